This is an optimization exercise on Yosys and OpenROAD, whose aim is a short achievable clock period and few clock cycles, not a production implementation.
At most, simulation tests tie the RTL to the original design; equivalence was not proved.
Runs are listed by start time; runs that overlapped did not see each other's results, and the first one shown may already differ from the original design.
Not every run is shown, and edits may drop behaviour that the tests do not exercise.
Function not checked in runs 2 to 7 and 9 to 15: the RTL went through the layout flow alone.
No activity file was given, so power comes from the tool's default toggle rates.

### flow/run.sh
#!/bin/bash
# synth_recipe.tcl (not shown) runs the flow's synth.tcl, then flattens the netlist and writes it again
# the make line also repeats each setting of config.mk as NAME=value (left out here)
make -C /OpenROAD-flow-scripts/flow DESIGN_CONFIG=/design/flow/config.mk WORK_HOME=/design/flow/orfs CLKGATE_MAP_FILE= SYNTH_SCRIPT=/design/flow/synth_recipe.tcl finish
### flow/config.mk
export PLATFORM = sky130hd
export DESIGN_NAME = Pipeline_top
export DESIGN_NICKNAME = Pipeline_top
export VERILOG_FILES = /design/flow/design.v
export SDC_FILE = /design/flow/constraint.sdc
export NUM_CORES = 4
export LEC_CHECK = 0
export CAP_MARGIN = 20
export CORE_MARGIN = 2
export CORE_UTILIZATION = 40
export SLEW_MARGIN = 20
### flow/constraint.sdc
create_clock -name core_clock -period 10.0 [get_ports {clk}]
set_input_delay 2.0000 -clock core_clock [delete_from_list [all_inputs] [get_ports {clk}]]
set_output_delay 2.0000 -clock core_clock [all_outputs]
set_load 0.01 [all_outputs]
### flow/design.v
module PC_Module(clk,rst,en,PC,PC_Next);
    input clk,rst,en;
    input [31:0]PC_Next;
    output [31:0]PC;
    reg [31:0]PC;
    always @(posedge clk)
    begin
        if(rst == 1'b0)
            PC <= {32{1'b0}};
        else if(en)
            PC <= PC_Next;
    end
endmodule
module PC_Adder (a,b,c);
    input [31:0]a,b;
    output [31:0]c;
    assign c = a + b;
endmodule
module Mux (a,b,s,c);
    input [31:0]a,b;
    input s;
    output [31:0]c;
    assign c = (~s) ? a : b ;
endmodule
module Mux_3_by_1 (a,b,c,s,d);
    input [31:0] a,b,c;
    input [1:0] s;
    output [31:0] d;
    assign d = (s == 2'b00) ? a : (s == 2'b01) ? b : (s == 2'b10) ? c : 32'h00000000;
endmodule
module Main_Decoder(
    input  [6:0] Op,
    output RegWrite,
    output [1:0] ImmSrc,
    output ALUSrc,
    output MemWrite,
    output ResultSrc,
    output Branch,
    output [1:0] ALUOp
);
    assign RegWrite =
           (Op == 7'b0000011) |    
           (Op == 7'b0110011) |    
           (Op == 7'b0010011);     
    assign ImmSrc =
           (Op == 7'b0100011) ? 2'b01 :    
           (Op == 7'b1100011) ? 2'b10 :    
                                2'b00;    
    assign ALUSrc =
           (Op == 7'b0000011) |
           (Op == 7'b0100011) |
           (Op == 7'b0010011);
    assign MemWrite = (Op == 7'b0100011);
    assign ResultSrc = (Op == 7'b0000011);
    assign Branch = (Op == 7'b1100011);
    assign ALUOp =
           (Op == 7'b0110011) ? 2'b10 :    
           (Op == 7'b0010011) ? 2'b10 :    
           (Op == 7'b1100011) ? 2'b01 :    
                                2'b00;    
endmodule
module ALU_Decoder(ALUOp,funct3,funct7,op,ALUControl);
    input [1:0]ALUOp;
    input [2:0]funct3;
    input [6:0]funct7,op;
    output [2:0]ALUControl;
    assign ALUControl = (ALUOp == 2'b00) ? 3'b000 :
                        (ALUOp == 2'b01) ? 3'b001 :
                        ((ALUOp == 2'b10) & (funct3 == 3'b000) & ({op[5],funct7[5]} == 2'b11)) ? 3'b001 : 
                        ((ALUOp == 2'b10) & (funct3 == 3'b000) & ({op[5],funct7[5]} != 2'b11)) ? 3'b000 : 
                        ((ALUOp == 2'b10) & (funct3 == 3'b010)) ? 3'b101 : 
                        ((ALUOp == 2'b10) & (funct3 == 3'b110)) ? 3'b011 : 
                        ((ALUOp == 2'b10) & (funct3 == 3'b111)) ? 3'b010 : 
                                                                  3'b000 ;
endmodule
module ALU(A,B,Result,ALUControl,OverFlow,Carry,Zero,Negative);
    input [31:0]A,B;
    input [2:0]ALUControl;
    output Carry,OverFlow,Zero,Negative;
    output [31:0]Result;
    wire Cout;
    wire [31:0]Sum;
    assign {Cout,Sum} = (ALUControl[0] == 1'b0) ? A + B :
                                          (A + ((~B)+1)) ;
    assign Result = (ALUControl == 3'b000) ? Sum :
                    (ALUControl == 3'b001) ? Sum :
                    (ALUControl == 3'b010) ? A & B :
                    (ALUControl == 3'b011) ? A | B :
                    (ALUControl == 3'b101) ? {{31{1'b0}},((A[31] ^ B[31]) ? A[31] : Sum[31])} : {32{1'b0}};
    assign OverFlow = ((Sum[31] ^ A[31]) & 
                      (~(ALUControl[0] ^ B[31] ^ A[31])) &
                      (~ALUControl[1]));
    assign Carry = ((~ALUControl[1]) & Cout);
    assign Zero = &(~Result);
    assign Negative = Result[31];
endmodule
module Sign_Extend (In,ImmSrc,Imm_Ext);
    input [31:0] In;
    input [1:0] ImmSrc;
    output [31:0] Imm_Ext;
    assign Imm_Ext =  (ImmSrc == 2'b00) ? {{20{In[31]}},In[31:20]} : 
                     (ImmSrc == 2'b01) ? {{20{In[31]}},In[31:25],In[11:7]} :
                     (ImmSrc == 2'b10) ? {{20{In[31]}},In[7],In[30:25],In[11:8],1'b0} : 32'h00000000;
endmodule
module Register_File(clk,rst,WE3,WD3,A1,A2,A3,RD1,RD2);
    input clk,rst,WE3;
    input [4:0]A1,A2,A3;
    input [31:0]WD3;
    output [31:0]RD1,RD2;
    reg [31:0] Register [31:1];
    always @ (posedge clk)
    begin
        if(WE3 & (A3 != 5'h00))
            Register[A3] <= WD3;
    end
    wire [31:0] R1 = (A1 == 5'h00) ? 32'd0 :
                     (WE3 & (A3 == A1)) ? WD3 : Register[A1];
    wire [31:0] R2 = (A2 == 5'h00) ? 32'd0 :
                     (WE3 & (A3 == A2)) ? WD3 : Register[A2];
    assign RD1 = (rst==1'b0) ? 32'd0 : R1;
    assign RD2 = (rst==1'b0) ? 32'd0 : R2;
endmodule
module hazard_unit(rst, RegWriteM, RegWriteW, RD_M, RD_W, Rs1_E, Rs2_E, ForwardAE, ForwardBE,
                   ResultSrcE, RD_E, Rs1_D, Rs2_D, PCSrcE, StallF, StallD, FlushD, FlushE);
    input rst, RegWriteM, RegWriteW;
    input [4:0] RD_M, RD_W, Rs1_E, Rs2_E;
    output [1:0] ForwardAE, ForwardBE;
    input ResultSrcE, PCSrcE;
    input [4:0] RD_E, Rs1_D, Rs2_D;
    output StallF, StallD, FlushD, FlushE;
    assign ForwardAE = (rst == 1'b0) ? 2'b00 : 
                       ((RegWriteM == 1'b1) & (RD_M != 5'h00) & (RD_M == Rs1_E)) ? 2'b10 :
                       ((RegWriteW == 1'b1) & (RD_W != 5'h00) & (RD_W == Rs1_E)) ? 2'b01 : 2'b00;
    assign ForwardBE = (rst == 1'b0) ? 2'b00 : 
                       ((RegWriteM == 1'b1) & (RD_M != 5'h00) & (RD_M == Rs2_E)) ? 2'b10 :
                       ((RegWriteW == 1'b1) & (RD_W != 5'h00) & (RD_W == Rs2_E)) ? 2'b01 : 2'b00;
    wire lwStall = ResultSrcE & ((RD_E == Rs1_D) | (RD_E == Rs2_D));
    assign StallF = lwStall;
    assign StallD = lwStall;
    assign FlushD = PCSrcE;
    assign FlushE = lwStall | PCSrcE;
endmodule
module fetch_cycle(
    input        clk,
    input        rst,
    input        PCSrcE,
    input [31:0] PCTargetE,
    input        StallF,
    input        StallD,
    input        FlushD,
    output [31:0] imem_addr,
    input  [31:0] imem_rdata,
    output [31:0] InstrD,
    output [31:0] PCD,
    output [31:0] PCPlus4D
);
    wire [31:0] PCF;
    wire [31:0] PCNext;
    wire [31:0] PCPlus4F;
    wire [31:0] InstrF;
    assign PCNext = PCSrcE ? PCTargetE : PCPlus4F;
    PC_Module u_pc (
        .clk     (clk),
        .rst     (rst),
        .en      (~StallF),
        .PC      (PCF),
        .PC_Next (PCNext)
    );
    PC_Adder u_pc_adder (
        .a (PCF),
        .b (32'h0000_0004),
        .c (PCPlus4F)
    );
    assign imem_addr = PCF;
    assign InstrF    = (rst == 1'b0) ? {32{1'b0}} : imem_rdata;
    reg [31:0] InstrF_reg;
    reg [31:0] PCF_reg;
    reg [31:0] PCPlus4F_reg;
    always @(posedge clk or negedge rst) begin
        if (!rst) begin
            InstrF_reg    <= 32'h0000_0000;
            PCF_reg       <= 32'h0000_0000;
            PCPlus4F_reg  <= 32'h0000_0000;
        end else if (FlushD) begin
            InstrF_reg    <= 32'h0000_0000;
            PCF_reg       <= 32'h0000_0000;
            PCPlus4F_reg  <= 32'h0000_0000;
        end else if (!StallD) begin
            InstrF_reg    <= InstrF;
            PCF_reg       <= PCF;
            PCPlus4F_reg  <= PCPlus4F;
        end
    end
    assign InstrD   = rst ? InstrF_reg    : 32'h0000_0000;
    assign PCD      = rst ? PCF_reg       : 32'h0000_0000;
    assign PCPlus4D = rst ? PCPlus4F_reg  : 32'h0000_0000;
endmodule
module decode_cycle(
    input clk,
    input rst,
    input FlushE,
    input [31:0] InstrD,
    input [31:0] PCD,
    input [31:0] PCPlus4D,
    input RegWriteW,
    input [4:0] RDW,
    input [31:0] ResultW,
    output RegWriteE,
    output ALUSrcE,
    output MemWriteE,
    output ResultSrcE,
    output BranchE,
    output [2:0] ALUControlE,
    output [31:0] RD1_E,
    output [31:0] RD2_E,
    output [31:0] Imm_Ext_E,
    output [4:0]  RD_E,
    output [31:0] PCE,
    output [31:0] PCPlus4E,
    output [4:0] RS1_E,
    output [4:0] RS2_E,
    output [2:0] funct3E,
    output [4:0] RS1_D,
    output [4:0] RS2_D
);
    wire [6:0] opcode = InstrD[6:0];
    wire [4:0] rd     = InstrD[11:7];
    wire [2:0] funct3 = InstrD[14:12];
    wire [4:0] rs1    = InstrD[19:15];
    wire [4:0] rs2    = InstrD[24:20];
    wire [6:0] funct7 = InstrD[31:25];
    assign RS1_D = rs1;
    assign RS2_D = rs2;
    wire RegWriteD;
    wire [1:0] ImmSrc;
    wire ALUSrcD;
    wire MemWriteD;
    wire ResultSrcD;
    wire BranchD;
    wire [1:0] ALUOp;
    Main_Decoder main_dec (
        .Op(opcode),
        .RegWrite(RegWriteD),
        .ImmSrc(ImmSrc),
        .ALUSrc(ALUSrcD),
        .MemWrite(MemWriteD),
        .ResultSrc(ResultSrcD),
        .Branch(BranchD),
        .ALUOp(ALUOp)
    );
    wire [2:0] ALUControlD;
    ALU_Decoder alu_dec (
        .funct3(funct3),
        .funct7(funct7),
        .op(opcode),
        .ALUOp(ALUOp),
        .ALUControl(ALUControlD)
    );
    wire [31:0] RD1_D;
    wire [31:0] RD2_D;
    Register_File rf (
        .clk(clk),
        .rst(rst),
        .WE3(RegWriteW),
        .A1(rs1),
        .A2(rs2),
        .A3(RDW),
        .WD3(ResultW),
        .RD1(RD1_D),
        .RD2(RD2_D)
    );
    wire [31:0] Imm_Ext_D;
    Sign_Extend imm_ext (
        .In(InstrD),
        .ImmSrc(ImmSrc),
        .Imm_Ext(Imm_Ext_D)
    );
    reg RegWriteD_r, ALUSrcD_r, MemWriteD_r, ResultSrcD_r, BranchD_r;
    reg [2:0] ALUControlD_r;
    reg [31:0] RD1_D_r, RD2_D_r, Imm_Ext_D_r;
    reg [4:0] rd_r;
    reg [31:0] PCD_r, PCPlus4D_r;
    reg [4:0] rs1_r, rs2_r;
    reg [2:0] funct3_r;
    always @(posedge clk or negedge rst) begin
        if (!rst) begin
            RegWriteD_r   <= 0;
            ALUSrcD_r     <= 0;
            MemWriteD_r   <= 0;
            ResultSrcD_r  <= 0;
            BranchD_r     <= 0;
            ALUControlD_r <= 0;
            RD1_D_r       <= 0;
            RD2_D_r       <= 0;
            Imm_Ext_D_r   <= 0;
            rd_r          <= 0;
            PCD_r         <= 0;
            PCPlus4D_r    <= 0;
            rs1_r         <= 0;
            rs2_r         <= 0;
            funct3_r      <= 0;
        end else if (FlushE) begin
            RegWriteD_r   <= 0;
            ALUSrcD_r     <= 0;
            MemWriteD_r   <= 0;
            ResultSrcD_r  <= 0;
            BranchD_r     <= 0;
            ALUControlD_r <= 0;
            RD1_D_r       <= 0;
            RD2_D_r       <= 0;
            Imm_Ext_D_r   <= 0;
            rd_r          <= 0;
            PCD_r         <= 0;
            PCPlus4D_r    <= 0;
            rs1_r         <= 0;
            rs2_r         <= 0;
            funct3_r      <= 0;
        end else begin
            RegWriteD_r   <= RegWriteD;
            ALUSrcD_r     <= ALUSrcD;
            MemWriteD_r   <= MemWriteD;
            ResultSrcD_r  <= ResultSrcD;
            BranchD_r     <= BranchD;
            ALUControlD_r <= ALUControlD;
            RD1_D_r       <= RD1_D;
            RD2_D_r       <= RD2_D;
            Imm_Ext_D_r   <= Imm_Ext_D;
            rd_r          <= rd;
            PCD_r         <= PCD;
            PCPlus4D_r    <= PCPlus4D;
            rs1_r         <= rs1;
            rs2_r         <= rs2;
            funct3_r      <= funct3;
        end
    end
    assign RegWriteE   = RegWriteD_r;
    assign ALUSrcE     = ALUSrcD_r;
    assign MemWriteE   = MemWriteD_r;
    assign ResultSrcE  = ResultSrcD_r;
    assign BranchE     = BranchD_r;
    assign ALUControlE= ALUControlD_r;
    assign RD1_E       = RD1_D_r;
    assign RD2_E       = RD2_D_r;
    assign Imm_Ext_E   = Imm_Ext_D_r;
    assign RD_E        = rd_r;
    assign PCE         = PCD_r;
    assign PCPlus4E    = PCPlus4D_r;
    assign RS1_E       = rs1_r;
    assign RS2_E       = rs2_r;
    assign funct3E     = funct3_r;
endmodule
module execute_cycle(
    clk, rst, 
    RegWriteE, ALUSrcE, MemWriteE, ResultSrcE, BranchE,
    ALUControlE, RD1_E, RD2_E, Imm_Ext_E, RD_E,
    PCE, PCPlus4E, 
    funct3E,          
    PCSrcE, PCTargetE,
    RegWriteM, MemWriteM, ResultSrcM,
    RD_M, PCPlus4M, WriteDataM, ALU_ResultM,
    ResultW, ForwardA_E, ForwardB_E
);
    input clk, rst;
    input RegWriteE, ALUSrcE, MemWriteE, ResultSrcE, BranchE;
    input [2:0] ALUControlE;
    input [31:0] RD1_E, RD2_E, Imm_Ext_E;
    input [4:0] RD_E;
    input [31:0] PCE, PCPlus4E;
    input [2:0] funct3E;        
    input [31:0] ResultW;
    input [1:0] ForwardA_E, ForwardB_E;
    output PCSrcE;
    output [31:0] PCTargetE;
    output RegWriteM, MemWriteM, ResultSrcM;
    output [4:0] RD_M;
    output [31:0] PCPlus4M, WriteDataM, ALU_ResultM;
    wire [31:0] Src_A, Src_B_interim, Src_B;
    wire [31:0] ResultE;
    wire ZeroE;
    Mux_3_by_1 srca_mux (
        .a(RD1_E),
        .b(ResultW),
        .c(ALU_ResultM),
        .s(ForwardA_E),
        .d(Src_A)
    );
    Mux_3_by_1 srcb_mux (
        .a(RD2_E),
        .b(ResultW),
        .c(ALU_ResultM),
        .s(ForwardB_E),
        .d(Src_B_interim)
    );
    Mux alu_src_mux (
        .a(Src_B_interim),
        .b(Imm_Ext_E),
        .s(ALUSrcE),
        .c(Src_B)
    );
    ALU alu (
        .A(Src_A),
        .B(Src_B),
        .Result(ResultE),
        .ALUControl(ALUControlE),
        .OverFlow(),
        .Carry(),
        .Zero(ZeroE),
        .Negative()
    );
    PC_Adder br_add (
        .a(PCE),
        .b(Imm_Ext_E),
        .c(PCTargetE)
    );
    reg branch_taken;
    always @(*) begin
        case (funct3E)
            3'b000: branch_taken = (ZeroE);       
            3'b001: branch_taken = (!ZeroE);      
            default: branch_taken = 1'b0;         
        endcase
    end
    assign PCSrcE = BranchE && branch_taken;
    reg RegWriteE_r, MemWriteE_r, ResultSrcE_r;
    reg [4:0] RD_E_r;
    reg [31:0] PCPlus4E_r, RD2_E_r, ResultE_r;
    always @(posedge clk or negedge rst) begin
        if(!rst) begin
            RegWriteE_r <= 0;
            MemWriteE_r <= 0;
            ResultSrcE_r <= 0;
            RD_E_r <= 0;
            PCPlus4E_r <= 0;
            RD2_E_r <= 0;
            ResultE_r <= 0;
        end else begin
            RegWriteE_r <= RegWriteE;
            MemWriteE_r <= MemWriteE;
            ResultSrcE_r <= ResultSrcE;
            RD_E_r <= RD_E;
            PCPlus4E_r <= PCPlus4E;
            RD2_E_r <= Src_B_interim;
            ResultE_r <= ResultE;
        end
    end
    assign RegWriteM = RegWriteE_r;
    assign MemWriteM = MemWriteE_r;
    assign ResultSrcM = ResultSrcE_r;
    assign RD_M = RD_E_r;
    assign PCPlus4M = PCPlus4E_r;
    assign WriteDataM = RD2_E_r;
    assign ALU_ResultM = ResultE_r;
endmodule
module memory_cycle(clk, rst, RegWriteM, MemWriteM, ResultSrcM, RD_M, PCPlus4M, WriteDataM, 
    ALU_ResultM, RegWriteW, ResultSrcW, RD_W, PCPlus4W, ALU_ResultW, ReadDataW,
    dmem_addr, dmem_wdata, dmem_we, dmem_rdata);
    input clk, rst, RegWriteM, MemWriteM, ResultSrcM;
    input [4:0] RD_M; 
    input [31:0] PCPlus4M, WriteDataM, ALU_ResultM;
    output RegWriteW, ResultSrcW; 
    output [4:0] RD_W;
    output [31:0] PCPlus4W, ALU_ResultW, ReadDataW;
    output [31:0] dmem_addr, dmem_wdata;
    output dmem_we;
    input [31:0] dmem_rdata;
    wire [31:0] ReadDataM;
    reg RegWriteM_r, ResultSrcM_r;
    reg [4:0] RD_M_r;
    reg [31:0] PCPlus4M_r, ALU_ResultM_r, ReadDataM_r;
    assign dmem_addr  = ALU_ResultM;
    assign dmem_wdata = WriteDataM;
    assign dmem_we    = MemWriteM;
    assign ReadDataM  = (~rst) ? 32'd0 : dmem_rdata;
    always @(posedge clk or negedge rst) begin
        if (rst == 1'b0) begin
            RegWriteM_r <= 1'b0; 
            ResultSrcM_r <= 1'b0;
            RD_M_r <= 5'h00;
            PCPlus4M_r <= 32'h00000000; 
            ALU_ResultM_r <= 32'h00000000; 
            ReadDataM_r <= 32'h00000000;
        end
        else begin
            RegWriteM_r <= RegWriteM; 
            ResultSrcM_r <= ResultSrcM;
            RD_M_r <= RD_M;
            PCPlus4M_r <= PCPlus4M; 
            ALU_ResultM_r <= ALU_ResultM; 
            ReadDataM_r <= ReadDataM;
        end
    end 
    assign RegWriteW = RegWriteM_r;
    assign ResultSrcW = ResultSrcM_r;
    assign RD_W = RD_M_r;
    assign PCPlus4W = PCPlus4M_r;
    assign ALU_ResultW = ALU_ResultM_r;
    assign ReadDataW = ReadDataM_r;
endmodule
module writeback_cycle(clk, rst, ResultSrcW, PCPlus4W, ALU_ResultW, ReadDataW, ResultW);
input clk, rst, ResultSrcW;
input [31:0] PCPlus4W, ALU_ResultW, ReadDataW;
output [31:0] ResultW;
Mux result_mux (    
                .a(ALU_ResultW),
                .b(ReadDataW),
                .s(ResultSrcW),
                .c(ResultW)
                );
endmodule
module Pipeline_top(
    input         clk,
    input         rst,
    output [31:0] imem_addr,
    input  [31:0] imem_rdata,
    output [31:0] dmem_addr,
    output [31:0] dmem_wdata,
    output        dmem_we,
    input  [31:0] dmem_rdata
);
    wire PCSrcE;
    wire RegWriteE;
    wire ALUSrcE;
    wire MemWriteE;
    wire ResultSrcE;
    wire BranchE;
    wire RegWriteM;
    wire MemWriteM;
    wire ResultSrcM;
    wire RegWriteW;
    wire ResultSrcW;
    wire [2:0] ALUControlE;
    wire [4:0] RD_E;
    wire [4:0] RD_M;
    wire [4:0] RDW;
    wire [4:0] RS1_E;
    wire [4:0] RS2_E;
    wire [31:0] PCTargetE;
    wire [31:0] InstrD;
    wire [31:0] PCD;
    wire [31:0] PCPlus4D;
    wire [31:0] RD1_E;
    wire [31:0] RD2_E;
    wire [31:0] Imm_Ext_E;
    wire [31:0] PCE;
    wire [31:0] PCPlus4E;
    wire [31:0] PCPlus4M;
    wire [31:0] WriteDataM;
    wire [31:0] ALU_ResultM;
    wire [31:0] PCPlus4W;
    wire [31:0] ALU_ResultW;
    wire [31:0] ReadDataW;
    wire [31:0] ResultW;
    wire [1:0] ForwardAE;
    wire [1:0] ForwardBE;
    wire [2:0] funct3E;
    wire [4:0] RS1_D;
    wire [4:0] RS2_D;
    wire StallF, StallD, FlushD, FlushE;
    fetch_cycle u_fetch (
        .clk       (clk),
        .rst       (rst),
        .PCSrcE    (PCSrcE),
        .PCTargetE (PCTargetE),
        .StallF    (StallF),
        .StallD    (StallD),
        .FlushD    (FlushD),
        .imem_addr (imem_addr),
        .imem_rdata(imem_rdata),
        .InstrD    (InstrD),
        .PCD       (PCD),
        .PCPlus4D  (PCPlus4D)
    );
    decode_cycle u_decode (
    .clk        (clk),
    .rst        (rst),
    .FlushE     (FlushE),
    .InstrD     (InstrD),
    .PCD        (PCD),
    .PCPlus4D   (PCPlus4D),
    .RegWriteW  (RegWriteW),
    .RDW        (RDW),
    .ResultW    (ResultW),
    .RegWriteE  (RegWriteE),
    .ALUSrcE    (ALUSrcE),
    .MemWriteE  (MemWriteE),
    .ResultSrcE (ResultSrcE),
    .BranchE    (BranchE),
    .ALUControlE(ALUControlE),
    .RD1_E      (RD1_E),
    .RD2_E      (RD2_E),
    .Imm_Ext_E  (Imm_Ext_E),
    .RD_E       (RD_E),
    .PCE        (PCE),
    .PCPlus4E   (PCPlus4E),
    .RS1_E      (RS1_E),
    .RS2_E      (RS2_E),
    .funct3E    (funct3E),
    .RS1_D      (RS1_D),
    .RS2_D      (RS2_D)
    );
    execute_cycle u_execute (
        .clk         (clk),
        .rst         (rst),
        .RegWriteE   (RegWriteE),
        .ALUSrcE     (ALUSrcE),
        .MemWriteE   (MemWriteE),
        .ResultSrcE  (ResultSrcE),
        .BranchE     (BranchE),
        .ALUControlE (ALUControlE),
        .RD1_E       (RD1_E),
        .RD2_E       (RD2_E),
        .Imm_Ext_E   (Imm_Ext_E),
        .RD_E        (RD_E),
        .PCE         (PCE),
        .PCPlus4E    (PCPlus4E),
        .ResultW     (ResultW),
        .ForwardA_E  (ForwardAE),
        .ForwardB_E  (ForwardBE),
        .PCSrcE      (PCSrcE),
        .RegWriteM   (RegWriteM),
        .MemWriteM   (MemWriteM),
        .ResultSrcM  (ResultSrcM),
        .RD_M        (RD_M),
        .PCPlus4M    (PCPlus4M),
        .WriteDataM  (WriteDataM),
        .ALU_ResultM (ALU_ResultM),
        .PCTargetE   (PCTargetE),
        .funct3E     (funct3E)
    );
    memory_cycle u_memory (
        .clk         (clk),
        .rst         (rst),
        .RegWriteM   (RegWriteM),
        .MemWriteM   (MemWriteM),
        .ResultSrcM  (ResultSrcM),
        .RD_M        (RD_M),
        .PCPlus4M    (PCPlus4M),
        .WriteDataM  (WriteDataM),
        .ALU_ResultM (ALU_ResultM),
        .RegWriteW   (RegWriteW),
        .ResultSrcW  (ResultSrcW),
        .RD_W        (RDW),
        .PCPlus4W    (PCPlus4W),
        .ALU_ResultW (ALU_ResultW),
        .ReadDataW   (ReadDataW),
        .dmem_addr   (dmem_addr),
        .dmem_wdata  (dmem_wdata),
        .dmem_we     (dmem_we),
        .dmem_rdata  (dmem_rdata)
    );
    writeback_cycle u_writeback (
        .clk        (clk),
        .rst        (rst),
        .ResultSrcW (ResultSrcW),
        .PCPlus4W   (PCPlus4W),
        .ALU_ResultW(ALU_ResultW),
        .ReadDataW  (ReadDataW),
        .ResultW    (ResultW)
    );
    hazard_unit u_hazard (
        .rst       (rst),
        .RegWriteM (RegWriteM),
        .RegWriteW (RegWriteW),
        .RD_M      (RD_M),
        .RD_W      (RDW),
        .Rs1_E     (RS1_E),
        .Rs2_E     (RS2_E),
        .ForwardAE (ForwardAE),
        .ForwardBE (ForwardBE),
        .ResultSrcE(ResultSrcE),
        .RD_E      (RD_E),
        .Rs1_D     (RS1_D),
        .Rs2_D     (RS2_D),
        .PCSrcE    (PCSrcE),
        .StallF    (StallF),
        .StallD    (StallD),
        .FlushD    (FlushD),
        .FlushE    (FlushE)
    );
endmodule
==> results of run 1 <==
worst max-delay path by stage:
| stage | slack (ns) | to | depth (start not counted) | start |
|---|---|---|---|---|
| floorplan | 2.45 | u_decode.rs1_r[4] | 26 | rst |
| global placement | 0.45 | u_fetch.u_pc.PC[26] | 24 | rst |
| detailed placement | 0.46 | u_fetch.u_pc.PC[26] | 24 | rst |
| CTS | 1.31 | u_fetch.u_pc.PC[26] | 24 | rst |
| global route | 0.80 | u_fetch.u_pc.PC[26] | 24 | rst |
| finish | 1.26 | u_fetch.u_pc.PC[26] | 24 | rst |
metal layers:
metal	vias to the layer above	GRT usage, %	wire (um)
met5	-	0	13
met4	2	10.55	10170
met3	522	4.890	22490
met2	2753	43.23	114900
met1	26740	36.78	98630
li1	22700	-	-
kinds of logic (layout without fill, tap and decap cells):
family | after synthesis | count (layout) | synth area share [%]
mux | 497 | 497 | 11.20
buf+inv | 656 | 785 | 3.602
fa+ha+maj | 130 | 130 | 2.365
compound gates | 1465 | 1465 | 14.27
other cells | 0 | 11 | 0
xor+xnor | 85 | 85 | 1.068
flops | 1366 | 1366 | 55.92
simple gates | 1790 | 1790 | 11.57
critical path, cell delays in order:
cell       delay [ns]
buf_8            0.21
nand2_1          0.11
or4_4            0.56
nor4_4           0.31
a21oi_2          0.22
buf_4            0.26
a221oi_1         0.54
inv_1            0.14
ha_1             0.53
inv_1            0.18
a21oi_1          0.23
o31ai_1          0.10
buf_4            0.16
a2111oi_0        0.68
o22ai_1          0.19
or4_1            0.65
mux2i_1          0.20
a2111o_1         0.38
nor4_1           0.31
nand3b_1         0.24
a21oi_4          0.57
buf_4            0.29
o211ai_1         0.12
o2111a_1         0.20
power by group:
part           switching [mW]  internal (mW)
Clock                    2.40           3.03
Combinational            1.21          0.524
Sequential              0.126           6.39
Total                    3.74           9.95
cell usage in the layout, fill, tap and decap left out, types with 32 or more instances in the layout:
cell type and count:
a211oi_1 248, a21oi_1 370, a221oi_1 113, a311oi_1 115, a31oi_1 91, and2_1 70, and3_1 75, buf_4 143
clkbuf_16 150, clkdlybuf4s50_1 161, dfrtp_1 334, dfxtp_1 32, edfxtp_1 992, ha_1 127, inv_1 191, mux2_2 53
mux2i_1 219, mux4_2 221, nand2_1 790, nand3_1 134, nor2_1 365, nor2_4 34, nor2b_1 110, nor3_1 51
o211ai_1 82, o21ai_0 170, o22ai_1 48, o31ai_1 36, xnor2_1 64
metrics by stage:
step,power (mW),hold WS (ns),area [um^2]
2_1_floorplan,7.532,0.3312,69720
6_report,13.69,0.3482,79010
4_1_cts,13.73,0.3507,78980
3_5_place_dp,8.337,0.3372,74190
5_1_grt,14.11,0.3538,78980
3_3_place_gp,8.323,0.3338,74190
cell type report:
type / instances / area, um^2 / area share (%)
diodes: 11 / 27.53 / 0.03484
multi-input cells: 3967 / 28600 / 36.19
inverters: 197 / 742.0 / 0.9391
clock inverters: 85 / 818.3 / 1.036
repair buffers: 317 / 2940 / 3.721
clock buffers: 186 / 3969 / 5.023
flip-flops and latches: 1366 / 39010 / 49.37
well taps: 2325 / 2909 / 3.682
==> impl_metrics.ini, run 1 <==
[global_route]
grt_max_degree = 154
gr-total-overflow = 0
antenna_found_initial = 9
grt_pass1_vias = 50920
grt_pass1_wl_um = 356000
gr-usage-all-layers_pct = 27.10

[synthesis]
yosysWarnings = 6
ys_types = 95
synth-main-ff-cell = edfxtp_1
syn-cell-area_um2 = 69720
synth-seq-cells = 1366
synth_top_area_share_pct = 42.73
synth_top_cell_by_area = edfxtp_1
synth_top_cells_by_count = 992 x edfxtp_1, 800 x nand2_1, 403 x nor2_1
synthTopCellsByArea = edfxtp_1 43%, dfrtp_1 12%, mux4_2 7.1%
syn_nets = 6185
seq_area_frac_synth_pct = 55.92
async_flop_share_pct = 25.04
synth_edf_count = 992
avgSynthCellArea_um2 = 11.64
synth_cells = 5989
yosysMostFrequentCell = edfxtp_1

[min_path]
min_path_cells = 0
whs_endpoint = u_memory.ResultSrcM_r
min_from = u_execute.ResultSrcE_r
holdCritPathClass = reg2reg

[final_layout]
fillers = 15780
layout.nets = 6194
top_register = u_decode.rf.Register
finalNonFillerCells = 8454
largest_register_ffs = 992
fin_util_pct = 45.55
final_layout_size_suffix_gt1_share_pct = 12.24
syn2layout_area_growth_pct = 13.32

[sta]
fmax_ghz = 0.1144
report.final.slew_viol_count = 0
rsz0062_at_grt = no
final_hold_viol_count = 0
fin_setup_tns_ns = 0
worstMarginPinSlew_ns = 1.152
finalSetupViolCount = 0
slew-limit-headroom_pct = 23.14
min_period_over_period_pct = 87.43
clock_skew_ns = 0.05903
timing.final.crit_period_ns = 8.743
fin_ws_ns = 1.257

[routing]
wirelength_um = 246200
final_antenna_net_count = 0
vias_per_cell = 6.236
wl_per_cell_um = 29.12
drt_pass1_iterations = 6
drt_iter0_drc = 6586
vias = 52720
drcViolationCount = 0

[clock_network]
root_buffer = clkbuf_16
cts_resized = 0
cts_tree = yes
ctsHoldBuffers = 0
cts_buffers = 149
htree_num_levels = 4
post_cts_buffers = 0
cts_buffer_depth = 3
clk_pin_slew_ns = 0.06
cts.sinks = 1366
clk_latency_ns = 0.84

[die]
die_y_um = 421.5
rows = 153
ios = 163
core_um2 = 173400
die_x_um = 421.5
start_util_pct = 40.20
die-area_um2 = 177700

[run_status]
status = no timing/DRC/antenna violations

[setup_path]
arrival_ns = 9.45
reg2reg_from = u_execute.RD_E_r[0]
crit_required_ns = 10.71
critPathLaunchType = input pin
critical_path_class = in2reg
worstRegToRegCells = 24
cp_max_fo = 26
rrSetupSlack_ns = 1.71
critPathCaptureType = flop
worstReg2RegEnd = u_fetch.u_pc.PC[26]

[placed_design]
post-dp-hpwl_um = 154400
io_buffers = 162
routabilityCongestion = 0.9329
dpl_worst_slack_ns = 0.4613
dpl.cell_count = 8172

[run]
maxCapViolCount = 0

[power_and_ir_drop]
ir_drop_v = 0.0001973
p_per_area_nw_per_um2 = 173.2
p_leak_nw = 28.16
Testbench counts, summed over its fixed seeds: cycles 117,931.
==> run 2: changes to the inputs <==
==> flow/design.v (replaced) <==
module Pipeline_top(
    input         clk,
    input         rst,
    output [31:0] imem_addr,
    input  [31:0] imem_rdata,
    output [31:0] dmem_addr,
    output [31:0] dmem_wdata,
    output        dmem_we,
    input  [31:0] dmem_rdata
);
    reg  [31:0] pcF;
    reg         vD;
    reg  [31:0] instrD, pcD;
    reg         hitD, predTD;
    reg  [1:0]  ctrD;
    reg  [9:0]  btgtD;
    reg         regwE, memwE, loadE, brE, bneE, predTE, hitE, mismE;
    reg  [1:0]  ctrE;
    reg  [4:0]  rdE;
    reg         subE, andE, orE, sltE;
    reg         faME, faWE, fbME, fbWE, fsME, fsWE;
    reg  [31:0] opAE, opBE, sdE, pc4E, tgtE;
    reg  [4:0]  bidxE, btagE;
    reg         regwM, memwM, loadM;
    reg  [4:0]  rdM;
    reg  [31:0] aluM, wdM;
    reg         bupdM;
    reg  [4:0]  bidxM, btagM;
    reg  [9:0]  btgtM;
    reg  [1:0]  bctrM;
    reg         regwW;
    reg  [4:0]  rdW;
    reg  [31:0] resW;
    reg  [31:0] rf [1:31];
    reg  [31:0] btb_v;
    reg  [4:0]  btb_tag [0:31];
    reg  [9:0]  btb_tgt [0:31];
    reg  [1:0]  btb_ctr [0:31];
    assign imem_addr = pcF;
    wire [4:0]  fidx    = pcF[6:2];
    wire        f_hit   = btb_v[fidx] & (btb_tag[fidx] == pcF[11:7]);
    wire [1:0]  f_ctr   = btb_ctr[fidx];
    wire [9:0]  f_btgt  = btb_tgt[fidx];
    wire        f_predT = f_hit & f_ctr[1];
    wire [31:0] pc4F    = pcF + 32'd4;
    wire [6:0] op     = instrD[6:0];
    wire [4:0] rdD    = instrD[11:7];
    wire [2:0] f3     = instrD[14:12];
    wire [4:0] rs1    = instrD[19:15];
    wire [4:0] rs2    = instrD[24:20];
    wire isR = (op == 7'b0110011);
    wire isI = (op == 7'b0010011);
    wire isL = (op == 7'b0000011);
    wire isS = (op == 7'b0100011);
    wire isB = (op == 7'b1100011);
    wire use1 = isR | isI | isL | isS | isB;
    wire use2 = isR | isS | isB;
    wire regwD = vD & (isR | isI | isL) & (rdD != 5'd0);
    wire [31:0] immI = {{20{instrD[31]}}, instrD[31:20]};
    wire [31:0] immS = {{20{instrD[31]}}, instrD[31:25], instrD[11:7]};
    wire [31:0] immB = {{20{instrD[31]}}, instrD[7], instrD[30:25], instrD[11:8], 1'b0};
    wire aluop = isR | isI;
    wire subD  = aluop & (f3 == 3'b010 | (isR & f3 == 3'b000 & instrD[30]));
    wire sltD  = aluop & (f3 == 3'b010);
    wire orD   = aluop & (f3 == 3'b110);
    wire andD  = aluop & (f3 == 3'b111);
    wire [31:0] rf1 = (rs1 == 5'd0) ? 32'd0 : (regwW & (rdW == rs1)) ? resW : rf[rs1];
    wire [31:0] rf2 = (rs2 == 5'd0) ? 32'd0 : (regwW & (rdW == rs2)) ? resW : rf[rs2];
    wire fa_m = regwE & (rdE == rs1);
    wire fa_w = ~fa_m & regwM & (rdM == rs1);
    wire fs_m = regwE & (rdE == rs2);
    wire fs_w = ~fs_m & regwM & (rdM == rs2);
    wire bReg = isR | isB;
    wire stall = vD & loadE & regwE & ((use1 & (rdE == rs1)) | (use2 & (rdE == rs2)));
    wire [31:0] pc4D  = pcD + 32'd4;
    wire [31:0] tgtD  = pcD + immB;
    wire        staticT = (f3 == 3'b001) | instrD[31];
    wire        brD     = vD & isB;
    wire        predTD2 = vD & (hitD ? predTD : (isB & staticT));
    wire        mismD   = predTD & ((tgtD[11:2] != btgtD) | (tgtD[31:12] != pcD[31:12]));
    wire [31:0] A  = faME ? aluM : faWE ? resW : opAE;
    wire [31:0] B  = fbME ? aluM : fbWE ? resW : opBE;
    wire [31:0] SD = fsME ? aluM : fsWE ? resW : sdE;
    wire [31:0] sum = A + (B ^ {32{subE}}) + {31'd0, subE};
    wire        lt  = (A[31] ^ B[31]) ? A[31] : sum[31];
    wire [31:0] aluE = andE ? (A & B) :
                       orE  ? (A | B) :
                       sltE ? {31'd0, lt} : sum;
    wire eq     = (A == B);
    wire takenE = brE & (eq ^ bneE);
    wire ex_redirect = takenE ? (~predTE | mismE) : predTE;
    wire [31:0] rpc  = takenE ? tgtE : pc4E;
    wire id_redirect = brD & ~hitD & staticT & ~stall & ~ex_redirect;
    wire [31:0] pc_next = ex_redirect ? rpc :
                          stall       ? pcF :
                          id_redirect ? tgtD :
                          f_predT     ? {pcF[31:12], f_btgt, 2'b00} : pc4F;
    always @(posedge clk or negedge rst) begin
        if (!rst) pcF <= 32'd0;
        else      pcF <= pc_next;
    end
    always @(posedge clk or negedge rst) begin
        if (!rst) begin
            vD <= 1'b0;
        end else if (ex_redirect | id_redirect) begin
            vD <= 1'b0;
        end else if (!stall) begin
            vD <= 1'b1;
        end
    end
    always @(posedge clk) begin
        if (!stall) begin
            instrD <= imem_rdata;
            pcD    <= pcF;
            hitD   <= f_hit;
            predTD <= f_predT;
            ctrD   <= f_ctr;
            btgtD  <= f_btgt;
        end
    end
    wire bubbleE = ex_redirect | stall | ~vD;
    always @(posedge clk or negedge rst) begin
        if (!rst) begin
            regwE <= 1'b0; memwE <= 1'b0; loadE <= 1'b0; brE <= 1'b0; predTE <= 1'b0;
        end else if (bubbleE) begin
            regwE <= 1'b0; memwE <= 1'b0; loadE <= 1'b0; brE <= 1'b0; predTE <= 1'b0;
        end else begin
            regwE  <= regwD;
            memwE  <= isS;
            loadE  <= isL;
            brE    <= isB;
            predTE <= predTD2;
        end
    end
    always @(posedge clk) begin
        rdE   <= rdD;
        bneE  <= (f3 == 3'b001);
        hitE  <= hitD;
        mismE <= mismD;
        ctrE  <= ctrD;
        subE  <= subD;
        sltE  <= sltD;
        orE   <= orD;
        andE  <= andD;
        faME  <= fa_m;
        faWE  <= fa_w;
        fbME  <= bReg & fs_m;
        fbWE  <= bReg & fs_w;
        fsME  <= fs_m;
        fsWE  <= fs_w;
        opAE  <= rf1;
        opBE  <= bReg ? rf2 : (isS ? immS : immI);
        sdE   <= rf2;
        pc4E  <= pc4D;
        tgtE  <= tgtD;
        bidxE <= pcD[6:2];
        btagE <= pcD[11:7];
    end
    always @(posedge clk or negedge rst) begin
        if (!rst) begin
            regwM <= 1'b0; memwM <= 1'b0; loadM <= 1'b0; bupdM <= 1'b0;
        end else begin
            regwM <= regwE; memwM <= memwE; loadM <= loadE; bupdM <= brE;
        end
    end
    always @(posedge clk) begin
        rdM   <= rdE;
        aluM  <= aluE;
        wdM   <= SD;
        bidxM <= bidxE;
        btagM <= btagE;
        btgtM <= tgtE[11:2];
        bctrM <= ~hitE ? {2{takenE}} :
                 takenE ? ((ctrE == 2'b11) ? 2'b11 : ctrE + 2'b01) :
                          ((ctrE == 2'b00) ? 2'b00 : ctrE - 2'b01);
    end
    assign dmem_addr  = aluM;
    assign dmem_wdata = wdM;
    assign dmem_we    = memwM;
    always @(posedge clk or negedge rst) begin
        if (!rst) regwW <= 1'b0;
        else      regwW <= regwM;
    end
    always @(posedge clk) begin
        rdW  <= rdM;
        resW <= loadM ? dmem_rdata : aluM;
    end
    always @(posedge clk) begin
        if (regwW) rf[rdW] <= resW;
    end
    always @(posedge clk or negedge rst) begin
        if (!rst) btb_v <= 32'd0;
        else if (bupdM) btb_v[bidxM] <= 1'b1;
    end
    always @(posedge clk) begin
        if (bupdM) begin
            btb_tag[bidxM] <= btagM;
            btb_tgt[bidxM] <= btgtM;
            btb_ctr[bidxM] <= bctrM;
        end
    end
endmodule
==> impl_metrics.ini, run 2 <==
[run_status]
status = no timing/DRC/antenna violations

[power_and_ir_drop]
p_int_mw = 16.46
p_leak_nw = 34.65
p_seq_share_pct = 49.0
power_frac_comb_pct = 17.5
p_clk_share_pct = 33.5
p_sw_mw = 6.897
swShare_pct = 29.52
p_per_area_nw_per_um2 = 227.4
power.total_mw = 23.36
ir_drop_v = 0.0001817

[synthesis]
avgSynthCellArea_um2 = 16.15
synthTopCellsByArea = edfxtp_1 54%, mux4_2 15%, dfxtp_1 7.1%
async_flop_share_pct = 3.729
yosysMostFrequentCell = edfxtp_1
synth-seq-cells = 2011
ys_types = 97
yosysWarnings = 1
syn-cell-area_um2 = 90450
synth_edf_count = 1614
syn_nets = 5800
synth_top_cells_by_count = 1614 x edfxtp_1, 613 x mux4_2, 322 x dfxtp_1
synth_cells = 5602
synth-main-ff-cell = edfxtp_1
seq_area_frac_synth_pct = 62.79
synth_top_area_share_pct = 53.58
synth_top_cell_by_area = edfxtp_1

[setup_path]
crit_path_max_incr_delay_ns = 0.77
cp_cell_sequence = buf_4 -> mux2i_1 -> o21a_1 -> ha_1 -> nor4_1 -> nand4_1 -> or3_1 -> a21boi_2 -> buf_4 -> nor2_1 -> or2_1 -> nor2_4 -> nand2_2 -> nor4_1 -> a211oi_1 -> o21ai_0
cp_num_buf_inv = 2
critical_path_depth = 16
crit_path_top_delay_cell = dfxtp_2
critPathTopFamily = simple AND/OR/NAND/NOR gates
cp_max_fo = 35
critical_path_class = reg2reg
arrival_ns = 7.35
critPathLaunchType = flop
worstRegToRegCells = 16
critPathCaptureType = flop
crit_required_ns = 10.77

[routing]
vias_per_cell = 6.105
drcViolationCount = 0
drt_pass1_iterations = 6
drt_iter0_drc = 6606
vias = 54400
wl_per_cell_um = 31.68
final_antenna_net_count = 0
wirelength_um = 282300

[final_layout]
final_layout_size_suffix_gt1_share_pct = 22.89
final_cell_mix = 1614 x edfxtp_1, 613 x mux4_2, 279 x dfxtp_1, 276 x mux2i_1, 243 x nor2_1
fin_util_pct = 45.67
final_common_cell = edfxtp_1
final_area_um2 = 102700
top_register = rf
reg.largest.list = rf (992), btb_tgt (320), btb_tag (160)
fillers = 19280
layout.nets = 5934
syn2layout_area_growth_pct = 13.57
largest_register_ffs = 992
finalNonFillerCells = 8910

[clock_network]
htree_num_levels = 4
cts_buffer_depth = 3
cts_buffers = 206
cts_resized = 0
cts_tree = yes
post_cts_buffers = 0
clk_pin_slew_ns = 0.06
ctsHoldBuffers = 0
clk_latency_ns = 0.88
cts.sinks = 2011
root_buffer = clkbuf_16

[global_route]
antenna_found_initial = 11
grt_pass1_wl_um = 402100
gr-total-overflow = 0
gr-usage-all-layers_pct = 24.24
grt_max_degree = 114
grt_pass1_vias = 54380

[placed_design]
dpl_worst_slack_ns = 3.137
post-dp-hpwl_um = 170100
place_area_um2 = 95800
io_buffers = 162
dpl.cell_count = 8520
routabilityCongestion = 0.9186

[min_path]
min_path_cells = 0
holdCritPathClass = reg2reg

[die]
core_um2 = 224900
die-area_um2 = 229900
ios = 163
die_x_um = 479.5
start_util_pct = 40.22
rows = 174
die_y_um = 479.5

[sta]
fin_ws_ns = 3.419
min_period_over_period_pct = 65.81
clock_skew_ns = 0.06127
worstMarginPinSlew_ns = 1.186
timing.final.crit_period_ns = 6.581
finalSetupViolCount = 0
hold_slack_ns = 0.3111
rsz0062_at_grt = no
slew-limit-headroom_pct = 20.75
fmax_ghz = 0.1520
final_hold_viol_count = 0
report.final.slew_viol_count = 0
fin_setup_tns_ns = 0

[run]
maxCapViolCount = 0
run 2: cell count changes in the layout (fill, tap and decap cells not counted), moves of 76 or more:
cell,before,now
dfxtp_1,32,279
nor2b_1,110,22
mux2_2,53,129
a211oi_1,248,87
mux4_2,221,613
nand2_1,790,213
a311oi_1,115,5
edfxtp_1,992,1614
dfrtp_1,334,70
a21oi_1,370,242
nor2_1,365,243
run 2: power by group through the flow:
| stage | Combinational (mW) | Clock [mW] | Sequential [mW] |
|---|---|---|---|
| 3_5_place_dp | 4.05 | 0 | 11.6 |
| 4_1_cts | 4.07 | 7.92 | 11.4 |
| 3_3_place_gp | 4.04 | 0 | 11.5 |
| 5_1_grt | 4.34 | 8.26 | 11.5 |
| 6_report | 4.09 | 7.83 | 11.4 |
| 2_1_floorplan | 2.64 | 0 | 11.1 |
run 2: final cells by class:
type	count	area, um^2	share of cell area, %
Antenna cell	2	5.005	0.004872
Clock buffer	289	5837	5.682
Clock inverter	99	1030	1.002
Inverter	118	442.9	0.4312
Multi-Input combinational cell	3097	32030	31.18
Sequential cell	2011	56870	55.36
Tap cell	2992	3744	3.644
Timing Repair Buffer	302	2769	2.696
run 2: final timing paths:
check | start | end | slack, ns
min in group asynchronous | rst | memwM | 1.18
max in group asynchronous | rst | pcF[3] | 8.21
worst min-delay path | btagE[4] | btagM[4] | 0.31
worst min register to register | btagE[4] | btagM[4] | 0.31
worst max register to register | faWE | pcF[28] | 3.42
worst max-delay path | faWE | pcF[28] | 3.42
run 2: kinds of logic after synthesis:
kind of cell	Yosys count	share of synthesized area, %
flip-flops	2011	62.79
multiplexers	1037	20.48
AO/OA/AOI/OAI	887	6.464
AND/OR/NAND/NOR	862	4.407
buffers and inverters	494	2.291
XOR/XNOR	179	1.733
adder cells (fa/ha/maj)	132	1.843
run 2: per-layer routing:
layer  wire length [um]  track usage (%)  part of all wire, %
met2             134400            39.06                   48
met4              12900            10.41                  4.6
met3              21140            3.986                  7.5
met5                  0                0                    0
met1             113800            32.58                   40
==> run 3: changes to the inputs <==
==> flow/flow/run.sh (new file) <==
#!/bin/bash
# Standard ORFS layout with a larger setup-slack target for the timing repair
# steps (the constraints and clock period are the standard flow's own).
set -euo pipefail
bash standard.sh SETUP_SLACK_MARGIN=7 finish > standard_flow.log 2>&1
==> flow/standard.sh (new file) <==
#!/bin/bash
# synth_recipe.tcl (not shown) runs the flow's synth.tcl, then flattens the netlist and writes it again
# the make line also repeats each setting of config.mk as NAME=value (left out here)
make -C /OpenROAD-flow-scripts/flow DESIGN_CONFIG=/design/flow/config.mk WORK_HOME=/design/flow/orfs CLKGATE_MAP_FILE= SYNTH_SCRIPT=/design/flow/synth_recipe.tcl "${@:-finish}"
removed: flow/run.sh
==> impl_metrics.ini, run 3 <==
[min_path]
min_path_cells = 0
min_from = btagE[3]
whs_endpoint = btagM[3]
holdCritPathClass = reg2reg

[clock_network]
htree_num_levels = 4
cts_buffer_depth = 3
cts.sinks = 2011
ctsHoldBuffers = 0
root_buffer = clkbuf_16
cts_tree = yes
clk_latency_ns = 0.89
clk_pin_slew_ns = 0.07
cts_buffers = 205

[routing]
drt_iter0_drc = 7623
wirelength_um = 310700
vias = 57670
wl_per_cell_um = 33.57
drt_pass1_iterations = 7
drcViolationCount = 0
final_antenna_net_count = 0
vias_per_cell = 6.231

[power_and_ir_drop]
p_sw_mw = 7.504
p_int_mw = 17.21
p_seq_share_pct = 46.7
ir_drop_v = 0.0001844
p_per_area_nw_per_um2 = 225.5
p_clk_share_pct = 31.3
swShare_pct = 30.36
p_leak_nw = 37.69
power.total_mw = 24.72
power_frac_comb_pct = 22.0

[sta]
clock_skew_ns = 0.08721
fin_setup_tns_ns = 0
final_hold_viol_count = 0
timing.final.crit_period_ns = 4.066
fin_ws_ns = 5.934
min_period_over_period_pct = 40.66
finalSetupViolCount = 0
slew-limit-headroom_pct = 24.18
report.final.slew_viol_count = 0
hold_slack_ns = 0.3251
worstMarginPinSlew_ns = 1.133
rsz0062_at_grt = yes
fmax_ghz = 0.2460

[global_route]
grt_pass1_vias = 57050
gr-usage-all-layers_pct = 26.40
grt_max_degree = 76
gr-total-overflow = 0
grt_pass1_wl_um = 432300
antenna_found_initial = 7

[die]
die-area_um2 = 229900
ios = 163
rows = 174
die_x_um = 479.5
die_y_um = 479.5
core_um2 = 224900
start_util_pct = 40.22

[synthesis]
synth-main-ff-cell = edfxtp_1
synth_top_cell_by_area = edfxtp_1
async_flop_share_pct = 3.729
synth-seq-cells = 2011
avgSynthCellArea_um2 = 16.15
ys_types = 97
syn-cell-area_um2 = 90450
synth_cells = 5602
synthTopCellsByArea = edfxtp_1 54%, mux4_2 15%, dfxtp_1 7.1%
syn_nets = 5800
yosysMostFrequentCell = edfxtp_1
synth_top_cells_by_count = 1614 x edfxtp_1, 613 x mux4_2, 322 x dfxtp_1
synth_top_area_share_pct = 53.58
yosysWarnings = 1
seq_area_frac_synth_pct = 62.79
synth_edf_count = 1614

[setup_path]
critPathLaunch = faWE
arrival_ns = 4.87
crit_required_ns = 10.80
worstReg2RegEnd = pcF[30]
critical_path_class = reg2reg
worstRegToRegCells = 19
reg2reg_from = faWE
critPathLaunchType = flop
critPathCaptureType = flop
rrSetupSlack_ns = 5.93
cp_max_fo = 8

[final_layout]
fillers = 18610
multi_input_area_um2 = 34280
final_cell_mix = 1614 x edfxtp_1, 619 x mux4_2, 317 x buf_4, 264 x mux2i_1, 235 x nor2_1
final_layout_size_suffix_gt1_share_pct = 34.89
finalNonFillerCells = 9255
top_register = rf
register_area_um2 = 57170
reg.largest.list = rf (992), btb_tgt (320), btb_tag (160)
layout.nets = 6277
syn2layout_area_growth_pct = 21.20
largest_register_ffs = 992
final_common_cell = edfxtp_1

[run]
maxCapViolCount = 0

[placed_design]
dpl_worst_slack_ns = 3.303
routabilityCongestion = 0.9373
dpl.cell_count = 8514
post-dp-hpwl_um = 172300
io_buffers = 162

[run_status]
status = no timing/DRC/antenna violations
-- run 3: cell types whose count changed in the layout (fill, tap and decap cells not counted), moves of 62 or more --
cell             delta
a21oi_1            -70
a21oi_2            +62
buf_4             +184
buf_6             +125
clkdlybuf4s50_1    -97
dfxtp_1            -68
dfxtp_4            +73
-- run 3: cell type report --
type	instances	share of cell area, %
clock inverters	86	0.9484
well taps	2992	3.415
clock buffers	299	5.230
repair buffers	633	6.572
multi-input cells	3110	31.27
inverters	118	0.4086
flip-flops and latches	2011	52.15
diodes	6	0.01370
-- run 3: worst max-delay path by stage --
stage	end	slack [ns]
floorplan	pcF[12]	6.41
global placement	pcF[6]	3.36
detailed placement	pcF[14]	3.30
CTS	pcF[9]	6.05
global route	aluM[0]	5.80
finish	pcF[30]	5.93
-- run 3: timing repair --
item	CTS	global route
pin swaps	128	124
gates cloned	46	4
resized for setup	1044	210
endpoints found under the setup margin	609	578
buffers inserted	226	73
-- run 3: through the flow --
step	instance area (um^2)	utilization [%]
finish	109600	48.75
global route	109600	48.75
CTS	107900	47.99
detailed placement	95990	42.68
global placement	95980	42.68
floorplan	90950	-
-- run 3: power groups by stage --
| stage | registers (mW) | logic [mW] | clock network [mW] |
|---|---|---|---|
| finish | 11.5 | 5.44 | 7.74 |
| floorplan | 11.1 | 2.69 | 0 |
| global placement | 11.7 | 3.96 | 0 |
| CTS | 11.5 | 5.06 | 7.82 |
| global route | 11.6 | 5.69 | 8.16 |
| detailed placement | 11.7 | 3.96 | 0 |
-- run 3: cell families (layout without fill, tap and decap cells) --
group,count (synthesis),after routing,synth area share [%]
adder cells (fa/ha/maj),132,132,1.843
AO/OA/AOI/OAI,887,889,6.464
flip-flops,2011,2011,62.79
AND/OR/NAND/NOR,862,873,4.407
buffers and inverters,494,1136,2.291
other,0,6,0
XOR/XNOR,179,179,1.733
multiplexers,1037,1037,20.48
-- run 3: routing by layer --
metal  GRT usage [%]  vias up  share of wire [%]
li1                -    23480                  -
met1           35.10    30150                 39
met2           41.54     3308                 46
met3           5.220      732                9.3
met4           13.00        2                5.7
met5               0        -             0.0042
-- run 3: worst max-delay path: stages (launching register included) --
cell,delay [ns]
dfxtp_4,0.38
buf_12,0.16
buf_4,0.13
mux2i_1,0.11
o21a_1,0.20
ha_1,0.32
nor4_4,0.38
nand4_1,0.18
buf_6,0.18
or3_4,0.42
a21boi_4,0.27
nor2_4,0.09
or2_4,0.29
nor2_4,0.13
buf_12,0.18
nand2_8,0.13
nand2_8,0.16
buf_12,0.14
o21ai_2,0.05
o21ai_1,0.08
==> run 4: changes to the inputs <==
==> flow/run.sh (new file) <==
#!/bin/bash
# synth_recipe.tcl (not shown) runs the flow's synth.tcl, then flattens the netlist and writes it again
# the make line also repeats each setting of config.mk as NAME=value (left out here)
make -C /OpenROAD-flow-scripts/flow DESIGN_CONFIG=/design/flow/config.mk WORK_HOME=/design/flow/orfs CLKGATE_MAP_FILE= SYNTH_SCRIPT=/design/flow/synth_recipe.tcl finish
--- a/flow/config.mk
+++ b/flow/config.mk
@@ -8,4 +8,6 @@
 export CAP_MARGIN = 20
 export CORE_MARGIN = 2
 export CORE_UTILIZATION = 40
+export GPL_TIMING_DRIVEN = 1
+export SETUP_SLACK_MARGIN = 5
 export SLEW_MARGIN = 20
removed: flow/flow/run.sh
removed: flow/standard.sh
==> impl_metrics.ini, run 4 <==
[final_layout]
final_layout_size_suffix_gt1_share_pct = 23.38
final_common_cell = edfxtp_1
largest_register_ffs = 992
syn2layout_area_growth_pct = 13.97
reg.largest.list = rf (992), btb_tgt (320), btb_tag (160)
final_cell_mix = 1614 x edfxtp_1, 613 x mux4_2, 279 x dfxtp_1, 275 x mux2i_1, 242 x nor2_1
fillers = 19260
top_register = rf
layout.nets = 5958

[setup_path]
crit_required_ns = 10.78
critPathLaunchType = flop
critical_path_class = reg2reg
critPathCaptureType = flop
cp_max_fo = 35
arrival_ns = 5.52

[clock_network]
cts_buffers = 206
cts_buffer_depth = 3
cts_tree = yes
htree_num_levels = 4
clk_latency_ns = 0.88
root_buffer = clkbuf_16
clk_pin_slew_ns = 0.06
cts.sinks = 2011

[die]
die_x_um = 479.5
rows = 174
core_um2 = 224900
start_util_pct = 40.22
ios = 163
die_y_um = 479.5
die-area_um2 = 229900

[min_path]
holdCritPathClass = reg2reg

[sta]
final_hold_viol_count = 0
slew-limit-headroom_pct = 20.39
finalSetupViolCount = 0
report.final.slew_viol_count = 0
rsz0062_at_grt = no
fin_setup_tns_ns = 0
clock_skew_ns = 0.05714
timing.final.crit_period_ns = 4.748
min_period_over_period_pct = 47.48
fmax_ghz = 0.2106
worstMarginPinSlew_ns = 1.191

[synthesis]
synth_top_area_share_pct = 53.58
synth-main-ff-cell = edfxtp_1
synth_top_cells_by_count = 1614 x edfxtp_1, 613 x mux4_2, 322 x dfxtp_1
syn_nets = 5800
syn-cell-area_um2 = 90450
yosysMostFrequentCell = edfxtp_1
synth_edf_count = 1614
seq_area_frac_synth_pct = 62.79
avgSynthCellArea_um2 = 16.15
synthTopCellsByArea = edfxtp_1 54%, mux4_2 15%, dfxtp_1 7.1%
synth_cells = 5602
ys_types = 97
synth-seq-cells = 2011
synth_top_cell_by_area = edfxtp_1
yosysWarnings = 1
async_flop_share_pct = 3.729

[power_and_ir_drop]
p_leak_nw = 34.81
ir_drop_v = 0.0001821
power.total_mw = 23.36
p_per_area_nw_per_um2 = 226.6

[routing]
drcViolationCount = 0
wirelength_um = 282900
vias = 54690
final_antenna_net_count = 0
drt_pass1_iterations = 6
drt_iter0_drc = 7031
wl_per_cell_um = 31.66
vias_per_cell = 6.120

[run]
maxCapViolCount = 0

[placed_design]
routabilityCongestion = 0.9186
post-dp-hpwl_um = 170100
io_buffers = 162

[global_route]
gr-usage-all-layers_pct = 24.26
grt_pass1_vias = 54370
grt_pass1_wl_um = 402400
antenna_found_initial = 11
grt_max_degree = 114
gr-total-overflow = 0

[run_status]
status = no timing/DRC/antenna violations
run 4: cell count changes in the layout (fill, tap and decap cells not counted), sizes merged, moves of 2 or more:
cell,before,now
bufbuf,16,0
inv,124,127
clkinv,62,72
buf,550,164
clkbuf,302,289
clkdlybuf4s50,64,161
diode,6,4
nand2,223,216
run 4: kinds of logic (layout without fill, tap and decap cells):
logic type | after synthesis | count (layout) | synth area share (%)
AOI/OAI and AO/OA | 887 | 887 | 6.464
xor gates and xnor gates | 179 | 179 | 1.733
adders and majority gates | 132 | 132 | 1.843
buffers and inverters | 494 | 831 | 2.291
DFF | 2011 | 2011 | 62.79
muxes | 1037 | 1037 | 20.48
other | 0 | 4 | 0
and+or+nand+nor | 862 | 863 | 4.407
run 4: path summary, 6_finish.rpt:
kind                            cells after the start      from  slack, ns        to
worst max register to register                     17      fbWE       5.25   pcF[28]
worst max-delay path                               17      fbWE       5.25   pcF[28]
max in group asynchronous                           1       rst       8.19    pcF[3]
worst min register to register                      0  btagE[4]       0.31  btagM[4]
min in group asynchronous                           1       rst       1.17     memwM
worst min-delay path                                0  btagE[4]       0.31  btagM[4]
run 4: area by class of cell:
type | instances | area [um^2] | share of cell area (%)
inverters | 118 | 442.9 | 0.4297
repair buffers | 325 | 3007 | 2.917
well taps | 2992 | 3744 | 3.631
flip-flops and latches | 2011 | 56890 | 55.18
diodes | 4 | 10.01 | 0.009710
clock inverters | 99 | 1030 | 0.9989
clock buffers | 289 | 5837 | 5.662
multi-input cells | 3098 | 32130 | 31.17
run 4: timing repair:
item / 4_1_cts / 5_1_grt
pin swaps: 4 / 1
setup buffers: 4 / 19
hold buffers: 0 / 0
cloned: 0 / 1
setup endpoints to repair: 45 / 38
resized for setup: 44 / 17
run 4: power by group:
part | switching, mW | total, mW | internal (mW)
registers | 1.17 | 11.4 | 10.3
logic | 2.35 | 4.10 | 1.75
clock network | 3.38 | 7.83 | 4.45
run 4: layer usage:
| metal | GRT usage (%) | up-vias | part of all wire (%) |
|---|---|---|---|
| met5 | 0 | - | 0 |
| met4 | 10.23 | 0 | 4.5 |
| met3 | 3.910 | 559 | 7.7 |
| met2 | 39.17 | 2615 | 48 |
| met1 | 32.65 | 28760 | 40 |
| li1 | - | 22760 | - |
run 4: through the flow:
stage          worst slack, ns  cell area [um^2]  utilization [%]  hold slack [ns]  instances
2_1_floorplan            5.664             90450                -           0.3096       5602
3_3_place_gp             3.173             95750            42.57           0.3124       8518
3_5_place_dp             3.137             95800            42.60           0.3171       8520
4_1_cts                  4.946            102800            45.72           0.3070       8912
5_1_grt                  5.006            103100            45.84           0.3140       8934
6_report                 5.252            103100            45.84           0.3087       8936
run 4: worst max-delay path, cell delays in order (launching register included):
cell and delay [ns]:
dfxtp_4 0.42, buf_12 0.22, mux2_2 0.37, mux2i_2 0.28, ha_1 0.30, nor4_2 0.33
nand4_1 0.12, buf_4 0.18, or3_1 0.37, a21boi_2 0.17, buf_6 0.26, nor2_4 0.14
or2_4 0.35, nor2_4 0.22, nand2_8 0.19, nor4_1 0.36, a211oi_1 0.08, o21ai_0 0.20
==> run 5: changes to the inputs <==
==> flow/design.v (replaced) <==
module Pipeline_top(
    input         clk,
    input         rst,
    output [31:0] imem_addr,
    input  [31:0] imem_rdata,
    output [31:0] dmem_addr,
    output [31:0] dmem_wdata,
    output        dmem_we,
    input  [31:0] dmem_rdata
);
    localparam BB = 5;               
    localparam BN = 1 << BB;         
    localparam TB = 10 - BB;         
    reg  [31:0] pcF;                 
    reg  [31:0] pcO;                 
    reg         vD;
    reg  [31:0] instrD, pcD;
    reg         hitD, predTD;
    reg  [1:0]  ctrD;
    reg  [9:0]  btgtD;
    reg         regwE, memwE, loadE, brE, predTE;
    reg         bneE, hitE, mismE;
    reg  [1:0]  ctrE;
    reg  [4:0]  rdE;
    reg         addE, subE, andE, orE, sltE;
    reg         faME, fbME, fbMPE, fbMNE, fsME;
    reg  [31:0] opAE, opBE, opBXE, sdE, pc4E, tgtE;
    reg  [BB-1:0] bidxE;
    reg  [TB-1:0] btagE;
    reg         regwM, memwM, loadM;
    reg  [4:0]  rdM;
    reg  [31:0] aluM, aluMn, wdM;
    reg         bupdM;
    reg  [BB-1:0] bidxM;
    reg  [TB-1:0] btagM;
    reg  [9:0]  btgtM;
    reg  [1:0]  bctrM;
    reg         regwW;
    reg  [4:0]  rdW;
    reg  [31:0] resW;
    reg  [31:0] rf [1:31];
    reg  [BN-1:0] btb_v;
    reg  [TB-1:0] btb_tag [0:BN-1];
    reg  [9:0]    btb_tgt [0:BN-1];
    reg  [1:0]    btb_ctr [0:BN-1];
    assign imem_addr = pcO;
    wire [BB-1:0] fidx  = pcF[BB+1:2];
    wire        f_hit   = btb_v[fidx] & (btb_tag[fidx] == pcF[11:BB+2]);
    wire [1:0]  f_ctr   = btb_ctr[fidx];
    wire [9:0]  f_btgt  = btb_tgt[fidx];
    wire        f_predT = f_hit & f_ctr[1];
    wire [31:0] pc4F    = pcF + 32'd4;
    wire [6:0] op     = instrD[6:0];
    wire [4:0] rdD    = instrD[11:7];
    wire [2:0] f3     = instrD[14:12];
    wire [4:0] rs1    = instrD[19:15];
    wire [4:0] rs2    = instrD[24:20];
    wire isR = (op == 7'b0110011);
    wire isI = (op == 7'b0010011);
    wire isL = (op == 7'b0000011);
    wire isS = (op == 7'b0100011);
    wire isB = (op == 7'b1100011);
    wire use1 = isR | isI | isL | isS | isB;
    wire use2 = isR | isS | isB;
    wire regwD = vD & (isR | isI | isL) & (rdD != 5'd0);
    wire [31:0] immI = {{20{instrD[31]}}, instrD[31:20]};
    wire [31:0] immS = {{20{instrD[31]}}, instrD[31:25], instrD[11:7]};
    wire [31:0] immB = {{20{instrD[31]}}, instrD[7], instrD[30:25], instrD[11:8], 1'b0};
    wire aluop = isR | isI;
    wire sltD  = aluop & (f3 == 3'b010);
    wire orD   = aluop & (f3 == 3'b110);
    wire andD  = aluop & (f3 == 3'b111);
    wire addD  = ~(sltD | orD | andD);
    wire subD  = isR & (f3 == 3'b000) & instrD[30];
    wire [31:0] resM = loadM ? dmem_rdata : aluM;
    wire [31:0] rf1 = (rs1 == 5'd0) ? 32'd0 : (regwW & (rdW == rs1)) ? resW : rf[rs1];
    wire [31:0] rf2 = (rs2 == 5'd0) ? 32'd0 : (regwW & (rdW == rs2)) ? resW : rf[rs2];
    wire fa_m = regwE & (rdE == rs1);
    wire fa_w = regwM & (rdM == rs1);
    wire fs_m = regwE & (rdE == rs2);
    wire fs_w = regwM & (rdM == rs2);
    wire bReg = isR | isB;
    wire [31:0] srcA = fa_w ? resM : rf1;
    wire [31:0] srcS = fs_w ? resM : rf2;
    wire [31:0] srcB = bReg ? srcS : (isS ? immS : immI);
    wire stall = vD & loadE & regwE & ((use1 & (rdE == rs1)) | (use2 & (rdE == rs2)));
    wire [31:0] pc4D  = pcD + 32'd4;
    wire [31:0] tgtD  = pcD + immB;
    wire        staticT = (f3 == 3'b001) | instrD[31];
    wire        brD     = vD & isB;
    wire        predTD2 = vD & (hitD ? predTD : (isB & staticT));
    wire        mismD   = predTD & ((tgtD[11:2] != btgtD) | (tgtD[31:12] != pcD[31:12]));
    wire        id_redirect = brD & ~hitD & staticT & ~stall;
    wire [31:0] A  = faME ? aluM : opAE;
    wire [31:0] B  = fbME ? aluM : opBE;
    wire [31:0] BX = ({32{fbMPE}} & aluM) | ({32{fbMNE}} & aluMn) | opBXE;
    wire [31:0] SD = fsME ? aluM : sdE;
    wire [32:0] sum33 = {A, 1'b1} + {BX, subE};
    wire [31:0] sum   = sum33[32:1];
    wire        lt    = $signed(A) < $signed(B);
    wire [31:0] aluE  = ({32{addE}} & sum) |
                        ({32{andE}} & (A & B)) |
                        ({32{orE}}  & (A | B)) |
                        {31'd0, sltE & lt};
    wire eq = (A == B);
    wire tk_eq = brE & ~bneE;                
    wire tk_ne = brE & bneE;                 
    wire rd_tk = ~predTE | mismE;            
    wire rd_nt = predTE;                     
    wire redir_eq = tk_eq ? rd_tk : rd_nt;
    wire redir_ne = tk_ne ? rd_tk : rd_nt;
    wire [31:0] rpc_eq = tk_eq ? tgtE : pc4E;
    wire [31:0] rpc_ne = tk_ne ? tgtE : pc4E;
    wire ex_redirect = eq ? redir_eq : redir_ne;
    wire takenE      = eq ? tk_eq : tk_ne;
    wire [31:0] pc_fd = stall       ? pcF :
                        id_redirect ? tgtD :
                        f_predT     ? {pcF[31:12], f_btgt, 2'b00} : pc4F;
    wire [31:0] pc_eq = redir_eq ? rpc_eq : pc_fd;
    wire [31:0] pc_ne = redir_ne ? rpc_ne : pc_fd;
    wire [31:0] pc_next = eq ? pc_eq : pc_ne;
    always @(posedge clk or negedge rst) begin
        if (!rst) pcF <= 32'd0;
        else      pcF <= pc_next;
    end
    always @(posedge clk) begin
        pcO <= rst ? pc_next : 32'd0;
    end
    always @(posedge clk or negedge rst) begin
        if (!rst) begin
            vD <= 1'b0;
        end else if (ex_redirect | id_redirect) begin
            vD <= 1'b0;
        end else if (!stall) begin
            vD <= 1'b1;
        end
    end
    always @(posedge clk) begin
        if (!stall) begin
            instrD <= imem_rdata;
            pcD    <= pcF;
            hitD   <= f_hit;
            predTD <= f_predT;
            ctrD   <= f_ctr;
            btgtD  <= f_btgt;
        end
    end
    wire bubbleE = ex_redirect | stall | ~vD;
    always @(posedge clk or negedge rst) begin
        if (!rst) begin
            regwE <= 1'b0; memwE <= 1'b0; loadE <= 1'b0; brE <= 1'b0; predTE <= 1'b0;
        end else if (bubbleE) begin
            regwE <= 1'b0; memwE <= 1'b0; loadE <= 1'b0; brE <= 1'b0; predTE <= 1'b0;
        end else begin
            regwE  <= regwD;
            memwE  <= isS;
            loadE  <= isL;
            brE    <= isB;
            predTE <= predTD2;
        end
    end
    always @(posedge clk) begin
        rdE   <= rdD;
        bneE  <= (f3 == 3'b001);
        hitE  <= hitD;
        mismE <= mismD;
        ctrE  <= ctrD;
        addE  <= addD;
        subE  <= subD;
        sltE  <= sltD;
        orE   <= orD;
        andE  <= andD;
        faME  <= fa_m;
        fbME  <= bReg & fs_m;
        fbMPE <= bReg & fs_m & ~subD;
        fbMNE <= bReg & fs_m & subD;
        fsME  <= fs_m;
        opAE  <= srcA;
        opBE  <= srcB;
        opBXE <= (bReg & fs_m) ? 32'd0 : (subD ? ~srcB : srcB);
        sdE   <= srcS;
        pc4E  <= pc4D;
        tgtE  <= tgtD;
        bidxE <= pcD[BB+1:2];
        btagE <= pcD[11:BB+2];
    end
    always @(posedge clk or negedge rst) begin
        if (!rst) begin
            regwM <= 1'b0; loadM <= 1'b0; bupdM <= 1'b0;
        end else begin
            regwM <= regwE; loadM <= loadE; bupdM <= brE;
        end
    end
    always @(posedge clk) begin
        memwM <= rst & memwE;
        rdM   <= rdE;
        aluM  <= aluE;
        aluMn <= ~aluE;
        wdM   <= SD;
        bidxM <= bidxE;
        btagM <= btagE;
        btgtM <= tgtE[11:2];
        bctrM <= ~hitE ? {2{takenE}} :
                 takenE ? ((ctrE == 2'b11) ? 2'b11 : ctrE + 2'b01) :
                          ((ctrE == 2'b00) ? 2'b00 : ctrE - 2'b01);
    end
    assign dmem_addr  = ~aluMn;
    assign dmem_wdata = wdM;
    assign dmem_we    = memwM;
    always @(posedge clk or negedge rst) begin
        if (!rst) regwW <= 1'b0;
        else      regwW <= regwM;
    end
    always @(posedge clk) begin
        rdW  <= rdM;
        resW <= resM;
    end
    always @(posedge clk) begin
        if (regwW) rf[rdW] <= resW;
    end
    always @(posedge clk or negedge rst) begin
        if (!rst) btb_v <= {BN{1'b0}};
        else if (bupdM) btb_v[bidxM] <= 1'b1;
    end
    always @(posedge clk) begin
        if (bupdM) begin
            btb_tag[bidxM] <= btagM;
            btb_tgt[bidxM] <= btgtM;
            btb_ctr[bidxM] <= bctrM;
        end
    end
endmodule
==> flow/flow/run.sh (new file) <==
#!/bin/bash
# Standard ORFS layout with a larger setup-slack target for the timing repair
# steps (the constraints and clock period are the standard flow's own).
set -euo pipefail
bash standard.sh SETUP_SLACK_MARGIN=7 finish > standard_flow.log 2>&1
==> flow/standard.sh (new file) <==
#!/bin/bash
# synth_recipe.tcl (not shown) runs the flow's synth.tcl, then flattens the netlist and writes it again
# the make line also repeats each setting of config.mk as NAME=value (left out here)
make -C /OpenROAD-flow-scripts/flow DESIGN_CONFIG=/design/flow/config.mk WORK_HOME=/design/flow/orfs CLKGATE_MAP_FILE= SYNTH_SCRIPT=/design/flow/synth_recipe.tcl "${@:-finish}"
--- a/flow/config.mk
+++ b/flow/config.mk
@@ -8,6 +8,4 @@
 export CAP_MARGIN = 20
 export CORE_MARGIN = 2
 export CORE_UTILIZATION = 40
-export GPL_TIMING_DRIVEN = 1
-export SETUP_SLACK_MARGIN = 5
 export SLEW_MARGIN = 20
removed: flow/run.sh
==> impl_metrics.ini, run 5 <==
[power_and_ir_drop]
p_per_area_nw_per_um2 = 221.5
p_leak_nw = 41.16
ir_drop_v = 0.0001743

[setup_path]
cp_cell_sequence = buf_6 -> buf_12 -> buf_16 -> mux2i_4 -> ha_4 -> nor4_4 -> nand4_1 -> buf_6 -> o31a_1 -> o21a_4 -> o21a_4 -> buf_12 -> nor3_4 -> nand2_2 -> or2_4 -> buf_6 -> o311ai_4 -> and2_1
cp_max_fo = 5
cp_num_buf_inv = 6
worstReg2RegEnd = pcO[23]
cp_common_cell = buf_6
crit_required_ns = 10.82
critical_path_depth = 18
rrSetupSlack_ns = 6.07
critPathLaunchType = flop
critPathLaunch = fbME
arrival_ns = 4.75
critPathTopFamily = simple AND/OR/NAND/NOR gates
worstRegToRegCells = 18
crit_end = pcO[23]
crit_path_max_incr_delay_ns = 0.41
reg2reg_from = fbME
critical_path_class = reg2reg
crit_path_top_delay_cell = dfxtp_4
critPathCaptureType = flop

[synthesis]
yosysMostFrequentCell = edfxtp_1
synth_cells = 5672
syn-cell-area_um2 = 93370
synth-seq-cells = 2112
synthTopCellsByArea = edfxtp_1 52%, mux4_2 17%, dfxtp_1 9.1%
synth-main-ff-cell = edfxtp_1
synth_edf_count = 1614
async_flop_share_pct = 3.504
syn_nets = 5903
synth_top_cells_by_count = 1614 x edfxtp_1, 693 x mux4_2, 424 x dfxtp_1
avgSynthCellArea_um2 = 16.46
seq_area_frac_synth_pct = 62.98
synth_top_cell_by_area = edfxtp_1
synth_top_area_share_pct = 51.91
ys_types = 86
yosysWarnings = 1

[sta]
timing.final.crit_period_ns = 3.933
worstMarginPinSlew_ns = 1.163
fin_setup_tns_ns = 0
min_period_over_period_pct = 39.33
finalSetupViolCount = 0
fin_ws_ns = 6.067
report.final.slew_viol_count = 0
rsz0062_at_grt = yes
final_hold_viol_count = 0
clock_skew_ns = 0.09178
slew-limit-headroom_pct = 22.35
fmax_ghz = 0.2543

[die]
start_util_pct = 40.19
die_y_um = 487.1
ios = 163
die-area_um2 = 237300
core_um2 = 232300
die_x_um = 487.1
rows = 177

[final_layout]
reg.largest.list = rf (992), btb_tgt (320), btb_tag (160)
top_register = rf
final_layout_size_suffix_gt1_share_pct = 39.35
final_cell_mix = 1614 x edfxtp_1, 693 x mux4_2, 355 x buf_4, 289 x dfxtp_1, 243 x nor2_1
layout.nets = 6549
fillers = 18820
syn2layout_area_growth_pct = 24.93
largest_register_ffs = 992
final_common_cell = edfxtp_1

[global_route]
grt_max_degree = 67
gr-usage-all-layers_pct = 25.09
antenna_found_initial = 5
gr-total-overflow = 0
grt_pass1_vias = 57920
grt_pass1_wl_um = 426000

[clock_network]
root_buffer = clkbuf_16
cts_buffers = 218
clk_latency_ns = 0.88
htree_num_levels = 4
ctsHoldBuffers = 0
cts_buffer_depth = 3
cts.sinks = 2112
cts_tree = yes
clk_pin_slew_ns = 0.06

[placed_design]
dpl_worst_slack_ns = 4.617
io_buffers = 162
post-dp-hpwl_um = 172800
routabilityCongestion = 0.8634

[routing]
wl_per_cell_um = 32.01
wirelength_um = 306200
drcViolationCount = 0
vias_per_cell = 6.096
vias = 58300
drt_pass1_iterations = 9
drt_iter0_drc = 6676
final_antenna_net_count = 0

[min_path]
holdCritPathClass = reg2reg
min_path_cells = 0

[run_status]
status = no timing/DRC/antenna violations

[run]
maxCapViolCount = 0
run 5: cell types whose count changed in the layout (fill, tap and decap cells not counted), moves of 58 or more:
cell and change:
buf_6 +175, inv_1 +73, nand2_1 -92, a221oi_1 -64, buf_12 +58, mux4_2 +80
mux2i_1 -87, buf_16 +58, a21oi_1 -119, dfxtp_2 +74, buf_4 +207, mux2_2 -67
clkdlybuf4s50_1 -97, o21ai_0 -147
run 5: how the worst min path moves through the flow:
stage	end	slack (ns)	startpoint
global placement	bidxM[1]	0.31	bidxE[1]
CTS	btagM[4]	0.33	btagE[4]
finish	btagM[4]	0.33	btagE[4]
global route	btagM[4]	0.34	btagE[4]
detailed placement	btagM[1]	0.31	btagE[1]
floorplan	bidxM[0]	0.31	bidxE[0]
run 5: what timing repair did:
| action | CTS | global route |
|---|---|---|
| resized for setup | 1306 | 246 |
| buffers inserted | 301 | 121 |
| setup endpoints to repair | 896 | 415 |
| pin swaps | 201 | 174 |
| gates cloned | 51 | 10 |
run 5: through the flow:
step / std cells / power (mW) / util (%) / hold WS [ns] / cell area (um^2)
6_report: 9564 / 25.84 / 50.21 / 0.3267 / 116600
5_1_grt: 9558 / 26.66 / 50.20 / 0.3358 / 116600
4_1_cts: 9426 / 25.67 / 49.21 / 0.3297 / 114300
3_5_place_dp: 8658 / 16.34 / 42.77 / 0.3121 / 99350
3_3_place_gp: 8658 / 16.26 / 42.77 / 0.3109 / 99350
2_1_floorplan: 5672 / 14.41 / - / 0.3096 / 94200
run 5: logic make-up after synthesis:
kind of cell | Yosys count | synth area share, %
xor gates and xnor gates | 182 | 1.784
and+or+nand+nor | 766 | 3.896
DFF | 2112 | 62.98
adders and majority gates | 165 | 2.227
muxes | 1015 | 20.28
buffers and inverters | 602 | 2.529
AOI/OAI and AO/OA | 830 | 6.301
run 5: report_power, final:
group	leakage, nW	internal [mW]	switching [mW]
logic	18.1	2.49	2.87
clock network	3.67	4.86	3.59
registers	19.4	10.8	1.26
total	41.2	18.1	7.72
run 5: final cells by class:
type | count | area (um^2) | area share (%)
antenna | 7 | 17.52 | 0.01502
clock buffer | 266 | 5882 | 5.043
clock inverter | 150 | 1652 | 1.416
inverter | 245 | 952.2 | 0.8163
multi-input combinational | 2963 | 36020 | 30.88
sequential | 2112 | 59070 | 50.64
tap | 3043 | 3807 | 3.264
timing repair buffer | 777 | 9239 | 7.920
timing repair inverter | 1 | 8.758 | 0.007509
run 5: worst register-to-register path: cells and delay by family, from the launching register on:
| family | cells | cell delay, ns |
|---|---|---|
| adders and majority gates | 1 | 0.25 |
| DFF | 1 | 0.41 |
| AOI/OAI and AO/OA | 4 | 0.92 |
| buffers and inverters | 6 | 0.78 |
| and+or+nand+nor | 6 | 1.27 |
| muxes | 1 | 0.28 |
run 5: layer usage:
metal / track usage [%] / up-vias / part of all wire [%]
met4: 11.58 / 0 / 5.3
met5: 0 / - / 0
met1: 32.12 / 30610 / 38
met3: 3.693 / 717 / 7.4
li1: - / 24050 / -
met2: 42.16 / 2919 / 49
==> run 6: changes to the inputs <==
--- a/flow/design.v
+++ b/flow/design.v
@@ -8,7 +8,7 @@
     output        dmem_we,
     input  [31:0] dmem_rdata
 );
-    localparam BB = 5;               
+    localparam BB = 4;               
     localparam BN = 1 << BB;         
     localparam TB = 10 - BB;         
     reg  [31:0] pcF;                 
@@ -16,39 +16,45 @@
     reg         vD;
     reg  [31:0] instrD, pcD;
     reg         hitD, predTD;
-    reg  [1:0]  ctrD;
     reg  [9:0]  btgtD;
     reg         regwE, memwE, loadE, brE, predTE;
-    reg         bneE, hitE, mismE;
-    reg  [1:0]  ctrE;
+    reg         bneE, hitE;
     reg  [4:0]  rdE;
     reg         addE, subE, andE, orE, sltE;
     reg         faME, fbME, fbMPE, fbMNE, fsME;
     reg  [31:0] opAE, opBE, opBXE, sdE, pc4E, tgtE;
+    reg  [9:0]  btgtE;
+    reg  [19:0] pchE;
+    reg         backE;
     reg  [BB-1:0] bidxE;
     reg  [TB-1:0] btagE;
     reg         regwM, memwM, loadM;
     reg  [4:0]  rdM;
     reg  [31:0] aluM, aluMn, wdM;
-    reg         bupdM;
+    reg         redirM;              
+    reg  [31:0] rpcM;
+    reg         bupdM, takenM, backM;
     reg  [BB-1:0] bidxM;
     reg  [TB-1:0] btagM;
     reg  [9:0]  btgtM;
-    reg  [1:0]  bctrM;
     reg         regwW;
     reg  [4:0]  rdW;
     reg  [31:0] resW;
     reg  [31:0] rf [1:31];
     reg  [BN-1:0] btb_v;
-    reg  [TB-1:0] btb_tag [0:BN-1];
-    reg  [9:0]    btb_tgt [0:BN-1];
-    reg  [1:0]    btb_ctr [0:BN-1];
+    reg  [BN-1:0] btb_pred;          
+    reg  [TB-1:0] btb_tag  [0:BN-1];
+    reg  [9:0]    btb_tgt  [0:BN-1];
+    reg  [1:0]    btb_ctr  [0:BN-1];
+    reg  [4:0]    btb_cnt  [0:BN-1];  
+    reg  [4:0]    btb_trip [0:BN-1];  
+    reg  [BN-1:0] btb_tv;             
+    reg  [BN-1:0] btb_back;           
     assign imem_addr = pcO;
     wire [BB-1:0] fidx  = pcF[BB+1:2];
     wire        f_hit   = btb_v[fidx] & (btb_tag[fidx] == pcF[11:BB+2]);
-    wire [1:0]  f_ctr   = btb_ctr[fidx];
     wire [9:0]  f_btgt  = btb_tgt[fidx];
-    wire        f_predT = f_hit & f_ctr[1];
+    wire        f_predT = f_hit & btb_pred[fidx];
     wire [31:0] pc4F    = pcF + 32'd4;
     wire [6:0] op     = instrD[6:0];
     wire [4:0] rdD    = instrD[11:7];
@@ -89,8 +95,8 @@
     wire        staticT = (f3 == 3'b001) | instrD[31];
     wire        brD     = vD & isB;
     wire        predTD2 = vD & (hitD ? predTD : (isB & staticT));
-    wire        mismD   = predTD & ((tgtD[11:2] != btgtD) | (tgtD[31:12] != pcD[31:12]));
     wire        id_redirect = brD & ~hitD & staticT & ~stall;
+    wire killE = redirM;             
     wire [31:0] A  = faME ? aluM : opAE;
     wire [31:0] B  = fbME ? aluM : opBE;
     wire [31:0] BX = ({32{fbMPE}} & aluM) | ({32{fbMNE}} & aluMn) | opBXE;
@@ -102,23 +108,14 @@
                         ({32{andE}} & (A & B)) |
                         ({32{orE}}  & (A | B)) |
                         {31'd0, sltE & lt};
-    wire eq = (A == B);
-    wire tk_eq = brE & ~bneE;                
-    wire tk_ne = brE & bneE;                 
-    wire rd_tk = ~predTE | mismE;            
-    wire rd_nt = predTE;                     
-    wire redir_eq = tk_eq ? rd_tk : rd_nt;
-    wire redir_ne = tk_ne ? rd_tk : rd_nt;
-    wire [31:0] rpc_eq = tk_eq ? tgtE : pc4E;
-    wire [31:0] rpc_ne = tk_ne ? tgtE : pc4E;
-    wire ex_redirect = eq ? redir_eq : redir_ne;
-    wire takenE      = eq ? tk_eq : tk_ne;
-    wire [31:0] pc_fd = stall       ? pcF :
-                        id_redirect ? tgtD :
-                        f_predT     ? {pcF[31:12], f_btgt, 2'b00} : pc4F;
-    wire [31:0] pc_eq = redir_eq ? rpc_eq : pc_fd;
-    wire [31:0] pc_ne = redir_ne ? rpc_ne : pc_fd;
-    wire [31:0] pc_next = eq ? pc_eq : pc_ne;
+    wire eq     = (A == B);
+    wire takenE = brE & (eq ^ bneE);
+    wire mismE  = hitE & ((tgtE[11:2] != btgtE) | (tgtE[31:12] != pchE));
+    wire mispE  = takenE ? (~predTE | mismE) : predTE;
+    wire [31:0] pc_next = redirM      ? rpcM :
+                          stall       ? pcF :
+                          id_redirect ? tgtD :
+                          f_predT     ? {pcF[31:12], f_btgt, 2'b00} : pc4F;
     always @(posedge clk or negedge rst) begin
         if (!rst) pcF <= 32'd0;
         else      pcF <= pc_next;
@@ -129,7 +126,7 @@
     always @(posedge clk or negedge rst) begin
         if (!rst) begin
             vD <= 1'b0;
-        end else if (ex_redirect | id_redirect) begin
+        end else if (redirM | id_redirect) begin
             vD <= 1'b0;
         end else if (!stall) begin
             vD <= 1'b1;
@@ -141,11 +138,10 @@
             pcD    <= pcF;
             hitD   <= f_hit;
             predTD <= f_predT;
-            ctrD   <= f_ctr;
             btgtD  <= f_btgt;
         end
     end
-    wire bubbleE = ex_redirect | stall | ~vD;
+    wire bubbleE = redirM | stall | ~vD;
     always @(posedge clk or negedge rst) begin
         if (!rst) begin
             regwE <= 1'b0; memwE <= 1'b0; loadE <= 1'b0; brE <= 1'b0; predTE <= 1'b0;
@@ -163,8 +159,6 @@
         rdE   <= rdD;
         bneE  <= (f3 == 3'b001);
         hitE  <= hitD;
-        mismE <= mismD;
-        ctrE  <= ctrD;
         addE  <= addD;
         subE  <= subD;
         sltE  <= sltD;
@@ -181,28 +175,34 @@
         sdE   <= srcS;
         pc4E  <= pc4D;
         tgtE  <= tgtD;
+        btgtE <= btgtD;
+        pchE  <= pcD[31:12];
+        backE <= instrD[31];
         bidxE <= pcD[BB+1:2];
         btagE <= pcD[11:BB+2];
     end
     always @(posedge clk or negedge rst) begin
         if (!rst) begin
-            regwM <= 1'b0; loadM <= 1'b0; bupdM <= 1'b0;
+            regwM <= 1'b0; loadM <= 1'b0; bupdM <= 1'b0; redirM <= 1'b0;
         end else begin
-            regwM <= regwE; loadM <= loadE; bupdM <= brE;
-        end
-    end
-    always @(posedge clk) begin
-        memwM <= rst & memwE;
-        rdM   <= rdE;
-        aluM  <= aluE;
-        aluMn <= ~aluE;
-        wdM   <= SD;
-        bidxM <= bidxE;
-        btagM <= btagE;
-        btgtM <= tgtE[11:2];
-        bctrM <= ~hitE ? {2{takenE}} :
-                 takenE ? ((ctrE == 2'b11) ? 2'b11 : ctrE + 2'b01) :
-                          ((ctrE == 2'b00) ? 2'b00 : ctrE - 2'b01);
+            regwM  <= regwE & ~killE;
+            loadM  <= loadE & ~killE;
+            bupdM  <= brE & ~killE;
+            redirM <= mispE & ~killE;
+        end
+    end
+    always @(posedge clk) begin
+        memwM  <= rst & memwE & ~killE;
+        rdM    <= rdE;
+        aluM   <= aluE;
+        aluMn  <= ~aluE;
+        wdM    <= SD;
+        rpcM   <= takenE ? tgtE : pc4E;
+        takenM <= takenE;
+        backM  <= backE;
+        bidxM  <= bidxE;
+        btagM  <= btagE;
+        btgtM  <= tgtE[11:2];
     end
     assign dmem_addr  = ~aluMn;
     assign dmem_wdata = wdM;
@@ -218,15 +218,34 @@
     always @(posedge clk) begin
         if (regwW) rf[rdW] <= resW;
     end
+    wire       u_hit  = btb_v[bidxM] & (btb_tag[bidxM] == btagM);
+    wire [1:0] u_ctr0 = btb_ctr[bidxM];
+    wire [4:0] u_cnt0 = btb_cnt[bidxM];
+    wire [4:0] u_trp0 = btb_trip[bidxM];
+    wire       u_tv0  = btb_tv[bidxM];
+    wire [1:0] u_ctr  = ~u_hit ? {2{takenM}} :
+                        takenM ? ((u_ctr0 == 2'b11) ? 2'b11 : u_ctr0 + 2'b01) :
+                                 ((u_ctr0 == 2'b00) ? 2'b00 : u_ctr0 - 2'b01);
+    wire [4:0] u_cnt  = ~takenM ? 5'd0 :
+                        ~u_hit ? 5'd1 :
+                        (u_cnt0 == 5'd31) ? 5'd31 : u_cnt0 + 5'd1;
+    wire [4:0] u_trp  = (u_hit & ~takenM) ? u_cnt0 : u_trp0;
+    wire       u_tv   = u_hit & (takenM ? u_tv0 : (u_cnt0 != 5'd31));
+    wire       u_pred = (backM & u_tv) ? (u_cnt != u_trp) : u_ctr[1];
     always @(posedge clk or negedge rst) begin
         if (!rst) btb_v <= {BN{1'b0}};
         else if (bupdM) btb_v[bidxM] <= 1'b1;
     end
     always @(posedge clk) begin
         if (bupdM) begin
-            btb_tag[bidxM] <= btagM;
-            btb_tgt[bidxM] <= btgtM;
-            btb_ctr[bidxM] <= bctrM;
+            btb_tag[bidxM]  <= btagM;
+            btb_tgt[bidxM]  <= btgtM;
+            btb_ctr[bidxM]  <= u_ctr;
+            btb_cnt[bidxM]  <= u_cnt;
+            btb_trip[bidxM] <= u_trp;
+            btb_tv[bidxM]   <= u_tv;
+            btb_back[bidxM] <= backM;
+            btb_pred[bidxM] <= u_pred;
         end
     end
 endmodule
==> impl_metrics.ini, run 6 <==
[run_status]
status = no timing/DRC/antenna violations

[final_layout]
fillers = 19080
final_cell_mix = 1548 x edfxtp_1, 694 x mux4_2, 366 x dfxtp_1, 263 x buf_4, 257 x mux2i_1
reg.largest.list = rf (992), btb_tgt (160), btb_tag (96)
layout.nets = 6502
largest_register_ffs = 992
final_layout_size_suffix_gt1_share_pct = 37.53
syn2layout_area_growth_pct = 23.46
multi_input_area_um2 = 36900
fin_util_pct = 49.56
finalNonFillerCells = 9509
final_common_cell = edfxtp_1
register_area_um2 = 57890
final_area_um2 = 115000
top_register = rf

[clock_network]
root_buffer = clkbuf_16
htree_num_levels = 4
cts_buffer_depth = 3
clk_pin_slew_ns = 0.07
cts_tree = yes
clk_latency_ns = 0.86
cts_buffers = 211
cts.sinks = 2091

[power_and_ir_drop]
p_per_area_nw_per_um2 = 222.3
swShare_pct = 29.88
p_int_mw = 17.93
p_sw_mw = 7.639
p_seq_share_pct = 46.5
ir_drop_v = 0.0001736
power_frac_comb_pct = 21.5
power.total_mw = 25.57
p_clk_share_pct = 31.9
p_leak_nw = 40.00

[global_route]
antenna_found_initial = 15
gr-total-overflow = 0
grt_max_degree = 72
gr-usage-all-layers_pct = 25.00
grt_pass1_wl_um = 425400
grt_pass1_vias = 57760

[min_path]
min_path_cells = 0
whs_endpoint = bidxM[3]
min_from = bidxE[3]
holdCritPathClass = reg2reg

[routing]
final_antenna_net_count = 0
wl_per_cell_um = 32.10
vias = 58040
vias_per_cell = 6.104
drcViolationCount = 0
wirelength_um = 305200
drt_pass1_iterations = 5
drt_iter0_drc = 7070

[sta]
fmax_ghz = 0.2730
clock_skew_ns = 0.05535
slew-limit-headroom_pct = 22.18
worstMarginPinSlew_ns = 1.166
report.final.slew_viol_count = 0
finalSetupViolCount = 0
timing.final.crit_period_ns = 3.663
fin_ws_ns = 6.337
min_period_over_period_pct = 36.63
rsz0062_at_grt = yes
final_hold_viol_count = 0
hold_slack_ns = 0.3161
fin_setup_tns_ns = 0

[synthesis]
ys_types = 95
async_flop_share_pct = 2.822
yosysWarnings = 1
synth_fa_ha_area_share_pct = 2.259
synth_top_family_by_area = multiplexers
synth_xor_area_share_pct = 1.673
synthMuxAreaShare_pct = 21.58
syn_nets = 5983
seq_area_frac_synth_pct = 61.88
synthTopCellsByArea = edfxtp_1 50%, mux4_2 16%, dfxtp_1 10%
synth_cells = 5750
synth_top_area_share_pct = 49.89
syn-cell-area_um2 = 93170
synth-main-ff-cell = edfxtp_1
synth-seq-cells = 2091
synth_top_cells_by_count = 1548 x edfxtp_1, 682 x mux4_2, 484 x dfxtp_1
yosysMostFrequentCell = edfxtp_1
synth-simple-area-share_pct = 4.313
synth_top_cell_by_area = edfxtp_1
synth_edf_count = 1548
synth-compound-area-share_pct = 5.740
avgSynthCellArea_um2 = 16.20

[placed_design]
place_area_um2 = 98930
routabilityCongestion = 0.8967
post-dp-hpwl_um = 164900
dpl.cell_count = 8713
io_buffers = 162
dpl_worst_slack_ns = 4.900

[run]
maxCapViolCount = 0

[setup_path]
critical_path_class = reg2reg
worstRegToRegCells = 14
worstReg2RegEnd = btb_pred[9]
crit_path_max_incr_delay_ns = 0.49
crit_required_ns = 10.59
cp_cell_sequence = buf_12 -> buf_16 -> mux4_2 -> mux2i_1 -> xnor2_1 -> or3_4 -> o31ai_4 -> and3_4 -> buf_12 -> nand2_8 -> o221ai_2 -> and4bb_4 -> buf_12 -> o41ai_2
cp_common_cell = buf_12
crit_path_top_delay_cell = mux4_2
reg2reg_from = bidxM[0]
cp_max_fo = 8
rrSetupSlack_ns = 6.34
arrival_ns = 4.25
critPathLaunchType = flop
critPathCaptureType = flop

[die]
die_y_um = 486.6
start_util_pct = 40.14
die_x_um = 486.6
ios = 163
core_um2 = 232100
die-area_um2 = 236800
rows = 177
==> run 6: cell count changes after synthesis, moves of 20 or more <==
cell,previous run,this run
xor2_1,57,77
nand2_1,133,204
a21o_1,57,27
mux4_1,0,23
clkbuf_1,240,216
dfxtp_1,424,484
inv_1,241,211
edfxtp_1,1614,1548
a211oi_1,157,111
a21oi_1,196,243
mux2i_1,249,316
==> run 6: kinds of logic after synthesis <==
group           after synthesis
buf+inv                     572
flops                      2091
simple gates                847
mux                        1108
xor+xnor                    178
fa+ha+maj                   167
compound gates              787
==> run 6: power groups by stage <==
stage               registers [mW]  clock network (mW)  logic (mW)
floorplan                     11.4                   0        2.95
finish                        11.9                8.16        5.50
global placement              12.0                   0        4.04
global route                  12.0                8.60        5.80
detailed placement            12.1                   0        4.07
CTS                           11.9                8.25        5.05
==> run 6: worst max-delay path, delay by kind of cell (launching register included) <==
kind | cells | cell delay, ns
DFF | 1 | 0.40
buffers and inverters | 4 | 0.56
xor gates and xnor gates | 1 | 0.11
muxes | 2 | 0.66
and+or+nand+nor | 4 | 1.15
AOI/OAI and AO/OA | 3 | 0.48
==> run 6: timing repair <==
action	in CTS	in global routing
pin swaps	175	160
cloned	48	21
hold buffers	0	0
buffers inserted	193	123
gates resized for setup	1179	325
endpoints found under the setup margin	1154	652
==> run 6: cell type report <==
class	instances	area share, %
clock inverters	113	1.078
inverters	214	0.7190
flip-flops and latches	2091	50.33
clock buffers	290	5.137
diodes	7	0.01523
multi-input cells	3090	32.08
well taps	3043	3.310
repair buffers	661	7.334
==> run 6: worst max path at each step <==
stage                  start          end  slack [ns]  cells after the start
floorplan           bidxM[0]  btb_pred[9]        6.31                     19
global placement    bidxM[0]  btb_pred[9]        4.92                     11
detailed placement  bidxM[0]  btb_pred[0]        4.90                     11
CTS                 bidxM[0]  btb_pred[9]        6.45                     12
global route        bidxM[0]  btb_pred[9]        6.27                     14
finish              bidxM[0]  btb_pred[9]        6.34                     14
==> run 6: per-layer routing <==
metal	vias to the layer above	wire length, um	global-route usage [%]
met5	-	13	0
met4	2	17180	12.16
met3	664	25340	4.081
met2	3003	143600	39.81
met1	30390	119100	33.42
li1	23980	-	-
==> run 7: changes to the inputs <==
--- a/flow/config.mk
+++ b/flow/config.mk
@@ -7,5 +7,6 @@
 export LEC_CHECK = 0
 export CAP_MARGIN = 20
 export CORE_MARGIN = 2
-export CORE_UTILIZATION = 40
+export CORE_UTILIZATION = 60
+export GPL_TIMING_DRIVEN = 1
 export SLEW_MARGIN = 20
==> impl_metrics.ini, run 7 <==
[synthesis]
ys_types = 95
syn-cell-area_um2 = 93170
syn_nets = 5983
yosysMostFrequentCell = edfxtp_1
async_flop_share_pct = 2.822
synth_top_cells_by_count = 1548 x edfxtp_1, 682 x mux4_2, 484 x dfxtp_1
synth_top_area_share_pct = 49.89
synth-main-ff-cell = edfxtp_1
yosysWarnings = 1
seq_area_frac_synth_pct = 61.88
synth-seq-cells = 2091
avgSynthCellArea_um2 = 16.20
synth_cells = 5750
synth_edf_count = 1548
synth_top_cell_by_area = edfxtp_1
synthTopCellsByArea = edfxtp_1 50%, mux4_2 16%, dfxtp_1 10%

[clock_network]
cts_tree = yes
htree_num_levels = 4
cts.sinks = 2091
cts_buffers = 208
clk_latency_ns = 0.83
clk_pin_slew_ns = 0.06
ctsHoldBuffers = 0
root_buffer = clkbuf_16
cts_buffer_depth = 3

[routing]
drt_iter0_drc = 7946
final_antenna_net_count = 0
vias = 58770
wl_per_cell_um = 34.02
vias_per_cell = 6.898
wirelength_um = 289800
drt_pass1_iterations = 8
drcViolationCount = 0

[power_and_ir_drop]
p_clk_share_pct = 31.7
p_leak_nw = 40.03
p_sw_mw = 7.537
power_frac_comb_pct = 21.9
p_seq_share_pct = 46.4
p_int_mw = 17.98
ir_drop_v = 0.0001995
power.total_mw = 25.51
p_per_area_nw_per_um2 = 224.3
swShare_pct = 29.54

[setup_path]
crit_required_ns = 10.55
critPathTopFamily = simple AND/OR/NAND/NOR gates
cp_num_buf_inv = 4
critPathLaunchType = flop
cp_cell_sequence = buf_12 -> buf_16 -> mux4_2 -> a22oi_2 -> nand2_2 -> ha_4 -> and4b_1 -> and2b_2 -> or3b_1 -> o31ai_1 -> nor3_1 -> nand4_1 -> and4bb_4 -> buf_12 -> buf_16 -> o41ai_4
arrival_ns = 4.38
critical_path_class = reg2reg
crit_path_top_delay_cell = mux4_2
cp_max_fo = 8
critPathCaptureType = flop
crit_path_max_incr_delay_ns = 0.51

[final_layout]
top_register = rf
final_area_um2 = 113700
largest_register_ffs = 992
register_area_um2 = 57870
final_layout_size_suffix_gt1_share_pct = 37.55
final_common_cell = edfxtp_1
reg.largest.list = rf (992), btb_tgt (160), btb_tag (96)
final_cell_mix = 1548 x edfxtp_1, 693 x mux4_2, 371 x dfxtp_1, 260 x buf_4, 257 x mux2i_1
fillers = 9389
layout.nets = 6528
syn2layout_area_growth_pct = 22.07
multi_input_area_um2 = 36770

[run]
maxCapViolCount = 0

[die]
rows = 144
die_y_um = 398.1
ios = 163
core_um2 = 154200
die-area_um2 = 158500
start_util_pct = 60.41
die_x_um = 398.1

[global_route]
met1_usage_pct = 51.57
grt_max_degree = 67
gr-total-overflow = 0
grt_pass1_vias = 57530
antenna_found_initial = 5
busiest_layer = met2
met2_usage_pct = 54.45
gr-usage-all-layers_pct = 35.98
use_met3_pct = 8.689
grt_pass1_wl_um = 406000

[placed_design]
io_buffers = 162
post-dp-hpwl_um = 154500
place_area_um2 = 97670
routabilityCongestion = 0.9117

[sta]
report.final.slew_viol_count = 0
slew-limit-headroom_pct = 21.87
final_hold_viol_count = 0
rsz0062_at_grt = yes
min_period_over_period_pct = 38.23
fmax_ghz = 0.2615
finalSetupViolCount = 0
worstMarginPinSlew_ns = 1.171
fin_setup_tns_ns = 0
clock_skew_ns = 0.03481
timing.final.crit_period_ns = 3.823

[min_path]
holdCritPathClass = reg2reg

[run_status]
status = no timing/DRC/antenna violations
==> run 7: through the flow <==
stage,util [%],setup WS [ns],cells,hold slack (ns)
after global routing,73.74,6.144,8519,0.3390
after detailed placement,63.33,5.146,7715,0.3143
after global placement,63.32,5.173,7714,0.3144
final,73.74,6.177,8520,0.3288
after floorplan,-,6.306,5750,0.3095
after CTS,71.95,6.334,8397,0.3301
==> run 7: routing by layer <==
layer,vias up,part of all wire (%)
li1,24010,-
met1,30410,38
met5,-,0.0090
met2,3727,46
met4,4,3.7
met3,613,12
==> run 7: cells by family (layout without fill, tap and decap cells) <==
family / Yosys count / in the layout / share of synthesized area, %
DFF: 2091 / 2091 / 61.88
muxes: 1108 / 1110 / 21.58
and+or+nand+nor: 847 / 849 / 4.313
AOI/OAI and AO/OA: 787 / 788 / 5.740
buffers and inverters: 572 / 1291 / 2.558
xor gates and xnor gates: 178 / 178 / 1.673
adders and majority gates: 167 / 167 / 2.259
other: 0 / 2 / 0
==> run 7: power groups by stage <==
stage | Clock [mW] | Combinational (mW) | Sequential [mW]
6_report | 8.10 | 5.59 | 11.8
5_1_grt | 8.48 | 5.86 | 11.9
4_1_cts | 8.15 | 5.05 | 11.8
3_5_place_dp | 0 | 4.11 | 11.9
3_3_place_gp | 0 | 4.07 | 11.9
2_1_floorplan | 0 | 2.95 | 11.4
==> run 7: worst paths after layout <==
check,slack (ns),start,endpoint,cells past startpoint
min in group asynchronous,1.06,rst,pcF[27],1
setup / recovery,6.18,bidxM[0],btb_pred[6],16
hold / removal,0.33,backE,backM,0
setup reg to reg,6.18,bidxM[0],btb_pred[6],16
max in group asynchronous,7.75,rst,pcF[2],2
hold reg to reg,0.33,backE,backM,0
==> run 7: cell type report <==
cell class                      instances  share of cell area [%]
Sequential cell                      2091                   50.88
Multi-Input combinational cell       3092                   32.33
Timing Repair Buffer                  688                   7.626
Clock buffer                          283                   5.037
Tap cell                             2044                   2.249
Clock inverter                        106                   1.144
Inverter                              214                  0.7305
Antenna cell                            2                0.004400
==> run 7: what timing repair did <==
action,in CTS,in global routing
pin swaps,201,167
gates resized for setup,1182,340
endpoints found under the setup margin,1075,688
setup buffers,237,102
gates cloned,56,18
==> run 8: changes to the inputs <==
--- a/flow/design.v
+++ b/flow/design.v
@@ -103,7 +103,7 @@
     wire [31:0] SD = fsME ? aluM : sdE;
     wire [32:0] sum33 = {A, 1'b1} + {BX, subE};
     wire [31:0] sum   = sum33[32:1];
-    wire        lt    = $signed(A) < $signed(B);
+    wire        lt    = (A[31] ^ B[31]) ? A[31] : (A[30:0] < B[30:0]);
     wire [31:0] aluE  = ({32{addE}} & sum) |
                         ({32{andE}} & (A & B)) |
                         ({32{orE}}  & (A | B)) |
--- a/flow/config.mk
+++ b/flow/config.mk
@@ -7,6 +7,5 @@
 export LEC_CHECK = 0
 export CAP_MARGIN = 20
 export CORE_MARGIN = 2
-export CORE_UTILIZATION = 60
-export GPL_TIMING_DRIVEN = 1
+export CORE_UTILIZATION = 40
 export SLEW_MARGIN = 20
==> impl_metrics.ini, run 8 <==
[final_layout]
largest_register_ffs = 992
final_layout_size_suffix_gt1_share_pct = 38.79
top_register = rf
multi_input_area_um2 = 37440
register_area_um2 = 57900
reg.largest.list = rf (992), btb_tgt (160), btb_tag (96)
syn2layout_area_growth_pct = 25.19
final_cell_mix = 1548 x edfxtp_1, 692 x mux4_2, 370 x dfxtp_1, 288 x buf_4, 235 x nor2_1
final_common_cell = edfxtp_1
layout.nets = 6631
fillers = 18830

[min_path]
holdCritPathClass = reg2reg
min_from = backE

[sta]
worstMarginPinSlew_ns = 1.269
fin_setup_tns_ns = 0
min_period_over_period_pct = 40.22
finalSetupViolCount = 0
timing.final.crit_period_ns = 4.022
report.final.slew_viol_count = 0
hold_slack_ns = 0.3294
final_hold_viol_count = 0
slew-limit-headroom_pct = 15.26
fmax_ghz = 0.2486
clock_skew_ns = 0.06365
rsz0062_at_grt = yes

[clock_network]
clk_pin_slew_ns = 0.06
root_buffer = clkbuf_16
ctsHoldBuffers = 0
cts_tree = yes
clk_latency_ns = 0.88
cts.sinks = 2091
cts_buffer_depth = 3
htree_num_levels = 4
cts_buffers = 213

[setup_path]
critical_path_class = reg2reg
critPathCaptureType = flop
reg2reg_from = bidxM[0]
arrival_ns = 4.58
crit_required_ns = 10.56
critPathLaunchType = flop
critPathLaunch = bidxM[0]
cp_max_fo = 8

[synthesis]
synth_top_cell_by_area = edfxtp_1
synth_edf_count = 1548
synthTopCellsByArea = edfxtp_1 50%, mux4_2 17%, dfxtp_1 10%
synth_cells = 5793
yosysMostFrequentCell = edfxtp_1
syn_nets = 6025
synth_top_cells_by_count = 1548 x edfxtp_1, 686 x mux4_2, 484 x dfxtp_1
synth-main-ff-cell = edfxtp_1
syn-cell-area_um2 = 93210
yosysWarnings = 1
seq_area_frac_synth_pct = 61.85
synth_top_area_share_pct = 49.87
ys_types = 102
async_flop_share_pct = 2.822
synth-seq-cells = 2091
avgSynthCellArea_um2 = 16.09

[routing]
wirelength_um = 308600
drt_pass1_iterations = 8
drcViolationCount = 0
final_antenna_net_count = 0
vias = 59060
vias_per_cell = 6.129
wl_per_cell_um = 32.03
drt_iter0_drc = 7212

[placed_design]
post-dp-hpwl_um = 170200
io_buffers = 162
routabilityCongestion = 0.9048

[die]
rows = 177
die_y_um = 486.7
core_um2 = 232100
start_util_pct = 40.16
die_x_um = 486.7
ios = 163
die-area_um2 = 236900

[run_status]
status = no timing/DRC/antenna violations

[power_and_ir_drop]
ir_drop_v = 0.0001779
p_per_area_nw_per_um2 = 220.7
p_leak_nw = 40.72

[global_route]
grt_max_degree = 65
gr-usage-all-layers_pct = 25.16
grt_pass1_vias = 57560
grt_pass1_wl_um = 427500
gr-total-overflow = 0
antenna_found_initial = 10

[run]
maxCapViolCount = 0
==> run 8: cell types whose count changed after synthesis, moves of 10 or more <==
cell,before,now
a21oi_1,243,195
a32o_1,1,12
nor2b_1,46,30
nand2_1,204,299
mux2i_1,316,266
xnor2_1,101,125
nand3_1,58,46
o32a_1,1,12
o21bai_1,28,38
mux2_2,86,57
inv_1,211,222
==> run 8: per-layer routing <==
layer / global-route usage (%) / vias up / share of wire, %
li1: - / 24280 / -
met1: 33.50 / 30850 / 39
met2: 40.51 / 3238 / 47
met3: 4.411 / 691 / 8.9
met4: 11.15 / 4 / 5.3
met5: 0 / - / 0.0087
==> run 8: cell type report <==
class	instances	area share [%]
antenna	7	0.01501
clock buffer	285	5.043
clock inverter	117	1.042
inverter	227	0.7795
multi-input combinational	3122	32.08
sequential	2091	49.62
tap	3043	3.263
timing repair buffer	744	8.159
==> run 8: cell families after synthesis <==
family	share of synthesized area [%]
flip-flops	61.85
AND/OR/NAND/NOR	4.510
buffers and inverters	2.556
adder cells (fa/ha/maj)	2.244
XOR/XNOR	1.955
AO/OA/AOI/OAI	6.155
multiplexers	20.73
==> run 8: power by group <==
part,internal (mW),switching (mW),leakage [nW]
clock,4.62,3.52,3.46
sequential,10.7,1.24,18.8
combinational,2.65,3.06,18.5
total,17.9,7.82,40.7
==> run 8: worst paths after layout <==
kind / slack, ns / cells past startpoint / end
max reg2reg: 5.98 / 15 / btb_pred[13]
min: 0.33 / 0 / backM
min in group asynchronous: 0.98 / 1 / pcF[29]
min reg2reg: 0.33 / 0 / backM
max: 5.98 / 15 / btb_pred[13]
max in group asynchronous: 7.71 / 2 / loadM
==> run 8: timing repair <==
action | in CTS | in global routing
pin swaps | 197 | 222
gates cloned | 57 | 15
gates resized for setup | 1316 | 377
setup endpoints to repair | 1298 | 868
buffers inserted | 248 | 148
==> run 8: critical path, cell delays in order (launching register included) <==
cell	delay, ns
dfxtp_4	0.47
buf_12	0.15
mux4_2	0.49
a22o_1	0.26
a221oi_4	0.27
inv_2	0.10
ha_4	0.20
a21boi_4	0.17
nand2_4	0.15
mux2i_1	0.14
or3_4	0.42
a221o_1	0.32
a211oi_4	0.19
buf_6	0.16
clkbuf_16	0.16
o41ai_2	0.06
==> run 8: stage by stage <==
stage | area, um^2 | utilization [%] | instances | worst slack [ns] | power, mW
after floorplan | 93630 | - | 5793 | 6.287 | 14.34
after global placement | 98780 | 42.56 | 8759 | 4.508 | 16.10
after detailed placement | 98780 | 42.56 | 8759 | 4.400 | 16.18
after CTS | 113300 | 48.80 | 9466 | 6.033 | 25.29
after global routing | 116700 | 50.27 | 9634 | 5.927 | 26.57
final | 116700 | 50.28 | 9636 | 5.978 | 25.75
Testbench counts for the RTL of run 8, summed over its fixed seeds: cycles 96,020.
==> run 9: changes to the inputs <==
==> flow/design.v (replaced) <==
module Pipeline_top(
    input         clk,
    input         rst,
    output [31:0] imem_addr,
    input  [31:0] imem_rdata,
    output [31:0] dmem_addr,
    output [31:0] dmem_wdata,
    output        dmem_we,
    input  [31:0] dmem_rdata
);
    localparam BB = 4;               
    localparam BN = 1 << BB;         
    localparam TB = 10 - BB;         
    reg  [31:0] pcF;                 
    reg  [BB-1:0] pcI;               
    reg  [31:0] pcOn;                
    reg         vD;
    reg  [31:0] instrD, pcD;
    reg         hitD, predTD;
    reg  [11:0] bimmD;
    reg         regwE, memwE, loadE, brE, predTE;
    reg         bneE;
    reg  [4:0]  rdE;
    reg         addE, subE, andE, orE, sltE;
    reg         faME, fbME, fsME;
    reg         s00E, s10E, s01aE, s01sE, s11aE;
    reg  [31:0] opAE, opBE, opBXE, sdE, altE, tgtE;
    reg  [11:0] bimmE;
    reg         aokE;
    reg  [BB-1:0] bidxE;
    reg  [TB-1:0] btagE;
    reg         regwM, memwM, loadM;
    reg  [4:0]  rdM;
    reg  [31:0] aluM, aluMn, wdM;
    reg         redirM;              
    reg  [31:0] rpcM;
    reg         bupdM, takenM;
    reg  [BB-1:0] bidxM;
    reg  [TB-1:0] btagM;
    reg  [9:0]  btgtM;
    reg  [11:0] bimmM;
    reg         uhitM, utv0M;
    reg  [1:0]  uctr0M;
    reg  [4:0]  ucnt0M, utrp0M;
    reg         regwW;
    reg  [4:0]  rdW;
    reg  [31:0] resW;
    reg  [31:0] rf [1:31];
    reg  [BN-1:0] btb_v;
    reg  [BN-1:0] btb_pred;          
    reg  [TB-1:0] btb_tag  [0:BN-1];
    reg  [9:0]    btb_tgt  [0:BN-1];
    reg  [11:0]   btb_imm  [0:BN-1];  
    reg  [1:0]    btb_ctr  [0:BN-1];
    reg  [4:0]    btb_cnt  [0:BN-1];  
    reg  [4:0]    btb_trip [0:BN-1];  
    reg  [BN-1:0] btb_tv;             
    assign imem_addr = ~pcOn;
    wire [BB-1:0] fidx  = pcI;
    wire        f_hit   = btb_v[fidx] & (btb_tag[fidx] == pcF[11:BB+2]);
    wire [9:0]  f_btgt  = btb_tgt[fidx];
    wire        f_predT = f_hit & btb_pred[fidx];
    wire [31:0] pc4F    = pcF + 32'd4;
    wire [6:0] op     = instrD[6:0];
    wire [4:0] rdD    = instrD[11:7];
    wire [2:0] f3     = instrD[14:12];
    wire [4:0] rs1    = instrD[19:15];
    wire [4:0] rs2    = instrD[24:20];
    wire isR = (op == 7'b0110011);
    wire isI = (op == 7'b0010011);
    wire isL = (op == 7'b0000011);
    wire isS = (op == 7'b0100011);
    wire isB = (op == 7'b1100011);
    wire use1 = isR | isI | isL | isS | isB;
    wire use2 = isR | isS | isB;
    wire regwD = vD & (isR | isI | isL) & (rdD != 5'd0);
    wire [31:0] immI = {{20{instrD[31]}}, instrD[31:20]};
    wire [31:0] immS = {{20{instrD[31]}}, instrD[31:25], instrD[11:7]};
    wire [31:0] immB = {{20{instrD[31]}}, instrD[7], instrD[30:25], instrD[11:8], 1'b0};
    wire aluop = isR | isI;
    wire sltD  = aluop & (f3 == 3'b010);
    wire orD   = aluop & (f3 == 3'b110);
    wire andD  = aluop & (f3 == 3'b111);
    wire addD  = ~(sltD | orD | andD);
    wire subD  = (isR & (f3 == 3'b000) & instrD[30]) | sltD;
    wire [31:0] resM = loadM ? dmem_rdata : aluM;
    wire [31:0] rf1 = (rs1 == 5'd0) ? 32'd0 : (regwW & (rdW == rs1)) ? resW : rf[rs1];
    wire [31:0] rf2 = (rs2 == 5'd0) ? 32'd0 : (regwW & (rdW == rs2)) ? resW : rf[rs2];
    wire fa_m = regwE & (rdE == rs1);
    wire fa_w = regwM & (rdM == rs1);
    wire fs_m = regwE & (rdE == rs2);
    wire fs_w = regwM & (rdM == rs2);
    wire bReg = isR | isB;
    wire fb_m = bReg & fs_m;
    wire [31:0] srcA = fa_w ? resM : rf1;
    wire [31:0] srcS = fs_w ? resM : rf2;
    wire [31:0] srcB = bReg ? srcS : (isS ? immS : immI);
    wire stall = vD & loadE & regwE & ((use1 & (rdE == rs1)) | (use2 & (rdE == rs2)));
    wire [31:0] pc4D    = pcD + 32'd4;
    wire [31:0] tgtD    = pcD + immB;
    wire        staticT = isB & ((f3 == 3'b001) | instrD[31]);
    wire        mismD   = hitD & predTD & ~(isB & (immB[12:1] == bimmD));
    wire        predTD2 = (hitD & ~mismD) ? predTD : staticT;
    wire        id_redirect = vD & ~stall & (mismD | (~hitD & staticT));
    wire [31:0] id_pc   = staticT ? tgtD : pc4D;
    wire killE = redirM;             
    wire [31:0] A  = faME ? aluM : opAE;
    wire [31:0] B  = fbME ? aluM : opBE;
    wire [31:0] SD = fsME ? aluM : sdE;
    wire [32:0] s00  = {opAE, 1'b1} + {opBXE, subE};
    wire [32:0] s10  = {aluM, 1'b1} + {opBXE, subE};
    wire [31:0] s01a = opAE + aluM;
    wire [32:0] s01s = {opAE, 1'b1} + {aluMn, 1'b1};
    wire [31:0] sum  = ({32{s00E}}  & s00[32:1]) |
                       ({32{s10E}}  & s10[32:1]) |
                       ({32{s01aE}} & s01a) |
                       ({32{s01sE}} & s01s[32:1]) |
                       ({32{s11aE}} & {aluM[30:0], 1'b0});
    wire        lt   = (A[31] ^ B[31]) ? A[31] : sum[31];
    wire [31:0] aluE = ({32{addE}} & sum) |
                       ({32{andE}} & (A & B)) |
                       ({32{orE}}  & (A | B)) |
                       {31'd0, sltE & lt};
    wire eq     = (A == B);
    wire takenE = eq ^ bneE;
    wire [31:0] pc_next = redirM      ? rpcM :
                          stall       ? pcF :
                          id_redirect ? id_pc :
                          f_predT     ? {pcF[31:12], f_btgt, 2'b00} : pc4F;
    always @(posedge clk) begin
        pcF  <= rst ? pc_next : 32'd0;
        pcOn <= rst ? ~pc_next : 32'hFFFF_FFFF;
    end
    always @(posedge clk or negedge rst) begin
        if (!rst) pcI <= {BB{1'b0}};
        else      pcI <= pc_next[BB+1:2];
    end
    always @(posedge clk or negedge rst) begin
        if (!rst) begin
            vD <= 1'b0;
        end else if (redirM | id_redirect) begin
            vD <= 1'b0;
        end else if (!stall) begin
            vD <= 1'b1;
        end
    end
    always @(posedge clk) begin
        if (!stall) begin
            instrD <= imem_rdata;
            pcD    <= pcF;
            hitD   <= f_hit;
            predTD <= f_predT;
            bimmD  <= btb_imm[fidx];
        end
    end
    wire bubbleE = redirM | stall | ~vD;
    always @(posedge clk or negedge rst) begin
        if (!rst) begin
            regwE <= 1'b0; memwE <= 1'b0; loadE <= 1'b0; brE <= 1'b0;
        end else if (bubbleE) begin
            regwE <= 1'b0; memwE <= 1'b0; loadE <= 1'b0; brE <= 1'b0;
        end else begin
            regwE  <= regwD;
            memwE  <= isS;
            loadE  <= isL;
            brE    <= isB;
        end
    end
    always @(posedge clk) begin
        rdE    <= rdD;
        bneE   <= (f3 == 3'b001);
        predTE <= predTD2;
        addE   <= addD;
        subE   <= subD;
        sltE   <= sltD;
        orE    <= orD;
        andE   <= andD;
        faME   <= fa_m;
        fbME   <= fb_m;
        fsME   <= fs_m;
        s00E   <= ~fa_m & ~fb_m;
        s10E   <=  fa_m & ~fb_m;
        s01aE  <= ~fa_m &  fb_m & ~subD;
        s01sE  <= ~fa_m &  fb_m &  subD;
        s11aE  <=  fa_m &  fb_m & ~subD;
        opAE   <= srcA;
        opBE   <= srcB;
        opBXE  <= subD ? ~srcB : srcB;
        sdE    <= srcS;
        altE   <= predTD2 ? pc4D : tgtD;
        tgtE   <= tgtD;
        bimmE  <= immB[12:1];
        aokE   <= (tgtD[31:12] == pcD[31:12]);
        bidxE  <= pcD[BB+1:2];
        btagE  <= pcD[11:BB+2];
    end
    always @(posedge clk or negedge rst) begin
        if (!rst) begin
            regwM <= 1'b0; loadM <= 1'b0; bupdM <= 1'b0; redirM <= 1'b0;
        end else begin
            regwM  <= regwE & ~killE;
            loadM  <= loadE & ~killE;
            bupdM  <= brE & aokE & ~killE;
            redirM <= brE & (takenE ^ predTE) & ~killE;
        end
    end
    always @(posedge clk) begin
        memwM  <= rst & memwE & ~killE;
        rdM    <= rdE;
        aluM   <= aluE;
        aluMn  <= ~aluE;
        wdM    <= SD;
        rpcM   <= altE;
        takenM <= takenE;
        bidxM  <= bidxE;
        btagM  <= btagE;
        btgtM  <= tgtE[11:2];
        bimmM  <= bimmE;
    end
    assign dmem_addr  = ~aluMn;
    assign dmem_wdata = wdM;
    assign dmem_we    = memwM;
    always @(posedge clk or negedge rst) begin
        if (!rst) regwW <= 1'b0;
        else      regwW <= regwM;
    end
    always @(posedge clk) begin
        rdW  <= rdM;
        resW <= resM;
    end
    always @(posedge clk) begin
        if (regwW) rf[rdW] <= resW;
    end
    wire [1:0] u_ctr = ~uhitM ? {2{takenM}} :
                       takenM ? ((uctr0M == 2'b11) ? 2'b11 : uctr0M + 2'b01) :
                                ((uctr0M == 2'b00) ? 2'b00 : uctr0M - 2'b01);
    wire [4:0] u_cnt = ~takenM ? 5'd0 :
                       ~uhitM ? 5'd1 :
                       (ucnt0M == 5'd31) ? 5'd31 : ucnt0M + 5'd1;
    wire [4:0] u_trp = (uhitM & ~takenM) ? ucnt0M : utrp0M;
    wire       u_tv  = uhitM & (takenM ? utv0M : (ucnt0M != 5'd31));
    wire       u_pred = (bimmM[11] & u_tv) ? (u_cnt != u_trp) : u_ctr[1];
    wire same = bupdM & (bidxM == bidxE);
    always @(posedge clk) begin
        uhitM  <= same ? (btagM == btagE) : (btb_v[bidxE] & (btb_tag[bidxE] == btagE));
        uctr0M <= same ? u_ctr : btb_ctr[bidxE];
        ucnt0M <= same ? u_cnt : btb_cnt[bidxE];
        utrp0M <= same ? u_trp : btb_trip[bidxE];
        utv0M  <= same ? u_tv  : btb_tv[bidxE];
    end
    always @(posedge clk or negedge rst) begin
        if (!rst) btb_v <= {BN{1'b0}};
        else if (bupdM) btb_v[bidxM] <= 1'b1;
    end
    always @(posedge clk) begin
        if (bupdM) begin
            btb_tag[bidxM]  <= btagM;
            btb_tgt[bidxM]  <= btgtM;
            btb_imm[bidxM]  <= bimmM;
            btb_ctr[bidxM]  <= u_ctr;
            btb_cnt[bidxM]  <= u_cnt;
            btb_trip[bidxM] <= u_trp;
            btb_tv[bidxM]   <= u_tv;
            btb_pred[bidxM] <= u_pred;
        end
    end
endmodule
==> impl_metrics.ini, run 9 <==
[sta]
fin_setup_tns_ns = 0
worstMarginPinSlew_ns = 1.201
min_period_over_period_pct = 36.58
report.final.slew_viol_count = 0
finalSetupViolCount = 0
rsz0062_at_grt = yes
clock_skew_ns = 0.05687
timing.final.crit_period_ns = 3.658
fmax_ghz = 0.2734
final_hold_viol_count = 0
hold_slack_ns = 0.3137
slew-limit-headroom_pct = 19.86

[routing]
wl_per_cell_um = 31.25
drt_pass1_iterations = 9
vias_per_cell = 6.176
drt_iter0_drc = 8572
drcViolationCount = 0
final_antenna_net_count = 0
vias = 68130
wirelength_um = 344700

[clock_network]
cts.sinks = 2255
ctsHoldBuffers = 0
clk_latency_ns = 0.92
htree_num_levels = 4
root_buffer = clkbuf_16
clk_pin_slew_ns = 0.07
cts_buffer_depth = 3
cts_tree = yes
cts_buffers = 223

[power_and_ir_drop]
p_sw_mw = 7.218
ir_drop_v = 0.0001901
p_clk_share_pct = 34.0
p_int_mw = 17.73
power_frac_comb_pct = 19.1
p_per_area_nw_per_um2 = 195.8
swShare_pct = 28.94
p_seq_share_pct = 46.9
p_leak_nw = 43.48

[final_layout]
register_area_um2 = 63080
largest_register_ffs = 992
syn2layout_area_growth_pct = 21.29
top_register = rf
reg.largest.list = rf (992), btb_imm (192), btb_tgt (160)
layout.nets = 7616
final_layout_size_suffix_gt1_share_pct = 34.63
fillers = 21980
final_common_cell = edfxtp_1
multi_input_area_um2 = 43480
final_cell_mix = 1742 x edfxtp_1, 799 x mux4_2, 333 x buf_4, 326 x dfxtp_1, 319 x nand2_1

[setup_path]
critPathCaptureType = flop
cp_max_fo = 7
critPathLaunchType = flop
critical_path_class = reg2reg
crit_required_ns = 10.77
worstReg2RegEnd = pcF[16]
arrival_ns = 4.43
reg2reg_from = pcI[0]
rrSetupSlack_ns = 6.34
worstRegToRegCells = 13

[synthesis]
seq_area_frac_synth_pct = 59.72
syn_nets = 7110
yosysMostFrequentCell = edfxtp_1
yosysWarnings = 1
synthTopCellsByArea = edfxtp_1 50%, mux4_2 17%, dfxtp_1 9.2%
syn-cell-area_um2 = 105000
ys_types = 91
synth_top_cell_by_area = edfxtp_1
synth_top_cells_by_count = 1742 x edfxtp_1, 799 x mux4_2, 483 x dfxtp_1
async_flop_share_pct = 1.330
synth_top_area_share_pct = 49.80
synth-main-ff-cell = edfxtp_1
synth-seq-cells = 2255
avgSynthCellArea_um2 = 15.42
synth_cells = 6813
synth_edf_count = 1742

[run_status]
status = no timing/DRC/antenna violations

[placed_design]
post-dp-hpwl_um = 196000
routabilityCongestion = 0.8922
io_buffers = 162

[min_path]
min_path_cells = 0
holdCritPathClass = reg2reg
min_from = altE[21]
whs_endpoint = rpcM[21]

[global_route]
grt_pass1_vias = 67080
gr-total-overflow = 0
antenna_found_initial = 14
grt_pass1_wl_um = 484100
gr-usage-all-layers_pct = 25.23
grt_max_degree = 67

[die]
die-area_um2 = 266700
die_x_um = 516.5
start_util_pct = 40.12
die_y_um = 516.5
ios = 163
rows = 188
core_um2 = 261800

[run]
maxCapViolCount = 0
==> run 9: cell types whose count changed in the layout (fill, tap and decap cells not counted), moves of 49 or more <==
cell      delta
mux2i_1     +49
edfxtp_1   +194
xnor2_1     +61
buf_12      -52
nand2_1     +97
o21ai_0     +59
mux4_2     +107
a21oi_1    +112
==> run 9: power groups by stage <==
stage	clock, mW	sequential (mW)	combinational, mW
after floorplan	0	11.4	2.61
after global placement	0	11.8	3.62
after detailed placement	0	11.9	3.66
after CTS	8.58	11.7	4.37
after global routing	8.93	11.8	5.08
final	8.48	11.7	4.75
==> run 9: cell families after synthesis <==
kind of cell | Yosys count | share of synthesized area, %
buffers and inverters | 676 | 2.513
XOR/XNOR | 282 | 2.407
flip-flops | 2255 | 59.72
AND/OR/NAND/NOR | 1113 | 5.069
AO/OA/AOI/OAI | 1115 | 7.044
multiplexers | 1141 | 20.46
adder cells (fa/ha/maj) | 231 | 2.787
==> run 9: cell type report <==
cell class                 count  area share (%)
antenna                        2        0.003928
clock buffer                 294           4.796
clock inverter               125           1.017
inverter                     276          0.8573
multi-input combinational   3885           34.13
sequential                  2255           49.51
tap                         3515           3.452
timing repair buffer         678           6.237
==> run 9: routing by layer <==
layer  up-vias  GRT usage, %  routed length, um
met5         -             0                 93
met4        14         11.44              18020
met3       766         4.341              29570
met2      3519         39.98             161000
met1     35650         34.03             136000
li1      28180             -                  -
==> run 9: worst max-delay path by stage <==
stage	slack, ns	startpoint	cells past startpoint	end
CTS	6.35	pcI[0]	13	pcF[16]
global route	6.18	pcI[0]	12	pcOn[25]
finish	6.34	pcI[0]	13	pcF[16]
floorplan	6.35	bupdM	3	btb_cnt[13][0]
global placement	5.10	pcI[0]	11	pcOn[17]
detailed placement	5.12	pcI[0]	11	pcOn[17]
==> run 9: metrics by stage <==
stage	area [um^2]	setup WS (ns)	std cells	util, %	total power [mW]
detailed placement	111400	5.120	10220	42.54	15.52
global route	127400	6.183	11030	48.66	25.77
global placement	111300	5.103	10220	42.52	15.44
finish	127400	6.342	11030	48.66	24.94
floorplan	105600	6.347	6813	-	14.02
CTS	124700	6.348	10910	47.64	24.63
==> run 9: critical path, stage by stage, from the launching register on <==
cell and delay (ns):
dfrtp_4 0.50, buf_16 0.15, mux4_2 0.49, mux4_2 0.53, xor2_1 0.17, nor4_2 0.26
nand4bb_1 0.19, or2_4 0.35, buf_12 0.17, buf_6 0.11, nand3_4 0.08, mux2i_1 0.23
o22ai_1 0.11, o2111a_1 0.17
==> run 9: what timing repair did <==
action / CTS / global route
gates resized for setup: 1227 / 361
setup buffers: 226 / 99
gates cloned: 51 / 15
setup endpoints to repair: 1404 / 564
pin swaps: 196 / 195
==> run 10: changes to the inputs <==
--- a/flow/design.v
+++ b/flow/design.v
@@ -22,7 +22,7 @@
     reg         bneE;
     reg  [4:0]  rdE;
     reg         addE, subE, andE, orE, sltE;
-    reg         faME, fbME, fsME;
+    reg         faME, fbME, fsME, fsLE;
     reg         s00E, s10E, s01aE, s01sE, s11aE;
     reg  [31:0] opAE, opBE, opBXE, sdE, altE, tgtE;
     reg  [11:0] bimmE;
@@ -48,18 +48,29 @@
     reg  [31:0] rf [1:31];
     reg  [BN-1:0] btb_v;
     reg  [BN-1:0] btb_pred;          
-    reg  [TB-1:0] btb_tag  [0:BN-1];
-    reg  [9:0]    btb_tgt  [0:BN-1];
-    reg  [11:0]   btb_imm  [0:BN-1];  
-    reg  [1:0]    btb_ctr  [0:BN-1];
-    reg  [4:0]    btb_cnt  [0:BN-1];  
-    reg  [4:0]    btb_trip [0:BN-1];  
-    reg  [BN-1:0] btb_tv;             
+    reg  [BN*TB-1:0] btb_tag;
+    reg  [BN*10-1:0] btb_tgt;
+    reg  [BN*12-1:0] btb_imm;         
+    reg  [BN*2-1:0]  btb_ctr;
+    reg  [BN*5-1:0]  btb_cnt;         
+    reg  [BN*5-1:0]  btb_trip;        
+    reg  [BN-1:0]    btb_tv;          
     assign imem_addr = ~pcOn;
-    wire [BB-1:0] fidx  = pcI;
-    wire        f_hit   = btb_v[fidx] & (btb_tag[fidx] == pcF[11:BB+2]);
-    wire [9:0]  f_btgt  = btb_tgt[fidx];
-    wire        f_predT = f_hit & btb_pred[fidx];
+    reg  [BN-1:0] fm;
+    reg  [9:0]  f_btgt;
+    reg  [11:0] f_bimm;
+    integer k;
+    always @(*) begin
+        f_btgt = 10'd0;
+        f_bimm = 12'd0;
+        for (k = 0; k < BN; k = k + 1) begin
+            fm[k] = btb_v[k] & (pcI == k) & (btb_tag[k*TB +: TB] == pcF[11:BB+2]);
+            f_btgt = f_btgt | ({10{fm[k]}} & btb_tgt[k*10 +: 10]);
+            f_bimm = f_bimm | ({12{fm[k]}} & btb_imm[k*12 +: 12]);
+        end
+    end
+    wire        f_hit   = |fm;
+    wire        f_predT = |(fm & btb_pred);
     wire [31:0] pc4F    = pcF + 32'd4;
     wire [6:0] op     = instrD[6:0];
     wire [4:0] rdD    = instrD[11:7];
@@ -72,7 +83,6 @@
     wire isS = (op == 7'b0100011);
     wire isB = (op == 7'b1100011);
     wire use1 = isR | isI | isL | isS | isB;
-    wire use2 = isR | isS | isB;
     wire regwD = vD & (isR | isI | isL) & (rdD != 5'd0);
     wire [31:0] immI = {{20{instrD[31]}}, instrD[31:20]};
     wire [31:0] immS = {{20{instrD[31]}}, instrD[31:25], instrD[11:7]};
@@ -95,7 +105,7 @@
     wire [31:0] srcA = fa_w ? resM : rf1;
     wire [31:0] srcS = fs_w ? resM : rf2;
     wire [31:0] srcB = bReg ? srcS : (isS ? immS : immI);
-    wire stall = vD & loadE & regwE & ((use1 & (rdE == rs1)) | (use2 & (rdE == rs2)));
+    wire stall = vD & loadE & regwE & ((use1 & (rdE == rs1)) | (bReg & (rdE == rs2)));
     wire [31:0] pc4D    = pcD + 32'd4;
     wire [31:0] tgtD    = pcD + immB;
     wire        staticT = isB & ((f3 == 3'b001) | instrD[31]);
@@ -106,7 +116,7 @@
     wire killE = redirM;             
     wire [31:0] A  = faME ? aluM : opAE;
     wire [31:0] B  = fbME ? aluM : opBE;
-    wire [31:0] SD = fsME ? aluM : sdE;
+    wire [31:0] SD = fsLE ? dmem_rdata : fsME ? aluM : sdE;
     wire [32:0] s00  = {opAE, 1'b1} + {opBXE, subE};
     wire [32:0] s10  = {aluM, 1'b1} + {opBXE, subE};
     wire [31:0] s01a = opAE + aluM;
@@ -116,7 +126,10 @@
                        ({32{s01aE}} & s01a) |
                        ({32{s01sE}} & s01s[32:1]) |
                        ({32{s11aE}} & {aluM[30:0], 1'b0});
-    wire        lt   = (A[31] ^ B[31]) ? A[31] : sum[31];
+    wire        lt00 = (opAE[31] ^ opBE[31]) ? opAE[31] : s00[32];
+    wire        lt10 = (aluM[31] ^ opBE[31]) ? aluM[31] : s10[32];
+    wire        lt01 = (opAE[31] ^ aluM[31]) ? opAE[31] : s01s[32];
+    wire        lt   = (s00E & lt00) | (s10E & lt10) | (s01sE & lt01);
     wire [31:0] aluE = ({32{addE}} & sum) |
                        ({32{andE}} & (A & B)) |
                        ({32{orE}}  & (A | B)) |
@@ -150,7 +163,7 @@
             pcD    <= pcF;
             hitD   <= f_hit;
             predTD <= f_predT;
-            bimmD  <= btb_imm[fidx];
+            bimmD  <= f_bimm;
         end
     end
     wire bubbleE = redirM | stall | ~vD;
@@ -177,7 +190,8 @@
         andE   <= andD;
         faME   <= fa_m;
         fbME   <= fb_m;
-        fsME   <= fs_m;
+        fsME   <= fs_m & ~loadE;
+        fsLE   <= fs_m & loadE;
         s00E   <= ~fa_m & ~fb_m;
         s10E   <=  fa_m & ~fb_m;
         s01aE  <= ~fa_m &  fb_m & ~subD;
@@ -241,11 +255,12 @@
     wire       u_tv  = uhitM & (takenM ? utv0M : (ucnt0M != 5'd31));
     wire       u_pred = (bimmM[11] & u_tv) ? (u_cnt != u_trp) : u_ctr[1];
     wire same = bupdM & (bidxM == bidxE);
-    always @(posedge clk) begin
-        uhitM  <= same ? (btagM == btagE) : (btb_v[bidxE] & (btb_tag[bidxE] == btagE));
-        uctr0M <= same ? u_ctr : btb_ctr[bidxE];
-        ucnt0M <= same ? u_cnt : btb_cnt[bidxE];
-        utrp0M <= same ? u_trp : btb_trip[bidxE];
+    integer w;
+    always @(posedge clk) begin
+        uhitM  <= same ? (btagM == btagE) : (btb_v[bidxE] & (btb_tag[bidxE*TB +: TB] == btagE));
+        uctr0M <= same ? u_ctr : btb_ctr[bidxE*2 +: 2];
+        ucnt0M <= same ? u_cnt : btb_cnt[bidxE*5 +: 5];
+        utrp0M <= same ? u_trp : btb_trip[bidxE*5 +: 5];
         utv0M  <= same ? u_tv  : btb_tv[bidxE];
     end
     always @(posedge clk or negedge rst) begin
@@ -253,15 +268,17 @@
         else if (bupdM) btb_v[bidxM] <= 1'b1;
     end
     always @(posedge clk) begin
-        if (bupdM) begin
-            btb_tag[bidxM]  <= btagM;
-            btb_tgt[bidxM]  <= btgtM;
-            btb_imm[bidxM]  <= bimmM;
-            btb_ctr[bidxM]  <= u_ctr;
-            btb_cnt[bidxM]  <= u_cnt;
-            btb_trip[bidxM] <= u_trp;
-            btb_tv[bidxM]   <= u_tv;
-            btb_pred[bidxM] <= u_pred;
+        for (w = 0; w < BN; w = w + 1) begin
+            if (bupdM && bidxM == w) begin
+                btb_tag[w*TB +: TB] <= btagM;
+                btb_tgt[w*10 +: 10] <= btgtM;
+                btb_imm[w*12 +: 12] <= bimmM;
+                btb_ctr[w*2 +: 2]   <= u_ctr;
+                btb_cnt[w*5 +: 5]   <= u_cnt;
+                btb_trip[w*5 +: 5]  <= u_trp;
+                btb_tv[w]           <= u_tv;
+                btb_pred[w]         <= u_pred;
+            end
         end
     end
 endmodule
==> impl_metrics.ini, run 10 <==
[run_status]
status = no timing/DRC/antenna violations

[setup_path]
critical_path_class = reg2reg
critPathTopFamily = compound AO/OA/AOI/OAI gates
arrival_ns = 4.54
cp_max_fo = 5
rrSetupSlack_ns = 6.23
cp_cell_sequence = ha_4 -> and3_4 -> a2111oi_4 -> a21boi_2 -> a2111oi_4 -> buf_4 -> o21ai_4 -> a221o_1 -> a2111oi_4 -> or3_4 -> mux2i_1 -> a221o_1 -> o32a_1
worstRegToRegCells = 13
crit_required_ns = 10.77
crit_path_top_delay_cell = a2111oi_4
critPathLaunchType = flop
cp_num_buf_inv = 1
critPathLaunch = opAE[2]
critPathCaptureType = flop
crit_path_max_incr_delay_ns = 0.39
critical_path_depth = 13
reg2reg_from = opAE[2]
cp_common_cell = a2111oi_4
worstReg2RegEnd = aluM[30]

[global_route]
met2_usage_pct = 41.24
busiest_layer = met2
grt_max_degree = 65
gr-total-overflow = 0
gr-usage-all-layers_pct = 26.54
use_met3_pct = 4.509
grt_pass1_vias = 68120
grt_pass1_wl_um = 506600
antenna_found_initial = 23
met1_usage_pct = 36.62

[final_layout]
largest_register_ffs = 992
layout.nets = 7964
final_area_um2 = 129700
final_common_cell = edfxtp_1
final_layout_size_suffix_gt1_share_pct = 33.78
final_cell_mix = 1742 x edfxtp_1, 650 x mux4_2, 347 x buf_4, 324 x dfxtp_1, 310 x nor2_1
syn2layout_area_growth_pct = 23.85
reg.largest.list = rf (992), btb_imm (192), btb_tgt (160)
finalNonFillerCells = 11380
top_register = rf

[clock_network]
clk_pin_slew_ns = 0.06
ctsHoldBuffers = 0
cts_buffer_depth = 3
clk_latency_ns = 0.93
cts.sinks = 2268
cts_tree = yes
root_buffer = clkbuf_16
cts_buffers = 231
htree_num_levels = 4

[sta]
fmax_ghz = 0.2652
fin_ws_ns = 6.229
min_period_over_period_pct = 37.71
final_hold_viol_count = 0
worstMarginPinSlew_ns = 1.144
finalSetupViolCount = 0
report.final.slew_viol_count = 0
rsz0062_at_grt = yes
fin_setup_tns_ns = 0
slew-limit-headroom_pct = 21.57
clock_skew_ns = 0.1059
timing.final.crit_period_ns = 3.771

[synthesis]
synth_edf_count = 1742
synth_cells = 7082
ys_types = 92
syn-cell-area_um2 = 104700
yosysWarnings = 1
avgSynthCellArea_um2 = 14.79
synth-compound-area-share_pct = 8.372
synth-simple-area-share_pct = 6.071
synth_top_cells_by_count = 1742 x edfxtp_1, 650 x mux4_2, 496 x dfxtp_1
synth_top_area_share_pct = 49.95
async_flop_share_pct = 1.323
yosysMostFrequentCell = edfxtp_1
synth-main-ff-cell = edfxtp_1
synthMuxAreaShare_pct = 16.90
syn_nets = 7379
synth_fa_ha_area_share_pct = 2.796
seq_area_frac_synth_pct = 60.15
synth_xor_area_share_pct = 3.187
synth-seq-cells = 2268
synthTopCellsByArea = edfxtp_1 50%, mux4_2 14%, dfxtp_1 9.5%
synth_top_family_by_area = multiplexers
synth_top_cell_by_area = edfxtp_1

[min_path]
min_path_cells = 0
min_from = altE[28]
whs_endpoint = rpcM[28]
holdCritPathClass = reg2reg

[routing]
drcViolationCount = 0
vias = 70710
vias_per_cell = 6.213
wl_per_cell_um = 31.92
wirelength_um = 363200
final_antenna_net_count = 0
drt_iter0_drc = 9267
drt_pass1_iterations = 6

[power_and_ir_drop]
p_leak_nw = 45.72
power.total_mw = 25.23
p_per_area_nw_per_um2 = 194.5
ir_drop_v = 0.0001666

[placed_design]
io_buffers = 162
routabilityCongestion = 0.9264
dpl.cell_count = 10450
post-dp-hpwl_um = 209500
dpl_worst_slack_ns = 5.251
place_area_um2 = 110900

[die]
ios = 163
core_um2 = 259900
die_x_um = 515.7
die-area_um2 = 265900
start_util_pct = 40.28
die_y_um = 515.7
rows = 187

[run]
maxCapViolCount = 0
==> run 10: cell types whose count changed in the layout (fill, tap and decap cells not counted), moves of 30 or more <==
| cell | before | now |
|---|---|---|
| o21ai_2 | 53 | 23 |
| a221oi_1 | 7 | 72 |
| a22oi_1 | 7 | 48 |
| buf_12 | 35 | 73 |
| a22o_1 | 6 | 79 |
| buf_6 | 135 | 188 |
| and3_1 | 40 | 72 |
| a21o_1 | 58 | 89 |
| nor2_1 | 261 | 310 |
| mux4_2 | 799 | 650 |
==> run 10: stage by stage <==
step,hold slack (ns),util (%)
final,0.3264,49.89
after global routing,0.3308,49.89
after floorplan,0.3096,-
after global placement,0.3102,42.67
after detailed placement,0.3121,42.67
after CTS,0.3270,48.85
==> run 10: layout make-up <==
cell class | instances | area (um^2)
multi-input cells | 4133 | 43800
repair buffers | 776 | 9133
clock buffers | 323 | 6469
fillers | 21380 | 130300
clock inverters | 114 | 1543
flip-flops and latches | 2268 | 63340
inverters | 257 | 1005
well taps | 3496 | 4374
diodes | 13 | 32.53
==> run 10: timing repair <==
| item | in CTS | in global routing |
|---|---|---|
| pin swaps | 253 | 209 |
| resized for setup | 1424 | 342 |
| endpoints found under the setup margin | 581 | 556 |
| buffers inserted | 308 | 115 |
| gates cloned | 48 | 8 |
==> run 10: report_power, final <==
part           internal, mW  leakage (nW)  total (mW)  switching (mW)
registers              10.9          20.5        11.8           0.903
logic                  2.00          21.3        4.30            2.30
clock network          5.22          3.90        9.09            3.88
==> run 10: how the worst max path moves through the flow <==
stage | endpoint | slack [ns]
5_1_grt | aluM[30] | 6.10
6_report | aluM[30] | 6.23
4_1_cts | aluM[30] | 6.24
2_1_floorplan | pcF[31] | 6.38
3_3_place_gp | opBXE[27] | 5.22
3_5_place_dp | opBXE[27] | 5.25
==> run 10: logic make-up (layout without fill, tap and decap cells) <==
family | after synthesis | count (layout)
AO/OA/AOI/OAI | 1266 | 1266
XOR/XNOR | 381 | 381
adder cells (fa/ha/maj) | 231 | 231
buffers and inverters | 687 | 1470
flip-flops | 2268 | 2268
multiplexers | 952 | 952
other | 0 | 13
AND/OR/NAND/NOR | 1297 | 1303
==> run 10: worst register-to-register path: cells and delay by family, from the launching register on <==
kind                     cells  cell delay [ns]
AO/OA/AOI/OAI                8             2.36
AND/OR/NAND/NOR              2             0.38
flip-flops                   1             0.36
adder cells (fa/ha/maj)      1             0.26
buffers and inverters        1             0.19
multiplexers                 1             0.07
==> run 10: per-layer routing <==
metal / wire length [um] / vias to the layer above / share of wire [%]
met5: 0 / - / 0
met4: 18150 / 0 / 5.0
met3: 36000 / 777 / 9.9
met2: 166600 / 4217 / 46
met1: 142500 / 36540 / 39
li1: - / 29180 / -
==> run 11: changes to the inputs <==
--- a/flow/design.v
+++ b/flow/design.v
@@ -22,16 +22,16 @@
     reg         bneE;
     reg  [4:0]  rdE;
     reg         addE, subE, andE, orE, sltE;
-    reg         faME, fbME, fsME, fsLE;
-    reg         s00E, s10E, s01aE, s01sE, s11aE;
-    reg  [31:0] opAE, opBE, opBXE, sdE, altE, tgtE;
+    reg         fsME, fsLE;
+    reg  [31:0] fwAE, fwBPE, fwBNE;    
+    reg  [31:0] opAE, opBXE, sdE, altE, tgtE;
     reg  [11:0] bimmE;
     reg         aokE;
     reg  [BB-1:0] bidxE;
     reg  [TB-1:0] btagE;
     reg         regwM, memwM, loadM;
     reg  [4:0]  rdM;
-    reg  [31:0] aluM, aluMn, wdM;
+    reg  [31:0] aluM, wdM;
     reg         redirM;              
     reg  [31:0] rpcM;
     reg         bupdM, takenM;
@@ -107,34 +107,29 @@
     wire [31:0] srcB = bReg ? srcS : (isS ? immS : immI);
     wire stall = vD & loadE & regwE & ((use1 & (rdE == rs1)) | (bReg & (rdE == rs2)));
     wire [31:0] pc4D    = pcD + 32'd4;
-    wire [31:0] tgtD    = pcD + immB;
+    wire [13:0] tlo     = {1'b0, pcD[12:0]} + {1'b0, immB[12:0]};
+    wire [18:0] hiP1    = pcD[31:13] + 19'd1;
+    wire [18:0] hiM1    = pcD[31:13] - 19'd1;
+    wire        hiSame  = instrD[31] ? tlo[13] : ~tlo[13];
+    wire [18:0] thi     = hiSame ? pcD[31:13] : (instrD[31] ? hiM1 : hiP1);
+    wire [31:0] tgtD    = {thi, tlo[12:0]};
     wire        staticT = isB & ((f3 == 3'b001) | instrD[31]);
     wire        mismD   = hitD & predTD & ~(isB & (immB[12:1] == bimmD));
     wire        predTD2 = (hitD & ~mismD) ? predTD : staticT;
     wire        id_redirect = vD & ~stall & (mismD | (~hitD & staticT));
     wire [31:0] id_pc   = staticT ? tgtD : pc4D;
     wire killE = redirM;             
-    wire [31:0] A  = faME ? aluM : opAE;
-    wire [31:0] B  = fbME ? aluM : opBE;
+    wire [31:0] A  = fwAE | opAE;
+    wire [31:0] BX = fwBPE | fwBNE | opBXE;     
     wire [31:0] SD = fsLE ? dmem_rdata : fsME ? aluM : sdE;
-    wire [32:0] s00  = {opAE, 1'b1} + {opBXE, subE};
-    wire [32:0] s10  = {aluM, 1'b1} + {opBXE, subE};
-    wire [31:0] s01a = opAE + aluM;
-    wire [32:0] s01s = {opAE, 1'b1} + {aluMn, 1'b1};
-    wire [31:0] sum  = ({32{s00E}}  & s00[32:1]) |
-                       ({32{s10E}}  & s10[32:1]) |
-                       ({32{s01aE}} & s01a) |
-                       ({32{s01sE}} & s01s[32:1]) |
-                       ({32{s11aE}} & {aluM[30:0], 1'b0});
-    wire        lt00 = (opAE[31] ^ opBE[31]) ? opAE[31] : s00[32];
-    wire        lt10 = (aluM[31] ^ opBE[31]) ? aluM[31] : s10[32];
-    wire        lt01 = (opAE[31] ^ aluM[31]) ? opAE[31] : s01s[32];
-    wire        lt   = (s00E & lt00) | (s10E & lt10) | (s01sE & lt01);
-    wire [31:0] aluE = ({32{addE}} & sum) |
-                       ({32{andE}} & (A & B)) |
-                       ({32{orE}}  & (A | B)) |
-                       {31'd0, sltE & lt};
-    wire eq     = (A == B);
+    wire [32:0] sum33 = {A, 1'b1} + {BX, subE};
+    wire [31:0] sum   = sum33[32:1];
+    wire        lt    = (A[31] ^ BX[31]) ? sum[31] : A[31];
+    wire [31:0] aluE  = ({32{addE}} & sum) |
+                        ({32{andE}} & (A & BX)) |
+                        ({32{orE}}  & (A | BX)) |
+                        {31'd0, sltE & lt};
+    wire eq     = (A == BX);              
     wire takenE = eq ^ bneE;
     wire [31:0] pc_next = redirM      ? rpcM :
                           stall       ? pcF :
@@ -188,23 +183,18 @@
         sltE   <= sltD;
         orE    <= orD;
         andE   <= andD;
-        faME   <= fa_m;
-        fbME   <= fb_m;
         fsME   <= fs_m & ~loadE;
         fsLE   <= fs_m & loadE;
-        s00E   <= ~fa_m & ~fb_m;
-        s10E   <=  fa_m & ~fb_m;
-        s01aE  <= ~fa_m &  fb_m & ~subD;
-        s01sE  <= ~fa_m &  fb_m &  subD;
-        s11aE  <=  fa_m &  fb_m & ~subD;
-        opAE   <= srcA;
-        opBE   <= srcB;
-        opBXE  <= subD ? ~srcB : srcB;
+        opAE   <= fa_m ? 32'd0 : srcA;
+        opBXE  <= fb_m ? 32'd0 : (subD ? ~srcB : srcB);
+        fwAE   <= {32{fa_m}} & aluE;
+        fwBPE  <= {32{fb_m & ~subD}} & aluE;
+        fwBNE  <= {32{fb_m & subD}} & ~aluE;
         sdE    <= srcS;
         altE   <= predTD2 ? pc4D : tgtD;
         tgtE   <= tgtD;
         bimmE  <= immB[12:1];
-        aokE   <= (tgtD[31:12] == pcD[31:12]);
+        aokE   <= hiSame & (tlo[12] == pcD[12]);
         bidxE  <= pcD[BB+1:2];
         btagE  <= pcD[11:BB+2];
     end
@@ -222,7 +212,6 @@
         memwM  <= rst & memwE & ~killE;
         rdM    <= rdE;
         aluM   <= aluE;
-        aluMn  <= ~aluE;
         wdM    <= SD;
         rpcM   <= altE;
         takenM <= takenE;
@@ -231,7 +220,7 @@
         btgtM  <= tgtE[11:2];
         bimmM  <= bimmE;
     end
-    assign dmem_addr  = ~aluMn;
+    assign dmem_addr  = aluM;
     assign dmem_wdata = wdM;
     assign dmem_we    = memwM;
     always @(posedge clk or negedge rst) begin
==> impl_metrics.ini, run 11 <==
[routing]
final_antenna_net_count = 0
drcViolationCount = 0
wl_per_cell_um = 32.96
drt_iter0_drc = 8692
wirelength_um = 337900
vias_per_cell = 6.235
vias = 63930
drt_pass1_iterations = 9

[synthesis]
syn_nets = 6424
ys_types = 103
syn-cell-area_um2 = 98930
synthTopCellsByArea = edfxtp_1 53%, mux4_2 15%, dfxtp_1 11%
yosysWarnings = 1
synth_cells = 6253
synth-seq-cells = 2293
synth_edf_count = 1742
async_flop_share_pct = 1.308
synth_top_cell_by_area = edfxtp_1
synth-main-ff-cell = edfxtp_1
yosysMostFrequentCell = edfxtp_1
avgSynthCellArea_um2 = 15.82
synth_top_cells_by_count = 1742 x edfxtp_1, 649 x mux4_2, 521 x dfxtp_1
seq_area_frac_synth_pct = 64.18
synth_top_area_share_pct = 52.88

[power_and_ir_drop]
p_per_area_nw_per_um2 = 189.8
ir_drop_v = 0.0001955
p_leak_nw = 42.06

[global_route]
gr-total-overflow = 0
antenna_found_initial = 24
grt_pass1_wl_um = 467900
gr-usage-all-layers_pct = 26.12
grt_pass1_vias = 61850
grt_max_degree = 72

[setup_path]
crit_path_max_incr_delay_ns = 0.44
cp_max_fo = 3
cp_cell_sequence = or3_4 -> fa_2 -> a211o_1 -> o211ai_1 -> o21ai_2 -> o21ai_4 -> o211ai_1 -> a211oi_2 -> nor2b_1 -> o211ai_1 -> nand2_1 -> fa_2 -> a221oi_4 -> inv_2 -> nor2_1
cp_num_buf_inv = 1
critPathLaunchType = flop
crit_path_top_delay_cell = fa_2
reg2reg_from = opBXE[0]
critical_path_class = reg2reg
critPathCaptureType = flop
arrival_ns = 4.59
critPathTopFamily = compound AO/OA/AOI/OAI gates
crit_required_ns = 10.82
cp_common_cell = o211ai_1
critPathLaunch = opBXE[0]

[clock_network]
htree_num_levels = 4
root_buffer = clkbuf_16
cts_buffer_depth = 3
cts_buffers = 234
clk_pin_slew_ns = 0.07
cts.sinks = 2293
cts_tree = yes
clk_latency_ns = 0.94

[run]
maxCapViolCount = 0

[final_layout]
layout.nets = 6976
top_register = rf
syn2layout_area_growth_pct = 22.84
final_cell_mix = 1742 x edfxtp_1, 649 x mux4_2, 387 x dfxtp_1, 307 x nor2_1, 298 x buf_4
reg.largest.list = rf (992), btb_imm (192), btb_tgt (160)
largest_register_ffs = 992
final_common_cell = edfxtp_1
final_layout_size_suffix_gt1_share_pct = 33.74

[die]
ios = 163
die-area_um2 = 251300
die_x_um = 501.3
core_um2 = 245900
start_util_pct = 40.23
die_y_um = 501.3
rows = 182

[sta]
rsz0062_at_grt = yes
min_period_over_period_pct = 37.65
finalSetupViolCount = 0
hold_slack_ns = 0.3142
worstMarginPinSlew_ns = 1.182
final_hold_viol_count = 0
fin_setup_tns_ns = 0
timing.final.crit_period_ns = 3.765
report.final.slew_viol_count = 0
fmax_ghz = 0.2656
clock_skew_ns = 0.09129
slew-limit-headroom_pct = 21.07

[min_path]
holdCritPathClass = reg2reg
min_from = altE[30]

[placed_design]
routabilityCongestion = 0.8673
post-dp-hpwl_um = 180500
io_buffers = 162

[run_status]
status = no timing/DRC/antenna violations
[run 11: cell types whose count changed after synthesis, sizes merged, moves of 27 or more]
cell    previous run  this run
a21oi            332       201
ha               226       101
xnor2            218       131
nand2            327       254
xor2             163       104
inv              256       199
clkbuf           313       257
a21o              90        45
mux2i            273       228
and3              99        60
or2                7        42
or3               16        46
a22oi             50        79
nor2             392       365
[run 11: final timing paths]
kind	endpoint	slack, ns	cells past startpoint
min in group asynchronous	btb_v[5]	1.08	2
worst max register to register	fwBNE[31]	6.23	15
worst min register to register	rpcM[30]	0.31	0
worst max-delay path	fwBNE[31]	6.23	15
worst min-delay path	rpcM[30]	0.31	0
max in group asynchronous	redirM	8.50	2
[run 11: cells by family (layout without fill, tap and decap cells)]
family / after synthesis / after routing / synth area share [%]
and+or+nand+nor: 1156 / 1161 / 5.758
DFF: 2293 / 2293 / 64.18
muxes: 898 / 898 / 17.32
AOI/OAI and AO/OA: 981 / 981 / 6.917
buffers and inverters: 585 / 1345 / 2.371
adders and majority gates: 105 / 105 / 1.358
xor gates and xnor gates: 235 / 236 / 2.096
other: 0 / 14 / 0
[run 11: power breakdown]
| group | total [mW] | switching [mW] | leakage, nW | internal [mW] |
|---|---|---|---|---|
| clock | 9.15 | 3.91 | 3.97 | 5.24 |
| combinational | 2.31 | 1.22 | 17.4 | 1.08 |
| sequential | 11.6 | 0.688 | 20.7 | 10.9 |
| total | 23.1 | 5.82 | 42.1 | 17.2 |
[run 11: final cells by class]
class	count	area, um^2
flip-flops and latches	2293	63800
diodes	14	35.03
clock inverters	139	1715
multi-input cells	3381	36480
fillers	20180	124400
repair buffers	692	8228
well taps	3220	4029
inverters	203	789.5
clock buffers	311	6447
[run 11: routing by layer]
metal,up-vias,share of wire (%),track usage (%)
met5,-,0,0
met4,0,4.4,9.944
met3,702,11,5.263
met2,3837,47,41.40
met1,33420,38,35.52
li1,25970,-,-
[run 11: what timing repair did]
action	CTS	global route
resized for setup	1197	268
setup buffers	254	95
gates cloned	38	15
pin swaps	220	148
endpoints found under the setup margin	704	434
hold buffers	0	0
[run 11: metrics by stage]
step | area (um^2) | cells | util (%) | worst slack [ns] | power (mW)
after floorplan | 99200 | 6253 | - | 6.585 | 12.48
after global placement | 104800 | 9387 | 42.62 | 5.219 | 13.44
after detailed placement | 104800 | 9387 | 42.62 | 5.259 | 13.47
after CTS | 119200 | 10130 | 48.47 | 6.354 | 22.91
after global routing | 121500 | 10240 | 49.40 | 6.157 | 23.67
final | 121500 | 10250 | 49.41 | 6.235 | 23.07
==> run 12: changes to the inputs <==
--- a/flow/config.mk
+++ b/flow/config.mk
@@ -8,4 +8,5 @@
 export CAP_MARGIN = 20
 export CORE_MARGIN = 2
 export CORE_UTILIZATION = 40
+export GPL_TIMING_DRIVEN = 1
 export SLEW_MARGIN = 20
==> impl_metrics.ini, run 12 <==
[run_status]
status = no timing/DRC/antenna violations

[placed_design]
post-dp-hpwl_um = 180500
io_buffers = 162
dpl.cell_count = 9387
routabilityCongestion = 0.8673
place_area_um2 = 104800

[final_layout]
layout.nets = 6976
largest_register_ffs = 992
fin_util_pct = 49.41
top_register = rf
final_common_cell = edfxtp_1
finalNonFillerCells = 10250
final_area_um2 = 121500
final_cell_mix = 1742 x edfxtp_1, 649 x mux4_2, 387 x dfxtp_1, 307 x nor2_1, 298 x buf_4
fillers = 20180
final_layout_size_suffix_gt1_share_pct = 33.74
reg.largest.list = rf (992), btb_imm (192), btb_tgt (160)
syn2layout_area_growth_pct = 22.84

[sta]
finalSetupViolCount = 0
min_period_over_period_pct = 37.65
report.final.slew_viol_count = 0
fmax_ghz = 0.2656
fin_setup_tns_ns = 0
clock_skew_ns = 0.09129
timing.final.crit_period_ns = 3.765
slew-limit-headroom_pct = 21.07
rsz0062_at_grt = yes
final_hold_viol_count = 0
worstMarginPinSlew_ns = 1.182

[setup_path]
rrSetupSlack_ns = 6.23
critPathLaunchType = flop
cp_max_fo = 3
arrival_ns = 4.59
crit_required_ns = 10.82
worstReg2RegEnd = fwBNE[31]
worstRegToRegCells = 15
critPathLaunch = opBXE[0]
reg2reg_from = opBXE[0]
crit_end = fwBNE[31]
critPathCaptureType = flop
critical_path_class = reg2reg

[synthesis]
synth_top_cell_by_area = edfxtp_1
synth-seq-cells = 2293
synth_edf_count = 1742
synth_top_area_share_pct = 52.88
synth_cells = 6253
yosysWarnings = 1
async_flop_share_pct = 1.308
syn_nets = 6424
seq_area_frac_synth_pct = 64.18
avgSynthCellArea_um2 = 15.82
synth_top_cells_by_count = 1742 x edfxtp_1, 649 x mux4_2, 521 x dfxtp_1
ys_types = 103
synthTopCellsByArea = edfxtp_1 53%, mux4_2 15%, dfxtp_1 11%
synth-main-ff-cell = edfxtp_1
syn-cell-area_um2 = 98930
yosysMostFrequentCell = edfxtp_1

[clock_network]
clk_latency_ns = 0.94
cts.sinks = 2293
cts_buffer_depth = 3
cts_buffers = 234
cts_tree = yes
clk_pin_slew_ns = 0.07
htree_num_levels = 4
root_buffer = clkbuf_16
ctsHoldBuffers = 0

[global_route]
gr-usage-all-layers_pct = 26.12
grt_max_degree = 72
grt_pass1_wl_um = 467900
antenna_found_initial = 24
grt_pass1_vias = 61850
gr-total-overflow = 0

[die]
die_y_um = 501.3
core_um2 = 245900
start_util_pct = 40.23
die-area_um2 = 251300
die_x_um = 501.3
ios = 163
rows = 182

[routing]
vias = 63930
drt_iter0_drc = 8692
drt_pass1_iterations = 9
drcViolationCount = 0
vias_per_cell = 6.235
wirelength_um = 337900
final_antenna_net_count = 0
wl_per_cell_um = 32.96

[power_and_ir_drop]
ir_drop_v = 0.0001955
p_leak_nw = 42.06
p_per_area_nw_per_um2 = 189.8

[min_path]
holdCritPathClass = reg2reg
min_from = altE[30]

[run]
maxCapViolCount = 0
==> run 12: logic make-up after synthesis <==
logic type / count (synthesis) / share of synthesized area (%)
flops: 2293 / 64.18
simple gates: 1156 / 5.758
compound gates: 981 / 6.917
mux: 898 / 17.32
buf+inv: 585 / 2.371
xor+xnor: 235 / 2.096
fa+ha+maj: 105 / 1.358
==> run 12: what timing repair did <==
action	4_1_cts	5_1_grt
resized for setup	1197	268
buffers inserted	254	95
pin swaps	220	148
endpoints found under the setup margin	704	434
gates cloned	38	15
==> run 12: stage by stage <==
stage               setup slack, ns  power, mW  hold WS (ns)
global route                  6.157      23.67        0.3228
CTS                           6.354      22.91        0.3084
detailed placement            5.259      13.47        0.3121
global placement              5.219      13.44        0.3104
finish                        6.235      23.07        0.3142
floorplan                     6.585      12.48        0.3096
==> run 12: per-layer routing <==
metal	track usage, %	vias up	part of all wire [%]
met2	41.40	3837	47
met3	5.263	702	11
li1	-	25970	-
met1	35.52	33420	38
met5	0	-	0
met4	9.944	0	4.4
==> run 12: worst min path at each step <==
stage           endpoint  cells past startpoint  slack (ns)
3_3_place_gp    rpcM[10]                      0        0.31
2_1_floorplan  bimmM[11]                      0        0.31
3_5_place_dp    rpcM[30]                      0        0.31
6_report        rpcM[30]                      0        0.31
4_1_cts         rpcM[30]                      0        0.31
5_1_grt         btgtM[2]                      0        0.32
==> run 12: critical path, stage by stage, from the launching register on <==
cell and delay [ns]:
dfxtp_2 0.33, or3_4 0.34, fa_2 0.37, a211o_1 0.28, o211ai_1 0.18, o21ai_2 0.15
o21ai_4 0.20, o211ai_1 0.18, a211oi_2 0.30, nor2b_1 0.08, o211ai_1 0.17, nand2_1 0.12
fa_2 0.44, a221oi_4 0.34, inv_2 0.11, nor2_1 0.09
==> run 12: where the power goes <==
part / internal, mW / total, mW / switching, mW / leakage, nW
combinational: 1.08 / 2.31 / 1.22 / 17.4
sequential: 10.9 / 11.6 / 0.688 / 20.7
clock: 5.24 / 9.15 / 3.91 / 3.97
total: 17.2 / 23.1 / 5.82 / 42.1
==> run 12: layout make-up <==
cell class                      instances  area [um^2]  share of cell area (%)
Clock inverter                        139         1715                   1.412
Clock buffer                          311         6447                   5.306
Timing Repair Buffer                  692         8228                   6.771
Inverter                              203        789.5                  0.6497
Sequential cell                      2293        63800                   52.50
Tap cell                             3220         4029                   3.315
Antenna cell                           14        35.03                 0.02883
Multi-Input combinational cell       3381        36480                   30.02
==> run 13: changes to the inputs <==
--- a/flow/config.mk
+++ b/flow/config.mk
@@ -8,5 +8,5 @@
 export CAP_MARGIN = 20
 export CORE_MARGIN = 2
 export CORE_UTILIZATION = 40
-export GPL_TIMING_DRIVEN = 1
+export PLACE_DENSITY = 0.8
 export SLEW_MARGIN = 20
==> impl_metrics.ini, run 13 <==
[run_status]
status = no timing/DRC/antenna violations

[clock_network]
cts_buffers = 216
ctsHoldBuffers = 0
clk_pin_slew_ns = 0.07
cts_tree = yes
root_buffer = clkbuf_16
htree_num_levels = 4
clk_latency_ns = 0.91
cts_buffer_depth = 3
cts.sinks = 2293

[setup_path]
crit_required_ns = 10.81
rrSetupSlack_ns = 6.40
arrival_ns = 4.42
cp_max_fo = 3
critPathLaunchType = flop
critPathCaptureType = flop
critical_path_class = reg2reg

[sta]
finalSetupViolCount = 0
report.final.slew_viol_count = 0
fin_setup_tns_ns = 0
fmax_ghz = 0.2774
timing.final.crit_period_ns = 3.605
worstMarginPinSlew_ns = 1.270
min_period_over_period_pct = 36.05
clock_skew_ns = 0.07837
rsz0062_at_grt = yes
final_hold_viol_count = 0
slew-limit-headroom_pct = 15.20

[die]
start_util_pct = 40.23
die-area_um2 = 251300
rows = 182
die_y_um = 501.3
die_x_um = 501.3
core_um2 = 245900
ios = 163

[routing]
wl_per_cell_um = 33.88
drt_pass1_iterations = 9
final_antenna_net_count = 0
vias_per_cell = 6.683
drcViolationCount = 0
vias = 67760
wirelength_um = 343500
drt_iter0_drc = 12680

[final_layout]
final_common_cell = edfxtp_1
layout.nets = 6886
finalNonFillerCells = 10140
final_layout_size_suffix_gt1_share_pct = 32.76
final_cell_mix = 1742 x edfxtp_1, 649 x mux4_2, 398 x dfxtp_1, 307 x nor2_1, 262 x buf_4
reg.largest.list = rf (992), btb_imm (192), btb_tgt (160)
top_register = rf
largest_register_ffs = 992
syn2layout_area_growth_pct = 21.09

[global_route]
grt_max_degree = 79
gr-total-overflow = 0
grt_pass1_vias = 65950
grt_pass1_wl_um = 467300
antenna_found_initial = 22
gr-usage-all-layers_pct = 25.59

[synthesis]
yosysWarnings = 1
synth_top_cells_by_count = 1742 x edfxtp_1, 649 x mux4_2, 521 x dfxtp_1
ys_types = 103
async_flop_share_pct = 1.308
avgSynthCellArea_um2 = 15.82
synth_cells = 6253
seq_area_frac_synth_pct = 64.18
synth_edf_count = 1742
syn_nets = 6424
synth-main-ff-cell = edfxtp_1
synth-seq-cells = 2293
synth_top_area_share_pct = 52.88
synth_top_cell_by_area = edfxtp_1
yosysMostFrequentCell = edfxtp_1
synthTopCellsByArea = edfxtp_1 53%, mux4_2 15%, dfxtp_1 11%
syn-cell-area_um2 = 98930

[power_and_ir_drop]
p_clk_share_pct = 38.1
ir_drop_v = 0.0002274
p_sw_mw = 5.788
swShare_pct = 25.76
p_int_mw = 16.68
p_seq_share_pct = 51.8
p_leak_nw = 41.21
p_per_area_nw_per_um2 = 187.6
power_frac_comb_pct = 10.0
power.total_mw = 22.47

[placed_design]
dpl.cell_count = 9379
routabilityCongestion = 0.9418
io_buffers = 162
post-dp-hpwl_um = 170900

[run]
maxCapViolCount = 0

[min_path]
holdCritPathClass = reg2reg
==> run 13: cell counts after synthesis <==
Identical to the previous run, type by type.
==> run 13: power by group through the flow <==
stage          Sequential [mW]  Clock (mW)  Combinational [mW]
2_1_floorplan             11.4           0                1.06
3_3_place_gp              11.7           0                1.62
3_5_place_dp              11.8           0                1.65
4_1_cts                   11.6        8.50                2.01
5_1_grt                   11.7        8.88                2.32
6_report                  11.7        8.57                2.25
==> run 13: timing repair <==
item / in CTS / in global routing
pin swaps: 150 / 140
gates resized for setup: 1037 / 375
setup buffers: 185 / 101
endpoints found under the hold margin: 0 / 0
setup endpoints to repair: 467 / 361
gates cloned: 30 / 22
==> run 13: area by class of cell <==
cell class	instances	area, um^2
fill	18930	126100
timing repair buffer	624	7386
clock buffer	292	6141
antenna	12	30.03
sequential	2293	63770
multi-input combinational	3376	36360
timing repair inverter	1	11.26
tap	3220	4029
clock inverter	118	1242
inverter	203	815.8
==> run 13: final timing paths <==
kind | endpoint | from | depth (start not counted)
min in group asynchronous | btb_v[11] | rst | 2
hold / removal | bimmM[8] | bimmE[8] | 0
setup / recovery | fwBNE[31] | fwBNE[0] | 15
setup reg to reg | fwBNE[31] | fwBNE[0] | 15
hold reg to reg | bimmM[8] | bimmE[8] | 0
max in group asynchronous | loadM | rst | 2
==> run 13: cells by family (layout without fill, tap and decap cells) <==
group | count (synthesis) | after routing | share of synthesized area, %
other | 0 | 12 | 0
XOR/XNOR | 235 | 235 | 2.096
AND/OR/NAND/NOR | 1156 | 1157 | 5.758
buffers and inverters | 585 | 1238 | 2.371
AO/OA/AOI/OAI | 981 | 981 | 6.917
multiplexers | 898 | 898 | 17.32
adder cells (fa/ha/maj) | 105 | 105 | 1.358
flip-flops | 2293 | 2293 | 64.18
==> run 13: per-layer routing <==
| metal | share of wire (%) | up-vias | GRT usage, % | routed length [um] |
|---|---|---|---|---|
| met1 | 30 | 33200 | 30.26 | 104300 |
| li1 | - | 25760 | - | - |
| met2 | 45 | 6839 | 40.26 | 155600 |
| met4 | 8.9 | 16 | 17.31 | 30610 |
| met3 | 15 | 1942 | 7.733 | 52890 |
| met5 | 0.034 | - | 0 | 117 |
==> run 13: metrics by stage <==
step	hold WS (ns)	setup WS, ns	area [um^2]	utilization (%)
floorplan	0.3096	6.585	99200	-
global placement	0.3101	5.650	104700	42.59
detailed placement	0.3121	5.663	104800	42.59
CTS	0.3175	6.379	116700	47.46
global route	0.3294	6.231	119800	48.70
finish	0.3093	6.395	119800	48.71
==> run 13: critical path, cell delays in order, from the launching register on <==
cell and delay, ns:
dfxtp_1 0.30, or3_4 0.39, fa_2 0.35, a211o_1 0.27, o211ai_1 0.17, o21ai_2 0.13
o21ai_2 0.19, o211ai_1 0.19, a211oi_2 0.26, nor2b_1 0.07, o211ai_1 0.16, nand2_1 0.11
fa_2 0.44, a221oi_4 0.31, inv_1 0.09, nor2_1 0.09
==> run 14: changes to the inputs <==
--- a/flow/design.v
+++ b/flow/design.v
@@ -12,7 +12,7 @@
     localparam BN = 1 << BB;         
     localparam TB = 10 - BB;         
     reg  [31:0] pcF;                 
-    reg  [BB-1:0] pcI;               
+    reg  [BN-1:0] pcI;               
     reg  [31:0] pcOn;                
     reg         vD;
     reg  [31:0] instrD, pcD;
@@ -23,7 +23,6 @@
     reg  [4:0]  rdE;
     reg         addE, subE, andE, orE, sltE;
     reg         fsME, fsLE;
-    reg  [31:0] fwAE, fwBPE, fwBNE;    
     reg  [31:0] opAE, opBXE, sdE, altE, tgtE;
     reg  [11:0] bimmE;
     reg         aokE;
@@ -64,7 +63,7 @@
         f_btgt = 10'd0;
         f_bimm = 12'd0;
         for (k = 0; k < BN; k = k + 1) begin
-            fm[k] = btb_v[k] & (pcI == k) & (btb_tag[k*TB +: TB] == pcF[11:BB+2]);
+            fm[k] = btb_v[k] & pcI[k] & (btb_tag[k*TB +: TB] == pcF[11:BB+2]);
             f_btgt = f_btgt | ({10{fm[k]}} & btb_tgt[k*10 +: 10]);
             f_bimm = f_bimm | ({12{fm[k]}} & btb_imm[k*12 +: 12]);
         end
@@ -119,8 +118,8 @@
     wire        id_redirect = vD & ~stall & (mismD | (~hitD & staticT));
     wire [31:0] id_pc   = staticT ? tgtD : pc4D;
     wire killE = redirM;             
-    wire [31:0] A  = fwAE | opAE;
-    wire [31:0] BX = fwBPE | fwBNE | opBXE;     
+    wire [31:0] A  = opAE;
+    wire [31:0] BX = opBXE;
     wire [31:0] SD = fsLE ? dmem_rdata : fsME ? aluM : sdE;
     wire [32:0] sum33 = {A, 1'b1} + {BX, subE};
     wire [31:0] sum   = sum33[32:1];
@@ -140,8 +139,8 @@
         pcOn <= rst ? ~pc_next : 32'hFFFF_FFFF;
     end
     always @(posedge clk or negedge rst) begin
-        if (!rst) pcI <= {BB{1'b0}};
-        else      pcI <= pc_next[BB+1:2];
+        if (!rst) pcI <= {{(BN-1){1'b0}}, 1'b1};
+        else      pcI <= {{(BN-1){1'b0}}, 1'b1} << pc_next[BB+1:2];
     end
     always @(posedge clk or negedge rst) begin
         if (!rst) begin
@@ -185,11 +184,8 @@
         andE   <= andD;
         fsME   <= fs_m & ~loadE;
         fsLE   <= fs_m & loadE;
-        opAE   <= fa_m ? 32'd0 : srcA;
-        opBXE  <= fb_m ? 32'd0 : (subD ? ~srcB : srcB);
-        fwAE   <= {32{fa_m}} & aluE;
-        fwBPE  <= {32{fb_m & ~subD}} & aluE;
-        fwBNE  <= {32{fb_m & subD}} & ~aluE;
+        opAE   <= fa_m ? aluE : srcA;
+        opBXE  <= (fb_m ? aluE : srcB) ^ {32{subD}};
         sdE    <= srcS;
         altE   <= predTD2 ? pc4D : tgtD;
         tgtE   <= tgtD;
--- a/flow/config.mk
+++ b/flow/config.mk
@@ -8,5 +8,4 @@
 export CAP_MARGIN = 20
 export CORE_MARGIN = 2
 export CORE_UTILIZATION = 40
-export PLACE_DENSITY = 0.8
 export SLEW_MARGIN = 20
==> impl_metrics.ini, run 14 <==
[power_and_ir_drop]
p_sw_mw = 5.801
p_leak_nw = 42.02
p_int_mw = 16.68
p_seq_share_pct = 50.2
power_frac_comb_pct = 11.1
ir_drop_v = 0.0001675
swShare_pct = 25.80
p_per_area_nw_per_um2 = 185.3
power.total_mw = 22.48
p_clk_share_pct = 38.7

[synthesis]
synth_edf_count = 1742
synth_top_area_share_pct = 54.04
yosysMostFrequentCell = edfxtp_1
async_flop_share_pct = 1.901
ys_types = 90
synthTopCellsByArea = edfxtp_1 54%, mux4_2 15%, dfxtp_1 8.8%
seq_area_frac_synth_pct = 63.92
synth_top_cells_by_count = 1742 x edfxtp_1, 645 x mux4_2, 425 x dfxtp_1
yosysWarnings = 1
syn_nets = 6273
synth_cells = 6103
syn-cell-area_um2 = 96800
synth-seq-cells = 2209
synth_top_cell_by_area = edfxtp_1
avgSynthCellArea_um2 = 15.86
synth-main-ff-cell = edfxtp_1

[final_layout]
fin_util_pct = 50.43
syn2layout_area_growth_pct = 25.31
top_register = rf
final_common_cell = edfxtp_1
reg.largest.list = rf (992), btb_imm (192), btb_tgt (160)
final_layout_size_suffix_gt1_share_pct = 36.99
final_cell_mix = 1742 x edfxtp_1, 645 x mux4_2, 312 x buf_4, 305 x nand2_1, 284 x dfxtp_1
layout.nets = 6867
finalNonFillerCells = 10090
largest_register_ffs = 992

[sta]
slew-limit-headroom_pct = 11.35
rsz0062_at_grt = yes
finalSetupViolCount = 0
fin_ws_ns = 6.546
min_period_over_period_pct = 34.54
clock_skew_ns = 0.06629
worstMarginPinSlew_ns = 1.293
report.final.slew_viol_count = 0
timing.final.crit_period_ns = 3.454
fin_setup_tns_ns = 0
final_hold_viol_count = 0
fmax_ghz = 0.2895

[die]
core_um2 = 240500
ios = 163
start_util_pct = 40.24
die_x_um = 495.9
die_y_um = 495.9
rows = 180
die-area_um2 = 245900

[clock_network]
clk_latency_ns = 0.90
ctsHoldBuffers = 0
cts_buffer_depth = 3
root_buffer = clkbuf_16
cts.sinks = 2209
cts_buffers = 223
clk_pin_slew_ns = 0.06
cts_tree = yes
htree_num_levels = 4

[routing]
vias_per_cell = 6.296
final_antenna_net_count = 0
wirelength_um = 340400
vias = 63510
wl_per_cell_um = 33.74
drt_pass1_iterations = 7
drt_iter0_drc = 9513
drcViolationCount = 0

[global_route]
grt_pass1_vias = 60690
grt_max_degree = 65
antenna_found_initial = 13
gr-usage-all-layers_pct = 26.76
gr-total-overflow = 0
grt_pass1_wl_um = 465300

[min_path]
holdCritPathClass = reg2reg
min_path_cells = 0

[run_status]
status = no timing/DRC/antenna violations

[setup_path]
cp_max_fo = 1
critPathLaunchType = flop
critical_path_class = reg2out
crit_required_ns = 8.00
critPathCaptureType = output pin
worstRegToRegCells = 16
arrival_ns = 1.45

[placed_design]
post-dp-hpwl_um = 177200
routabilityCongestion = 0.8686
dpl.cell_count = 9202
dpl_worst_slack_ns = 5.388
io_buffers = 162

[run]
maxCapViolCount = 0
-- run 14: cell types whose count changed in the layout (fill, tap and decap cells not counted), sizes merged, moves of 39 or more --
cell and delta:
a22oi +90, a22o -54, buf +121, o221ai +39
dfxtp -96, a221oi -70, nor2 -87, nand2 +80
xor2 +60
-- run 14: worst paths after layout --
kind | start | end | slack [ns]
hold reg to reg | tgtE[9] | btgtM[7] | 0.32
max in group asynchronous | rst | redirM | 8.02
setup / recovery | pcOn[29] | imem_addr[29] | 6.55
hold / removal | tgtE[9] | btgtM[7] | 0.32
setup reg to reg | flop | opBXE[10] | 6.61
min in group asynchronous | rst | pcI[10] | 1.14
-- run 14: routing by layer --
metal | vias up | track usage [%] | part of all wire, %
met5 | - | 0 | 0.011
li1 | 25410 | - | -
met3 | 837 | 6.354 | 11
met4 | 6 | 11.76 | 5.1
met1 | 33140 | 36.26 | 38
met2 | 4116 | 41.18 | 46
-- run 14: repair_timing --
action | 4_1_cts | 5_1_grt
pin swaps | 119 | 252
buffers inserted | 212 | 153
gates cloned | 72 | 18
gates resized for setup | 1262 | 521
setup endpoints to repair | 358 | 1048
-- run 14: power groups by stage --
stage	Combinational [mW]	Sequential [mW]	Clock [mW]
6_report	2.50	11.3	8.70
5_1_grt	2.58	11.3	9.11
4_1_cts	2.22	11.3	8.76
3_5_place_dp	1.77	11.4	0
3_3_place_gp	1.76	11.4	0
2_1_floorplan	1.02	11.1	0
-- run 14: stage by stage --
| step | area (um^2) | hold WS, ns |
|---|---|---|
| after detailed placement | 102300 | 0.3121 |
| final | 121300 | 0.3221 |
| after floorplan | 96900 | 0.3096 |
| after global routing | 121300 | 0.3288 |
| after CTS | 117100 | 0.3215 |
| after global placement | 102300 | 0.3103 |
-- run 14: cell type report --
| class | instances | area, um^2 |
|---|---|---|
| Fill cell | 19380 | 119200 |
| Sequential cell | 2209 | 62170 |
| Multi-Input combinational cell | 3327 | 37150 |
| Timing Repair Buffer | 746 | 9620 |
| Clock buffer | 292 | 6137 |
| Tap cell | 3185 | 3985 |
| Clock inverter | 129 | 1470 |
| Inverter | 190 | 730.7 |
| Antenna cell | 9 | 22.52 |
-- run 14: worst max-delay path: stages (launching register included) --
cell     delay, ns
dfxtp_4       0.39
inv_2         0.05
buf_6         0.12
-- run 14: logic make-up (layout without fill, tap and decap cells) --
| kind of cell | Yosys count | count (layout) | synth area share, % |
|---|---|---|---|
| mux | 889 | 889 | 17.56 |
| xor+xnor | 274 | 274 | 2.479 |
| other cells | 0 | 9 | 0 |
| simple gates | 1032 | 1039 | 5.071 |
| flops | 2209 | 2209 | 63.92 |
| buf+inv | 576 | 1357 | 2.559 |
| compound gates | 1019 | 1021 | 7.042 |
| fa+ha+maj | 104 | 104 | 1.368 |
==> run 15: changes to the inputs <==
--- a/flow/design.v
+++ b/flow/design.v
@@ -16,6 +16,7 @@
     reg  [31:0] pcOn;                
     reg         vD;
     reg  [31:0] instrD, pcD;
+    reg         pdB, pdT, pdBS;      
     reg         hitD, predTD;
     reg  [11:0] bimmD;
     reg         regwE, memwE, loadE, brE, predTE;
@@ -71,6 +72,7 @@
     wire        f_hit   = |fm;
     wire        f_predT = |(fm & btb_pred);
     wire [31:0] pc4F    = pcF + 32'd4;
+    wire        f_isB   = (imem_rdata[6:0] == 7'b1100011);
     wire [6:0] op     = instrD[6:0];
     wire [4:0] rdD    = instrD[11:7];
     wire [2:0] f3     = instrD[14:12];
@@ -85,7 +87,6 @@
     wire regwD = vD & (isR | isI | isL) & (rdD != 5'd0);
     wire [31:0] immI = {{20{instrD[31]}}, instrD[31:20]};
     wire [31:0] immS = {{20{instrD[31]}}, instrD[31:25], instrD[11:7]};
-    wire [31:0] immB = {{20{instrD[31]}}, instrD[7], instrD[30:25], instrD[11:8], 1'b0};
     wire aluop = isR | isI;
     wire sltD  = aluop & (f3 == 3'b010);
     wire orD   = aluop & (f3 == 3'b110);
@@ -106,14 +107,17 @@
     wire [31:0] srcB = bReg ? srcS : (isS ? immS : immI);
     wire stall = vD & loadE & regwE & ((use1 & (rdE == rs1)) | (bReg & (rdE == rs2)));
     wire [31:0] pc4D    = pcD + 32'd4;
-    wire [13:0] tlo     = {1'b0, pcD[12:0]} + {1'b0, immB[12:0]};
+    wire [12:0] immBt   = {pdBS, instrD[7], instrD[30:25], instrD[11:8], 1'b0};
+    wire [13:0] tlo     = {1'b0, pcD[12:0]} + {1'b0, immBt};
     wire [18:0] hiP1    = pcD[31:13] + 19'd1;
     wire [18:0] hiM1    = pcD[31:13] - 19'd1;
-    wire        hiSame  = instrD[31] ? tlo[13] : ~tlo[13];
-    wire [18:0] thi     = hiSame ? pcD[31:13] : (instrD[31] ? hiM1 : hiP1);
+    wire        hiSame  = pdBS ? tlo[13] : ~tlo[13];
+    wire [18:0] thiC1   = pdBS ? pcD[31:13] : hiP1;      
+    wire [18:0] thiC0   = pdBS ? hiM1 : pcD[31:13];      
+    wire [18:0] thi     = tlo[13] ? thiC1 : thiC0;
     wire [31:0] tgtD    = {thi, tlo[12:0]};
-    wire        staticT = isB & ((f3 == 3'b001) | instrD[31]);
-    wire        mismD   = hitD & predTD & ~(isB & (immB[12:1] == bimmD));
+    wire        staticT = pdT;
+    wire        mismD   = hitD & predTD & ~(pdB & (immBt[12:1] == bimmD));
     wire        predTD2 = (hitD & ~mismD) ? predTD : staticT;
     wire        id_redirect = vD & ~stall & (mismD | (~hitD & staticT));
     wire [31:0] id_pc   = staticT ? tgtD : pc4D;
@@ -154,6 +158,9 @@
     always @(posedge clk) begin
         if (!stall) begin
             instrD <= imem_rdata;
+            pdB    <= f_isB;
+            pdT    <= f_isB & ((imem_rdata[14:12] == 3'b001) | imem_rdata[31]);
+            pdBS   <= f_isB & imem_rdata[31];
             pcD    <= pcF;
             hitD   <= f_hit;
             predTD <= f_predT;
@@ -189,7 +196,7 @@
         sdE    <= srcS;
         altE   <= predTD2 ? pc4D : tgtD;
         tgtE   <= tgtD;
-        bimmE  <= immB[12:1];
+        bimmE  <= immBt[12:1];
         aokE   <= hiSame & (tlo[12] == pcD[12]);
         bidxE  <= pcD[BB+1:2];
         btagE  <= pcD[11:BB+2];
==> impl_metrics.ini, run 15 <==
[setup_path]
worstReg2RegEnd = pcF[31]
rrSetupSlack_ns = 6.53
crit_required_ns = 10.79
critical_path_class = reg2reg
critPathLaunchType = flop
critPathCaptureType = flop
cp_max_fo = 5
worstRegToRegCells = 13
arrival_ns = 4.26
reg2reg_from = instrD[8]

[sta]
fmax_ghz = 0.2883
fin_setup_tns_ns = 0
timing.final.crit_period_ns = 3.468
rsz0062_at_grt = yes
final_hold_viol_count = 0
finalSetupViolCount = 0
clock_skew_ns = 0.03225
slew-limit-headroom_pct = 21.63
worstMarginPinSlew_ns = 1.163
report.final.slew_viol_count = 0
min_period_over_period_pct = 34.68

[routing]
final_antenna_net_count = 0
wl_per_cell_um = 33.64
drcViolationCount = 0
vias = 63080
drt_pass1_iterations = 6
wirelength_um = 336600
drt_iter0_drc = 8704
vias_per_cell = 6.304

[placed_design]
post-dp-hpwl_um = 181200
place_area_um2 = 102500
io_buffers = 162
routabilityCongestion = 0.9098

[clock_network]
clk_pin_slew_ns = 0.07
cts.sinks = 2212
htree_num_levels = 4
root_buffer = clkbuf_16
cts_tree = yes
cts_buffers = 218
cts_buffer_depth = 3
clk_latency_ns = 0.90
ctsHoldBuffers = 0

[min_path]
whs_endpoint = rpcM[23]
holdCritPathClass = reg2reg
min_from = altE[23]
min_path_cells = 0

[global_route]
grt_pass1_vias = 61150
gr-total-overflow = 0
grt_max_degree = 72
antenna_found_initial = 19
gr-usage-all-layers_pct = 26.56
grt_pass1_wl_um = 462500

[power_and_ir_drop]
ir_drop_v = 0.0002012
p_per_area_nw_per_um2 = 184.1
p_leak_nw = 40.17

[synthesis]
synth-main-ff-cell = edfxtp_1
synth_top_cells_by_count = 1745 x edfxtp_1, 637 x mux4_2, 425 x dfxtp_1
synth_edf_count = 1745
synth-seq-cells = 2212
yosysMostFrequentCell = edfxtp_1
synth_top_cell_by_area = edfxtp_1
synthTopCellsByArea = edfxtp_1 54%, mux4_2 15%, dfxtp_1 8.8%
yosysWarnings = 1
synth_cells = 6123
async_flop_share_pct = 1.899
syn-cell-area_um2 = 97080
synth_top_area_share_pct = 53.98
syn_nets = 6277
ys_types = 95
avgSynthCellArea_um2 = 15.85
seq_area_frac_synth_pct = 63.83

[die]
die_y_um = 496.6
core_um2 = 241000
die_x_um = 496.6
start_util_pct = 40.28
die-area_um2 = 246700
ios = 163
rows = 180

[final_layout]
final_cell_mix = 1745 x edfxtp_1, 637 x mux4_2, 303 x dfxtp_1, 299 x nand2_1, 293 x buf_4
reg.largest.list = rf (992), btb_imm (192), btb_tgt (160)
final_common_cell = edfxtp_1
syn2layout_area_growth_pct = 21.88
top_register = rf
layout.nets = 6770
largest_register_ffs = 992
final_area_um2 = 118300
final_layout_size_suffix_gt1_share_pct = 33.31

[run]
maxCapViolCount = 0

[run_status]
status = no timing/DRC/antenna violations
-- run 15: where the power goes --
part,internal (mW),switching [mW]
combinational,0.972,1.21
sequential,10.6,0.609
clock,4.73,3.66
total,16.3,5.48
-- run 15: through the flow --
| step | std cells | hold WS, ns | utilization [%] | total power, mW | setup slack (ns) |
|---|---|---|---|---|---|
| 3_3_place_gp | 9210 | 0.3104 | 42.53 | 13.04 | 5.043 |
| 5_1_grt | 10000 | 0.3240 | 49.09 | 22.31 | 6.486 |
| 6_report | 10010 | 0.3210 | 49.10 | 21.78 | 6.532 |
| 2_1_floorplan | 6123 | 0.3096 | - | 12.13 | 6.852 |
| 3_5_place_dp | 9211 | 0.3121 | 42.53 | 13.08 | 4.984 |
| 4_1_cts | 9879 | 0.3168 | 48.00 | 21.65 | 6.516 |
-- run 15: kinds of logic (layout without fill, tap and decap cells) --
| family | Yosys count | count (layout) | share of synthesized area, % |
|---|---|---|---|
| AOI/OAI and AO/OA | 1034 | 1037 | 7.353 |
| buffers and inverters | 563 | 1236 | 2.498 |
| muxes | 888 | 888 | 17.42 |
| xor gates and xnor gates | 270 | 270 | 2.436 |
| DFF | 2212 | 2212 | 63.83 |
| other | 0 | 9 | 0 |
| adders and majority gates | 88 | 88 | 1.150 |
| and+or+nand+nor | 1068 | 1081 | 5.315 |
-- run 15: what timing repair did --
action / CTS / global route
gates resized for setup: 1159 / 311
buffers inserted: 199 / 95
gates cloned: 53 / 22
setup endpoints to repair: 882 / 379
pin swaps: 170 / 153
-- run 15: worst max-delay path by stage --
stage | startpoint | endpoint | slack, ns
finish | instrD[8] | pcF[31] | 6.53
global placement | rst | pcOn[24] | 5.04
global route | instrD[8] | pcOn[20] | 6.49
CTS | pcOn[15] | imem_addr[15] | 6.52
detailed placement | rst | pcOn[24] | 4.98
floorplan | bidxM[0] | btb_cnt[20] | 6.85
-- run 15: critical path: stages (launching register included) --
cell and delay, ns:
edfxtp_1 0.39, buf_6 0.17, ha_4 0.18, fa_2 0.40, a211oi_4 0.28, o21ai_2 0.09, a311o_2 0.44, a21boi_4 0.21
buf_12 0.17, nor2_4 0.07, mux2i_4 0.21, or3_1 0.32, a311o_1 0.30, and3_1 0.15
-- run 15: cell type report --
class                   instances  area [um^2]
flip-flops and latches       2212        62230
diodes                          9        22.52
repair buffers                663         7905
clock inverters               128         1244
fillers                     19860       122700
well taps                    3185         3985
inverters                     157        634.4
clock buffers                 288         6037
multi-input cells            3364        36260
-- run 15: layer usage --
layer  up-vias  GRT usage (%)  share of wire (%)
met5         -              0             0.0033
met4         2          13.68                6.0
met3       782          5.455                 11
met2      3926          40.45                 45
met1     32900          36.11                 38
li1      25470              -                  -
==> run 16: changes to the inputs <==
--- a/flow/design.v
+++ b/flow/design.v
@@ -11,12 +11,16 @@
     localparam BB = 4;               
     localparam BN = 1 << BB;         
     localparam TB = 10 - BB;         
-    reg  [31:0] pcF;                 
+    reg  [31:0] pcFn;                
     reg  [BN-1:0] pcI;               
-    reg  [31:0] pcOn;                
+    reg  [31:0] pcO;                 
+    wire [31:0] pcF = ~pcFn;
     reg         vD;
     reg  [31:0] instrD, pcD;
     reg         pdB, pdT, pdBS;      
+    reg  [31:1] rs1oh, rs2oh;        
+    reg         stallR;              
+    reg  [13:0] tloD;                
     reg         hitD, predTD;
     reg  [11:0] bimmD;
     reg         regwE, memwE, loadE, brE, predTE;
@@ -31,9 +35,7 @@
     reg  [TB-1:0] btagE;
     reg         regwM, memwM, loadM;
     reg  [4:0]  rdM;
-    reg  [31:0] aluM, wdM;
-    reg         redirM;              
-    reg  [31:0] rpcM;
+    reg  [31:0] aluO, aluMn, wdM;    
     reg         bupdM, takenM;
     reg  [BB-1:0] bidxM;
     reg  [TB-1:0] btagM;
@@ -45,7 +47,7 @@
     reg         regwW;
     reg  [4:0]  rdW;
     reg  [31:0] resW;
-    reg  [31:0] rf [1:31];
+    reg  [32*32-1:0] rf;             
     reg  [BN-1:0] btb_v;
     reg  [BN-1:0] btb_pred;          
     reg  [BN*TB-1:0] btb_tag;
@@ -55,7 +57,7 @@
     reg  [BN*5-1:0]  btb_cnt;         
     reg  [BN*5-1:0]  btb_trip;        
     reg  [BN-1:0]    btb_tv;          
-    assign imem_addr = ~pcOn;
+    assign imem_addr = pcO;
     reg  [BN-1:0] fm;
     reg  [9:0]  f_btgt;
     reg  [11:0] f_bimm;
@@ -73,6 +75,12 @@
     wire        f_predT = |(fm & btb_pred);
     wire [31:0] pc4F    = pcF + 32'd4;
     wire        f_isB   = (imem_rdata[6:0] == 7'b1100011);
+    wire [31:0] f_rs1oh = 32'd1 << imem_rdata[19:15];
+    wire [6:0]  f_op    = imem_rdata[6:0];
+    wire        f_use1  = (f_op == 7'b0110011) | (f_op == 7'b0010011) | (f_op == 7'b0000011) |
+                          (f_op == 7'b0100011) | (f_op == 7'b1100011);
+    wire        f_bReg  = (f_op == 7'b0110011) | (f_op == 7'b1100011);
+    wire [31:0] f_rs2oh = 32'd1 << imem_rdata[24:20];
     wire [6:0] op     = instrD[6:0];
     wire [4:0] rdD    = instrD[11:7];
     wire [2:0] f3     = instrD[14:12];
@@ -83,7 +91,6 @@
     wire isL = (op == 7'b0000011);
     wire isS = (op == 7'b0100011);
     wire isB = (op == 7'b1100011);
-    wire use1 = isR | isI | isL | isS | isB;
     wire regwD = vD & (isR | isI | isL) & (rdD != 5'd0);
     wire [31:0] immI = {{20{instrD[31]}}, instrD[31:20]};
     wire [31:0] immS = {{20{instrD[31]}}, instrD[31:25], instrD[11:7]};
@@ -93,9 +100,20 @@
     wire andD  = aluop & (f3 == 3'b111);
     wire addD  = ~(sltD | orD | andD);
     wire subD  = (isR & (f3 == 3'b000) & instrD[30]) | sltD;
+    wire [31:0] aluM = ~aluMn;
     wire [31:0] resM = loadM ? dmem_rdata : aluM;
-    wire [31:0] rf1 = (rs1 == 5'd0) ? 32'd0 : (regwW & (rdW == rs1)) ? resW : rf[rs1];
-    wire [31:0] rf2 = (rs2 == 5'd0) ? 32'd0 : (regwW & (rdW == rs2)) ? resW : rf[rs2];
+    reg  [31:0] rd1, rd2;
+    integer r;
+    always @(*) begin
+        rd1 = 32'd0;
+        rd2 = 32'd0;
+        for (r = 1; r < 32; r = r + 1) begin
+            rd1 = rd1 | ({32{rs1oh[r]}} & rf[r*32 +: 32]);
+            rd2 = rd2 | ({32{rs2oh[r]}} & rf[r*32 +: 32]);
+        end
+    end
+    wire [31:0] rf1 = (regwW & (rdW == rs1) & (rs1 != 5'd0)) ? resW : rd1;
+    wire [31:0] rf2 = (regwW & (rdW == rs2) & (rs2 != 5'd0)) ? resW : rd2;
     wire fa_m = regwE & (rdE == rs1);
     wire fa_w = regwM & (rdM == rs1);
     wire fs_m = regwE & (rdE == rs2);
@@ -105,10 +123,10 @@
     wire [31:0] srcA = fa_w ? resM : rf1;
     wire [31:0] srcS = fs_w ? resM : rf2;
     wire [31:0] srcB = bReg ? srcS : (isS ? immS : immI);
-    wire stall = vD & loadE & regwE & ((use1 & (rdE == rs1)) | (bReg & (rdE == rs2)));
+    wire stall = stallR;
     wire [31:0] pc4D    = pcD + 32'd4;
     wire [12:0] immBt   = {pdBS, instrD[7], instrD[30:25], instrD[11:8], 1'b0};
-    wire [13:0] tlo     = {1'b0, pcD[12:0]} + {1'b0, immBt};
+    wire [13:0] tlo     = tloD;          
     wire [18:0] hiP1    = pcD[31:13] + 19'd1;
     wire [18:0] hiM1    = pcD[31:13] - 19'd1;
     wire        hiSame  = pdBS ? tlo[13] : ~tlo[13];
@@ -121,7 +139,6 @@
     wire        predTD2 = (hitD & ~mismD) ? predTD : staticT;
     wire        id_redirect = vD & ~stall & (mismD | (~hitD & staticT));
     wire [31:0] id_pc   = staticT ? tgtD : pc4D;
-    wire killE = redirM;             
     wire [31:0] A  = opAE;
     wire [31:0] BX = opBXE;
     wire [31:0] SD = fsLE ? dmem_rdata : fsME ? aluM : sdE;
@@ -134,13 +151,15 @@
                         {31'd0, sltE & lt};
     wire eq     = (A == BX);              
     wire takenE = eq ^ bneE;
-    wire [31:0] pc_next = redirM      ? rpcM :
+    wire mpx     = bneE ^ predTE;
+    wire ex_redirect = eq ? (brE & ~mpx) : (brE & mpx);
+    wire [31:0] pc_next = ex_redirect ? altE :
                           stall       ? pcF :
                           id_redirect ? id_pc :
                           f_predT     ? {pcF[31:12], f_btgt, 2'b00} : pc4F;
     always @(posedge clk) begin
-        pcF  <= rst ? pc_next : 32'd0;
-        pcOn <= rst ? ~pc_next : 32'hFFFF_FFFF;
+        pcO  <= rst ? pc_next : 32'd0;
+        pcFn <= rst ? ~pc_next : 32'hFFFF_FFFF;
     end
     always @(posedge clk or negedge rst) begin
         if (!rst) pcI <= {{(BN-1){1'b0}}, 1'b1};
@@ -149,7 +168,7 @@
     always @(posedge clk or negedge rst) begin
         if (!rst) begin
             vD <= 1'b0;
-        end else if (redirM | id_redirect) begin
+        end else if (ex_redirect | id_redirect) begin
             vD <= 1'b0;
         end else if (!stall) begin
             vD <= 1'b1;
@@ -161,13 +180,23 @@
             pdB    <= f_isB;
             pdT    <= f_isB & ((imem_rdata[14:12] == 3'b001) | imem_rdata[31]);
             pdBS   <= f_isB & imem_rdata[31];
+            tloD   <= {1'b0, pcF[12:0]} + {1'b0, f_isB & imem_rdata[31], imem_rdata[7],
+                                            imem_rdata[30:25], imem_rdata[11:8], 1'b0};
+            rs1oh  <= f_rs1oh[31:1];
+            rs2oh  <= f_rs2oh[31:1];
             pcD    <= pcF;
             hitD   <= f_hit;
             predTD <= f_predT;
             bimmD  <= f_bimm;
         end
     end
-    wire bubbleE = redirM | stall | ~vD;
+    always @(posedge clk or negedge rst) begin
+        if (!rst) stallR <= 1'b0;
+        else      stallR <= ~stall & ~ex_redirect & ~id_redirect & regwD & isL &
+                            ((f_use1 & (imem_rdata[19:15] == rdD)) |
+                             (f_bReg & (imem_rdata[24:20] == rdD)));
+    end
+    wire bubbleE = ex_redirect | stall | ~vD;
     always @(posedge clk or negedge rst) begin
         if (!rst) begin
             regwE <= 1'b0; memwE <= 1'b0; loadE <= 1'b0; brE <= 1'b0;
@@ -203,27 +232,26 @@
     end
     always @(posedge clk or negedge rst) begin
         if (!rst) begin
-            regwM <= 1'b0; loadM <= 1'b0; bupdM <= 1'b0; redirM <= 1'b0;
+            regwM <= 1'b0; loadM <= 1'b0; bupdM <= 1'b0;
         end else begin
-            regwM  <= regwE & ~killE;
-            loadM  <= loadE & ~killE;
-            bupdM  <= brE & aokE & ~killE;
-            redirM <= brE & (takenE ^ predTE) & ~killE;
-        end
-    end
-    always @(posedge clk) begin
-        memwM  <= rst & memwE & ~killE;
+            regwM  <= regwE;
+            loadM  <= loadE;
+            bupdM  <= brE & aokE;
+        end
+    end
+    always @(posedge clk) begin
+        memwM  <= rst & memwE;
         rdM    <= rdE;
-        aluM   <= aluE;
+        aluO   <= aluE;
+        aluMn  <= ~aluE;
         wdM    <= SD;
-        rpcM   <= altE;
         takenM <= takenE;
         bidxM  <= bidxE;
         btagM  <= btagE;
         btgtM  <= tgtE[11:2];
         bimmM  <= bimmE;
     end
-    assign dmem_addr  = aluM;
+    assign dmem_addr  = aluO;
     assign dmem_wdata = wdM;
     assign dmem_we    = memwM;
     always @(posedge clk or negedge rst) begin
@@ -234,8 +262,10 @@
         rdW  <= rdM;
         resW <= resM;
     end
-    always @(posedge clk) begin
-        if (regwW) rf[rdW] <= resW;
+    integer wr;
+    always @(posedge clk) begin
+        for (wr = 1; wr < 32; wr = wr + 1)
+            if (regwW && rdW == wr) rf[wr*32 +: 32] <= resW;
     end
     wire [1:0] u_ctr = ~uhitM ? {2{takenM}} :
                        takenM ? ((uctr0M == 2'b11) ? 2'b11 : uctr0M + 2'b01) :
==> impl_metrics.ini, run 16 <==
[routing]
wl_per_cell_um = 37.12
drt_pass1_iterations = 13
vias_per_cell = 6.793
wirelength_um = 380800
final_antenna_net_count = 0
vias = 69690
drt_iter0_drc = 14230
drcViolationCount = 0

[synthesis]
synth_cells = 6579
async_flop_share_pct = 1.845
synth-main-ff-cell = edfxtp_1
syn-cell-area_um2 = 93460
synthTopCellsByArea = edfxtp_1 58%, dfxtp_1 8.9%, a22oi_1 4.3%
yosysWarnings = 1
synth_edf_count = 1820
avgSynthCellArea_um2 = 14.21
synth_top_area_share_pct = 58.48
ys_types = 98
synth-seq-cells = 2277
seq_area_frac_synth_pct = 68.49
syn_nets = 6733
synth_top_cells_by_count = 1820 x edfxtp_1, 539 x a22oi_1, 415 x dfxtp_1
synth_top_cell_by_area = edfxtp_1
yosysMostFrequentCell = edfxtp_1

[placed_design]
routabilityCongestion = 0.9139
io_buffers = 162
post-dp-hpwl_um = 202900
place_area_um2 = 99460
dpl_worst_slack_ns = 5.342

[final_layout]
reg.largest.list = rf (992), btb_imm (192), btb_tgt (160)
top_register = rf
final_area_um2 = 113700
layout.nets = 7165
final_layout_size_suffix_gt1_share_pct = 23.65
final_cell_mix = 1820 x edfxtp_1, 529 x a22oi_1, 344 x nand2_1, 295 x buf_4, 275 x dfxtp_1
largest_register_ffs = 992
fillers = 19590
syn2layout_area_growth_pct = 21.63
final_common_cell = edfxtp_1

[die]
die_x_um = 487.4
rows = 177
die_y_um = 487.4
die-area_um2 = 237500
start_util_pct = 40.19
core_um2 = 232500
ios = 163

[global_route]
grt_pass1_wl_um = 515600
antenna_found_initial = 25
grt_pass1_vias = 66220
gr-usage-all-layers_pct = 30.78
grt_max_degree = 67
gr-total-overflow = 0

[setup_path]
cp_cell_sequence = buf_6
critical_path_class = reg2out
crit_path_max_incr_delay_ns = 0.39
crit_path_top_delay_cell = dfxtp_4
critPathTopFamily = flip-flops
critPathCaptureType = output pin
crit_required_ns = 8.00
cp_num_buf_inv = 1
critPathLaunchType = flop
arrival_ns = 1.40
cp_max_fo = 1

[clock_network]
cts_buffer_depth = 3
clk_latency_ns = 0.91
htree_num_levels = 4
cts_buffers = 222
root_buffer = clkbuf_16
clk_pin_slew_ns = 0.07
cts_tree = yes
cts.sinks = 2277

[sta]
finalSetupViolCount = 0
fin_setup_tns_ns = 0
min_period_over_period_pct = 34.01
slew-limit-headroom_pct = 19.84
rsz0062_at_grt = yes
clock_skew_ns = 0.04410
fmax_ghz = 0.2940
worstMarginPinSlew_ns = 1.191
timing.final.crit_period_ns = 3.401
report.final.slew_viol_count = 0
final_hold_viol_count = 0
fin_ws_ns = 6.599

[power_and_ir_drop]
p_per_area_nw_per_um2 = 197.2
p_leak_nw = 38.94
ir_drop_v = 0.0001877

[run_status]
status = no timing/DRC/antenna violations

[min_path]
holdCritPathClass = reg2reg

[run]
maxCapViolCount = 0
[run 16: cell types whose count changed after synthesis, moves of 112 or more]
| cell | previous run | this run |
|---|---|---|
| mux4_2 | 637 | 100 |
| a22oi_1 | 111 | 539 |
| a221oi_1 | 38 | 268 |
| a22o_1 | 44 | 270 |
| mux2i_1 | 207 | 73 |
| xnor2_1 | 109 | 221 |
[run 16: per-stage QoR]
stage | hold slack [ns] | total power [mW] | std cells | utilization [%]
3_5_place_dp | 0.3150 | 13.64 | 9599 | 42.77
2_1_floorplan | 0.3096 | 12.47 | 6579 | -
6_report | 0.3122 | 22.41 | 10260 | 48.89
4_1_cts | 0.3198 | 22.10 | 10120 | 47.59
3_3_place_gp | 0.3134 | 13.59 | 9599 | 42.76
5_1_grt | 0.3129 | 22.90 | 10250 | 48.88
[run 16: final timing paths]
kind	from	end	slack [ns]	depth (start not counted)
setup / recovery	wdM[1]	dmem_wdata[1]	6.60	1
hold reg to reg	bimmE[9]	bimmM[9]	0.31	0
min in group asynchronous	rst	memwE	1.37	2
hold / removal	bimmE[9]	bimmM[9]	0.31	0
setup reg to reg	rs1oh[24]	opAE[24]	6.66	9
max in group asynchronous	rst	loadM	7.95	2
[run 16: area by class of cell]
| type | count | area (um^2) | area share, % |
|---|---|---|---|
| flip-flops and latches | 2277 | 64260 | 56.53 |
| multi-input cells | 3691 | 31190 | 27.44 |
| repair buffers | 617 | 6390 | 5.621 |
| clock buffers | 290 | 5992 | 5.271 |
| well taps | 3043 | 3807 | 3.349 |
| clock inverters | 123 | 1229 | 1.081 |
| inverters | 202 | 773.2 | 0.6802 |
| diodes | 15 | 37.54 | 0.03302 |
[run 16: logic make-up (layout without fill, tap and decap cells)]
| family | Yosys count | in the layout | share of synthesized area [%] |
|---|---|---|---|
| AOI/OAI and AO/OA | 1773 | 1773 | 14.38 |
| xor gates and xnor gates | 297 | 297 | 2.783 |
| other | 0 | 15 | 0 |
| DFF | 2277 | 2277 | 68.49 |
| adders and majority gates | 89 | 89 | 1.205 |
| and+or+nand+nor | 1323 | 1326 | 6.988 |
| buffers and inverters | 614 | 1232 | 2.553 |
| muxes | 206 | 206 | 3.593 |
[run 16: layer usage]
metal	vias up	global-route usage [%]	part of all wire [%]
met4	18	19.60	8.1
met5	-	0	0.053
met2	6367	45.50	43
li1	27140	-	-
met3	1666	10.19	15
met1	34490	38.79	35
[run 16: report_power, final]
part	leakage [nW]	switching (mW)	internal (mW)
Sequential	20.7	0.520	11.1
Combinational	14.7	1.52	0.854
Clock	3.50	3.78	4.67
[run 16: repair_timing]
item                       in CTS  in global routing
setup buffers                  97                114
setup endpoints to repair     468                343
gates cloned                   13                  6
resized for setup            1126                446
pin swaps                     100                183
hold buffers                    0                  0
Testbench counts for the RTL of run 16, summed over its fixed seeds: cycles 94,733.
==> run 17: changes to the inputs <==
--- a/flow/config.mk
+++ b/flow/config.mk
@@ -7,5 +7,7 @@
 export LEC_CHECK = 0
 export CAP_MARGIN = 20
 export CORE_MARGIN = 2
-export CORE_UTILIZATION = 40
+export CORE_UTILIZATION = 55
+export CTS_CLUSTER_DIAMETER = 80
+export CTS_CLUSTER_SIZE = 20
 export SLEW_MARGIN = 20
==> impl_metrics.ini, run 17 <==
[clock_network]
htree_num_levels = 4
cts_buffers = 140
clk_pin_slew_ns = 0.09
clk_latency_ns = 0.86
cts.sinks = 2277
root_buffer = clkbuf_16
cts_buffer_depth = 3
cts_tree = yes
ctsHoldBuffers = 0

[global_route]
gr-total-overflow = 0
antenna_found_initial = 25
grt_pass1_wl_um = 507800
gr-usage-all-layers_pct = 42.21
grt_pass1_vias = 64830
grt_max_degree = 71

[sta]
report.final.slew_viol_count = 0
fin_setup_tns_ns = 0
worstMarginPinSlew_ns = 1.217
fmax_ghz = 0.2975
timing.final.crit_period_ns = 3.361
final_hold_viol_count = 0
min_period_over_period_pct = 33.61
finalSetupViolCount = 0
clock_skew_ns = 0.03416
hold_slack_ns = 0.3344
rsz0062_at_grt = yes
slew-limit-headroom_pct = 18.79

[setup_path]
critical_path_class = in2reg
critPathLaunchType = input pin
arrival_ns = 3.95
rrSetupSlack_ns = 6.73
cp_max_fo = 2
crit_required_ns = 10.59
critPathCaptureType = flop

[placed_design]
dpl.cell_count = 8778
place_area_um2 = 98440
post-dp-hpwl_um = 198800
routabilityCongestion = 0.9643
io_buffers = 162

[synthesis]
synth_xor_area_share_pct = 2.783
synth_top_area_share_pct = 58.48
synth_top_cell_by_area = edfxtp_1
synth-compound-area-share_pct = 14.38
avgSynthCellArea_um2 = 14.21
ys_types = 98
yosysMostFrequentCell = edfxtp_1
yosysWarnings = 1
synth_fa_ha_area_share_pct = 1.205
synth_edf_count = 1820
synthTopCellsByArea = edfxtp_1 58%, dfxtp_1 8.9%, a22oi_1 4.3%
synth_top_family_by_area = compound AO/OA/AOI/OAI gates
async_flop_share_pct = 1.845
synthMuxAreaShare_pct = 3.593
syn-cell-area_um2 = 93460
syn_nets = 6733
synth-seq-cells = 2277
synth_cells = 6579
synth_top_cells_by_count = 1820 x edfxtp_1, 539 x a22oi_1, 415 x dfxtp_1
seq_area_frac_synth_pct = 68.49
synth-main-ff-cell = edfxtp_1
synth-simple-area-share_pct = 6.988

[die]
die_x_um = 416.2
die_y_um = 416.2
ios = 163
die-area_um2 = 173200
start_util_pct = 55.27
rows = 151
core_um2 = 169100

[final_layout]
final_common_cell = edfxtp_1
layout.nets = 7067
final_area_um2 = 109200
top_register = rf
reg.largest.list = rf (992), btb_imm (192), btb_tgt (160)
finalNonFillerCells = 9239
largest_register_ffs = 992
final_cell_mix = 1820 x edfxtp_1, 534 x a22oi_1, 340 x nand2_1, 294 x dfxtp_1, 282 x buf_4
final_layout_size_suffix_gt1_share_pct = 21.58
syn2layout_area_growth_pct = 16.79

[routing]
vias_per_cell = 7.446
drcViolationCount = 0
drt_pass1_iterations = 10
drt_iter0_drc = 13080
final_antenna_net_count = 0
wirelength_um = 377800
vias = 68790
wl_per_cell_um = 40.89

[run_status]
status = no timing/DRC/antenna violations

[power_and_ir_drop]
p_leak_nw = 37.36
ir_drop_v = 0.0001885
power.total_mw = 19.92
p_per_area_nw_per_um2 = 182.5

[min_path]
holdCritPathClass = reg2reg

[run]
maxCapViolCount = 0
## run 17: path summary, 6_finish.rpt
check                      cells past startpoint           from        to
setup / recovery                              13  imem_rdata[8]  tloD[11]
min in group asynchronous                      2            rst     memwE
setup reg to reg                              13       pcFn[10]    pcI[9]
hold reg to reg                                0        tgtE[3]  btgtM[1]
hold / removal                                 0        tgtE[3]  btgtM[1]
max in group asynchronous                      2            rst  btb_v[9]
## run 17: cells by family after synthesis
| group | after synthesis |
|---|---|
| mux | 206 |
| fa+ha+maj | 89 |
| xor+xnor | 297 |
| compound gates | 1773 |
| buf+inv | 614 |
| simple gates | 1323 |
| flops | 2277 |
## run 17: what timing repair did
item,4_1_cts,5_1_grt
hold endpoints to repair,0,0
pin swaps,98,176
resized for setup,1050,400
setup endpoints to repair,344,386
cloned,19,6
setup buffers,107,79
## run 17: layout make-up
type	instances	area (um^2)
diodes	13	32.53
clock buffers	202	3955
clock inverters	35	385.4
fillers	12320	59940
inverters	202	777.0
multi-input cells	3695	31030
flip-flops and latches	2277	64210
well taps	2218	2775
repair buffers	597	5989
## run 17: where the power goes
| group | internal, mW | switching, mW | total, mW | leakage (nW) |
|---|---|---|---|---|
| combinational | 0.792 | 1.40 | 2.20 | 14.5 |
| clock | 2.90 | 3.26 | 6.16 | 2.10 |
| sequential | 11.1 | 0.514 | 11.6 | 20.7 |
## run 17: layer usage
metal / GRT usage, % / wire length (um) / vias to the layer above
met5: 0.2223 / 184 / -
met4: 28.73 / 33560 / 22
met3: 12.53 / 50680 / 1678
met2: 63.26 / 164100 / 6072
met1: 53.11 / 129200 / 34180
li1: - / - / 26840
## run 17: critical path: stages
cell and delay (ns):
buf_8 0.11, ha_4 0.18, fa_2 0.34, a21o_1 0.18
a21oi_2 0.17, o21bai_1 0.09, a21oi_2 0.17, nor2b_1 0.07
o21a_1 0.19, o21ai_1 0.12, nand2b_1 0.09, a21oi_2 0.16
xnor2_1 0.09
## run 17: per-stage QoR
stage | setup slack, ns | utilization [%]
after floorplan | 6.051 | -
after global placement | 5.276 | 58.21
after detailed placement | 5.285 | 58.21
after CTS | 6.634 | 63.12
after global routing | 6.561 | 64.54
final | 6.639 | 64.55
==> run 18: changes to the inputs <==
--- a/flow/config.mk
+++ b/flow/config.mk
@@ -8,6 +8,4 @@
 export CAP_MARGIN = 20
 export CORE_MARGIN = 2
 export CORE_UTILIZATION = 55
-export CTS_CLUSTER_DIAMETER = 80
-export CTS_CLUSTER_SIZE = 20
 export SLEW_MARGIN = 20
==> impl_metrics.ini, run 18 <==
[clock_network]
clk_latency_ns = 0.92
cts_buffer_depth = 3
htree_num_levels = 4
cts.sinks = 2277
cts_buffers = 224
cts_tree = yes
root_buffer = clkbuf_16
clk_pin_slew_ns = 0.07
ctsHoldBuffers = 0

[synthesis]
synth-main-ff-cell = edfxtp_1
synth-seq-cells = 2277
yosysMostFrequentCell = edfxtp_1
synth_top_area_share_pct = 58.48
syn-cell-area_um2 = 93460
seq_area_frac_synth_pct = 68.49
synthTopCellsByArea = edfxtp_1 58%, dfxtp_1 8.9%, a22oi_1 4.3%
ys_types = 98
synth_top_cells_by_count = 1820 x edfxtp_1, 539 x a22oi_1, 415 x dfxtp_1
synth_edf_count = 1820
yosysWarnings = 1
synth_top_cell_by_area = edfxtp_1
synth_cells = 6579
async_flop_share_pct = 1.845
avgSynthCellArea_um2 = 14.21
syn_nets = 6733

[final_layout]
syn2layout_area_growth_pct = 20.85
fin_util_pct = 66.80
final_layout_size_suffix_gt1_share_pct = 23.49
layout.nets = 7200
reg.largest.list = rf (992), btb_imm (192), btb_tgt (160)
final_cell_mix = 1820 x edfxtp_1, 532 x a22oi_1, 343 x nand2_1, 322 x buf_4, 303 x dfxtp_1
final_common_cell = edfxtp_1
fillers = 11970
top_register = rf
largest_register_ffs = 992

[sta]
worstMarginPinSlew_ns = 1.265
rsz0062_at_grt = yes
fin_ws_ns = 6.629
fin_setup_tns_ns = 0
report.final.slew_viol_count = 0
hold_slack_ns = 0.3312
min_period_over_period_pct = 33.71
final_hold_viol_count = 0
finalSetupViolCount = 0
slew-limit-headroom_pct = 15.04
clock_skew_ns = 0.04808
timing.final.crit_period_ns = 3.371
fmax_ghz = 0.2966

[global_route]
grt_pass1_wl_um = 512100
grt_pass1_vias = 66160
antenna_found_initial = 29
grt_max_degree = 71
gr-total-overflow = 0
gr-usage-all-layers_pct = 42.52

[setup_path]
worstReg2RegEnd = pcI[14]
cp_num_buf_inv = 1
worstRegToRegCells = 17
critPathLaunch = pcO[10]
crit_required_ns = 8.00
arrival_ns = 1.37
crit_path_max_incr_delay_ns = 0.37
cp_cell_sequence = buf_6
critPathTopFamily = flip-flops
cp_max_fo = 1
reg2reg_from = pcFn[10]
crit_path_top_delay_cell = dfxtp_4
critPathLaunchType = flop
rrSetupSlack_ns = 6.72
critical_path_class = reg2out
critPathCaptureType = output pin

[die]
die-area_um2 = 173200
core_um2 = 169100
die_y_um = 416.2
die_x_um = 416.2
start_util_pct = 55.27
rows = 151
ios = 163

[routing]
vias = 69850
drt_iter0_drc = 13790
wl_per_cell_um = 40.27
drt_pass1_iterations = 13
wirelength_um = 381600
vias_per_cell = 7.370
drcViolationCount = 0
final_antenna_net_count = 0

[power_and_ir_drop]
swShare_pct = 25.65
p_int_mw = 16.58
p_seq_share_pct = 51.9
p_leak_nw = 39.20
ir_drop_v = 0.0002417
p_sw_mw = 5.721
power_frac_comb_pct = 9.8
p_clk_share_pct = 38.2
power.total_mw = 22.30
p_per_area_nw_per_um2 = 197.4

[min_path]
holdCritPathClass = reg2reg
min_from = tgtE[3]
min_path_cells = 0
whs_endpoint = btgtM[1]

[placed_design]
io_buffers = 162
post-dp-hpwl_um = 198800
dpl_worst_slack_ns = 5.285
routabilityCongestion = 0.9643

[run_status]
status = no timing/DRC/antenna violations

[run]
maxCapViolCount = 0
==> run 18: cell counts after synthesis <==
No cell type changed its count.
==> run 18: worst max-delay path by stage <==
| stage | slack [ns] | to | cells after the start |
|---|---|---|---|
| 2_1_floorplan | 6.05 | tloD[13] | 12 |
| 3_3_place_gp | 5.28 | tloD[13] | 13 |
| 3_5_place_dp | 5.28 | tloD[11] | 13 |
| 4_1_cts | 6.58 | imem_addr[10] | 1 |
| 5_1_grt | 6.61 | imem_addr[10] | 1 |
| 6_report | 6.63 | imem_addr[10] | 1 |
==> run 18: repair_timing <==
action	in CTS	in global routing
gates resized for setup	1077	407
setup endpoints to repair	353	413
setup buffers	131	102
cloned	19	8
hold endpoints to repair	0	0
pin swaps	129	183
==> run 18: kinds of logic after synthesis <==
logic type / Yosys count / synth area share, %
compound gates: 1773 / 14.38
simple gates: 1323 / 6.988
xor+xnor: 297 / 2.783
flops: 2277 / 68.49
mux: 206 / 3.593
buf+inv: 614 / 2.553
fa+ha+maj: 89 / 1.205
==> run 18: routing by layer <==
metal  wire (um)  share of wire, %  GRT usage (%)
met3       52910                14          13.12
met4       34150               8.9          27.89
met1      128800                34          53.28
met2      165500                43          64.08
met5         200             0.052         0.2223
==> run 18: layout make-up <==
type                    instances  area [um^2]  area share, %
inverters                     202        779.5         0.6901
repair buffers                645         6499          5.754
well taps                    2218         2775          2.457
flip-flops and latches       2277        64200          56.84
multi-input cells            3696        31280          27.69
clock buffers                 319         6235          5.520
diodes                         13        32.53        0.02880
clock inverters               107         1156          1.024
==> run 18: power groups by stage <==
| stage | clock network (mW) | logic [mW] | registers [mW] |
|---|---|---|---|
| 2_1_floorplan | 0 | 0.810 | 11.7 |
| 3_3_place_gp | 0 | 1.79 | 11.7 |
| 3_5_place_dp | 0 | 1.80 | 11.7 |
| 4_1_cts | 8.53 | 1.95 | 11.5 |
| 5_1_grt | 8.90 | 2.27 | 11.6 |
| 6_report | 8.53 | 2.20 | 11.6 |
==> run 18: stage by stage <==
step | instances | area [um^2]
2_1_floorplan | 6579 | 93590
3_3_place_gp | 8778 | 98420
3_5_place_dp | 8778 | 98440
4_1_cts | 9354 | 110100
5_1_grt | 9469 | 112900
6_report | 9477 | 113000
==> run 19: changes to the inputs <==
--- a/flow/config.mk
+++ b/flow/config.mk
@@ -7,5 +7,5 @@
 export LEC_CHECK = 0
 export CAP_MARGIN = 20
 export CORE_MARGIN = 2
-export CORE_UTILIZATION = 55
+export CORE_UTILIZATION = 62
 export SLEW_MARGIN = 20
==> impl_metrics.ini, run 19 <==
[die]
die_x_um = 392.3
rows = 142
core_um2 = 149800
start_util_pct = 62.40
die_y_um = 392.3
ios = 163
die-area_um2 = 153900

[global_route]
grt_max_degree = 72
gr-total-overflow = 0
antenna_found_initial = 19
grt_pass1_vias = 66280
grt_pass1_wl_um = 492300
gr-usage-all-layers_pct = 46.08

[routing]
wirelength_um = 363500
drt_iter0_drc = 15070
final_antenna_net_count = 0
drcViolationCount = 0
vias_per_cell = 7.637
wl_per_cell_um = 39.56
vias = 70180
drt_pass1_iterations = 19

[placed_design]
io_buffers = 162
post-dp-hpwl_um = 187900
routabilityCongestion = 0.9685

[final_layout]
syn2layout_area_growth_pct = 19.61
top_register = rf
final_layout_size_suffix_gt1_share_pct = 22.93
final_common_cell = edfxtp_1
reg.largest.list = rf (992), btb_imm (192), btb_tgt (160)
largest_register_ffs = 992
layout.nets = 7124
final_cell_mix = 1820 x edfxtp_1, 528 x a22oi_1, 341 x nand2_1, 307 x dfxtp_1, 269 x a22o_1

[synthesis]
synth_top_cells_by_count = 1820 x edfxtp_1, 539 x a22oi_1, 415 x dfxtp_1
synth_top_area_share_pct = 58.48
avgSynthCellArea_um2 = 14.21
yosysWarnings = 1
synth_cells = 6579
yosysMostFrequentCell = edfxtp_1
ys_types = 98
async_flop_share_pct = 1.845
syn_nets = 6733
synth_edf_count = 1820
syn-cell-area_um2 = 93460
synth-main-ff-cell = edfxtp_1
seq_area_frac_synth_pct = 68.49
synthTopCellsByArea = edfxtp_1 58%, dfxtp_1 8.9%, a22oi_1 4.3%
synth_top_cell_by_area = edfxtp_1
synth-seq-cells = 2277

[clock_network]
cts_tree = yes
cts_buffers = 222
clk_latency_ns = 0.88
cts_buffer_depth = 3
htree_num_levels = 4
cts.sinks = 2277
clk_pin_slew_ns = 0.07
root_buffer = clkbuf_16

[min_path]
min_from = tgtE[8]
holdCritPathClass = reg2reg

[setup_path]
crit_required_ns = 10.74
critPathLaunchType = flop
critPathCaptureType = flop
cp_max_fo = 11
critical_path_class = reg2reg
critPathLaunch = pcFn[7]
arrival_ns = 4.11
reg2reg_from = pcFn[7]

[power_and_ir_drop]
p_leak_nw = 38.74
p_per_area_nw_per_um2 = 198.7
power.total_mw = 22.21
ir_drop_v = 0.0001921

[sta]
timing.final.crit_period_ns = 3.369
slew-limit-headroom_pct = 20.03
rsz0062_at_grt = yes
final_hold_viol_count = 0
report.final.slew_viol_count = 0
fmax_ghz = 0.2968
min_period_over_period_pct = 33.69
finalSetupViolCount = 0
clock_skew_ns = 0.03266
fin_setup_tns_ns = 0
worstMarginPinSlew_ns = 1.198

[run]
maxCapViolCount = 0

[run_status]
status = no timing/DRC/antenna violations
## run 19: cell counts after synthesis
Identical to the previous run, type by type.
## run 19: worst max-delay path, cell delays in order (launching register included)
cell      delay, ns
dfxtp_4        0.36
buf_12         0.13
buf_16         0.16
buf_4          0.16
xnor2_4        0.18
nor4_4         0.08
and2_4         0.19
buf_12         0.15
a221oi_4       0.31
nand3_4        0.14
o311a_4        0.41
o31a_1         0.37
buf_4          0.17
a22oi_2        0.30
nor2_1         0.09
## run 19: power by group
| group | leakage (nW) | internal (mW) | switching (mW) |
|---|---|---|---|
| combinational | 14.4 | 0.784 | 1.37 |
| sequential | 20.7 | 11.1 | 0.538 |
| clock | 3.58 | 4.76 | 3.70 |
| total | 38.7 | 16.6 | 5.60 |
## run 19: timing repair
item	CTS	global route
pin swaps	125	168
endpoints found under the hold margin	0	0
gates resized for setup	1061	412
hold buffers	0	0
cloned	19	7
buffers inserted	92	91
endpoints found under the setup margin	380	480
## run 19: worst paths after layout
kind,end,slack [ns],depth (start not counted)
worst max-delay path,pcI[3],6.63,14
min in group asynchronous,memwE,1.39,2
worst max register to register,pcI[3],6.63,14
worst min-delay path,btgtM[6],0.33,0
worst min register to register,btgtM[6],0.33,0
max in group asynchronous,stallR,7.97,2
## run 19: stage by stage
step	cell area (um^2)	utilization (%)	worst slack, ns	hold slack, ns	std cells
6_report	111800	74.64	6.631	0.3298	9189
5_1_grt	111800	74.62	6.600	0.3413	9178
4_1_cts	109200	72.94	6.624	0.3305	9079
3_5_place_dp	97990	65.42	5.146	0.3157	8553
3_3_place_gp	97990	65.42	5.175	0.3139	8553
2_1_floorplan	93590	-	6.051	0.3096	6579
## run 19: per-layer routing
metal	routed length [um]	global-route usage, %	up-vias
met5	482	0.5423	-
met1	116200	56.98	34060
met4	33790	31.56	42
li1	-	-	27050
met2	155000	67.35	7043
met3	58050	17.39	1987
## run 19: cell type report
class / instances / area [um^2]
sequential: 2277 / 64180
fill: 9313 / 37990
multi-input combinational: 3693 / 31070
clock buffer: 295 / 6087
timing repair buffer: 574 / 5887
tap: 2016 / 2522
clock inverter: 120 / 1231
inverter: 202 / 770.7
antenna: 12 / 30.03
## run 19: cells by family after synthesis
family / count (synthesis) / share of synthesized area, %
simple gates: 1323 / 6.988
xor+xnor: 297 / 2.783
buf+inv: 614 / 2.553
fa+ha+maj: 89 / 1.205
flops: 2277 / 68.49
mux: 206 / 3.593
compound gates: 1773 / 14.38

[re-timing with driven ports]
The flow's constraints put no driver on any port. The routed layouts listed below were extracted and timed again, unchanged, in two steps. Step 1 assumes that a clkbuf_16 drives the clock port and a buf_2 every other input. Step 2 also shifts input and output timing later by t, the mid clock arrival at the registers, as if the neighbouring blocks saw the same clock. a / b / c = ideal ports / drivers / drivers and shift; a / b = the first two.
| run | shift t [ns] | setup slack, ns | worst hold slack (ns) | slew at the worst register clock pin (ns) | worst slew at a driven data input, ns |
|---|---|---|---|---|---|
| run 1 | 0.891 | 1.257 / 1.284 / 0.394 | 0.348 / 0.348 / 0.348 | 0.07 / 0.07 | 0.12 |
| run 2 | 0.938 | 3.419 / 3.419 / 3.419 | 0.311 / 0.311 / 0.311 | 0.07 / 0.07 | 0.13 |
| run 3 | 0.939 | 5.934 / 5.934 / 5.934 | 0.325 / 0.325 / 0.325 | 0.07 / 0.07 | 0.16 |
| run 4 | 0.937 | 5.252 / 5.252 / 5.252 | 0.309 / 0.309 / 0.309 | 0.07 / 0.07 | 0.13 |
| run 5 | 0.922 | 6.067 / 6.067 / 5.848 | 0.327 / 0.327 / 0.327 | 0.07 / 0.07 | 0.07 |
| run 6 | 0.939 | 6.337 / 6.337 / 6.049 | 0.316 / 0.316 / 0.316 | 0.07 / 0.07 | 0.14 |
| run 7 | 0.905 | 6.177 / 6.177 / 6.065 | 0.329 / 0.329 / 0.329 | 0.07 / 0.07 | 0.12 |
| run 8 | 0.930 | 5.978 / 5.978 / 5.978 | 0.329 / 0.329 / 0.329 | 0.07 / 0.07 | 0.14 |
| run 9 | 0.982 | 6.342 / 6.342 / 6.025 | 0.314 / 0.314 / 0.314 | 0.07 / 0.07 | 0.16 |
| run 10 | 0.967 | 6.229 / 6.229 / 5.937 | 0.326 / 0.326 / 0.326 | 0.08 / 0.08 | 0.24 |
| run 11 | 0.982 | 6.235 / 6.235 / 5.960 | 0.314 / 0.314 / 0.314 | 0.07 / 0.07 | 0.18 |
| run 12 | 0.982 | 6.235 / 6.235 / 5.960 | 0.314 / 0.314 / 0.314 | 0.07 / 0.07 | 0.18 |
| run 13 | 0.959 | 6.395 / 6.395 / 6.056 | 0.309 / 0.309 / 0.309 | 0.08 / 0.08 | 0.21 |
| run 14 | 0.958 | 6.546 / 6.456 / 5.733 | 0.322 / 0.322 / 0.322 | 0.07 / 0.07 | 0.24 |
| run 15 | 0.968 | 6.532 / 6.457 / 6.030 | 0.321 / 0.321 / 0.321 | 0.07 / 0.07 | 0.19 |
| run 16 | 0.962 | 6.599 / 6.510 / 5.836 | 0.312 / 0.312 / 0.312 | 0.07 / 0.07 | 0.17 |
| run 17 | 0.918 | 6.639 / 6.581 / 5.761 | 0.334 / 0.334 / 0.334 | 0.09 / 0.09 | 0.15 |
| run 18 | 0.983 | 6.629 / 6.536 / 5.824 | 0.331 / 0.331 / 0.331 | 0.07 / 0.07 | 0.15 |
| run 19 | 0.946 | 6.631 / 6.565 / 5.759 | 0.330 / 0.330 / 0.330 | 0.07 / 0.07 | 0.14 |
After both steps setup and hold are still met in every run listed. The setup slack of run 17, which loses most, moves by -0.058 ns with the drivers and by -0.878 ns with both steps.
